What follows belongs to an exercise in optimizing a design on an open flow for a short achievable clock period and few clock cycles; a production flow would make more cautious choices. Function was checked by simulation only, so behaviour that the tests miss may differ from the original. The runs stand in the order in which they began. Some may have run side by side, so a run need not build on the results above it, and the first need not be the original design. The series may have gaps, and a smaller design here may also do less where the tests do not look. Power is estimated from default activity; no workload was simulated.

$ cat flow/design.v
module mux_2 #(
    parameter WIDTH = 32
) (
    input  select,
    input  [WIDTH-1:0]    D0,
    input  [WIDTH-1:0]    D1,
    output [WIDTH-1:0]    out
);
assign out = ( select == 1'b0   ) ? D0 : D1;
endmodule
module mux_4 (
    input  [1 :0]    select,
    input  [31:0]    D0,
    input  [31:0]    D1,
    input  [31:0]   D2,
    input  [31:0]   D3,
    output [31:0]   out
);
assign out = ( select == 2'd0   ) ? D0 : 
             ( select == 2'd1   ) ? D1 : 
             ( select == 2'd2   ) ? D2 :
                                    D3 ;
endmodule
module add_sub32 (
    input             op,
    input   [31:0]    A,
    input   [31:0]    B,
    output  [31:0]    R,
    output            carryOut
);
    wire [32:0] result;
    assign result = !op ? A + B : A + ((~B) + 1); 
    assign R = result[31:0];
    assign carryOut = op ? result[32] : 1'b0;
endmodule
module comparator (
    input   [31:0]    A,
    input   [31:0]    B,
    output            eq,
    output            lt,
    output            gt
);
    assign eq = ( A == B ); 
    assign lt = ( A <  B ); 
    assign gt = ( A >  B ); 
endmodule
module mod_and (
    input   [31:0]    A,
    input   [31:0]    B,
    output  [31:0]    R
);
    assign R = A & B;
endmodule
module mod_or (
    input   [31:0]    A,
    input   [31:0]    B,
    output  [31:0]    R
);
    assign R = A | B;
endmodule
module mod_xor (
    input   [31:0]    A,
    input   [31:0]    B,
    output  [31:0]    R
);
    assign R = A ^ B;
endmodule
module alu_dp (
    input   [2: 0]    op,
    input   [31:0]    A,
    input   [31:0]    B,
    output  [3: 0]    flags,
    output  [31:0]    R
);
    wire eq, lt, gt;
    wire opAddSub = op[0];
    wire [31:0] resultAddSub;
    wire [31:0] resultOr;
    wire [31:0] resultXor;
    wire [31:0] resultAnd;
    comparator LOGIC (
            .A      ( A     ),
            .B      ( B     ),
            .eq     ( eq    ),
            .lt     ( lt    ),
            .gt     ( gt    )
    );
    assign flags[0] = !(eq);
    assign flags[1] = eq;
    assign flags[2] = lt;
    assign flags[3] = gt;
    add_sub32 ARITHMETIC (
            .op         ( opAddSub      ),
            .A          ( A             ),
            .B          ( B             ),
            .R          ( resultAddSub  ),
            .carryOut   (               )
    );
    mod_or OR (
        .A ( A          ),
        .B ( B          ),
        .R ( resultOr   )
    );
    mod_xor XOR (
        .A ( A          ),
        .B ( B          ),
        .R ( resultXor  )
    );
    mod_and AND (
        .A ( A          ),
        .B ( B          ),
        .R ( resultAnd  )
    );
    assign R =  ( (op ==  3'd0) || (op ==  3'd1) ) ? resultAddSub :  
                (  op ==  3'd2 ) ? resultAnd :                       
                (  op ==  3'd3 ) ? resultOr  :                       
                (  op ==  3'd4 ) ? resultXor :                       
                32'b0;                              
endmodule
module alu_uc (
    input               clk,
    input       [6:0]   funct7e3, 
    input       [1:0]   aluOp,
    input       [3:0]   flags,
    output              branch,
    output reg  [2:0]   op
);
parameter   add     = 3'd0,
            sub     = 3'd1,
            _and    = 3'd2,
            _or     = 3'd3,
            _xor    = 3'd4;
always @(*) begin
    case(aluOp)
        2'b00: begin
            op = add;
        end
        2'b01: begin                 
            op = add;
        end
        2'b10: begin                 
            casex(funct7e3)
                7'b0000000: begin    
                    op = add;
                end
                7'b0100000: begin    
                    op = sub;
                end
                7'bxxxx111: begin    
                    op = _and;
                end
                7'bxxxx110: begin    
                    op = _or;
                end
                7'bxxxx100: begin    
                    op = _xor;
                end
                default: begin
                    op = add;
                end
            endcase
        end
        default: begin
            op = add;
        end
    endcase
end
    assign branch = funct7e3[2:0] == 3'b001 ? flags[0]:   
                    (funct7e3[2:0] == 3'b000 ? flags[1]:   
                    (funct7e3[2:0] == 3'b100 ? flags[2]:   
                    (funct7e3[2:0] == 3'b101 ? flags[3]:   
                    1'b0)));
endmodule
module immediateG(
    input   [31:0]      instruction,
    output  [31:0]      immediate 
);
    assign immediate =  ( instruction[6:0] == 7'b0000011 ) ? {{20{instruction[31]}}, instruction[31:20]                                     } :  
                        ( instruction[6:0] == 7'b1100011 ) ? {{20{instruction[31]}}, instruction[31], instruction[30:25], instruction[11:7] } :  
                        ( instruction[6:0] == 7'b0100011 ) ? {{20{instruction[31]}}, instruction[31:25], instruction[11:7]                  } :  
                        32'b0;  
endmodule
module mod_reg(
        input [31:0] in, 
        input clk, 
        input load, 
        output reg [31:0] out
        );
    always @(posedge clk) begin
        if(load == 1'b1) out <= in; 
    end
endmodule
module reg_file (
    input   [4:0]   ra,     
    input   [4:0]   rb,         
    input           we,      
    input   [31:0]  Din,       
    input   [4: 0]  rw,      
    input           clk,
    input reset,              
    output  [31:0]  DoutA, 
    output  [31:0]  DoutB  
);
    wire [31:0] r_out [31:0];    
    reg [31:0] we_reg;           
    integer j;
    always @ (*) begin
        for(j = 0; j < 32; j = j + 1)
            we_reg[j] = 1'b0;               
        if(we == 1'b1) we_reg[rw] = 1'b1;   
    end
    assign r_out[0] = 32'b0;     
    genvar i;        
    generate    
        for(i = 1; i < 32; i = i+1) begin : regs
            mod_reg xI (.in(Din), .clk(clk), .load(we_reg[i]), .out(r_out[i]));  
        end
    endgenerate
    assign DoutA = (we && (rw == ra) && (ra != 5'd0)) ? Din : r_out[ra];
    assign DoutB = (we && (rw == rb) && (rb != 5'd0)) ? Din : r_out[rb];
endmodule
module controller (
    input       [6 :0]  opcode,
    output reg          mem_re,
    output reg          mem_we,
    output reg          reg_file_write,
    output reg          branch_instruction,
    output reg  [1 :0]  alu_op,
    output reg  [1 :0]  select_mux_1,
    output reg  [1 :0]  select_mux_2,
    output reg  [1 :0]  select_mux_4
);
    always @(*) begin
            case (opcode)
                7'b0110011: begin    
                    mem_re          = 1'b0;
                    mem_we          = 1'b0;
                    reg_file_write  = 1'b1;
                    alu_op          = 2'b10;
                    select_mux_1    = 2'b0;
                    select_mux_2    = 2'b1;
                    select_mux_4    = 2'b0;
                    branch_instruction = 1'b0;
                end    
                7'b0000011: begin    
                    mem_re          = 1'b1;
                    mem_we          = 1'b0;
                    reg_file_write  = 1'b1;
                    alu_op          = 2'b01;
                    select_mux_1    = 2'b1;
                    select_mux_2    = 2'b0;
                    select_mux_4    = 2'b0;
                    branch_instruction = 1'b0;
                end    
                7'b0100011: begin    
                    mem_re          = 1'b0;
                    mem_we          = 1'b1;
                    reg_file_write  = 1'b0;
                    alu_op          = 2'b00;
                    select_mux_1    = 2'b1;
                    select_mux_2    = 2'b0;
                    select_mux_4    = 2'b01;
                    branch_instruction = 1'b0;
                end
                7'b1100011: begin    
                    mem_re          = 1'b0;
                    mem_we          = 1'b0;
                    reg_file_write  = 1'b0;
                    alu_op          = 2'b00;
                    select_mux_1    = 2'b0;
                    select_mux_2    = 2'b0;
                    select_mux_4    = 2'b0;
                    branch_instruction = 1'b1;
                end
                default: begin       
                    mem_re          = 1'b0;
                    mem_we          = 1'b0;
                    reg_file_write  = 1'b0;
                    alu_op          = 2'b0;
                    select_mux_1    = 2'b0;
                    select_mux_2    = 2'b0;
                    select_mux_4    = 2'b0;
                    branch_instruction = 1'b0;
                end
            endcase
    end
endmodule
module hazard(
    input clock,
    input reset,
    input select_mux_3,
    input select_mux_3_wb,
    input [6:0] opcode,
    input [4:0] rs1,
    input [4:0] rs2,
    input [4:0] rd_ex_mem,
    input [4:0] rd_mem_wb,
    input branch_instruction_controller,
    input branch_instruction_id_ex,
    output pc_load,
    output if_id_load,
    output mux5_selector
);
parameter [6:0] RTYPE = 7'b0110011,
                STYPE = 7'b0100011,
                SBTYPE = 7'b1100011,
                ITYPE =  7'b0000011;
wire data_hazard;
assign data_hazard = (((opcode == RTYPE) || (opcode == STYPE) || (opcode == SBTYPE) || (opcode == ITYPE)) && 
                     (((rs1 != 0) && ((rs1 == rd_ex_mem) || (rs1 == rd_mem_wb))))) ||
                     (((opcode == RTYPE) || (opcode == STYPE) || (opcode == SBTYPE)) && 
                     ((rs2 != 0) && ((rs2 == rd_ex_mem) || (rs2 == rd_mem_wb))));
assign pc_load = ~(data_hazard);
assign if_id_load = ~(data_hazard);
assign mux5_selector = data_hazard ;
endmodule
module id_ex_reg (
    input               clk,
    input               reset,
    input               mem_re_in,
    input               mem_we_in,
    input               branch_instruction_in,
    input               reg_file_write_in,
    input       [1:0]   alu_op_in,
    input       [4:0]   addr_rd_in,
    input       [1:0]   select_mux_1_in,
    input       [1:0]   select_mux_2_in,
    input       [1:0]   select_mux_4_in,
    input       [31:0]  reg_a_in,
    input       [31:0]  reg_b_in,
    input       [31:0]  immediate_in,
    input       [31:0]  pc_in,            
    input       [6:0]   funct7e3_in,
    output reg          mem_re_out,
    output reg          branch_instruction_out,
    output reg          mem_we_out,
    output reg          reg_file_write_out,
    output reg  [1:0]   alu_op_out,
    output reg  [1:0]   select_mux_1_out,
    output reg  [1:0]   select_mux_2_out,
    output reg  [1:0]   select_mux_4_out,
    output reg  [31:0]  reg_a_out,
    output reg  [31:0]  reg_b_out,
    output reg  [31:0]  immediate_out,
    output reg  [31:0]  pc_out,    
    output reg  [4:0]   addr_rd_out,       
    output reg  [6:0]   funct7e3_out
);
    always @(posedge clk) begin
        if (reset) begin
            mem_re_out          <= 1'b0;
            mem_we_out          <= 1'b0;
            reg_file_write_out  <= 1'b0;
            alu_op_out          <= 2'b0;
            select_mux_1_out    <= 2'b0;
            select_mux_2_out    <= 2'b0;
            select_mux_4_out    <= 2'b0;
            branch_instruction_out <= 1'b0;
            reg_a_out           <= 32'b0;
            addr_rd_out         <= 5'b0;
            reg_b_out           <= 32'b0;
            immediate_out       <= 32'b0;
            pc_out              <= 32'b0;   
            funct7e3_out        <= 7'b0;
        end else begin
            mem_re_out          <= mem_re_in;
            branch_instruction_out <= branch_instruction_in;
            mem_we_out          <= mem_we_in;
            reg_file_write_out  <= reg_file_write_in;
            alu_op_out          <= alu_op_in;
            select_mux_1_out    <= select_mux_1_in;
            select_mux_2_out    <= select_mux_2_in;
            select_mux_4_out    <= select_mux_4_in;
            addr_rd_out         <= addr_rd_in;            
            reg_a_out           <= reg_a_in;
            reg_b_out           <= reg_b_in;
            immediate_out       <= immediate_in;
            pc_out              <= pc_in;     
            funct7e3_out        <= funct7e3_in;
        end
    end
endmodule
module ex_mem_reg (
    input               clk,
    input               reset,
    input               branch_instruction_in,
    input               mem_re_in,
    input               mem_we_in,
    input               reg_file_write_in,
    input               branch_in,
    input       [1:0]   select_mux_2_in,
    input       [1:0]   select_mux_4_in,
    input       [31:0]  reg_b_in,
    input       [4:0]   addr_rd_in,
    input       [31:0]  alu_in,
    input       [31:0]  add_pc_in,
    output reg          mem_re_out,
    output reg          mem_we_out,
    output reg          reg_file_write_out,
    output reg          branch_out,
    output reg  [1:0]   select_mux_2_out,
    output reg  [1:0]   select_mux_4_out,
    output reg  [31:0]  reg_b_out,
    output reg  [31:0]  alu_out,
    output reg          branch_instruction_out,
    output reg [4:0]    addr_rd_out,
    output reg  [31:0]  add_pc_out
);
    always @(posedge clk) begin
        if (reset) begin
            mem_re_out          <= 1'b0;
            mem_we_out          <= 1'b0;
            branch_instruction_out <= 1'b0;
            reg_file_write_out  <= 1'b0;
            branch_out          <= 1'b0;
            select_mux_2_out    <= 2'b0;
            select_mux_4_out    <= 2'b0;
            addr_rd_out         <= 5'b0;
            reg_b_out           <= 32'b0;
            alu_out             <= 32'b0;
            add_pc_out          <= 32'b0;
        end else begin
            mem_re_out          <= mem_re_in;
            mem_we_out          <= mem_we_in;
            reg_file_write_out  <= reg_file_write_in;
            branch_out          <= branch_in;
            select_mux_2_out    <= select_mux_2_in;
            select_mux_4_out    <= select_mux_4_in;
            branch_instruction_out <= branch_instruction_in;
            addr_rd_out         <= addr_rd_in;
            reg_b_out           <= reg_b_in;
            alu_out             <= alu_in;
            add_pc_out          <= add_pc_in;
        end
    end
endmodule
module mem_wb_reg (
    input               clk,
    input               reset,
    input               select_mux_3_in,
    input        [4:0]  addr_rd_in,
    input               reg_file_write_in,
    input       [31:0]  mem_in,
    input       [31:0]  alu_result_in,
    input       [1:0]   select_mux_2_in,
    output reg          select_mux_3_out,
    output reg          reg_file_write_out,
    output reg  [4:0]   addr_rd_out,
    output reg  [31:0]  mem_out,
    output reg  [31:0]  alu_result_out,
    output reg  [1:0]   select_mux_2_out
);
    always @(posedge clk) begin
        if (reset) begin
            select_mux_3_out          <= 1'b0;
            reg_file_write_out  <= 1'b0;
            select_mux_2_out    <= 2'b0;
            addr_rd_out         <= 5'b0;
            mem_out             <= 32'b0;
            alu_result_out      <= 32'b0;
        end else begin
            select_mux_3_out          <= select_mux_3_in;
            addr_rd_out          <= addr_rd_in;
            reg_file_write_out  <= reg_file_write_in;
            select_mux_2_out    <= select_mux_2_in;
            mem_out             <= mem_in;
            alu_result_out      <= alu_result_in;
        end
    end
endmodule
module if_id_register(
    input clock,
    input reset,
    input load,
    input [31:0] instruction_in,
    input [31:0] pc_in,
    output [31:0] instruction_out,
    output [31:0] pc_out
);
reg [31:0] instruction, pc;
always @(posedge clock) begin
    if(reset) begin
        instruction <= 32'b0;
        pc <= 32'b0;
    end else if (load) begin
        instruction <= instruction_in;
        pc <= pc_in;
    end else begin
        instruction <= instruction;
        pc <= pc;
    end
end
assign instruction_out = instruction;
assign pc_out = pc;
endmodule
module pc(
    input clock,
    input reset,
    input load,
    input [31:0] pc_in,
    output [31:0] pc_out,
    output [31:0] pc_fetch
);
reg [31:0] pc;
    always @(posedge clock) begin
        if(reset) begin
            pc <= 32'hFFFFFFFF;
        end else begin
            pc <= pc_fetch;
        end
    end
assign pc_fetch = load ? pc_in : pc;
assign pc_out = pc;
endmodule
module instruction_fetch(
    input clock,
    input reset,
    input pc_load,
    input if_id_load,
    input mux3_selector,
    input [31:0] pc_branch_in,
    output [31:0] imem_addr,
    input [31:0] imem_rdata,
    output [31:0] pc_out,
    output [31:0] instruction_out
);
parameter WIDTH_PC = 32;
wire [WIDTH_PC - 1:0] s_pc_out, s_pc_in, s_pc_fetch, s_instruction_out;
mux_2 #(
    .WIDTH(32)
) MUX3 (
    .select(mux3_selector),
    .D0(s_pc_out + 32'd1),
    .D1(pc_branch_in),
    .out(s_pc_in)
);
pc PC(
    .clock(clock),
    .reset(reset),
    .load(pc_load),
    .pc_in(s_pc_in),
    .pc_out(s_pc_out),
    .pc_fetch(s_pc_fetch)
);
assign imem_addr = s_pc_fetch;
assign s_instruction_out = imem_rdata;
if_id_register IF_ID (
    .clock(clock),
    .load(if_id_load),
    .reset(reset),
    .instruction_in(s_instruction_out),
    .pc_in(s_pc_fetch),
    .instruction_out(instruction_out),
    .pc_out(pc_out)
);
endmodule
module instruction_decode(
    input clock,
    input reset,
    input write_enable,
    input select_mux_3,
    input select_mux_3_wb,
    input [31:0] instruction,
    input [31:0] pc,
    input [31:0] Din,
    input [4:0]  rw,
    input [4:0]  rd_ex_mem,
    input [4:0]  rd_mem_wb,
    output pc_load,
    output if_id_load,
    output          mem_re_out,
    output          mem_we_out,
    output          reg_file_write_out,
    output          branch_instruction,
    output  [1:0]   alu_op_out,
    output  [1:0]   select_mux_1_out,
    output  [1:0]   select_mux_2_out,
    output  [1:0]   select_mux_4_out,
    output  [31:0]  reg_a_out,
    output  [31:0]  reg_b_out,
    output  [31:0]  immediate_out,
    output  [31:0]  pc_out,
    output  [4:0]   addr_rd_out,           
    output  [6:0]   funct7e3_out,
    output          mux3_selector,
    output  [31:0]   branch_address
);
parameter [6:0] RTYPE = 7'b0110011,
                STYPE = 7'b0100011,
                SBTYPE = 7'b1100011,
                ITYPE =  7'b0000011;
wire [4:0] s_ra, s_rb, s_rd;
wire [31:0] s_out_a, s_out_b, s_immediate, s_branch_address;
wire s_pc_load, s_if_id_load, s_mux5_selector;
wire s_do_branch;
wire mem_re_int, mem_we_int, reg_file_write_int, branch_instruction_int, branch_instruction_id_ex;
wire [1:0] alu_op_int, select_mux_1_int, select_mux_2_int, select_mux_4_int;
hazard HAZARD(
    .clock(clock),
    .reset(reset),
    .rs1(s_ra),
    .select_mux_3(select_mux_3),
    .select_mux_3_wb(select_mux_3_wb),
    .rs2(s_rb),
    .opcode(instruction[6:0]),
    .rd_ex_mem(rd_ex_mem),
    .rd_mem_wb(rd_mem_wb),
    .branch_instruction_controller(branch_instruction_int),
    .branch_instruction_id_ex(branch_instruction_id_ex),
    .pc_load(s_pc_load),
    .if_id_load(s_if_id_load),
    .mux5_selector(s_mux5_selector)
);
controller CONTROLLER(
    .opcode(instruction[6:0]),
    .mem_re(mem_re_int),
    .mem_we(mem_we_int),
    .reg_file_write(reg_file_write_int),
    .branch_instruction(branch_instruction_int),
    .alu_op(alu_op_int),
    .select_mux_1(select_mux_1_int),
    .select_mux_2(select_mux_2_int),
    .select_mux_4(select_mux_4_int)
);
reg_file REGISTER_FILE (
    .reset(reset),
    .ra(s_ra),
    .rb(s_rb),
    .we(write_enable),
    .Din(Din),
    .rw(rw),
    .clk(clock),
    .DoutA(s_out_a),
    .DoutB(s_out_b)
);
immediateG IMMEDIATE(
    .instruction(instruction),
    .immediate(s_immediate)
);
id_ex_reg ID_EX_REGISTER(
    .clk(clock),
    .reset(reset),  
    .mem_re_in(s_mux5_selector ? 1'b0 :  mem_re_int),
    .mem_we_in(s_mux5_selector ? 1'b0  : mem_we_int),
    .reg_file_write_in(s_mux5_selector ? 1'b0  : reg_file_write_int),
    .alu_op_in(s_mux5_selector ? 2'b0  : alu_op_int),
    .select_mux_1_in(s_mux5_selector ? 2'b0  : select_mux_1_int),
    .select_mux_2_in(s_mux5_selector ? 2'b0  : select_mux_2_int),
    .select_mux_4_in(s_mux5_selector ? 2'b0  : select_mux_4_int),
    .reg_a_in(s_out_a),
    .reg_b_in(s_out_b),
    .addr_rd_in((s_mux5_selector || !reg_file_write_int) ? 5'b0 : s_rd),
    .addr_rd_out(addr_rd_out),
    .immediate_in(s_immediate),
    .pc_in(pc),
    .funct7e3_in({1'b0, instruction[30], 2'b00, instruction[14:12]}),
    .mem_re_out(mem_re_out),
    .mem_we_out(mem_we_out),
    .reg_file_write_out(reg_file_write_out),
    .alu_op_out(alu_op_out),
    .select_mux_1_out(select_mux_1_out),
    .select_mux_2_out(select_mux_2_out),
    .select_mux_4_out(select_mux_4_out),
    .reg_a_out(reg_a_out),
    .reg_b_out(reg_b_out),
    .immediate_out(immediate_out),
    .pc_out(pc_out),
    .branch_instruction_in(s_mux5_selector ? 1'b0 : branch_instruction_int),
    .branch_instruction_out(branch_instruction_id_ex),
    .funct7e3_out(funct7e3_out)
);
assign s_ra = instruction[19:15];
assign s_rb = instruction[24:20];
assign s_rd = instruction[11:7];
assign pc_load = s_pc_load;
assign if_id_load = s_if_id_load;
assign branch_instruction = branch_instruction_id_ex;
assign branch_address = pc + s_immediate;
assign mux3_selector = (s_out_a == s_out_b) && (instruction[6:0] == SBTYPE);
endmodule
module ex (
    input               clk,
    input               reset,
    input               mem_re_in,
    input               mem_we_in,
    input               branch_instruction_in,
    input               reg_file_write_in,
    input       [6:0]   funct7e3,
    input       [1:0]   alu_op,
    input       [4:0]   addr_rd_in,
    input       [1:0]   select_mux_1,
    input       [1:0]   select_mux_2_in,
    input       [1:0]   select_mux_4_in,
    input       [31:0]  reg_in_a,
    input       [31:0]  reg_in_b,
    input       [31:0]  immediate_in,
    input       [31:0]  pc_in,
    output              mem_re_out,
    output              mem_we_out,
    output              reg_file_write_out,
    output              branch_out,
    output      [1:0]   select_mux_2_out,
    output      [1:0]   select_mux_4_out,
    output      [4:0]   addr_rd_out,
    output      [31:0]  reg_b_out,
    output      [31:0]  alu_out,
    output              branch_instruction_out,
    output      [31:0]  add_pc_out
    );
    wire [3:0] flags;
    wire [2:0] op;
    wire branch_in;
    wire [31:0] alu_in, add_pc_in;
    wire [31:0] mux_1_out;
    mux_4 MUX_1 (
        .select     (select_mux_1),
        .D0         (reg_in_b),
        .D1         (immediate_in),
        .D2         (32'b0),  
        .D3         (32'b0),
        .out        (mux_1_out)
    );
    alu_uc ALU_UC (
        .clk        (clk),
        .funct7e3   (funct7e3),
        .aluOp      (alu_op),
        .op         (op),
        .branch     (branch_in),
        .flags      (flags)
    );
    alu_dp ALU_DP (
        .op         (op),
        .A          (reg_in_a),
        .B          (mux_1_out),
        .flags      (flags),
        .R          (alu_in)
    );
    add_sub32 ADD_BRANCH (
    .op         ( 1'b0             ),
    .A          ( immediate_in    ),
    .B          ( pc_in           ),
    .R          ( add_pc_in       ),
    .carryOut   (                  )
);
    ex_mem_reg EX_MEM_REG (
        .clk                (clk),
        .reset              (reset),
        .mem_re_in          (mem_re_in),
        .mem_we_in          (mem_we_in),
        .addr_rd_in         (addr_rd_in),
        .addr_rd_out        (addr_rd_out),
        .branch_instruction_in (branch_instruction_in),
        .branch_instruction_out (branch_instruction_out),
        .reg_file_write_in  (reg_file_write_in),
        .branch_in          (branch_in),
        .select_mux_2_in    (select_mux_2_in),
        .select_mux_4_in    (select_mux_4_in),
        .reg_b_in           (reg_in_b),
        .alu_in             (alu_in),
        .add_pc_in          (add_pc_in),
        .mem_re_out         (mem_re_out),
        .mem_we_out         (mem_we_out),
        .reg_file_write_out (reg_file_write_out),
        .branch_out         (branch_out),
        .select_mux_2_out   (select_mux_2_out),
        .select_mux_4_out   (select_mux_4_out),
        .reg_b_out          (reg_b_out),
        .alu_out            (alu_out),
        .add_pc_out         (add_pc_out)
    );
endmodule
module mem (
    input               clk,
    input               reset,
    input               mem_we,
    input               mem_re,
    input   [4:0]       addr_rd_in,
    input               branch_instruction,
    input               branch_in,
    input               reg_file_write_in,
    input       [31:0]  alu_out,
    input       [31:0]  reg_out_b,
    input       [1:0]   select_mux_4_in,
    input       [1:0]   select_mux_2_in,
    output      [31:0]  dmem_addr,
    output      [31:0]  dmem_wdata,
    output              dmem_we,
    input       [31:0]  dmem_rdata,
    output              reg_file_write_out,
    output      [4:0]   addr_rd_out,
    output      [31:0]  mem_out,
    output      [31:0]  alu_result_out,
    output      [1:0]   select_mux_2_out,
    output              select_mux_3_out,
    output             select_mux_3_out_wb
);
    wire [31:0] mem_data_out, mux_4_out;
    assign select_mux_3_out = branch_instruction & branch_in;
    mux_4 MUX_4 (
            .select     ( select_mux_4_in  ),
            .D0         ( alu_out       ),
            .D1         ( reg_out_b     ),
            .D2         ( 32'b0         ),
            .D3         ( 32'b0         ),
            .out        ( mux_4_out     )
    );
    assign dmem_addr    = alu_out;
    assign dmem_wdata   = mux_4_out;
    assign dmem_we      = mem_we;
    assign mem_data_out = dmem_rdata;
    mem_wb_reg MEM_WB (
        .clk                ( clk                ),
        .reset              ( reset              ),
        .reg_file_write_in  ( reg_file_write_in  ),
        .addr_rd_in         (addr_rd_in),
        .select_mux_3_in    (select_mux_3_out),
        .mem_in             ( mem_data_out       ),
        .alu_result_in      ( alu_out            ),
        .select_mux_2_in    ( select_mux_2_in    ),
        .reg_file_write_out ( reg_file_write_out ),
        .mem_out            ( mem_out            ),
        .select_mux_3_out   (select_mux_3_out_wb),
        .addr_rd_out        (addr_rd_out),
        .alu_result_out     ( alu_result_out     ),
        .select_mux_2_out   ( select_mux_2_out   )
    );
endmodule
module wb (
    input wire reg_file_write_in,
    input  wire [4:0] addr_rd,    
    input  wire [1:0] select_mux_2,  
    input  wire [31:0] mem_out,   
    input  wire [31:0] alu_out,   
    output wire [31:0] mux_2_out,  
    output wire [4:0] addr_out,    
    output wire reg_file_write_out
);
    assign addr_out = addr_rd;
    assign reg_file_write_out = reg_file_write_in;
    mux_4 MUX_2 (
        .select (select_mux_2),
        .D0     (mem_out),
        .D1     (alu_out),
        .D2     (32'b0),        
        .D3     (32'b0),        
        .out    (mux_2_out)
    );
endmodule
module riscv_pipeline(
    input               clock,
    input               reset,
    output      [31:0]  imem_addr,
    input       [31:0]  imem_rdata,
    output      [31:0]  dmem_addr,
    output      [31:0]  dmem_wdata,
    output              dmem_we,
    input       [31:0]  dmem_rdata
    );
    wire pc_load, if_id_load;
    wire mem_re_out_id, mem_we_out_id, reg_file_write_out_id, branch_instruction_id, branch_instruction_ex;
    wire [1:0] alu_op_out, select_mux_1_out, select_mux_2_out_id, select_mux_4_out_id;
    wire [31:0] reg_a_out, reg_b_out_id, immediate_out, pc_out_if, pc_out_id, instruction_out, alu_out_ex, add_pc_out_ex;
    wire [6:0] funct7e3_out;
    wire branch_out_ex, mem_re_out_ex, mem_we_out_ex, reg_file_write_out_ex;
    wire [1:0] select_mux_2_out_ex, select_mux_4_out_ex;
    wire [31:0] reg_b_out_ex;
    wire [31:0] alu_result_out_mem, mem_out, add_pc_out_mem;
    wire [1:0] select_mux_2_out_mem;
    wire select_mux_3_out_mem;
    wire select_mux_3_out_wb;
    wire [4:0] addr_rd, addr_rd_out_ID, addr_rd_out_EX, addr_rd_out_MEM, addr_rd_out_WB;
    wire reg_file_write_wb_in, reg_file_write_wb_out;  
    wire [31:0] wb_out;  
    instruction_fetch IF (
        .clock(clock),
        .reset(reset),
        .pc_load(pc_load),
        .if_id_load(if_id_load),
        .mux3_selector(select_mux_3_out_mem),  
        .pc_branch_in(add_pc_out_ex),  
        .imem_addr(imem_addr),
        .imem_rdata(imem_rdata),
        .pc_out(pc_out_if),
        .instruction_out(instruction_out)
    );
    instruction_decode ID (
        .clock(clock),
        .reset(reset),
        .select_mux_3(select_mux_3_out_mem),
        .select_mux_3_wb(select_mux_3_out_wb),
        .write_enable(reg_file_write_wb_out),  
        .instruction(instruction_out),
        .pc(pc_out_if),
        .Din(wb_out),
        .rw(addr_rd_out_WB),
        .rd_ex_mem(addr_rd_out_ID),  
        .rd_mem_wb(addr_rd_out_EX),
        .pc_load(pc_load),
        .if_id_load(if_id_load),
        .mem_re_out(mem_re_out_id),
        .mem_we_out(mem_we_out_id),
        .reg_file_write_out(reg_file_write_out_id),
        .branch_instruction(branch_instruction_id),
        .alu_op_out(alu_op_out),
        .select_mux_1_out(select_mux_1_out),
        .select_mux_2_out(select_mux_2_out_id),
        .select_mux_4_out(select_mux_4_out_id),
        .reg_a_out(reg_a_out),
        .reg_b_out(reg_b_out_id),
        .addr_rd_out(addr_rd_out_ID),
        .immediate_out(immediate_out),
        .pc_out(pc_out_id),
        .funct7e3_out(funct7e3_out),
        .mux3_selector(select_mux_3_out_mem),
        .branch_address(add_pc_out_ex)
    );
    ex EX (
        .clk(clock),
        .reset(reset),
        .addr_rd_in(addr_rd_out_ID),
        .branch_instruction_in(branch_instruction_id),
        .branch_instruction_out(branch_instruction_ex),
        .mem_re_in(mem_re_out_id),
        .mem_we_in(mem_we_out_id),
        .reg_file_write_in(reg_file_write_out_id),
        .funct7e3(funct7e3_out),
        .alu_op(alu_op_out),
        .select_mux_1(select_mux_1_out),
        .select_mux_2_in(select_mux_2_out_id),
        .select_mux_4_in(select_mux_4_out_id),
        .reg_in_a(reg_a_out),
        .reg_in_b(reg_b_out_id),
        .immediate_in(immediate_out),
        .pc_in(pc_out_id),
        .mem_re_out(mem_re_out_ex),
        .mem_we_out(mem_we_out_ex),
        .reg_file_write_out(reg_file_write_out_ex),
        .branch_out(branch_out_ex),
        .select_mux_2_out(select_mux_2_out_ex),
        .select_mux_4_out(select_mux_4_out_ex),
        .reg_b_out(reg_b_out_ex),
        .alu_out(alu_out_ex),
        .addr_rd_out(addr_rd_out_EX),
        .add_pc_out()
    );
    mem MEM (
        .clk(clock),
        .reset(reset),
        .addr_rd_in(addr_rd_out_EX),
        .mem_we(mem_we_out_ex),
        .mem_re(mem_re_out_ex),
        .branch_instruction(branch_instruction_ex),
        .branch_in(branch_out_ex),
        .reg_file_write_in(reg_file_write_out_ex),
        .alu_out(alu_out_ex),
        .reg_out_b(reg_b_out_ex),
        .select_mux_4_in(select_mux_4_out_ex),
        .select_mux_2_in(select_mux_2_out_ex),
        .dmem_addr(dmem_addr),
        .dmem_wdata(dmem_wdata),
        .dmem_we(dmem_we),
        .dmem_rdata(dmem_rdata),
        .reg_file_write_out(reg_file_write_wb_in),
        .mem_out(mem_out),
        .addr_rd_out(addr_rd_out_MEM),
        .alu_result_out(alu_result_out_mem),
        .select_mux_2_out(select_mux_2_out_mem),
        .select_mux_3_out(),
        .select_mux_3_out_wb(select_mux_3_out_wb)
    );
    wb WB (
        .addr_rd(addr_rd_out_MEM),
        .reg_file_write_in(reg_file_write_wb_in),
        .reg_file_write_out(reg_file_write_wb_out),
        .select_mux_2(select_mux_2_out_mem),
        .mem_out(mem_out),
        .alu_out(alu_result_out_mem),
        .mux_2_out(wb_out),
        .addr_out(addr_rd_out_WB)
    );
endmodule
$ cat flow/run.sh
#!/bin/bash
# synth_recipe.tcl (not shown) runs the flow's synth.tcl, then flattens the netlist and writes it again
# the make line also repeats each setting of config.mk as NAME=value (left out here)
make -C /OpenROAD-flow-scripts/flow DESIGN_CONFIG=/design/flow/config.mk WORK_HOME=/design/flow/orfs CLKGATE_MAP_FILE= SYNTH_SCRIPT=/design/flow/synth_recipe.tcl finish
$ cat flow/config.mk
export PLATFORM = sky130hd
export DESIGN_NAME = riscv_pipeline
export DESIGN_NICKNAME = riscv_pipeline
export VERILOG_FILES = /design/flow/design.v
export SDC_FILE = /design/flow/constraint.sdc
export NUM_CORES = 4
export LEC_CHECK = 0
export CAP_MARGIN = 20
export CORE_MARGIN = 2
export CORE_UTILIZATION = 30
export SLEW_MARGIN = 20
$ cat flow/constraint.sdc
create_clock -name core_clock -period 12.0 [get_ports {clock}]
set_input_delay 2.4000 -clock core_clock [delete_from_list [all_inputs] [get_ports {clock}]]
set_output_delay 2.4000 -clock core_clock [all_outputs]
set_load 0.01 [all_outputs]
==> results of run 1 <==
-- stage by stage --
step	utilization [%]	hold slack, ns	cell area, sq um
finish	35.1	0.426	75100
global route	35.1	0.453	75000
CTS	35.0	0.435	75000
detailed placement	32.7	0.434	70000
global placement	32.7	0.421	70000
floorplan	-	0.403	64500
-- area by class of cell --
class | count | area (sq um)
fillers | 20900 | 139000
repair buffers | 366 | 3250
flip-flops and latches | 1353 | 37000
inverters | 140 | 526
diodes | 24 | 60.1
well taps | 2838 | 3550
clock buffers | 183 | 4010
multi-input cells | 3732 | 25700
clock inverters | 87 | 952
-- state kept, by name, summed over array words and instances, names as in the netlist, 2 cells and up, named ones only --
register / cells
EX.EX_MEM_REG.addr_rd_out: 5
EX.EX_MEM_REG.alu_out: 32
EX.EX_MEM_REG.reg_b_out: 32
ID.ID_EX_REGISTER.addr_rd_out: 5
ID.ID_EX_REGISTER.alu_op_out: 2
ID.ID_EX_REGISTER.funct7e3_out: 4
ID.ID_EX_REGISTER.immediate_out: 12
ID.ID_EX_REGISTER.reg_a_out: 32
ID.ID_EX_REGISTER.reg_b_out: 32
ID.REGISTER_FILE.regs.xI.out: 992
IF.IF_ID.instruction: 32
IF.IF_ID.pc: 32
IF.PC.pc: 32
MEM.MEM_WB.addr_rd_out: 5
MEM.MEM_WB.alu_result_out: 32
MEM.MEM_WB.mem_out: 32
-- power breakdown --
group          switching (W)  total [W]  internal (W)
Combinational        0.00104    0.00163      0.000586
Clock                0.00205    0.00478       0.00274
Sequential          0.000128    0.00525       0.00512
Total                0.00321     0.0117       0.00844
-- Yosys cell counts, types with 46 or more instances --
cell type,number,area share (%)
sky130_fd_sc_hd__nand3_1,234,1.8
sky130_fd_sc_hd__a22oi_1,413,4.8
sky130_fd_sc_hd__and3_1,551,5.3
sky130_fd_sc_hd__mux2_2,61,1.1
sky130_fd_sc_hd__a22o_1,71,0.96
sky130_fd_sc_hd__ha_1,127,2.5
sky130_fd_sc_hd__a211oi_1,46,0.54
sky130_fd_sc_hd__dfxtp_1,361,11
sky130_fd_sc_hd__xor2_1,54,0.73
sky130_fd_sc_hd__o21ai_0,84,0.65
sky130_fd_sc_hd__and2_1,76,0.74
sky130_fd_sc_hd__a2111oi_0,167,2.3
sky130_fd_sc_hd__nand2_1,239,1.4
sky130_fd_sc_hd__mux2i_1,61,0.95
sky130_fd_sc_hd__edfxtp_1,992,46
sky130_fd_sc_hd__nand4_1,143,1.4
sky130_fd_sc_hd__nor3_1,59,0.46
sky130_fd_sc_hd__clkbuf_1,318,1.9
sky130_fd_sc_hd__inv_1,140,0.82
sky130_fd_sc_hd__nor2b_1,120,1.2
sky130_fd_sc_hd__a221oi_1,99,1.3
sky130_fd_sc_hd__a21oi_1,174,1.4
sky130_fd_sc_hd__nor2_1,342,2.0
sky130_fd_sc_hd__xnor2_1,104,1.4
sky130_fd_sc_hd__buf_2,47,0.36
-- how the worst min path moves through the flow --
| stage | slack (ns) | to | from |
|---|---|---|---|
| after floorplan | 0.40 | EX.EX_MEM_REG.reg_b_out[11] | ID.ID_EX_REGISTER.reg_b_out[11] |
| after global placement | 0.42 | EX.EX_MEM_REG.select_mux_2_out[0] | ID.ID_EX_REGISTER.select_mux_2_out[0] |
| after detailed placement | 0.43 | EX.EX_MEM_REG.select_mux_2_out[0] | ID.ID_EX_REGISTER.select_mux_2_out[0] |
| after CTS | 0.43 | EX.EX_MEM_REG.select_mux_4_out[0] | ID.ID_EX_REGISTER.select_mux_4_out[0] |
| after global routing | 0.45 | EX.EX_MEM_REG.select_mux_4_out[0] | ID.ID_EX_REGISTER.select_mux_4_out[0] |
| final | 0.43 | EX.EX_MEM_REG.select_mux_4_out[0] | ID.ID_EX_REGISTER.select_mux_4_out[0] |
-- per-layer routing --
metal  vias to the layer above  share of wire (%)
met5                         -               0.15
met4                        35                8.6
met3                      1766                 17
met2                      6030                 40
met1                     28400                 35
li1                      22200                  -
-- worst reg2reg max path: cells and delay by family, from the launching register on --
| family | cells | cell delay [ns] |
|---|---|---|
| compound gates | 4 | 1.40 |
| flops | 1 | 0.91 |
| xor+xnor | 1 | 0.17 |
| simple gates | 7 | 3.77 |
| buf+inv | 3 | 1.46 |
-- layout by cell type, fill, tap and decap left out, drive strengths merged, types with 71 or more instances in the layout --
cell / netlist / layout
xnor2: 104 / 104
nand4: 143 / 143
nand3: 234 / 234
clkbuf: 318 / 183
a2111oi: 167 / 167
buf: 103 / 205
nand2: 239 / 239
a221oi: 99 / 99
nor2: 342 / 342
and2: 77 / 77
and3: 552 / 552
o21ai: 90 / 90
clkdlybuf4s50: 0 / 161
inv: 140 / 150
edfxtp: 992 / 992
a22oi: 413 / 413
nor2b: 120 / 120
dfxtp: 361 / 361
ha: 127 / 127
a22o: 71 / 71
a21oi: 174 / 174
-- cell families (layout without fill, tap and decap cells) --
| family | Yosys count | after routing | share of synthesized area (%) |
|---|---|---|---|
| compound gates | 1324 | 1324 | 15.4 |
| simple gates | 1998 | 1998 | 17.0 |
| fa+ha+maj | 130 | 130 | 2.56 |
| xor+xnor | 158 | 158 | 2.15 |
| flops | 1353 | 1353 | 57.4 |
| mux | 122 | 122 | 2.01 |
| buf+inv | 561 | 776 | 3.49 |
| other cells | 0 | 24 | 0 |
==> reports/qor_table.md, run 1 <==
| Metric | This run |
|---|---|
| Remaining Overflow, GRT | 0 |
| Worst Setup End Kind | primary output |
| Largest net degree at the start of global routing | 140 |
| Clk_skew | 0.0365 ns |
| Post-CTS setup buffer count | 0 |
| HP Class | flop to flop |
| Via count of the first global-routing pass | 53600 |
| Cell area after technology mapping | 0.0645 sq mm |
| Final setup slack of the worst path | 0.604 ns |
| Total power density per cell area | 155 mW/mm^2 |
| Clk buf depth | 3 |
| Die height | 468 um |
| Sum of negative setup slack | 0 ns |
| Minimum setup slack among reg-to-reg paths | 4.16 ns |
| Ratio of cells with drive above 1 in the final layout | 11.6% |
| Number of instances in the synthesized netlist | 5646 |
| Initial antenna violation count | 33 |
| H-tree lvl count | 4 |
| Hold violation total from the final report | 0 |
| Library cell contributing the largest single delay on the critical path | sky130_fd_sc_hd__dfxtp_1 |
| End of the worst register-to-register path | IF.PC.pc[30] |
| Outcome | timing/DRC/antenna clean |
| Max-slew headroom | 12.6% |
| Setup slack at placement | 1.96 ns |
| Detailed-route wire length | 334000 um |
| Clock network latency to the later pin of the worst-skew pair | 0.84 ns |
| Vias after detailed routing | 58400 |
| Detailed Route Iter0 Violations | 12000 |
| Detail Placement HPWL | 202000 um |
| Leakage power | 27.8 nW |
| Most frequently used flop master after synthesis | sky130_fd_sc_hd__edfxtp_1 |
| Capture point of the critical path | imem_addr[0] |
| Resize count post-CTS | 0 |
| Number of cell rows | 170 |
| Syn avg cell area | 11.4 sq um |
| DRC violations left | 0 |
| Vias/cell | 6.70 |
| Longest individual stage delay on the worst path | 0.91 ns |
| Worst Setup Start Kind | flop |
| Achievable frequency | 0.0878 GHz |
| Placeable core area | 0.214 sq mm |
| Global routing met3 resource utilization | 13.8% |
| Average detailed-routed wire length per instance | 38.3 um |
| Critical-path maximum fanout | 92 |
| 1st-pass router iterations | 10 |
| Number of nets in the layout | 5936 |
| Start point of the critical path | IF.IF_ID.instruction[15] |
| Data required, critical path | 9.60 ns |
| Most repeated library cell on the critical path | sky130_fd_sc_hd__buf_4 |
| Crit path time final | 11.40 ns |
| Worst path depth | 16 |
| Die Footprint | 0.219 sq mm |
| Placer Congestion | 1.04 |
| Total placed cells including tap cells | 8429 |
| Synth cell types | 86 |
| Worst EP arrival | 9.00 ns |
| Cell-by-cell trace of the critical path | buf_4 > nand2b_1 > nor2_2 > buf_4 > a221oi_1 > and4_1 > a31oi_1 > xor2_1 > nor4_2 > nand4_1 > nor4_2 > buf_4 > and2_4 > nand2_1 > o211ai_1 > clkdlybuf4s50_1 |
| VDD IR-drop max | 0.000131 V |
| Post-route insts no fill | 8723 |
| Number of instances on the worst hold path | 1 |
| Pwr Total | 0.0117 W |
| Grt met1 use | 35.5% |
| Count of pins over their slew limit | 0 |
| Setup CP Type | flop to primary output |
| Transition at the pin with the smallest max-transition slack | 1.30 ns |
| Dominant delay contributor by cell family on the critical path | simple AND/OR/NAND/NOR gates |
| Global-route total usage across every layer | 29.3% |
| EDFF count, synth | 992 |
| Area overhead of the layout relative to synthesis | 16.5% |
| Initial cell density of the core | 30.1% |
| Final clock period utilization by the worst path | 95.0% |
| Clock slew at reported path FFs | 0.07 ns |
| Startpoint of the worst-slack reg-to-reg timing path | IF.IF_ID.instruction[15] |
| Die Span X | 468 um |
| Number of cells on the worst reg-to-reg path | 15 |
| TritonCTS Sinks | 1353 |
| Antenna Nets Post-Route | 0 |
| Count of state elements after synthesis | 1353 |
| Count of synthesis-stage warnings from yosys | 9 |
| Unrepaired setup endpoints after global routing | false |
| Max-cap viol count | 0 |
| Number of buffers added on ports | 162 |
| Buffers & Inverters on Critical Path | 4 |
| Number of buffers inserted during clock tree synthesis | 147 |
| TritonCTS clock tree | done |
| Routing layer with the top usage in global route | met2 |
| Met2 usage | 41.2% |
| # hold bufs at CTS | 0 |
| Sequential share of the synthesized area | 57.4% |
| CTS root buf | sky130_fd_sc_hd__clkbuf_16 |
| I/O pins | 163 |
| Total setup violations reported at the end of the flow | 0 |
| Share of synthesized registers carrying an async set or reset | 0% |
| Global-route wire length before repair | 446000 um |
Testbench counts, summed over its fixed seeds: cycles 36,745.
==> inputs of run 2 (changes only) <==
==> flow/design.v (replaced) <==
module riscv_pipeline(
    input               clock,
    input               reset,
    output      [31:0]  imem_addr,
    input       [31:0]  imem_rdata,
    output      [31:0]  dmem_addr,
    output      [31:0]  dmem_wdata,
    output              dmem_we,
    input       [31:0]  dmem_rdata
    );
    localparam [6:0] OP_R  = 7'b0110011,
                     OP_LW = 7'b0000011,
                     OP_SW = 7'b0100011,
                     OP_BR = 7'b1100011;
    localparam [2:0] ALU_ADD = 3'd0,
                     ALU_SUB = 3'd1,
                     ALU_AND = 3'd2,
                     ALU_OR  = 3'd3,
                     ALU_XOR = 3'd4;
    reg  [31:0] fpc;                  
    reg         d_valid;
    reg  [31:0] d_ir;
    reg  [31:0] d_pc;
    reg         x_valid;
    reg         x_we;                 
    reg  [4:0]  x_rd;
    reg         x_lw;
    reg         x_br;                 
    reg  [2:0]  x_aluop;
    reg  [31:0] x_a, x_b;
    reg         x_fa, x_fb;           
    reg  [31:0] x_target;
    reg         w_we;
    reg  [4:0]  w_rd;
    reg         w_lw;
    reg  [31:0] w_alu;
    reg  [31:0] w_ld;
    reg  [31:0] m_addr;
    reg  [31:0] m_wdata;
    reg         m_we;
    reg  [31:0] rf [1:31];
    assign imem_addr  = fpc;
    assign dmem_addr  = m_addr;
    assign dmem_wdata = m_wdata;
    assign dmem_we    = m_we;
    wire [31:0] w_res = w_lw ? w_ld : w_alu;
    always @(posedge clock) begin
        if (w_we)
            rf[w_rd] <= w_res;
    end
    wire [31:0] opa = x_fa ? w_res : x_a;
    wire [31:0] opb = x_fb ? w_res : x_b;
    reg  [31:0] alu;
    always @(*) begin
        case (x_aluop)
            ALU_SUB: alu = opa - opb;
            ALU_AND: alu = opa & opb;
            ALU_OR:  alu = opa | opb;
            ALU_XOR: alu = opa ^ opb;
            default: alu = opa + opb;
        endcase
    end
    wire x_redirect = x_valid & x_br & (opa == opb);
    wire [6:0] d_op  = d_ir[6:0];
    wire [4:0] d_rd  = d_ir[11:7];
    wire [4:0] d_rs1 = d_ir[19:15];
    wire [4:0] d_rs2 = d_ir[24:20];
    wire [31:0] d_imm_i = {{20{d_ir[31]}}, d_ir[31:20]};
    wire [31:0] d_imm_s = {{20{d_ir[31]}}, d_ir[31:25], d_ir[11:7]};
    wire d_is_r  = d_op == OP_R;
    wire d_is_lw = d_op == OP_LW;
    wire d_is_sw = d_op == OP_SW;
    wire d_is_br = d_op == OP_BR;
    wire d_same  = d_rs1 == d_rs2;    
    reg  [2:0] d_aluop;
    always @(*) begin
        case (d_ir[14:12])
            3'b111:  d_aluop = ALU_AND;
            3'b110:  d_aluop = ALU_OR;
            3'b100:  d_aluop = ALU_XOR;
            default: d_aluop = d_ir[30] ? ALU_SUB : ALU_ADD;
        endcase
    end
    wire d_we = (d_is_r | d_is_lw) & (d_rd != 5'd0);
    wire [31:0] rf1 = (d_rs1 == 5'd0) ? 32'd0 : rf[d_rs1];
    wire [31:0] rf2 = (d_rs2 == 5'd0) ? 32'd0 : rf[d_rs2];
    wire byp1 = w_we & (w_rd == d_rs1);
    wire byp2 = w_we & (w_rd == d_rs2);
    wire [31:0] v1 = byp1 ? w_res : rf1;
    wire [31:0] v2 = byp2 ? w_res : rf2;
    wire dep1 = x_valid & x_we & (x_rd == d_rs1);
    wire dep2 = x_valid & x_we & (x_rd == d_rs2);
    wire d_stall = d_valid & (
                     ((d_is_lw | d_is_sw) & dep1) |
                     (d_is_sw & dep2 & x_lw & 1'b0));
    wire d_br_late    = d_is_br & ~d_same & (dep1 | dep2);
    wire [31:0] d_target = d_pc + d_imm_s;
    wire d_redirect   = d_valid & ~x_redirect & d_is_br & ~d_same & ~(dep1 | dep2) & (v1 == v2);
    wire d_issue = d_valid & ~d_stall & ~x_redirect;
    wire [31:0] x_res = x_lw ? dmem_rdata : alu;
    wire [31:0] st_data = dep2 ? x_res : v2;
    wire [6:0] f_op  = imem_rdata[6:0];
    wire f_same = (f_op == OP_BR) & (imem_rdata[19:15] == imem_rdata[24:20]);
    wire [31:0] f_imm_s = {{20{imem_rdata[31]}}, imem_rdata[31:25], imem_rdata[11:7]};
    wire [31:0] f_seq = f_same ? fpc + f_imm_s : fpc + 32'd1;
    wire f_keep = ~x_redirect & ~d_redirect & ~d_stall;
    always @(posedge clock) begin
        if (reset) begin
            fpc     <= 32'd0;
            d_valid <= 1'b0;
            x_valid <= 1'b0;
            x_we    <= 1'b0;
            x_br    <= 1'b0;
            x_lw    <= 1'b0;
            w_we    <= 1'b0;
            m_we    <= 1'b0;
        end else begin
            if (x_redirect)
                fpc <= x_target;
            else if (d_redirect)
                fpc <= d_target;
            else if (!d_stall)
                fpc <= f_seq;
            if (x_redirect | d_redirect)
                d_valid <= 1'b0;
            else if (!d_stall)
                d_valid <= 1'b1;
            x_valid <= d_issue;
            x_we    <= d_issue & d_we;
            x_br    <= d_issue & d_br_late;
            x_lw    <= d_issue & d_is_lw;
            m_we    <= d_issue & d_is_sw;
            w_we    <= x_valid & x_we;
        end
    end
    always @(posedge clock) begin
        if (!d_stall) begin
            d_ir <= imem_rdata;
            d_pc <= fpc;
        end
        x_rd     <= d_rd;
        x_aluop  <= d_aluop;
        x_a      <= v1;
        x_b      <= v2;
        x_fa     <= dep1;
        x_fb     <= dep2;
        x_target <= d_target;
        m_addr   <= v1 + (d_is_sw ? d_imm_s : d_imm_i);
        m_wdata  <= st_data;
        w_rd     <= x_rd;
        w_lw     <= x_lw;
        w_alu    <= alu;
        w_ld     <= dmem_rdata;
    end
endmodule
==> run 2 against run 1 <==
Against the previous run: synthesized cell count fell by 12%; sequential power is 7.2% higher; fmax grew 62%; critical path type is now input pin to flop.
==> reports/qor_table.md, run 2 <==
| Metric | This run | Change |
|---|---|---|
| Outcome | timing/DRC/antenna clean | unchanged |
| Top-area cell type share of the netlist area | 46.3% | was 46.2% |
| End of the worst register-to-register path | m_addr[30] | was IF.PC.pc[30] |
| Total power density per cell area | 157 mW/mm^2 | was 155 mW/mm^2 |
| Data required, critical path | 12.68 ns | was 9.60 ns |
| Sequential share of the synthesized area | 54.7% | was 57.4% |
| Crit path time final | 7.02 ns | was 11.40 ns |
| VDD IR-drop max | 0.000113 V | was 0.000131 V |
| Setup slack at placement | 4.22 ns | was 1.96 ns |
| Leakage power | 27.4 nW | was 27.8 nW |
| Clock slew at reported path FFs | 0.06 ns | was 0.07 ns |
| EDFF count, synth | 1056 | was 992 |
| Total placed cells including tap cells | 7981 | was 8429 |
| Minimum setup slack among reg-to-reg paths | 5.03 ns | was 4.16 ns |
| TritonCTS Sinks | 1345 | was 1353 |
| Worst Setup Start Kind | input pin | was flop |
| Most used standard cell by instance count after synthesis | sky130_fd_sc_hd__edfxtp_1 | unchanged |
| Antenna Nets Post-Route | 0 | unchanged |
| Total setup violations reported at the end of the flow | 0 | unchanged |
| Most frequent standard cell in the layout excluding fill and tap cells | sky130_fd_sc_hd__edfxtp_1 | unchanged |
| Most frequent cells in the layout | sky130_fd_sc_hd__edfxtp_1, sky130_fd_sc_hd__mux4_2, sky130_fd_sc_hd__nor2_1 | was sky130_fd_sc_hd__edfxtp_1, sky130_fd_sc_hd__and3_1, sky130_fd_sc_hd__a22oi_1 |
| Hold Path Sink | w_rd[0] | was EX.EX_MEM_REG.select_mux_4_out[0] |
| Critical-path maximum fanout | 21 | was 92 |
| Gate power share | 18.0% | was 14.0% |
| Number of instances on the worst hold path | 0 | was 1 |
| Clk_skew | 0.0550 ns | was 0.0365 ns |
| Clock network latency to the later pin of the worst-skew pair | 0.81 ns | was 0.84 ns |
| Max-cap viol count | 0 | unchanged |
| Buffers & Inverters on Critical Path | 2 | was 4 |
| HP Class | flop to flop | unchanged |
| Average detailed-routed wire length per instance | 29.1 um | was 38.3 um |
| Post-route insts no fill | 8251 | was 8723 |
| Cell-by-cell trace of the critical path | clkdlybuf4s50_1 > xor2_1 > nor3_1 > nand4_1 > nor4b_2 > buf_4 > and2_1 > ha_1 > a21o_1 > a21o_1 > a21oi_1 > nand3_1 > o2111ai_1 > a21boi_0 > o41ai_1 > o21ai_0 > xnor2_1 > nor3_1 > a21oi_1 > o31ai_1 | was buf_4 > nand2b_1 > nor2_2 > buf_4 > a221oi_1 > and4_1 > a31oi_1 > xor2_1 > nor4_2 > nand4_1 > nor4_2 > buf_4 > and2_4 > nand2_1 > o211ai_1 > clkdlybuf4s50_1 |
| Die Footprint | 0.232 sq mm | was 0.219 sq mm |
| Max FFs per register | 992 | unchanged |
| Count of pins over their slew limit | 0 | unchanged |
| Number of buffers added on ports | 162 | unchanged |
| Setup CP Type | input pin to flop | was flop to primary output |
| H-tree lvl count | 4 | unchanged |
| Most frequently used flop master after synthesis | sky130_fd_sc_hd__edfxtp_1 | unchanged |
| Detailed-route wire length | 240000 um | was 334000 um |
| Unrepaired setup endpoints after global routing | false | unchanged |
| Cell type contributing the most total cell area after synthesis | sky130_fd_sc_hd__edfxtp_1 | unchanged |
| Clk pwr share | 36.1% | was 41.0% |
| Number of nets in the layout | 5380 | was 5936 |
| Achievable frequency | 0.142 GHz | was 0.0878 GHz |
| Number of cell rows | 175 | was 170 |
| Net Sw Frac | 28.7% | was 27.6% |
| DRC violations left | 0 | unchanged |
| Top cells by area in the synthesized netlist | sky130_fd_sc_hd__edfxtp_1, sky130_fd_sc_hd__mux4_2, sky130_fd_sc_hd__dfxtp_1 | was sky130_fd_sc_hd__edfxtp_1, sky130_fd_sc_hd__dfxtp_1, sky130_fd_sc_hd__and3_1 |
| Count of state elements after synthesis | 1345 | was 1353 |
| Placeable core area | 0.227 sq mm | was 0.214 sq mm |
| Global-route total usage across every layer | 20.2% | was 29.3% |
| Detailed Route Iter0 Violations | 7202 | was 12000 |
| Portion of total power attributed to sequential cells | 45.9% | was 45.0% |
| Number of inserted filler cells in the final layout | 21900 | was 20900 |
| Initial cell density of the core | 30.1% | about the same |
| Longest individual stage delay on the worst path | 0.81 ns | was 0.91 ns |
| Clk buf depth | 3 | unchanged |
| Utilization after layout | 34.4% | was 35.1% |
| Placer Congestion | 0.946 | was 1.04 |
| Remaining Overflow, GRT | 0 | unchanged |
| Share of synthesized registers carrying an async set or reset | 0% | unchanged |
| Worst EP arrival | 7.71 ns | was 9.00 ns |
| I/O pins | 163 | unchanged |
| Dominant delay contributor by cell family on the critical path | compound AO/OA/AOI/OAI gates | was simple AND/OR/NAND/NOR gates |
| Largest net degree at the start of global routing | 101 | was 140 |
| Library cell contributing the largest single delay on the critical path | sky130_fd_sc_hd__and2_1 | was sky130_fd_sc_hd__dfxtp_1 |
| Vias/cell | 5.82 | was 6.70 |
| Post-synth top cells | sky130_fd_sc_hd__edfxtp_1, sky130_fd_sc_hd__mux4_2, sky130_fd_sc_hd__nor2_1 | was sky130_fd_sc_hd__edfxtp_1, sky130_fd_sc_hd__and3_1, sky130_fd_sc_hd__a22oi_1 |
| Ratio of cells with drive above 1 in the final layout | 17.8% | was 11.6% |
| Number of instances in the synthesized netlist | 4991 | was 5646 |
| Switching Power | 0.00352 W | was 0.00321 W |
| 1st-pass router iterations | 7 | was 10 |
| Cell area after technology mapping | 0.0685 sq mm | was 0.0645 sq mm |
| Detail Placement HPWL | 158000 um | was 202000 um |
| TritonCTS clock tree | done | unchanged |
| Origin of the worst min-delay path | x_rd[0] | was ID.ID_EX_REGISTER.select_mux_4_out[0] |
| Via count of the first global-routing pass | 46600 | was 53600 |
| Number of buffers inserted during clock tree synthesis | 144 | was 147 |
| Area overhead of the layout relative to synthesis | 14.2% | was 16.5% |
| Syn avg cell area | 13.7 sq um | was 11.4 sq um |
| Resize count post-CTS | 0 | unchanged |
| Vias after detailed routing | 48000 | was 58400 |
| Die Span X | 482 um | was 468 um |
| Max-slew headroom | 9.13% | was 12.6% |
| CTS root buf | sky130_fd_sc_hd__clkbuf_16 | unchanged |
| Post-CTS setup buffer count | 0 | unchanged |
| Final clock period utilization by the worst path | 58.5% | was 95.0% |
| Worst Setup End Kind | flop | was primary output |
| Sum of negative setup slack | 0 ns | unchanged |
| Hold violation total from the final report | 0 | unchanged |
| Global-route wire length before repair | 340000 um | was 446000 um |
| Transition at the pin with the smallest max-transition slack | 1.36 ns | was 1.30 ns |
| Internal power summed over all cells | 0.00875 W | was 0.00844 W |
| Final setup slack of the worst path | 4.98 ns | was 0.604 ns |
| Count of synthesis-stage warnings from yosys | 1 | was 9 |
| Number of cells on the worst reg-to-reg path | 19 | was 15 |
| Register containing the most flip-flops in the final layout | rf | was ID.REGISTER_FILE.regs.xI.out |
| Pwr Total | 0.0123 W | was 0.0117 W |
| # hold bufs at CTS | 0 | unchanged |
| Die height | 482 um | was 468 um |
| Initial antenna violation count | 17 | was 33 |
| Synth cell types | 104 | was 86 |
==> run 2: cell types whose count changed after synthesis, sizes merged, moves of 64 or more <==
cell     change
mux2i       +94
nand3      -183
a21o        +78
clkbuf     -148
inv         +71
mux4       +438
a2111oi    -158
nor2b       -76
dfxtp       -72
nand4      -116
a221oi      -78
edfxtp      +64
a22oi      -309
and3       -534
==> run 2: through the flow <==
step,hold slack [ns],area [sq um]
floorplan,0.373,68500
global placement,0.392,73500
detailed placement,0.388,73500
CTS,0.400,78100
global route,0.412,78200
finish,0.401,78200
==> run 2: power groups by stage <==
stage | clock (W) | combinational, W | sequential [W]
after floorplan | 0 | 0.00127 | 0.00569
after global placement | 0 | 0.00209 | 0.00573
after detailed placement | 0 | 0.00212 | 0.00573
after CTS | 0.00448 | 0.00213 | 0.00563
after global routing | 0.00467 | 0.00233 | 0.00564
final | 0.00443 | 0.00220 | 0.00563
==> run 2: routing by layer <==
metal	global-route usage, %	up-vias	wire length (um)
li1	-	20000	-
met1	27.8	24500	96900
met2	30.1	2948	105000
met3	5.40	502	27800
met4	8.19	10	10600
met5	0	-	58
==> run 2: how the worst max path moves through the flow <==
stage / startpoint / to / cells after the start
after global routing: imem_rdata[22] / fpc[30] / 20
final: imem_rdata[22] / fpc[30] / 20
after CTS: imem_rdata[22] / fpc[30] / 20
after floorplan: imem_rdata[3] / fpc[30] / 18
after detailed placement: imem_rdata[22] / fpc[30] / 20
after global placement: imem_rdata[3] / fpc[30] / 20
==> run 2: final cells by class <==
| type | count | area [sq um] | share of cell area, % |
|---|---|---|---|
| Sequential cell | 1345 | 37500 | 48.0 |
| Multi-Input combinational cell | 3119 | 28800 | 36.8 |
| Clock buffer | 196 | 3970 | 5.08 |
| Tap cell | 3009 | 3760 | 4.81 |
| Timing Repair Buffer | 296 | 2730 | 3.49 |
| Inverter | 215 | 808 | 1.03 |
| Clock inverter | 65 | 631 | 0.806 |
| Antenna cell | 6 | 15.0 | 0.0192 |
==> run 2: cells by family after synthesis <==
group                      share of synthesized area (%)
xor gates and xnor gates                            1.73
DFF                                                 54.7
buffers and inverters                               3.68
muxes                                               17.3
adders and majority gates                           3.58
and+or+nand+nor                                     7.13
AOI/OAI and AO/OA                                   11.8
Testbench counts for the RTL of run 2, summed over its fixed seeds: cycles 26,614.
==> inputs of run 3 (changes only) <==
==> flow/design.v (replaced) <==
module add32 (
    input  [31:0] a,
    input  [31:0] b,
    input         cin,
    output [31:0] s
);
    wire [32:0] t = {a, cin} + {b, cin};
    assign s = t[32:1];
endmodule
module add12 (
    input  [11:0] a,
    input  [11:0] b,
    output [12:0] s
);
    assign s = {1'b0, a} + {1'b0, b};
endmodule
module eq32 (
    input  [31:0] a,
    input  [31:0] b,
    output        eq
);
    assign eq = (a == b);
endmodule
module alu_eq (
    input  [2:0]  op,        
    input  [31:0] a,
    input  [31:0] b,
    input  [31:0] c,
    output        eq
);
    wire        sub = (op == 3'd1);
    wire [31:0] bb  = sub ? ~b : b;
    wire [31:0] k   = a ^ bb ^ c;                     
    wire [31:0] co  = (a & bb) | ((a ^ bb) & k);      
    wire        eq_arith = (k == {co[30:0], sub});
    assign eq = (op == 3'd2) ? ((a & b) == c) :
                (op == 3'd3) ? ((a | b) == c) :
                (op == 3'd4) ? ((a ^ b) == c) : eq_arith;
endmodule
module rf_read (
    input  [991:0] r,
    input  [4:0]   sel,
    output [31:0]  q
);
    wire [1023:0] all = {r, 32'd0};
    assign q = all[sel*32 +: 32];
endmodule
module riscv_pipeline(
    input               clock,
    input               reset,
    output      [31:0]  imem_addr,
    input       [31:0]  imem_rdata,
    output      [31:0]  dmem_addr,
    output      [31:0]  dmem_wdata,
    output              dmem_we,
    input       [31:0]  dmem_rdata
    );
    localparam [6:0] OP_R  = 7'b0110011,
                     OP_LW = 7'b0000011,
                     OP_SW = 7'b0100011,
                     OP_BR = 7'b1100011;
    localparam [2:0] ALU_ADD = 3'd0,
                     ALU_SUB = 3'd1,
                     ALU_AND = 3'd2,
                     ALU_OR  = 3'd3,
                     ALU_XOR = 3'd4;
    function automatic [31:0] pick(input s, input [31:0] a, input [31:0] b);
        pick = ({32{s}} & a) | ({32{~s}} & b);
    endfunction
    reg  [31:0] fpc;                  
    reg         d_valid;
    reg  [31:0] d_ir;
    reg  [31:0] d_pc;
    reg  [31:0] d_rf1, d_rf2;         
    reg         x_valid;
    reg         x_we;                 
    reg  [4:0]  x_rd;
    reg         x_lw;
    reg  [2:0]  x_aluop;
    reg  [31:0] x_a, x_b;
    reg         x_fa, x_fb;           
    reg         w_we;
    reg  [4:0]  w_rd;
    reg  [31:0] w_res;
    reg         p_we;                 
    reg  [4:0]  p_rd;
    reg  [31:0] p_res;
    reg  [31:0] m_addr;
    reg  [31:0] m_wdata;
    reg         m_we;
    reg  [31:0] rf [1:31];
    assign imem_addr  = fpc;
    assign dmem_addr  = m_addr;
    assign dmem_wdata = m_wdata;
    assign dmem_we    = m_we;
    always @(posedge clock) begin
        if (w_we)
            rf[w_rd] <= w_res;
    end
    wire [31:0] opa = x_fa ? w_res : x_a;
    wire [31:0] opb = x_fb ? w_res : x_b;
    wire        x_sub = (x_aluop == ALU_SUB);
    wire [31:0] x_sum;
    add32 ALU_ADD_SUB (.a(opa), .b(x_sub ? ~opb : opb), .cin(x_sub), .s(x_sum));
    reg  [31:0] alu;
    always @(*) begin
        case (x_aluop)
            ALU_AND: alu = opa & opb;
            ALU_OR:  alu = opa | opb;
            ALU_XOR: alu = opa ^ opb;
            default: alu = x_sum;
        endcase
    end
    wire [31:0] x_res = x_lw ? dmem_rdata : alu;
    wire [6:0] d_op  = d_ir[6:0];
    wire [4:0] d_rd  = d_ir[11:7];
    wire [4:0] d_rs1 = d_ir[19:15];
    wire [4:0] d_rs2 = d_ir[24:20];
    wire [31:0] d_imm_i = {{20{d_ir[31]}}, d_ir[31:20]};
    wire [31:0] d_imm_s = {{20{d_ir[31]}}, d_ir[31:25], d_ir[11:7]};
    wire d_is_r  = d_op == OP_R;
    wire d_is_lw = d_op == OP_LW;
    wire d_is_sw = d_op == OP_SW;
    wire d_is_br = d_op == OP_BR;
    wire d_same  = d_rs1 == d_rs2;    
    reg  [2:0] d_aluop;
    always @(*) begin
        case (d_ir[14:12])
            3'b111:  d_aluop = ALU_AND;
            3'b110:  d_aluop = ALU_OR;
            3'b100:  d_aluop = ALU_XOR;
            default: d_aluop = d_ir[30] ? ALU_SUB : ALU_ADD;
        endcase
    end
    wire d_we = (d_is_r | d_is_lw) & (d_rd != 5'd0);
    wire [991:0] rf_flat;
    genvar gi;
    generate
        for (gi = 1; gi < 32; gi = gi + 1) begin : flat
            assign rf_flat[32*gi-1 -: 32] = rf[gi];
        end
    endgenerate
    wire [31:0] f_rf1, f_rf2;
    rf_read RD1 (.r(rf_flat), .sel(imem_rdata[19:15]), .q(f_rf1));
    rf_read RD2 (.r(rf_flat), .sel(imem_rdata[24:20]), .q(f_rf2));
    wire byp1  = w_we & (w_rd == d_rs1);
    wire byp2  = w_we & (w_rd == d_rs2);
    wire pbyp1 = p_we & (p_rd == d_rs1);
    wire pbyp2 = p_we & (p_rd == d_rs2);
    wire [31:0] v1 = byp1 ? w_res : pbyp1 ? p_res : d_rf1;
    wire [31:0] v2 = byp2 ? w_res : pbyp2 ? p_res : d_rf2;
    wire dep1 = x_valid & x_we & (x_rd == d_rs1);
    wire dep2 = x_valid & x_we & (x_rd == d_rs2);
    wire [31:0] d_imm_m = d_is_sw ? d_imm_s : d_imm_i;
    wire        x_arith = (x_aluop == ALU_ADD) | (x_aluop == ALU_SUB);
    wire [31:0] x_logic = (x_aluop == ALU_AND) ? (opa & opb) :
                          (x_aluop == ALU_OR)  ? (opa | opb) : (opa ^ opb);
    wire [31:0] csa_u   = x_arith ? opa : x_logic;
    wire [31:0] csa_w   = x_arith ? (x_sub ? ~opb : opb) : 32'd0;
    wire [31:0] csa_s   = csa_u ^ csa_w ^ d_imm_m;
    wire [31:0] csa_c   = (csa_u & csa_w) | (csa_u & d_imm_m) | (csa_w & d_imm_m);
    wire [31:0] addr_alu, addr_ld, addr_rf;
    add32 AGU_X  (.a(csa_s), .b({csa_c[30:0], 1'b0}), .cin(x_sub), .s(addr_alu));
    add32 AGU_LD (.a(dmem_rdata), .b(d_imm_m), .cin(1'b0), .s(addr_ld));
    add32 AGU_RF (.a(v1), .b(d_imm_m), .cin(1'b0), .s(addr_rf));
    wire [31:0] d_addr = pick(dep1, pick(x_lw, addr_ld, addr_alu), addr_rf);
    wire [31:0] d_other = dep1 ? v2 : v1;
    wire eq_rf, eq_ld, eq_alu;
    eq32   CMP_RF  (.a(v1), .b(v2), .eq(eq_rf));
    eq32   CMP_LD  (.a(dmem_rdata), .b(d_other), .eq(eq_ld));
    alu_eq CMP_ALU (.op(x_aluop), .a(opa), .b(opb), .c(d_other), .eq(eq_alu));
    wire d_eq = (dep1 | dep2) ? (x_lw ? eq_ld : eq_alu) : eq_rf;
    wire [31:0] d_target;
    add32 BR_TARGET (.a(d_pc), .b(d_imm_s), .cin(1'b0), .s(d_target));
    wire d_redirect = d_valid & d_is_br & ~d_same & d_eq;
    wire [31:0] st_data = dep2 ? x_res : v2;
    wire [6:0] f_op  = imem_rdata[6:0];
    wire f_same = (f_op == OP_BR) & (imem_rdata[19:15] == imem_rdata[24:20]);
    wire [11:0] f_imm_s = {imem_rdata[31:25], imem_rdata[11:7]};
    wire [12:0] f_lo;
    add12 F_TARGET (.a(fpc[11:0]), .b(f_imm_s), .s(f_lo));
    wire [19:0] f_hi   = fpc[31:12];
    wire [19:0] f_hi_p = fpc[31:12] + 20'd1;
    wire [19:0] f_hi_m = fpc[31:12] - 20'd1;
    wire [31:0] f_hi_t = pick(f_lo[12] == f_imm_s[11], {12'd0, f_hi},
                              pick(f_lo[12], {12'd0, f_hi_p}, {12'd0, f_hi_m}));
    wire [31:0] f_target = {f_hi_t[19:0], f_lo[11:0]};
    wire [31:0] f_inc    = fpc + 32'd1;
    wire [31:0] f_seq    = pick(f_same, f_target, f_inc);
    wire [31:0] f_next   = pick(d_redirect, d_target, f_seq);
    always @(posedge clock) begin
        if (reset) begin
            fpc     <= 32'd0;
            d_valid <= 1'b0;
            x_valid <= 1'b0;
            x_we    <= 1'b0;
            x_lw    <= 1'b0;
            w_we    <= 1'b0;
            p_we    <= 1'b0;
            m_we    <= 1'b0;
        end else begin
            fpc     <= f_next;
            d_valid <= ~d_redirect;
            x_valid <= d_valid;
            x_we    <= d_valid & d_we;
            x_lw    <= d_valid & d_is_lw;
            m_we    <= d_valid & d_is_sw;
            w_we    <= x_valid & x_we;
            p_we    <= w_we;
        end
    end
    always @(posedge clock) begin
        d_ir     <= imem_rdata;
        d_pc     <= fpc;
        d_rf1    <= f_rf1;
        d_rf2    <= f_rf2;
        x_rd     <= d_rd;
        x_aluop  <= d_aluop;
        x_a      <= v1;
        x_b      <= v2;
        x_fa     <= dep1;
        x_fb     <= dep2;
        m_addr   <= d_addr;
        m_wdata  <= st_data;
        w_rd     <= x_rd;
        w_res    <= x_res;
        p_rd     <= w_rd;
        p_res    <= w_res;
    end
endmodule
==> flow/flow/run.sh (new file) <==
#!/bin/bash
# Layout: the standard flow (standard.sh, standard synthesis unchanged),
# with a timing-repair target well below the 12 ns clock, so that the repair
# works on every path and not only on ones that fail 12 ns; repairs may use
# any cell footprint, and the port buffers are strong buffers rather than the
# default delay cell. Everything else is the standard flow.
set -uo pipefail
bash standard.sh \
    SETUP_SLACK_MARGIN=8.7 \
    MATCH_CELL_FOOTPRINT=0 \
    'BUFFER_PORTS_ARGS=-buffer_cell sky130_fd_sc_hd__buf_8' \
    finish > standard_flow.log 2>&1
status=$?
cp -f orfs/logs/*/*/*/*.log . 2>/dev/null || true
exit $status
==> flow/standard.sh (new file) <==
#!/bin/bash
# synth_recipe.tcl (not shown) runs the flow's synth.tcl, then flattens the netlist and writes it again
# the make line also repeats each setting of config.mk as NAME=value (left out here)
make -C /OpenROAD-flow-scripts/flow DESIGN_CONFIG=/design/flow/config.mk WORK_HOME=/design/flow/orfs CLKGATE_MAP_FILE= SYNTH_SCRIPT=/design/flow/synth_recipe.tcl "${@:-finish}"
--- a/flow/config.mk
+++ b/flow/config.mk
@@ -7,5 +7,8 @@
 export LEC_CHECK = 0
 export CAP_MARGIN = 20
 export CORE_MARGIN = 2
-export CORE_UTILIZATION = 30
+export CORE_UTILIZATION = 70
+export PLACE_DENSITY = 0.75
 export SLEW_MARGIN = 20
+export SYNTH_HIERARCHICAL = 1
+export SYNTH_MINIMUM_KEEP_SIZE = 0
removed: flow/run.sh
==> run 3 against run 2 <==
Against the previous run: the flow now stops in global routing; synthesized area increased by 13%; synthesized cell count increased by 23%.
==> reports/qor_table.md, run 3 <==
| Metric | This run | Change |
|---|---|---|
| Cell area after technology mapping | 0.0777 sq mm | was 0.0685 sq mm |
| Placer Congestion | 1.09 | was 0.946 |
| EDFF count, synth | 992 | was 1056 |
| CTS root buf | sky130_fd_sc_hd__clkbuf_16 | unchanged |
| Post-synth top cells | sky130_fd_sc_hd__edfxtp_1, sky130_fd_sc_hd__nand2_1, sky130_fd_sc_hd__mux2i_1 | was sky130_fd_sc_hd__edfxtp_1, sky130_fd_sc_hd__mux4_2, sky130_fd_sc_hd__nor2_1 |
| TritonCTS Sinks | 1371 | was 1345 |
| Top-area cell type share of the netlist area | 38.3% | was 46.3% |
| Stage where the run ended | global routing |  |
| I/O pins | 163 | unchanged |
| Share of synthesized registers carrying an async set or reset | 0% | unchanged |
| Count of state elements after synthesis | 1371 | was 1345 |
| Die height | 337 um | was 482 um |
| First error line in the log | [ERROR GRT-0232] Routing congestion too high. Check the congestion heatmap in the GUI. |  |
| Most frequently used flop master after synthesis | sky130_fd_sc_hd__edfxtp_1 | unchanged |
| Cell type contributing the most total cell area after synthesis | sky130_fd_sc_hd__edfxtp_1 | unchanged |
| Top cells by area in the synthesized netlist | sky130_fd_sc_hd__edfxtp_1, sky130_fd_sc_hd__mux4_2, sky130_fd_sc_hd__dfxtp_1 | unchanged |
| Number of cell rows | 122 | was 175 |
| Number of buffers added on ports | 162 | unchanged |
| Clk buf depth | 3 | unchanged |
| Die Span X | 337 um | was 482 um |
| Most used standard cell by instance count after synthesis | sky130_fd_sc_hd__edfxtp_1 | unchanged |
| Number of instances in the synthesized netlist | 6115 | was 4991 |
| Largest net degree at the start of global routing | 71 |  |
| Number of buffers inserted during clock tree synthesis | 143 | was 144 |
| Detail Placement HPWL | 167000 um | was 158000 um |
| Outcome | aborted with a tool error | was timing/DRC/antenna clean |
| Count of synthesis-stage warnings from yosys | 7 | was 1 |
| Global-route total usage across every layer | 87.4% |  |
| H-tree lvl count | 4 | unchanged |
| Remaining Overflow, GRT | 623 |  |
| Initial cell density of the core | 70.4% | was 30.1% |
| Sequential share of the synthesized area | 48.1% | was 54.7% |
| Syn avg cell area | 12.7 sq um | was 13.7 sq um |
| Synth cell types | 90 | was 104 |
==> run 3: worst max path at each step <==
| stage | end | slack [ns] | depth (start not counted) |
|---|---|---|---|
| CTS | flop | 7.31 | 22 |
| global placement | flop | 5.81 | 17 |
| floorplan | flop | 7.16 | 12 |
| detailed placement | flop | 5.73 | 17 |
==> run 3: what timing repair did <==
action / 4_1_cts
pin swaps: 223
setup endpoints to repair: 288
resized for setup: 1082
cloned: 87
hold buffers: 0
buffers inserted: 317
==> run 3: power groups by stage <==
| stage | combinational, W | sequential (W) | clock [W] |
|---|---|---|---|
| 2_1_floorplan | 0.00217 | 0.00627 | 0 |
| 3_3_place_gp | 0.00328 | 0.00641 | 0 |
| 3_5_place_dp | 0.00332 | 0.00644 | 0 |
| 4_1_cts | 0.00425 | 0.00634 | 0.00462 |
==> run 3: Yosys stat by module, one instance, submodules excluded <==
module / flops+latches / times used / cells
riscv_pipeline: 1371 / 1 / 2987
rf_read: 0 / 2 / 688
alu_eq: 0 / 1 / 379
add32: 0 / 5 / 241
add12: 0 / 1 / 82
eq32: 0 / 2 / 43
==> run 3: logic make-up after synthesis <==
group                    share of synthesized area [%]
AO/OA/AOI/OAI                                     10.9
XOR/XNOR                                          5.53
adder cells (fa/ha/maj)                           6.55
buffers and inverters                             3.62
flip-flops                                        48.1
multiplexers                                      18.4
other                                          0.00483
AND/OR/NAND/NOR                                   6.85
==> run 3: layer usage <==
metal  GRT usage, %  overflow
met5           63.5        20
met1           87.0        46
met2           95.7       232
met3           80.9        77
met4           86.7       248
==> run 3: through the flow <==
stage	util [%]	instances	setup slack, ns	cell area (sq um)	hold slack (ns)
CTS	86.9	8155	7.31	95900	0.393
floorplan	-	6122	7.16	79200	0.326
detailed placement	74.5	7493	5.73	82200	0.390
global placement	74.5	7493	5.81	82200	0.384
Testbench counts for the RTL of run 3, summed over its fixed seeds: cycles 25,940.
==> inputs of run 4 (changes only) <==
==> flow/design.v (replaced) <==
module add32 (
    input  [31:0] a,
    input  [31:0] b,
    input         cin,
    output [31:0] s
);
    wire [32:0] t = {a, cin} + {b, cin};
    assign s = t[32:1];
endmodule
module add12 (
    input  [11:0] a,
    input  [11:0] b,
    output [12:0] s
);
    assign s = {1'b0, a} + {1'b0, b};
endmodule
module eq32 (
    input  [31:0] a,
    input  [31:0] b,
    output        eq
);
    assign eq = (a == b);
endmodule
module alu_pg (
    input  [31:0] a,
    input  [31:0] b,
    output [31:0] p,
    output [31:0] g
);
    assign p = a ^ b;
    assign g = a & b;
endmodule
module alu_eq (
    input  [2:0]  op,        
    input  [31:0] p,
    input  [31:0] g,
    input  [31:0] c,
    output        eq
);
    wire [31:0] k  = p ^ c;
    wire [31:0] co = g | (p & ~c);
    wire        eq_arith = (k == {co[30:0], op == 3'd1});
    assign eq = (op == 3'd2) ? (g == c) :
                (op == 3'd3) ? ((p | g) == c) :
                (op == 3'd4) ? (p == c) : eq_arith;
endmodule
module rf_read (
    input  [991:0] r,
    input  [4:0]   sel,
    output [31:0]  q
);
    wire [1023:0] all = {r, 32'd0};
    assign q = all[sel*32 +: 32];
endmodule
module riscv_pipeline(
    input               clock,
    input               reset,
    output      [31:0]  imem_addr,
    input       [31:0]  imem_rdata,
    output      [31:0]  dmem_addr,
    output      [31:0]  dmem_wdata,
    output              dmem_we,
    input       [31:0]  dmem_rdata
    );
    localparam [6:0] OP_R  = 7'b0110011,
                     OP_LW = 7'b0000011,
                     OP_SW = 7'b0100011,
                     OP_BR = 7'b1100011;
    localparam [2:0] ALU_ADD = 3'd0,
                     ALU_SUB = 3'd1,
                     ALU_AND = 3'd2,
                     ALU_OR  = 3'd3,
                     ALU_XOR = 3'd4;
    function automatic [31:0] pick(input s, input [31:0] a, input [31:0] b);
        pick = ({32{s}} & a) | ({32{~s}} & b);
    endfunction
    reg  [31:0] fpc;                  
    reg         d_valid;
    reg  [31:0] d_ir;
    reg  [31:0] d_rf1, d_rf2;         
    reg         d_is_lw, d_is_sw;
    reg         d_brl;                
    reg         d_we;                 
    reg  [31:0] d_imm_m;              
    reg  [31:0] d_target;             
    reg  [2:0]  d_aluop;
    reg         d_dep1, d_dep2;       
    reg         d_byp1, d_byp2;       
    reg         d_pby1, d_pby2;       
    reg         x_valid;
    reg         x_we;                 
    reg  [4:0]  x_rd;
    reg         x_lw;
    reg  [2:0]  x_aluop;
    reg         x_sub, x_arith;       
    reg  [1:0]  x_lop;                
    reg  [31:0] x_a;
    reg  [31:0] x_b;                  
    reg         w_we;
    reg  [4:0]  w_rd;
    reg  [31:0] w_res;
    reg  [31:0] w_wd;                 
    reg         p_we;                 
    reg  [4:0]  p_rd;
    reg  [31:0] p_res;
    reg  [31:0] m_addr;
    reg  [31:0] m_wdata;
    reg         m_we;
    reg  [31:0] rf [1:31];
    assign imem_addr  = fpc;
    assign dmem_addr  = m_addr;
    assign dmem_wdata = m_wdata;
    assign dmem_we    = m_we;
    always @(posedge clock) begin
        if (w_we)
            rf[w_rd] <= w_wd;
    end
    wire [31:0] x_p, x_g;
    alu_pg ALU_PG (.a(x_a), .b(x_b), .p(x_p), .g(x_g));
    wire [31:0] x_sum;
    add32 ALU_ADD_SUB (.a(x_a), .b(x_b), .cin(x_sub), .s(x_sum));
    wire [31:0] x_logic = (x_lop == 2'd0) ? x_g :
                          (x_lop == 2'd1) ? (x_p | x_g) : x_p;
    wire [31:0] alu   = x_arith ? x_sum : x_logic;
    wire [31:0] x_res = x_lw ? dmem_rdata : alu;
    wire [4:0] d_rd  = d_ir[11:7];
    wire [4:0] d_rs1 = d_ir[19:15];
    wire [4:0] d_rs2 = d_ir[24:20];
    wire [31:0] v1 = d_byp1 ? w_res : d_pby1 ? p_res : d_rf1;
    wire [31:0] v2 = d_byp2 ? w_res : d_pby2 ? p_res : d_rf2;
    wire [31:0] csa_s = x_arith ? (x_p ^ d_imm_m) : (x_logic ^ d_imm_m);
    wire [31:0] csa_c = x_arith ? (x_g | (x_p & d_imm_m)) : (x_logic & d_imm_m);
    wire [31:0] addr_alu, addr_rf;
    add32 AGU_X  (.a(csa_s), .b({csa_c[30:0], 1'b0}), .cin(x_sub), .s(addr_alu));
    add32 AGU_RF (.a(v1), .b(d_imm_m), .cin(1'b0), .s(addr_rf));
    wire [31:0] d_addr = pick(d_dep1, addr_alu, addr_rf);
    wire [31:0] d_other = d_dep1 ? v2 : v1;
    wire eq_rf, eq_ld, eq_alu;
    eq32   CMP_RF  (.a(v1), .b(v2), .eq(eq_rf));
    eq32   CMP_LD  (.a(dmem_rdata), .b(d_other), .eq(eq_ld));
    alu_eq CMP_ALU (.op(x_aluop), .p(x_p), .g(x_g), .c(d_other), .eq(eq_alu));
    wire d_eq = (d_dep1 | d_dep2) ? (x_lw ? eq_ld : eq_alu) : eq_rf;
    wire d_stall = d_valid & x_lw & (d_is_lw | d_is_sw) & d_dep1;
    wire d_go = d_valid & ~d_stall;
    wire d_redirect = d_go & d_brl & d_eq;
    wire [31:0] st_data = d_dep2 ? x_res : v2;
    wire [6:0] f_op  = imem_rdata[6:0];
    wire [4:0] f_rd  = imem_rdata[11:7];
    wire f_is_r  = f_op == OP_R;
    wire f_is_lw = f_op == OP_LW;
    wire f_is_sw = f_op == OP_SW;
    wire f_is_br = f_op == OP_BR;
    wire f_same  = f_is_br & (imem_rdata[19:15] == imem_rdata[24:20]);
    wire f_brl   = f_is_br & (imem_rdata[19:15] != imem_rdata[24:20]);
    wire f_we    = (f_is_r | f_is_lw) & (f_rd != 5'd0);
    wire [11:0] f_imm_s = {imem_rdata[31:25], imem_rdata[11:7]};
    wire [31:0] f_imm_m = f_is_sw ? {{20{imem_rdata[31]}}, f_imm_s}
                                  : {{20{imem_rdata[31]}}, imem_rdata[31:20]};
    reg  [2:0] f_aluop;
    always @(*) begin
        case (imem_rdata[14:12])
            3'b111:  f_aluop = ALU_AND;
            3'b110:  f_aluop = ALU_OR;
            3'b100:  f_aluop = ALU_XOR;
            default: f_aluop = imem_rdata[30] ? ALU_SUB : ALU_ADD;
        endcase
    end
    wire [12:0] f_lo;
    add12 F_TARGET (.a(fpc[11:0]), .b(f_imm_s), .s(f_lo));
    wire [19:0] f_hi   = fpc[31:12];
    wire [19:0] f_hi_p = fpc[31:12] + 20'd1;
    wire [19:0] f_hi_m = fpc[31:12] - 20'd1;
    wire [31:0] f_hi_t = pick(f_lo[12] == f_imm_s[11], {12'd0, f_hi},
                              pick(f_lo[12], {12'd0, f_hi_p}, {12'd0, f_hi_m}));
    wire [31:0] f_target = {f_hi_t[19:0], f_lo[11:0]};
    wire [31:0] f_inc    = fpc + 32'd1;
    wire [31:0] f_seq    = pick(f_same, f_target, f_inc);
    wire [31:0] f_next   = d_stall ? fpc : pick(d_redirect, d_target, f_seq);
    wire [4:0] n_rs1 = d_stall ? d_rs1 : imem_rdata[19:15];
    wire [4:0] n_rs2 = d_stall ? d_rs2 : imem_rdata[24:20];
    wire [31:0] f_rf1, f_rf2;
    wire [991:0] rf_flat;
    genvar gi;
    generate
        for (gi = 1; gi < 32; gi = gi + 1) begin : flat
            assign rf_flat[32*gi-1 -: 32] = rf[gi];
        end
    endgenerate
    rf_read RD1 (.r(rf_flat), .sel(imem_rdata[19:15]), .q(f_rf1));
    rf_read RD2 (.r(rf_flat), .sel(imem_rdata[24:20]), .q(f_rf2));
    wire       n_xwe = d_go & d_we;
    wire       n_wwe = x_valid & x_we;
    always @(posedge clock) begin
        if (reset) begin
            fpc     <= 32'd0;
            d_valid <= 1'b0;
            d_dep1  <= 1'b0;
            d_dep2  <= 1'b0;
            d_byp1  <= 1'b0;
            d_byp2  <= 1'b0;
            d_pby1  <= 1'b0;
            d_pby2  <= 1'b0;
            x_valid <= 1'b0;
            x_we    <= 1'b0;
            x_lw    <= 1'b0;
            w_we    <= 1'b0;
            p_we    <= 1'b0;
            m_we    <= 1'b0;
        end else begin
            fpc     <= f_next;
            if (!d_stall)
                d_valid <= ~d_redirect;
            d_dep1  <= n_xwe & (d_rd == n_rs1);
            d_dep2  <= n_xwe & (d_rd == n_rs2);
            d_byp1  <= n_wwe & (x_rd == n_rs1);
            d_byp2  <= n_wwe & (x_rd == n_rs2);
            d_pby1  <= w_we & (w_rd == n_rs1);
            d_pby2  <= w_we & (w_rd == n_rs2);
            x_valid <= d_go;
            x_we    <= n_xwe;
            x_lw    <= d_go & d_is_lw;
            m_we    <= d_go & d_is_sw;
            w_we    <= n_wwe;
            p_we    <= w_we;
        end
    end
    always @(posedge clock) begin
        if (!d_stall) begin
            d_ir     <= imem_rdata;
            d_is_lw  <= f_is_lw;
            d_is_sw  <= f_is_sw;
            d_brl    <= f_brl;
            d_we     <= f_we;
            d_imm_m  <= f_imm_m;
            d_target <= f_target;
            d_aluop  <= f_aluop;
        end
        d_rf1    <= d_stall ? v1 : f_rf1;
        d_rf2    <= d_stall ? v2 : f_rf2;
        x_rd     <= d_rd;
        x_aluop  <= d_aluop;
        x_sub    <= d_aluop == ALU_SUB;
        x_arith  <= (d_aluop == ALU_ADD) | (d_aluop == ALU_SUB);
        x_lop    <= (d_aluop == ALU_AND) ? 2'd0 : (d_aluop == ALU_OR) ? 2'd1 : 2'd2;
        x_a      <= d_dep1 ? x_res : v1;
        x_b      <= (d_dep2 ? x_res : v2) ^ {32{d_aluop == ALU_SUB}};
        m_addr   <= d_addr;
        m_wdata  <= st_data;
        w_rd     <= x_rd;
        w_res    <= x_res;
        if (n_wwe)
            w_wd <= x_res;
        p_rd     <= w_rd;
        p_res    <= w_res;
    end
endmodule
--- a/flow/flow/run.sh
+++ b/flow/flow/run.sh
@@ -6,7 +6,7 @@
 # default delay cell. Everything else is the standard flow.
 set -uo pipefail
 bash standard.sh \
-    SETUP_SLACK_MARGIN=8.7 \
+    SETUP_SLACK_MARGIN=8.3 \
     MATCH_CELL_FOOTPRINT=0 \
     'BUFFER_PORTS_ARGS=-buffer_cell sky130_fd_sc_hd__buf_8' \
     finish > standard_flow.log 2>&1
--- a/flow/config.mk
+++ b/flow/config.mk
@@ -7,8 +7,7 @@
 export LEC_CHECK = 0
 export CAP_MARGIN = 20
 export CORE_MARGIN = 2
-export CORE_UTILIZATION = 70
-export PLACE_DENSITY = 0.75
+export CORE_UTILIZATION = 45
 export SLEW_MARGIN = 20
 export SYNTH_HIERARCHICAL = 1
 export SYNTH_MINIMUM_KEEP_SIZE = 0
==> run 4 against run 3 <==
Against the previous run: the layout now fails its checks (capacitance limit, slew limit); synthesized area decreased by 4.8%; synthesized cell count decreased by 8.2%.
==> reports/qor_table.md, run 4 <==
| Metric | This run | Change |
|---|---|---|
| Clock network latency to the later pin of the worst-skew pair | 0.83 ns |  |
| Placer Congestion | 0.972 | was 1.09 |
| Cell-by-cell trace of the critical path | buf_8 > xor2_1 > or2_2 > o31ai_1 > o32ai_4 > buf_4 > a211o_1 |  |
| Number of inserted filler cells in the final layout | 13200 |  |
| Via count of the first global-routing pass | 52300 |  |
| Critical-path maximum fanout | 67 |  |
| TritonCTS clock tree | done |  |
| Most frequent cells in the layout | sky130_fd_sc_hd__edfxtp_1, sky130_fd_sc_hd__mux4_2, sky130_fd_sc_hd__nand2_1 |  |
| Unrepaired setup endpoints after global routing | true |  |
| Top cells by area in the synthesized netlist | sky130_fd_sc_hd__edfxtp_1, sky130_fd_sc_hd__mux4_2, sky130_fd_sc_hd__dfxtp_1 | unchanged |
| Worst Setup Start Kind | input pin |  |
| Gate power share | 24.5% |  |
| Global-route wire length before repair | 382000 um |  |
| Switching Power | 0.00423 W |  |
| Die height | 409 um | was 337 um |
| Number of cell rows | 148 | was 122 |
| Synth cell types | 97 | was 90 |
| Number of cells on the worst reg-to-reg path | 21 |  |
| Transition at the pin with the smallest max-transition slack | 1.50 ns |  |
| HP Class | flop to flop |  |
| Summed area of non-filler cells in the final layout | 0.0909 sq mm |  |
| I/O pins | 163 | unchanged |
| Count of state elements after synthesis | 1407 | was 1371 |
| Layout violations | capacitance limit, slew limit |  |
| Internal power summed over all cells | 0.00963 W |  |
| Clk pwr share | 35.0% |  |
| Remaining Overflow, GRT | 0 |  |
| Share of synthesized registers carrying an async set or reset | 0% | unchanged |
| Post-synth top cells | sky130_fd_sc_hd__edfxtp_1, sky130_fd_sc_hd__mux4_2, sky130_fd_sc_hd__nand2_1 | was sky130_fd_sc_hd__edfxtp_1, sky130_fd_sc_hd__nand2_1, sky130_fd_sc_hd__mux2i_1 |
| Portion of total power attributed to sequential cells | 40.5% |  |
| Crit path time final | 4.88 ns |  |
| EDFF count, synth | 1090 | was 992 |
| Number of nets in the layout | 6245 |  |
| Worst path depth | 7 |  |
| Placed Area | 0.0789 sq mm | was 0.0822 sq mm |
| Initial cell density of the core | 45.4% | was 70.4% |
| Total power density per cell area | 152 mW/mm^2 |  |
| Detail Placement HPWL | 166000 um | was 167000 um |
| Number of buffers added on ports | 162 | unchanged |
| Dominant delay contributor by cell family on the critical path | compound AO/OA/AOI/OAI gates |  |
| Buffers & Inverters on Critical Path | 2 |  |
| Most used standard cell by instance count after synthesis | sky130_fd_sc_hd__edfxtp_1 | unchanged |
| Final clock period utilization by the worst path | 40.6% |  |
| Data required, critical path | 12.67 ns |  |
| Max-slew headroom | -0.588% |  |
| VDD IR-drop max | 0.000159 V |  |
| Top-area cell type share of the netlist area | 44.2% | was 38.3% |
| CTS root buf | sky130_fd_sc_hd__clkbuf_16 | unchanged |
| Count of pins over their slew limit | 1 |  |
| Net Sw Frac | 30.5% |  |
| Syn avg cell area | 13.2 sq um | was 12.7 sq um |
| TritonCTS Sinks | 1407 | was 1371 |
| Setup CP Type | input pin to flop |  |
| Number of instances in the synthesized netlist | 5615 | was 6115 |
| Library cell contributing the largest single delay on the critical path | sky130_fd_sc_hd__o31ai_1 |  |
| Global-route total usage across every layer | 31.6% |  |
| Worst EP arrival | 5.55 ns |  |
| Antenna Nets Post-Route | 0 |  |
| Ratio of cells with drive above 1 in the final layout | 31.3% |  |
| Die Footprint | 0.168 sq mm |  |
| Cell area after technology mapping | 0.0740 sq mm | was 0.0777 sq mm |
| Vias/cell | 6.58 |  |
| Max FFs per register | 992 |  |
| 1st-pass router iterations | 6 |  |
| Sequential share of the synthesized area | 52.8% | was 48.1% |
| Total setup violations reported at the end of the flow | 0 |  |
| Most frequently used flop master after synthesis | sky130_fd_sc_hd__edfxtp_1 | unchanged |
| Sum of negative setup slack | 0 ns |  |
| Count of synthesis-stage warnings from yosys | 7 | unchanged |
| Cell type contributing the most total cell area after synthesis | sky130_fd_sc_hd__edfxtp_1 | unchanged |
| Area overhead of the layout relative to synthesis | 22.9% |  |
| Outcome | finished with violations | was aborted with a tool error |
| H-tree lvl count | 4 | unchanged |
| Die Span X | 409 um | was 337 um |
| Average detailed-routed wire length per instance | 33.2 um |  |
| Clock slew at reported path FFs | 0.06 ns |  |
| Most frequent standard cell in the layout excluding fill and tap cells | sky130_fd_sc_hd__edfxtp_1 |  |
| Number of buffers inserted during clock tree synthesis | 156 | was 143 |
| Achievable frequency | 0.205 GHz |  |
| Detailed Route Iter0 Violations | 7133 |  |
| Max-cap viol count | 1 |  |
| Pwr Total | 0.0139 W |  |
| Register containing the most flip-flops in the final layout | rf |  |
| Vias after detailed routing | 54700 |  |
| Longest individual stage delay on the worst path | 1.21 ns |  |
| Detailed-route wire length | 276000 um |  |
| Leakage power | 32.7 nW |  |
| Hold violation total from the final report | 0 |  |
| Largest net degree at the start of global routing | 87 |  |
| Clk_skew | 0.0492 ns |  |
| Clk buf depth | 3 | unchanged |
| Number of instances on the worst hold path | 0 |  |
| Worst Setup End Kind | flop |  |
| Placeable core area | 0.163 sq mm |  |
| Initial antenna violation count | 10 |  |
| DRC violations left | 0 |  |
[run 4: layout make-up]
type | count | area, sq um | area share, %
clock buffers | 216 | 4340 | 4.78
multi-input cells | 3729 | 35500 | 39.1
flip-flops and latches | 1407 | 39300 | 43.2
repair buffers | 613 | 7810 | 8.58
inverters | 97 | 410 | 0.451
well taps | 2175 | 2720 | 2.99
diodes | 4 | 10.0 | 0.0110
clock inverters | 74 | 818 | 0.900
[run 4: what timing repair did]
item | CTS | global route
cloned | 23 | 22
setup buffers | 145 | 134
pin swaps | 64 | 101
setup endpoints to repair | 263 | 236
hold buffers | 0 | 0
gates resized for setup | 551 | 301
[run 4: metrics by stage]
stage / hold slack (ns) / utilization [%] / cells / worst slack [ns]
global route: 0.356 / 55.8 / 8311 / 7.07
detailed placement: 0.358 / 48.4 / 7677 / 5.73
CTS: 0.349 / 53.8 / 8135 / 7.29
global placement: 0.355 / 48.4 / 7677 / 5.76
finish: 0.352 / 55.8 / 8315 / 7.12
floorplan: 0.348 / - / 5618 / 6.80
[run 4: worst paths after layout]
| path | start | endpoint | slack (ns) |
|---|---|---|---|
| max reg2reg | d_pby1 | fpc[31] | 7.54 |
| max | imem_rdata[19] | fpc[30] | 7.12 |
| min reg2reg | w_res[8] | p_res[8] | 0.35 |
| min | w_res[8] | p_res[8] | 0.35 |
[run 4: power groups by stage]
stage	sequential (W)	combinational (W)	clock [W]
2_1_floorplan	0.00565	0.00188	0
3_3_place_gp	0.00569	0.00298	0
4_1_cts	0.00561	0.00315	0.00491
3_5_place_dp	0.00570	0.00296	0
6_report	0.00561	0.00339	0.00485
5_1_grt	0.00563	0.00358	0.00510
[run 4: per-module statistics from Yosys, one instance, submodules excluded]
module,area (sq um),cells,copies in the design,flops+latches
add32,1740,243,3,0
riscv_pipeline,48900,3036,1,1407
rf_read,8130,688,2,0
alu_pg,400,32,1,0
add12,628,82,1,0
eq32,347,43,2,0
alu_eq,1920,274,1,0
[run 4: cell families after synthesis]
logic type	Yosys count	synth area share, %
fa+ha+maj	175	3.00
buf+inv	485	2.94
other cells	1	0.00507
compound gates	1258	11.9
xor+xnor	352	4.17
flops	1407	52.8
mux	793	17.5
simple gates	1144	7.67
[run 4: per-layer routing]
layer | part of all wire [%] | track usage (%) | routed length (um) | vias up
li1 | - | - | - | 22900
met3 | 9.8 | 6.50 | 27100 | 552
met4 | 4.9 | 13.1 | 13400 | 4
met1 | 40 | 43.2 | 109000 | 28200
met2 | 46 | 49.0 | 127000 | 3074
met5 | 0.012 | 0 | 34 | -
Testbench counts for the RTL of run 4, summed over its fixed seeds: cycles 25,994.
==> inputs of run 5 (changes only) <==
--- a/flow/design.v
+++ b/flow/design.v
@@ -1,18 +1,96 @@
+module pg32 (
+    input  [31:0] a,
+    input  [31:0] b,
+    output [31:0] p,
+    output [31:0] g
+);
+    assign p = a ^ b;
+    assign g = a & b;
+endmodule
+module ks32 (
+    input  [31:0] p,
+    input  [31:0] g,
+    input         cin,
+    output [31:0] s
+);
+    wire [31:0] G0, P0, G1, P1, G2, P2, G3, P3, G4, P4, G5;
+    assign G0 = {g[31:1], g[0] | (p[0] & cin)};
+    assign P0 = p;
+    genvar i;
+    generate
+        for (i = 0; i < 32; i = i + 1) begin : lvl
+            if (i >= 1)  begin : a1 assign G1[i] = G0[i] | (P0[i] & G0[i-1]);  assign P1[i] = P0[i] & P0[i-1];  end
+            else         begin : b1 assign G1[i] = G0[i];                       assign P1[i] = P0[i];             end
+            if (i >= 2)  begin : a2 assign G2[i] = G1[i] | (P1[i] & G1[i-2]);  assign P2[i] = P1[i] & P1[i-2];  end
+            else         begin : b2 assign G2[i] = G1[i];                       assign P2[i] = P1[i];             end
+            if (i >= 4)  begin : a3 assign G3[i] = G2[i] | (P2[i] & G2[i-4]);  assign P3[i] = P2[i] & P2[i-4];  end
+            else         begin : b3 assign G3[i] = G2[i];                       assign P3[i] = P2[i];             end
+            if (i >= 8)  begin : a4 assign G4[i] = G3[i] | (P3[i] & G3[i-8]);  assign P4[i] = P3[i] & P3[i-8];  end
+            else         begin : b4 assign G4[i] = G3[i];                       assign P4[i] = P3[i];             end
+            if (i >= 16) begin : a5 assign G5[i] = G4[i] | (P4[i] & G4[i-16]); end
+            else         begin : b5 assign G5[i] = G4[i];                       end
+        end
+    endgenerate
+    assign s = p ^ {G5[30:0], cin};
+endmodule
 module add32 (
     input  [31:0] a,
     input  [31:0] b,
     input         cin,
     output [31:0] s
 );
-    wire [32:0] t = {a, cin} + {b, cin};
-    assign s = t[32:1];
+    wire [31:0] p, g;
+    pg32 PG (.a(a), .b(b), .p(p), .g(g));
+    ks32 KS (.p(p), .g(g), .cin(cin), .s(s));
+endmodule
+module pg12 (
+    input  [11:0] a,
+    input  [11:0] b,
+    output [11:0] p,
+    output [11:0] g
+);
+    assign p = a ^ b;
+    assign g = a & b;
+endmodule
+module ks12 (
+    input  [11:0] p,
+    input  [11:0] g,
+    output [12:0] s
+);
+    wire [11:0] G1, P1, G2, P2, G3, P3, G4;
+    genvar i;
+    generate
+        for (i = 0; i < 12; i = i + 1) begin : lvl
+            if (i >= 1) begin : a1 assign G1[i] = g[i] | (p[i] & g[i-1]);    assign P1[i] = p[i] & p[i-1];   end
+            else        begin : b1 assign G1[i] = g[i];                      assign P1[i] = p[i];            end
+            if (i >= 2) begin : a2 assign G2[i] = G1[i] | (P1[i] & G1[i-2]); assign P2[i] = P1[i] & P1[i-2]; end
+            else        begin : b2 assign G2[i] = G1[i];                     assign P2[i] = P1[i];           end
+            if (i >= 4) begin : a3 assign G3[i] = G2[i] | (P2[i] & G2[i-4]); assign P3[i] = P2[i] & P2[i-4]; end
+            else        begin : b3 assign G3[i] = G2[i];                     assign P3[i] = P2[i];           end
+            if (i >= 8) begin : a4 assign G4[i] = G3[i] | (P3[i] & G3[i-8]); end
+            else        begin : b4 assign G4[i] = G3[i];                     end
+        end
+    endgenerate
+    assign s = {G4[11], p ^ {G4[10:0], 1'b0}};
 endmodule
 module add12 (
     input  [11:0] a,
     input  [11:0] b,
     output [12:0] s
 );
-    assign s = {1'b0, a} + {1'b0, b};
+    wire [11:0] p, g;
+    pg12 PG (.a(a), .b(b), .p(p), .g(g));
+    ks12 KS (.p(p), .g(g), .s(s));
+endmodule
+module sel20 (
+    input  [19:0] hi,
+    input  [19:0] hi_p,
+    input  [19:0] hi_m,
+    input         keep,
+    input         up,
+    output [19:0] q
+);
+    assign q = keep ? hi : (up ? hi_p : hi_m);
 endmodule
 module eq32 (
     input  [31:0] a,
@@ -170,12 +248,14 @@
     wire [19:0] f_hi   = fpc[31:12];
     wire [19:0] f_hi_p = fpc[31:12] + 20'd1;
     wire [19:0] f_hi_m = fpc[31:12] - 20'd1;
-    wire [31:0] f_hi_t = pick(f_lo[12] == f_imm_s[11], {12'd0, f_hi},
-                              pick(f_lo[12], {12'd0, f_hi_p}, {12'd0, f_hi_m}));
-    wire [31:0] f_target = {f_hi_t[19:0], f_lo[11:0]};
+    wire [19:0] f_hi_t;
+    sel20 F_TARGET_HI (.hi(f_hi), .hi_p(f_hi_p), .hi_m(f_hi_m),
+                       .keep(f_lo[12] == f_imm_s[11]), .up(f_lo[12]), .q(f_hi_t));
+    wire [31:0] f_target = {f_hi_t, f_lo[11:0]};
     wire [31:0] f_inc    = fpc + 32'd1;
-    wire [31:0] f_seq    = pick(f_same, f_target, f_inc);
-    wire [31:0] f_next   = d_stall ? fpc : pick(d_redirect, d_target, f_seq);
+    wire [31:0] f_other  = d_stall ? fpc : pick(d_redirect, d_target, f_inc);
+    wire        f_take   = f_same & ~d_stall & ~d_redirect;
+    wire [31:0] f_next   = pick(f_take, f_target, f_other);
     wire [4:0] n_rs1 = d_stall ? d_rs1 : imem_rdata[19:15];
     wire [4:0] n_rs2 = d_stall ? d_rs2 : imem_rdata[24:20];
     wire [31:0] f_rf1, f_rf2;
--- a/flow/flow/run.sh
+++ b/flow/flow/run.sh
@@ -6,7 +6,7 @@
 # default delay cell. Everything else is the standard flow.
 set -uo pipefail
 bash standard.sh \
-    SETUP_SLACK_MARGIN=8.3 \
+    SETUP_SLACK_MARGIN=8.0 \
     MATCH_CELL_FOOTPRINT=0 \
     'BUFFER_PORTS_ARGS=-buffer_cell sky130_fd_sc_hd__buf_8' \
     finish > standard_flow.log 2>&1
--- a/flow/config.mk
+++ b/flow/config.mk
@@ -5,9 +5,9 @@
 export SDC_FILE = /design/flow/constraint.sdc
 export NUM_CORES = 4
 export LEC_CHECK = 0
-export CAP_MARGIN = 20
+export CAP_MARGIN = 40
 export CORE_MARGIN = 2
-export CORE_UTILIZATION = 45
-export SLEW_MARGIN = 20
+export CORE_UTILIZATION = 40
+export SLEW_MARGIN = 40
 export SYNTH_HIERARCHICAL = 1
 export SYNTH_MINIMUM_KEEP_SIZE = 0
==> run 5 against run 4 <==
Against the previous run: now clean on timing, DRC and antenna; flip-flop and latch count unchanged; clock skew decreased by 0.0071 ns; count of clock-buffer cells in the layout decreased by 13; combinational power barely moved; critical path depth grew 13; synthesized cell count shrank 1.8%; non-clock buffer count is 167 lower; largest cell class unchanged; clock power fell by 2%.
==> reports/qor_table.md, run 5 <==
| Metric | This run | Change |
|---|---|---|
| Final clock period utilization by the worst path | 35.6% | was 40.6% |
| Most frequent standard cell in the layout excluding fill and tap cells | sky130_fd_sc_hd__edfxtp_1 | unchanged |
| Remaining Overflow, GRT | 0 | unchanged |
| Net Sw Frac | 30.4% | was 30.5% |
| Detailed-route wire length | 260000 um | was 276000 um |
| Portion of total power attributed to sequential cells | 40.9% | was 40.5% |
| Number of instances on the worst hold path | 0 | unchanged |
| Area overhead of the layout relative to synthesis | 19.3% | was 22.9% |
| Achievable frequency | 0.234 GHz | was 0.205 GHz |
| Number of cells on the worst reg-to-reg path | 20 | was 21 |
| Switching Power | 0.00419 W | was 0.00423 W |
| Global-route wire length before repair | 363000 um | was 382000 um |
| Sequential cell area | 0.0391 sq mm | was 0.0393 sq mm |
| Hold violation total from the final report | 0 | unchanged |
| Placer Congestion | 0.970 | was 0.972 |
| Clock network latency to the later pin of the worst-skew pair | 0.83 ns | about the same |
| Number of buffers inserted during clock tree synthesis | 151 | was 156 |
| Detailed Route Iter0 Violations | 5223 | was 7133 |
| Leakage power | 32.0 nW | was 32.7 nW |
| Number of buffers added on ports | 162 | unchanged |
| Xor and xnor area share after synthesis | 4.30% | was 4.17% |
| VDD IR-drop max | 0.000140 V | was 0.000159 V |
| Share of synthesized registers carrying an async set or reset | 0% | unchanged |
| Post-synth top cells | sky130_fd_sc_hd__edfxtp_1, sky130_fd_sc_hd__mux4_2, sky130_fd_sc_hd__mux2i_1 | was sky130_fd_sc_hd__edfxtp_1, sky130_fd_sc_hd__mux4_2, sky130_fd_sc_hd__nand2_1 |
| Most frequent cells in the layout | sky130_fd_sc_hd__edfxtp_1, sky130_fd_sc_hd__mux4_2, sky130_fd_sc_hd__mux2i_1 | was sky130_fd_sc_hd__edfxtp_1, sky130_fd_sc_hd__mux4_2, sky130_fd_sc_hd__nand2_1 |
| Number of cell rows | 157 | was 148 |
| Initial cell density of the core | 40.3% | was 45.4% |
| Multi-input logic area | 0.0346 sq mm | was 0.0355 sq mm |
| TritonCTS clock tree | done | unchanged |
| Multiplexer area fraction after synthesis | 18.7% | was 17.5% |
| Top cells by area in the synthesized netlist | sky130_fd_sc_hd__edfxtp_1, sky130_fd_sc_hd__mux4_2, sky130_fd_sc_hd__dfxtp_1 | unchanged |
| Most frequently used flop master after synthesis | sky130_fd_sc_hd__edfxtp_1 | unchanged |
| Die height | 434 um | was 409 um |
| Sum of negative setup slack | 0 ns | unchanged |
| EDFF count, synth | 1090 | unchanged |
| Total setup violations reported at the end of the flow | 0 | unchanged |
| Count of pins over their slew limit | 0 | was 1 |
| H-tree lvl count | 4 | unchanged |
| Number of nets in the layout | 6000 | was 6245 |
| Max-slew headroom | 36.6% | was -0.588% |
| Placeable core area | 0.183 sq mm | was 0.163 sq mm |
| Clk_skew | 0.0421 ns | was 0.0492 ns |
| Worst Setup End Kind | flop | unchanged |
| Clock slew at reported path FFs | 0.06 ns | about the same |
| Library cell contributing the largest single delay on the critical path | sky130_fd_sc_hd__or4_1 | was sky130_fd_sc_hd__o31ai_1 |
| Average detailed-routed wire length per instance | 31.1 um | was 33.2 um |
| Minimum setup slack among reg-to-reg paths | 7.73 ns | was 7.54 ns |
| Worst Setup Start Kind | flop | was input pin |
| Gate power share | 24.5% | about the same |
| Most repeated library cell on the critical path | sky130_fd_sc_hd__nor2_1 |  |
| Buffers & Inverters on Critical Path | 4 | was 2 |
| Main combinational cell family by area after synthesis | multiplexers | unchanged |
| Crit path time final | 4.27 ns | was 4.88 ns |
| Vias/cell | 6.14 | was 6.58 |
| Internal power summed over all cells | 0.00959 W | was 0.00963 W |
| Clk buf depth | 3 | unchanged |
| Dominant delay contributor by cell family on the critical path | compound AO/OA/AOI/OAI gates | unchanged |
| Count of state elements after synthesis | 1407 | unchanged |
| Cell type contributing the most total cell area after synthesis | sky130_fd_sc_hd__edfxtp_1 | unchanged |
| Vias after detailed routing | 51200 | was 54700 |
| Largest net degree at the start of global routing | 81 | was 87 |
| Setup CP Type | flop to flop | was input pin to flop |
| Clk pwr share | 34.6% | was 35.0% |
| TritonCTS Sinks | 1407 | unchanged |
| Antenna Nets Post-Route | 0 | unchanged |
| Initial antenna violation count | 5 | was 10 |
| Cell area after technology mapping | 0.0739 sq mm | was 0.0740 sq mm |
| Critical-path maximum fanout | 8 | was 67 |
| 1st-pass router iterations | 6 | unchanged |
| Sequential share of the synthesized area | 52.9% | was 52.8% |
| Cell-by-cell trace of the critical path | buf_12 > buf_4 > mux2i_1 > nor2_1 > a21oi_2 > nor2_1 > a21o_4 > a22oi_2 > o221ai_2 > or4_1 > o31a_1 > o211ai_4 > nand2b_4 > a311oi_4 > buf_12 > buf_8 > a22oi_1 > nor2_1 > a31oi_4 > o21ai_1 | was buf_8 > xor2_1 > or2_2 > o31ai_1 > o32ai_4 > buf_4 > a211o_1 |
| Unrepaired setup endpoints after global routing | true | unchanged |
| HP Class | flop to flop | unchanged |
| Die Footprint | 0.188 sq mm | was 0.168 sq mm |
| Number of instances in the synthesized netlist | 5512 | was 5615 |
| Tightest hold margin | 0.364 ns | was 0.352 ns |
| Hold Path Sink | p_res[22] | was p_res[8] |
| Post-synthesis compound-gate area fraction | 11.7% | was 11.9% |
| Total power density per cell area | 156 mW/mm^2 | was 152 mW/mm^2 |
| Number of inserted filler cells in the final layout | 15800 | was 13200 |
| Max-cap viol count | 0 | was 1 |
| Count of synthesis-stage warnings from yosys | 7 | unchanged |
| Data required, critical path | 12.75 ns | was 12.67 ns |
| Die Span X | 434 um | was 409 um |
| Transition at the pin with the smallest max-transition slack | 0.951 ns | was 1.50 ns |
| Startpoint of the worst-slack reg-to-reg timing path | d_pby1 | unchanged |
| DRC violations left | 0 | unchanged |
| Outcome | timing/DRC/antenna clean | was finished with violations |
| Worst EP arrival | 5.02 ns | was 5.55 ns |
| Detail Placement HPWL | 160000 um | was 166000 um |
| Top-area cell type share of the netlist area | 44.3% | was 44.2% |
| CTS root buf | sky130_fd_sc_hd__clkbuf_16 | unchanged |
| Ratio of cells with drive above 1 in the final layout | 27.5% | was 31.3% |
| Synthesized-area fraction occupied by adder cells | 3.07% | was 3.00% |
| Longest individual stage delay on the worst path | 0.53 ns | was 1.21 ns |
| Origin of the worst min-delay path | w_res[22] | was w_res[8] |
| Via count of the first global-routing pass | 50400 | was 52300 |
| Area share of and/or/nand/nor cells after synthesis | 6.48% | was 7.67% |
| Most used standard cell by instance count after synthesis | sky130_fd_sc_hd__edfxtp_1 | unchanged |
| I/O pins | 163 | unchanged |
| Synth cell types | 103 | was 97 |
| Max FFs per register | 992 | unchanged |
| Register containing the most flip-flops in the final layout | rf | unchanged |
| Syn avg cell area | 13.4 sq um | was 13.2 sq um |
| Global-route total usage across every layer | 26.8% | was 31.6% |
[run 5: cell count changes after synthesis, moves of 32 or more]
| cell | change |
|---|---|
| sky130_fd_sc_hd__a21o_1 | +32 |
| sky130_fd_sc_hd__a21oi_1 | -33 |
| sky130_fd_sc_hd__a221oi_1 | -38 |
| sky130_fd_sc_hd__a22o_1 | +51 |
| sky130_fd_sc_hd__buf_2 | +38 |
| sky130_fd_sc_hd__clkbuf_1 | -80 |
| sky130_fd_sc_hd__mux2i_1 | +85 |
| sky130_fd_sc_hd__nor2b_1 | -37 |
| sky130_fd_sc_hd__o21ai_1 | +42 |
| sky130_fd_sc_hd__o31ai_1 | -35 |
| sky130_fd_sc_hd__or3_1 | -32 |
[run 5: timing repair]
item | CTS | global route
setup buffers | 59 | 68
gates resized for setup | 365 | 146
pin swaps | 60 | 74
cloned | 24 | 10
endpoints found under the setup margin | 178 | 117
hold buffers | 0 | 0
[run 5: cell families (layout without fill, tap and decap cells)]
group	Yosys count	after routing
adders and majority gates	181	181
other	1	5
AOI/OAI and AO/OA	1243	1244
xor gates and xnor gates	363	363
buffers and inverters	451	818
and+or+nand+nor	987	987
DFF	1407	1407
muxes	879	879
[run 5: per-module statistics from Yosys (local to each module, per instance), excerpt]
module	area, sq um	cells inside	flops+latches
ks32	1300	207	0
alu_pg	400	32	0
alu_eq	1920	274	0
rf_read	8130	688	0
riscv_pipeline	48500	2885	1407
ks12	415	64	0
sel20	419	66	0
pg32	400	32	0
eq32	347	43	0
pg12	150	12	0
[run 5: cell type report]
cell class	count	area share, %
diodes	3	0.00852
clock buffers	203	4.90
clock inverters	78	0.862
inverters	91	0.406
multi-input cells	3656	39.2
flip-flops and latches	1407	44.4
well taps	2464	3.50
repair buffers	446	6.68
[run 5: how the worst max path moves through the flow]
stage          depth (start not counted)      startpoint  slack (ns)   endpoint
2_1_floorplan                         14  imem_rdata[27]        7.47       flop
3_3_place_gp                           9  imem_rdata[15]        5.75  d_rf1[24]
3_5_place_dp                          10  imem_rdata[15]        5.78  d_rf1[24]
4_1_cts                               16          d_pby2        7.85       flop
5_1_grt                               21          d_pby1        7.60       flop
6_report                              20          d_pby1        7.73       flop
[run 5: through the flow]
stage / setup WS (ns) / power (W) / utilization (%) / instances / instance area, sq um
floorplan: 7.47 / 0.00760 / - / 5513 / 74100
global placement: 5.75 / 0.00873 / 43.0 / 7864 / 78700
detailed placement: 5.78 / 0.00872 / 43.3 / 7902 / 79300
CTS: 7.85 / 0.0137 / 47.3 / 8266 / 86700
global route: 7.60 / 0.0142 / 48.1 / 8346 / 88100
finish: 7.73 / 0.0138 / 48.1 / 8348 / 88100
[run 5: power groups by stage]
| stage | Clock (W) | Combinational (W) | Sequential (W) |
|---|---|---|---|
| 6_report | 0.00477 | 0.00337 | 0.00564 |
| 5_1_grt | 0.00501 | 0.00357 | 0.00566 |
| 4_1_cts | 0.00483 | 0.00319 | 0.00564 |
| 3_5_place_dp | 0 | 0.00300 | 0.00573 |
| 3_3_place_gp | 0 | 0.00301 | 0.00572 |
| 2_1_floorplan | 0 | 0.00193 | 0.00567 |
[run 5: per-layer routing]
metal | global-route usage, % | part of all wire (%) | wire length [um]
met1 | 35.5 | 40 | 105000
met2 | 44.2 | 48 | 124000
met5 | 0 | 0.0069 | 18
met3 | 4.24 | 7.4 | 19100
met4 | 10.6 | 4.3 | 11300
Testbench counts for the RTL of run 5, summed over its fixed seeds: cycles 25,994.
==> inputs of run 6 (changes only) <==
--- a/flow/design.v
+++ b/flow/design.v
@@ -83,14 +83,20 @@
     ks12 KS (.p(p), .g(g), .s(s));
 endmodule
 module sel20 (
-    input  [19:0] hi,
-    input  [19:0] hi_p,
-    input  [19:0] hi_m,
-    input         keep,
-    input         up,
+    input  [19:0] a,
+    input  [19:0] b,
+    input         s,
     output [19:0] q
 );
-    assign q = keep ? hi : (up ? hi_p : hi_m);
+    assign q = s ? a : b;
+endmodule
+module sel32 (
+    input  [31:0] a,
+    input  [31:0] b,
+    input         s,
+    output [31:0] q
+);
+    assign q = s ? a : b;
 endmodule
 module eq32 (
     input  [31:0] a,
@@ -248,14 +254,16 @@
     wire [19:0] f_hi   = fpc[31:12];
     wire [19:0] f_hi_p = fpc[31:12] + 20'd1;
     wire [19:0] f_hi_m = fpc[31:12] - 20'd1;
+    wire [19:0] f_hi_c  = f_imm_s[11] ? f_hi   : f_hi_p;
+    wire [19:0] f_hi_nc = f_imm_s[11] ? f_hi_m : f_hi;
     wire [19:0] f_hi_t;
-    sel20 F_TARGET_HI (.hi(f_hi), .hi_p(f_hi_p), .hi_m(f_hi_m),
-                       .keep(f_lo[12] == f_imm_s[11]), .up(f_lo[12]), .q(f_hi_t));
+    sel20 F_TARGET_HI (.a(f_hi_c), .b(f_hi_nc), .s(f_lo[12]), .q(f_hi_t));
     wire [31:0] f_target = {f_hi_t, f_lo[11:0]};
     wire [31:0] f_inc    = fpc + 32'd1;
     wire [31:0] f_other  = d_stall ? fpc : pick(d_redirect, d_target, f_inc);
     wire        f_take   = f_same & ~d_stall & ~d_redirect;
-    wire [31:0] f_next   = pick(f_take, f_target, f_other);
+    wire [31:0] f_next;
+    sel32 F_NEXT (.a(f_target), .b(f_other), .s(f_take), .q(f_next));
     wire [4:0] n_rs1 = d_stall ? d_rs1 : imem_rdata[19:15];
     wire [4:0] n_rs2 = d_stall ? d_rs2 : imem_rdata[24:20];
     wire [31:0] f_rf1, f_rf2;
--- a/flow/flow/run.sh
+++ b/flow/flow/run.sh
@@ -6,7 +6,7 @@
 # default delay cell. Everything else is the standard flow.
 set -uo pipefail
 bash standard.sh \
-    SETUP_SLACK_MARGIN=8.0 \
+    SETUP_SLACK_MARGIN=8.3 \
     MATCH_CELL_FOOTPRINT=0 \
     'BUFFER_PORTS_ARGS=-buffer_cell sky130_fd_sc_hd__buf_8' \
     finish > standard_flow.log 2>&1
--- a/flow/config.mk
+++ b/flow/config.mk
@@ -7,7 +7,7 @@
 export LEC_CHECK = 0
 export CAP_MARGIN = 40
 export CORE_MARGIN = 2
-export CORE_UTILIZATION = 40
+export CORE_UTILIZATION = 45
 export SLEW_MARGIN = 40
 export SYNTH_HIERARCHICAL = 1
 export SYNTH_MINIMUM_KEEP_SIZE = 0
==> run 6 against run 5 <==
Against the previous run: critical path depth decreased by 7; still clean; sequential share of layout area fell by 1.1 points; fmax down 7.1%; sequential power decreased by 0.7%; global-route usage up 3.6 points; core utilization rose by 6.9 points; clock power barely moved.
==> reports/qor_table.md, run 6 <==
| Metric | This run | Change |
|---|---|---|
| Origin of the worst min-delay path | w_res[31] | was w_res[22] |
| Library cell contributing the largest single delay on the critical path | sky130_fd_sc_hd__nor4_4 | was sky130_fd_sc_hd__or4_1 |
| Placeable core area | 0.165 sq mm | was 0.183 sq mm |
| Achievable frequency | 0.218 GHz | was 0.234 GHz |
| Detailed Route Iter0 Violations | 5559 | was 5223 |
| Grt met1 use | 40.6% | was 35.5% |
| HP Class | flop to flop | unchanged |
| Clock network latency to the later pin of the worst-skew pair | 0.82 ns | was 0.83 ns |
| Clk buf depth | 3 | unchanged |
| Count of synthesis-stage warnings from yosys | 7 | unchanged |
| Clk_skew | 0.0274 ns | was 0.0421 ns |
| Met2 usage | 49.2% | was 44.2% |
| Vias/cell | 6.41 | was 6.14 |
| Remaining Overflow, GRT | 0 | unchanged |
| Worst Setup End Kind | flop | unchanged |
| Global-route wire length before repair | 372000 um | was 363000 um |
| Routing layer with the top usage in global route | met2 | unchanged |
| Most frequently used flop master after synthesis | sky130_fd_sc_hd__edfxtp_1 | unchanged |
| Final clock period utilization by the worst path | 38.3% | was 35.6% |
| TritonCTS clock tree | done | unchanged |
| Largest net degree at the start of global routing | 86 | was 81 |
| Clock slew at reported path FFs | 0.06 ns | about the same |
| Global-route total usage across every layer | 30.4% | was 26.8% |
| Longest individual stage delay on the worst path | 0.55 ns | was 0.53 ns |
| Die height | 412 um | was 434 um |
| Initial antenna violation count | 4 | was 5 |
| Outcome | timing/DRC/antenna clean | unchanged |
| Most frequent standard cell in the layout excluding fill and tap cells | sky130_fd_sc_hd__edfxtp_1 | unchanged |
| Number of inserted filler cells in the final layout | 13400 | was 15800 |
| Number of cell rows | 149 | was 157 |
| Number of nets in the layout | 6191 | was 6000 |
| Number of instances on the worst hold path | 0 | unchanged |
| Average detailed-routed wire length per instance | 32.2 um | was 31.1 um |
| Transition at the pin with the smallest max-transition slack | 0.977 ns | was 0.951 ns |
| Multi-input logic area | 0.0360 sq mm | was 0.0346 sq mm |
| Max-cap viol count | 0 | unchanged |
| Register containing the most flip-flops in the final layout | rf | unchanged |
| H-tree lvl count | 4 | unchanged |
| Die Span X | 412 um | was 434 um |
| Antenna Nets Post-Route | 0 | unchanged |
| Worst EP arrival | 5.29 ns | was 5.02 ns |
| Most used standard cell by instance count after synthesis | sky130_fd_sc_hd__edfxtp_1 | unchanged |
| Sequential cell area | 0.0393 sq mm | was 0.0391 sq mm |
| Syn avg cell area | 13.3 sq um | was 13.4 sq um |
| Cell-by-cell trace of the critical path | buf_8 > xor2_1 > nor4_1 > nand4_1 > nor2_4 > nand2_1 > a311oi_4 > buf_4 > buf_12 > nor4_4 > clkbuf_16 > mux2_2 > nor2b_1 | was buf_12 > buf_4 > mux2i_1 > nor2_1 > a21oi_2 > nor2_1 > a21o_4 > a22oi_2 > o221ai_2 > or4_1 > o31a_1 > o211ai_4 > nand2b_4 > a311oi_4 > buf_12 > buf_8 > a22oi_1 > nor2_1 > a31oi_4 > o21ai_1 |
| Area overhead of the layout relative to synthesis | 21.2% | was 19.3% |
| Data required, critical path | 12.69 ns | was 12.75 ns |
| EDFF count, synth | 1090 | unchanged |
| Global routing met3 resource utilization | 5.17% | was 4.24% |
| Number of cells on the worst reg-to-reg path | 19 | was 20 |
| Startpoint of the worst-slack reg-to-reg timing path | d_pby1 | unchanged |
| Number of buffers added on ports | 162 | unchanged |
| TritonCTS Sinks | 1407 | unchanged |
| I/O pins | 163 | unchanged |
| Via count of the first global-routing pass | 51800 | was 50400 |
| Leakage power | 32.8 nW | was 32.0 nW |
| Crit path time final | 4.59 ns | was 4.27 ns |
| Worst Setup Start Kind | input pin | was flop |
| Synth cell types | 108 | was 103 |
| Critical-path maximum fanout | 8 | unchanged |
| Vias after detailed routing | 52900 | was 51200 |
| Tightest hold margin | 0.358 ns | was 0.364 ns |
| Count of state elements after synthesis | 1407 | unchanged |
| Hold violation total from the final report | 0 | unchanged |
| Share of synthesized registers carrying an async set or reset | 0% | unchanged |
| Number of buffers inserted during clock tree synthesis | 155 | was 151 |
| Die Footprint | 0.170 sq mm | was 0.188 sq mm |
| 1st-pass router iterations | 5 | was 6 |
| Cell area after technology mapping | 0.0748 sq mm | was 0.0739 sq mm |
| Placer Congestion | 0.995 | was 0.970 |
| Total power density per cell area | 153 mW/mm^2 | was 156 mW/mm^2 |
| Post-synth top cells | sky130_fd_sc_hd__edfxtp_1, sky130_fd_sc_hd__mux4_2, sky130_fd_sc_hd__dfxtp_1 | was sky130_fd_sc_hd__edfxtp_1, sky130_fd_sc_hd__mux4_2, sky130_fd_sc_hd__mux2i_1 |
| Detail Placement HPWL | 159000 um | was 160000 um |
| Count of pins over their slew limit | 0 | unchanged |
| Top-area cell type share of the netlist area | 43.7% | was 44.3% |
| Top cells by area in the synthesized netlist | sky130_fd_sc_hd__edfxtp_1, sky130_fd_sc_hd__mux4_2, sky130_fd_sc_hd__dfxtp_1 | unchanged |
| Detailed-route wire length | 266000 um | was 260000 um |
| Sequential share of the synthesized area | 52.2% | was 52.9% |
| Max FFs per register | 992 | unchanged |
| Number of instances in the synthesized netlist | 5639 | was 5512 |
| Initial cell density of the core | 45.3% | was 40.3% |
| Sum of negative setup slack | 0 ns | unchanged |
| DRC violations left | 0 | unchanged |
| Setup CP Type | input pin to flop | was flop to flop |
| CTS root buf | sky130_fd_sc_hd__clkbuf_16 | unchanged |
| Unrepaired setup endpoints after global routing | true | unchanged |
| VDD IR-drop max | 0.000130 V | was 0.000140 V |
| Max-slew headroom | 34.8% | was 36.6% |
| Ratio of cells with drive above 1 in the final layout | 31.7% | was 27.5% |
| Start point of the critical path | dmem_rdata[23] | was d_pby1 |
| Most frequent cells in the layout | sky130_fd_sc_hd__edfxtp_1, sky130_fd_sc_hd__mux4_2, sky130_fd_sc_hd__nand2_1 | was sky130_fd_sc_hd__edfxtp_1, sky130_fd_sc_hd__mux4_2, sky130_fd_sc_hd__mux2i_1 |
| Cell type contributing the most total cell area after synthesis | sky130_fd_sc_hd__edfxtp_1 | unchanged |
| Total setup violations reported at the end of the flow | 0 | unchanged |
==> run 6: changes by cell type in the layout (fill, tap and decap cells not counted), sizes merged, moves of 29 or more <==
cell,before,now
a21oi,196,294
a22o,247,207
buf,418,477
clkbuf,231,260
inv,95,140
mux2,132,185
mux2i,363,267
nand2,335,304
nor2,260,293
nor2b,24,76
o21ai,271,219
o31ai,72,103
xnor2,172,140
==> run 6: worst max-delay path: cells and delay by family <==
kind / cells / cell delay (ns)
simple gates: 6 / 1.36
buf+inv: 4 / 0.73
mux: 1 / 0.34
xor+xnor: 1 / 0.30
compound gates: 1 / 0.14
==> run 6: through the flow <==
| stage | utilization, % | total power, W | setup WS (ns) | instances | area (sq um) |
|---|---|---|---|---|---|
| finish | 55.0 | 0.0139 | 7.41 | 8265 | 90700 |
| CTS | 53.9 | 0.0137 | 7.55 | 8187 | 88900 |
| global route | 55.0 | 0.0144 | 7.30 | 8263 | 90700 |
| floorplan | - | 0.00755 | 7.45 | 5640 | 75300 |
| detailed placement | 48.3 | 0.00859 | 5.83 | 7740 | 79700 |
| global placement | 48.0 | 0.00860 | 5.82 | 7702 | 79200 |
==> run 6: logic make-up (layout without fill, tap and decap cells) <==
logic type | Yosys count | in the layout | synth area share, %
and+or+nand+nor | 1058 | 1058 | 7.02
DFF | 1407 | 1407 | 52.2
muxes | 836 | 836 | 18.2
adders and majority gates | 181 | 181 | 3.03
other | 1 | 4 | 0.00501
buffers and inverters | 511 | 942 | 3.27
AOI/OAI and AO/OA | 1306 | 1309 | 12.3
xor gates and xnor gates | 339 | 339 | 3.97
==> run 6: per-module statistics from Yosys (local to each module, per instance), excerpt <==
| module | cells inside | flip-flops and latches | copies in the design | cell area [sq um] |
|---|---|---|---|---|
| alu_pg | 32 | 0 | 1 | 400 |
| rf_read | 688 | 0 | 2 | 8130 |
| ks32 | 207 | 0 | 3 | 1300 |
| eq32 | 43 | 0 | 2 | 347 |
| sel32 | 36 | 0 | 1 | 544 |
| pg12 | 12 | 0 | 1 | 150 |
==> run 6: power breakdown <==
part / internal (W) / switching, W
registers: 0.00543 / 0.000165
clock network: 0.00277 / 0.00203
logic: 0.00149 / 0.00203
==> run 6: area by class of cell <==
class | instances | area share, %
clock inverters | 73 | 0.864
diodes | 2 | 0.00552
well taps | 2189 | 3.02
flip-flops and latches | 1407 | 43.3
clock buffers | 214 | 4.72
repair buffers | 523 | 7.77
inverters | 132 | 0.580
multi-input cells | 3725 | 39.7
==> run 6: timing repair <==
action                     in CTS  in global routing
setup endpoints to repair     266                167
gates cloned                   46                 15
gates resized for setup       587                217
hold buffers                    0                  0
setup buffers                 114                 59
pin swaps                      78                 86
==> run 6: worst paths after layout <==
path / slack [ns] / to
max: 7.41 / fpc[29]
min: 0.36 / p_res[31]
max reg2reg: 7.43 / fpc[29]
min reg2reg: 0.36 / p_res[31]
==> run 6: routing by layer <==
| metal | wire length (um) | part of all wire, % | vias to the layer above |
|---|---|---|---|
| met5 | 6 | 0.0023 | - |
| met4 | 12900 | 4.9 | 2 |
| met3 | 21500 | 8.1 | 574 |
| met2 | 125000 | 47 | 2584 |
| met1 | 106000 | 40 | 27100 |
| li1 | - | - | 22700 |
Testbench counts for the RTL of run 6, summed over its fixed seeds: cycles 25,994.
==> inputs of run 7 (changes only) <==
--- a/flow/design.v
+++ b/flow/design.v
@@ -177,7 +177,7 @@
     reg         x_lw;
     reg  [2:0]  x_aluop;
     reg         x_sub, x_arith;       
-    reg  [1:0]  x_lop;                
+    reg  [2:0]  x_lop;                
     reg  [31:0] x_a;
     reg  [31:0] x_b;                  
     reg         w_we;
@@ -203,8 +203,8 @@
     alu_pg ALU_PG (.a(x_a), .b(x_b), .p(x_p), .g(x_g));
     wire [31:0] x_sum;
     add32 ALU_ADD_SUB (.a(x_a), .b(x_b), .cin(x_sub), .s(x_sum));
-    wire [31:0] x_logic = (x_lop == 2'd0) ? x_g :
-                          (x_lop == 2'd1) ? (x_p | x_g) : x_p;
+    wire [31:0] x_logic = ({32{x_lop[0]}} & x_g) | ({32{x_lop[1]}} & (x_p | x_g)) |
+                          ({32{x_lop[2]}} & x_p);
     wire [31:0] alu   = x_arith ? x_sum : x_logic;
     wire [31:0] x_res = x_lw ? dmem_rdata : alu;
     wire [4:0] d_rd  = d_ir[11:7];
@@ -219,12 +219,12 @@
     add32 AGU_RF (.a(v1), .b(d_imm_m), .cin(1'b0), .s(addr_rf));
     wire [31:0] d_addr = pick(d_dep1, addr_alu, addr_rf);
     wire [31:0] d_other = d_dep1 ? v2 : v1;
-    wire eq_rf, eq_ld, eq_alu;
+    wire eq_rf, eq_alu;
     eq32   CMP_RF  (.a(v1), .b(v2), .eq(eq_rf));
-    eq32   CMP_LD  (.a(dmem_rdata), .b(d_other), .eq(eq_ld));
     alu_eq CMP_ALU (.op(x_aluop), .p(x_p), .g(x_g), .c(d_other), .eq(eq_alu));
-    wire d_eq = (d_dep1 | d_dep2) ? (x_lw ? eq_ld : eq_alu) : eq_rf;
-    wire d_stall = d_valid & x_lw & (d_is_lw | d_is_sw) & d_dep1;
+    wire d_eq = (d_dep1 | d_dep2) ? eq_alu : eq_rf;
+    wire d_stall = d_valid & x_lw & (((d_is_lw | d_is_sw) & d_dep1) |
+                                     (d_brl & (d_dep1 | d_dep2)));
     wire d_go = d_valid & ~d_stall;
     wire d_redirect = d_go & d_brl & d_eq;
     wire [31:0] st_data = d_dep2 ? x_res : v2;
@@ -260,10 +260,11 @@
     sel20 F_TARGET_HI (.a(f_hi_c), .b(f_hi_nc), .s(f_lo[12]), .q(f_hi_t));
     wire [31:0] f_target = {f_hi_t, f_lo[11:0]};
     wire [31:0] f_inc    = fpc + 32'd1;
-    wire [31:0] f_other  = d_stall ? fpc : pick(d_redirect, d_target, f_inc);
-    wire        f_take   = f_same & ~d_stall & ~d_redirect;
-    wire [31:0] f_next;
-    sel32 F_NEXT (.a(f_target), .b(f_other), .s(f_take), .q(f_next));
+    wire [31:0] f_other  = d_stall ? fpc : f_inc;
+    wire        f_take   = f_same & ~d_stall;
+    wire [31:0] f_seq, f_next;
+    sel32 F_SEQ  (.a(f_target), .b(f_other), .s(f_take), .q(f_seq));
+    sel32 F_NEXT (.a(d_target), .b(f_seq), .s(d_redirect), .q(f_next));
     wire [4:0] n_rs1 = d_stall ? d_rs1 : imem_rdata[19:15];
     wire [4:0] n_rs2 = d_stall ? d_rs2 : imem_rdata[24:20];
     wire [31:0] f_rf1, f_rf2;
@@ -329,7 +330,7 @@
         x_aluop  <= d_aluop;
         x_sub    <= d_aluop == ALU_SUB;
         x_arith  <= (d_aluop == ALU_ADD) | (d_aluop == ALU_SUB);
-        x_lop    <= (d_aluop == ALU_AND) ? 2'd0 : (d_aluop == ALU_OR) ? 2'd1 : 2'd2;
+        x_lop    <= {d_aluop == ALU_XOR, d_aluop == ALU_OR, d_aluop == ALU_AND};
         x_a      <= d_dep1 ? x_res : v1;
         x_b      <= (d_dep2 ? x_res : v2) ^ {32{d_aluop == ALU_SUB}};
         m_addr   <= d_addr;
==> run 7 against run 6 <==
Against the previous run: clock skew grew 0.0030 ns; die area shrank 0.84%; wire length shrank 5.7%.
==> reports/qor_table.md, run 7 <==
| Metric | This run | Change |
|---|---|---|
| Sequential cell area | 0.0393 sq mm | about the same |
| Number of instances in the synthesized netlist | 5587 | was 5639 |
| Average detailed-routed wire length per instance | 30.6 um | was 32.2 um |
| Worst Setup Start Kind | flop | was input pin |
| Hold violation total from the final report | 0 | unchanged |
| Final clock period utilization by the worst path | 34.8% | was 38.3% |
| Leakage power | 32.2 nW | was 32.8 nW |
| Total setup violations reported at the end of the flow | 0 | unchanged |
| Max FFs per register | 992 | unchanged |
| Most repeated library cell on the critical path | sky130_fd_sc_hd__nand4_1 |  |
| Initial antenna violation count | 1 | was 4 |
| Post-synth top cells | sky130_fd_sc_hd__edfxtp_1, sky130_fd_sc_hd__mux4_2, sky130_fd_sc_hd__dfxtp_1 | unchanged |
| Most used standard cell by instance count after synthesis | sky130_fd_sc_hd__edfxtp_1 | unchanged |
| EDFF count, synth | 1090 | unchanged |
| Top cells by area in the synthesized netlist | sky130_fd_sc_hd__edfxtp_1, sky130_fd_sc_hd__mux4_2, sky130_fd_sc_hd__dfxtp_1 | unchanged |
| Worst EP arrival | 4.86 ns | was 5.29 ns |
| Clock slew at reported path FFs | 0.06 ns | about the same |
| Remaining Overflow, GRT | 0 | unchanged |
| Sequential share of the synthesized area | 52.7% | was 52.2% |
| H-tree lvl count | 4 | unchanged |
| Most frequently used flop master after synthesis | sky130_fd_sc_hd__edfxtp_1 | unchanged |
| Most frequent cells in the layout | sky130_fd_sc_hd__edfxtp_1, sky130_fd_sc_hd__mux4_2, sky130_fd_sc_hd__mux2i_1 | was sky130_fd_sc_hd__edfxtp_1, sky130_fd_sc_hd__mux4_2, sky130_fd_sc_hd__nand2_1 |
| Cell type contributing the most total cell area after synthesis | sky130_fd_sc_hd__edfxtp_1 | unchanged |
| Total placed cells including tap cells | 7710 | was 7740 |
| Most frequent standard cell in the layout excluding fill and tap cells | sky130_fd_sc_hd__edfxtp_1 | unchanged |
| 1st-pass router iterations | 6 | was 5 |
| Global-route wire length before repair | 354000 um | was 372000 um |
| Buffers & Inverters on Critical Path | 4 | unchanged |
| Die height | 410 um | was 412 um |
| Via count of the first global-routing pass | 51000 | was 51800 |
| Setup CP Type | flop to flop | was input pin to flop |
| Number of inserted filler cells in the final layout | 13400 | about the same |
| Longest individual stage delay on the worst path | 0.46 ns | was 0.55 ns |
| Count of synthesis-stage warnings from yosys | 7 | unchanged |
| Area overhead of the layout relative to synthesis | 20.6% | was 21.2% |
| Detail Placement HPWL | 150000 um | was 159000 um |
| Initial cell density of the core | 45.1% | was 45.3% |
| Cell-by-cell trace of the critical path | buf_6 > mux2i_1 > o21a_1 > inv_1 > a21o_1 > xnor2_2 > nand4_1 > nor4_2 > nand4_1 > o31a_1 > o211ai_2 > nor3b_4 > a21oi_4 > nor2_4 > buf_12 > clkbuf_16 > mux2_4 > nor2b_1 | was buf_8 > xor2_1 > nor4_1 > nand4_1 > nor2_4 > nand2_1 > a311oi_4 > buf_4 > buf_12 > nor4_4 > clkbuf_16 > mux2_2 > nor2b_1 |
| VDD IR-drop max | 0.000141 V | was 0.000130 V |
| Outcome | timing/DRC/antenna clean | unchanged |
| Clk_skew | 0.0303 ns | was 0.0274 ns |
| Unrepaired setup endpoints after global routing | true | unchanged |
| Critical-path maximum fanout | 8 | unchanged |
| Placer Congestion | 0.965 | was 0.995 |
| Clk buf depth | 3 | unchanged |
| Die Footprint | 0.168 sq mm | was 0.170 sq mm |
| Largest net degree at the start of global routing | 74 | was 86 |
| Worst Setup End Kind | flop | unchanged |
| Die Span X | 410 um | was 412 um |
| Number of buffers added on ports | 162 | unchanged |
| Register containing the most flip-flops in the final layout | rf | unchanged |
| Origin of the worst min-delay path | w_res[16] | was w_res[31] |
| Placeable core area | 0.164 sq mm | was 0.165 sq mm |
| Vias/cell | 6.30 | was 6.41 |
| HP Class | flop to flop | unchanged |
| Data required, critical path | 12.69 ns | about the same |
| Top-area cell type share of the netlist area | 44.1% | was 43.7% |
| Sum of negative setup slack | 0 ns | unchanged |
| Count of state elements after synthesis | 1408 | was 1407 |
| Number of nets in the layout | 6106 | was 6191 |
| Count of pins over their slew limit | 0 | unchanged |
| Vias after detailed routing | 51500 | was 52900 |
| Startpoint of the worst-slack reg-to-reg timing path | d_pby2 | was d_pby1 |
| Clock network latency to the later pin of the worst-skew pair | 0.82 ns | about the same |
| Detailed Route Iter0 Violations | 5653 | was 5559 |
| Number of cell rows | 149 | unchanged |
| TritonCTS clock tree | done | unchanged |
| CTS root buf | sky130_fd_sc_hd__clkbuf_16 | unchanged |
| Dominant delay contributor by cell family on the critical path | simple AND/OR/NAND/NOR gates | unchanged |
| Share of synthesized registers carrying an async set or reset | 0% | unchanged |
| Max-cap viol count | 0 | unchanged |
| Start point of the critical path | d_pby2 | was dmem_rdata[23] |
| Library cell contributing the largest single delay on the critical path | sky130_fd_sc_hd__dfxtp_4 | was sky130_fd_sc_hd__nor4_4 |
| Ratio of cells with drive above 1 in the final layout | 30.9% | was 31.7% |
| Multi-input logic area | 0.0351 sq mm | was 0.0360 sq mm |
| Transition at the pin with the smallest max-transition slack | 0.856 ns | was 0.977 ns |
| TritonCTS Sinks | 1408 | was 1407 |
| Placed Area | 0.0793 sq mm | was 0.0797 sq mm |
| Antenna Nets Post-Route | 0 | unchanged |
| Number of buffers inserted during clock tree synthesis | 152 | was 155 |
| Syn avg cell area | 13.3 sq um | about the same |
| Detailed-route wire length | 250000 um | was 266000 um |
| Max-slew headroom | 43.0% | was 34.8% |
| Cell area after technology mapping | 0.0742 sq mm | was 0.0748 sq mm |
| DRC violations left | 0 | unchanged |
| Achievable frequency | 0.240 GHz | was 0.218 GHz |
| Post-route insts no fill | 8179 | was 8265 |
| Total power density per cell area | 152 mW/mm^2 | was 153 mW/mm^2 |
| I/O pins | 163 | unchanged |
| Summed area of non-filler cells in the final layout | 0.0894 sq mm | was 0.0907 sq mm |
| Synth cell types | 92 | was 108 |
| Crit path time final | 4.17 ns | was 4.59 ns |
| Global-route total usage across every layer | 28.9% | was 30.4% |
run 7: per-layer routing:
metal / up-vias / track usage (%) / wire length [um]
met3: 508 / 4.51 / 18200
met5: - / 0 / 13
met1: 26300 / 37.9 / 98900
met4: 2 / 11.4 / 10700
met2: 2312 / 48.3 / 123000
li1: 22400 / - / -
run 7: per-module statistics from Yosys, one instance, submodules excluded, a selection:
module | flops+latches | copies in the design | cells | cell area [sq um]
ks32 | 0 | 3 | 207 | 1300
ks12 | 0 | 1 | 64 | 415
sel32 | 0 | 2 | 36 | 544
pg12 | 0 | 1 | 12 | 150
alu_eq | 0 | 1 | 274 | 1920
riscv_pipeline | 1408 | 1 | 2975 | 48200
alu_pg | 0 | 1 | 32 | 400
pg32 | 0 | 3 | 32 | 400
eq32 | 0 | 1 | 43 | 347
sel20 | 0 | 1 | 22 | 323
rf_read | 0 | 2 | 688 | 8130
run 7: what timing repair did:
item / 4_1_cts / 5_1_grt
setup endpoints to repair: 259 / 188
buffers inserted: 97 / 35
resized for setup: 606 / 161
pin swaps: 59 / 54
cloned: 37 / 15
hold buffers: 0 / 0
run 7: power breakdown:
group | switching (W) | total, W | leakage [nW] | internal, W
clock | 0.00204 | 0.00480 | 2.51 | 0.00276
combinational | 0.00183 | 0.00318 | 17.1 | 0.00136
sequential | 0.000156 | 0.00558 | 12.6 | 0.00542
total | 0.00403 | 0.0136 | 32.2 | 0.00954
run 7: cells by family (layout without fill, tap and decap cells):
logic type	after synthesis	after routing	synth area share (%)
muxes	859	859	18.8
DFF	1408	1408	52.7
buffers and inverters	525	926	3.31
xor gates and xnor gates	324	324	3.83
AOI/OAI and AO/OA	1288	1288	11.6
other	1	3	0.00506
and+or+nand+nor	1001	1001	6.68
adders and majority gates	181	181	3.05
run 7: path summary, 6_finish.rpt:
kind              cells after the start  slack, ns         to
hold / removal                        0       0.37  p_res[16]
hold reg to reg                       0       0.37  p_res[16]
setup / recovery                     18       7.83    fpc[21]
setup reg to reg                     18       7.83    fpc[21]
run 7: area by class of cell:
class | count | area share (%)
Sequential cell | 1408 | 44.0
Multi-Input combinational cell | 3655 | 39.2
Timing Repair Buffer | 490 | 7.38
Clock buffer | 187 | 4.67
Tap cell | 2189 | 3.06
Clock inverter | 97 | 1.06
Inverter | 152 | 0.659
Antenna cell | 1 | 0.00280
run 7: per-stage QoR:
| step | util (%) | hold slack, ns | total power (W) | setup slack [ns] |
|---|---|---|---|---|
| 2_1_floorplan | - | 0.351 | 0.00740 | 7.42 |
| 3_3_place_gp | 47.9 | 0.355 | 0.00835 | 6.17 |
| 3_5_place_dp | 48.2 | 0.358 | 0.00835 | 6.17 |
| 4_1_cts | 53.6 | 0.358 | 0.0134 | 7.91 |
| 5_1_grt | 54.4 | 0.378 | 0.0140 | 7.75 |
| 6_report | 54.4 | 0.370 | 0.0136 | 7.83 |
Testbench counts for the RTL of run 7, summed over its fixed seeds: cycles 26,076.
==> inputs of run 8 (changes only) <==
--- a/flow/design.v
+++ b/flow/design.v
@@ -264,7 +264,7 @@
     wire        f_take   = f_same & ~d_stall;
     wire [31:0] f_seq, f_next;
     sel32 F_SEQ  (.a(f_target), .b(f_other), .s(f_take), .q(f_seq));
-    sel32 F_NEXT (.a(d_target), .b(f_seq), .s(d_redirect), .q(f_next));
+    sel32 F_NEXT (.a(d_target & ~{32{reset}}), .b(f_seq), .s(d_redirect | reset), .q(f_next));
     wire [4:0] n_rs1 = d_stall ? d_rs1 : imem_rdata[19:15];
     wire [4:0] n_rs2 = d_stall ? d_rs2 : imem_rdata[24:20];
     wire [31:0] f_rf1, f_rf2;
@@ -280,8 +280,8 @@
     wire       n_xwe = d_go & d_we;
     wire       n_wwe = x_valid & x_we;
     always @(posedge clock) begin
+        fpc <= f_next;
         if (reset) begin
-            fpc     <= 32'd0;
             d_valid <= 1'b0;
             d_dep1  <= 1'b0;
             d_dep2  <= 1'b0;
@@ -296,7 +296,6 @@
             p_we    <= 1'b0;
             m_we    <= 1'b0;
         end else begin
-            fpc     <= f_next;
             if (!d_stall)
                 d_valid <= ~d_redirect;
             d_dep1  <= n_xwe & (d_rd == n_rs1);
==> run 8 against run 7 <==
Against the previous run: sequential share of layout area shrank 0.37 points; global-route usage grew 0.92 points; total power grew 7.1%; cell count grew 0.39%; synthesized area grew 0.11%; highest routed layer unchanged; critical endpoint is now m_addr[28]; worst setup slack gained 0.18 ns; clock power grew 1%; register-to-register slack gained 0.18 ns; cell area grew 0.82%; flip-flop and latch count is the same; wire length grew 2.7%; count of clock-buffer cells in the layout grew 16.
==> reports/qor_table.md, run 8 <==
| Metric | This run | Change |
|---|---|---|
| Vias/cell | 6.36 | was 6.30 |
| Final setup slack of the worst path | 8.01 ns | was 7.83 ns |
| Count of synthesis-stage warnings from yosys | 7 | unchanged |
| TritonCTS clock tree | done | unchanged |
| Post-synth top cells | sky130_fd_sc_hd__edfxtp_1, sky130_fd_sc_hd__mux4_2, sky130_fd_sc_hd__dfxtp_1 | unchanged |
| Xor and xnor area share after synthesis | 3.83% | about the same |
| EDFF count, synth | 1090 | unchanged |
| Leakage power | 32.5 nW | was 32.2 nW |
| Top-area cell type share of the netlist area | 44.1% | about the same |
| Main combinational cell family by area after synthesis | multiplexers | unchanged |
| Clock slew at reported path FFs | 0.07 ns | was 0.06 ns |
| Clock network latency to the later pin of the worst-skew pair | 0.83 ns | was 0.82 ns |
| Number of buffers added on ports | 162 | unchanged |
| DRC violations left | 0 | unchanged |
| Longest individual stage delay on the worst path | 0.55 ns | was 0.46 ns |
| Most frequent standard cell in the layout excluding fill and tap cells | sky130_fd_sc_hd__edfxtp_1 | unchanged |
| TritonCTS Sinks | 1408 | unchanged |
| Initial antenna violation count | 3 | was 1 |
| Achievable frequency | 0.251 GHz | was 0.240 GHz |
| Register containing the most flip-flops in the final layout | rf | unchanged |
| Area share of and/or/nand/nor cells after synthesis | 6.63% | was 6.68% |
| Transition at the pin with the smallest max-transition slack | 0.870 ns | was 0.856 ns |
| Largest net degree at the start of global routing | 73 | was 74 |
| Clk buf depth | 3 | unchanged |
| Initial cell density of the core | 45.2% | was 45.1% |
| Synthesized-area fraction occupied by adder cells | 3.05% | about the same |
| VDD IR-drop max | 0.000138 V | was 0.000141 V |
| Vias after detailed routing | 52200 | was 51500 |
| Most frequent cells in the layout | sky130_fd_sc_hd__edfxtp_1, sky130_fd_sc_hd__mux4_2, sky130_fd_sc_hd__mux2i_1, sky130_fd_sc_hd__nand2_1, sky130_fd_sc_hd__buf_4 | was sky130_fd_sc_hd__edfxtp_1, sky130_fd_sc_hd__mux4_2, sky130_fd_sc_hd__mux2i_1 |
| Tightest hold margin | 0.363 ns | was 0.370 ns |
| Number of cell rows | 149 | unchanged |
| Die Footprint | 0.168 sq mm | about the same |
| Library cell contributing the largest single delay on the critical path | sky130_fd_sc_hd__or4_1 | was sky130_fd_sc_hd__dfxtp_4 |
| Number of buffers inserted during clock tree synthesis | 154 | was 152 |
| Detailed Route Iter0 Violations | 5978 | was 5653 |
| Clk_skew | 0.0355 ns | was 0.0303 ns |
| Final clock period utilization by the worst path | 33.2% | was 34.8% |
| Count of pins over their slew limit | 0 | unchanged |
| I/O pins | 163 | unchanged |
| Worst Setup Start Kind | flop | unchanged |
| H-tree lvl count | 4 | unchanged |
| Number of instances in the synthesized netlist | 5572 | was 5587 |
| Number of nets in the layout | 6139 | was 6106 |
| Diode insertion count for antenna repair | 0 | was 1 |
| Worst EP arrival | 4.69 ns | was 4.86 ns |
| Setup slack at placement | 5.89 ns | was 6.17 ns |
| Max FFs per register | 992 | unchanged |
| Cell type contributing the most total cell area after synthesis | sky130_fd_sc_hd__edfxtp_1 | unchanged |
| Average detailed-routed wire length per instance | 31.3 um | was 30.6 um |
| Placer Congestion | 1.01 | was 0.965 |
| Share of synthesized registers carrying an async set or reset | 0% | unchanged |
| Hold violation total from the final report | 0 | unchanged |
| Count of state elements after synthesis | 1408 | unchanged |
| Antenna Nets Post-Route | 0 | unchanged |
| Global-route total usage across every layer | 29.8% | was 28.9% |
| Max-slew headroom | 42.0% | was 43.0% |
| Cell area after technology mapping | 0.0743 sq mm | was 0.0742 sq mm |
| Placeable core area | 0.164 sq mm | unchanged |
| Most frequently used flop master after synthesis | sky130_fd_sc_hd__edfxtp_1 | unchanged |
| Detail Placement HPWL | 153000 um | was 150000 um |
| Top cells by area in the synthesized netlist | sky130_fd_sc_hd__edfxtp_1, sky130_fd_sc_hd__mux4_2, sky130_fd_sc_hd__dfxtp_1 | unchanged |
| Most used standard cell by instance count after synthesis | sky130_fd_sc_hd__edfxtp_1 | unchanged |
| CTS root buf | sky130_fd_sc_hd__clkbuf_16 | unchanged |
| Global-route wire length before repair | 364000 um | was 354000 um |
| Outcome | timing/DRC/antenna clean | unchanged |
| Multiplexer area fraction after synthesis | 18.9% | was 18.8% |
| Crit path time final | 3.99 ns | was 4.17 ns |
| 1st-pass router iterations | 6 | unchanged |
| Cell-by-cell trace of the critical path | clkbuf_16 > mux2i_1 > nor2_1 > a21oi_2 > inv_2 > ha_1 > or2_2 > ha_1 > o211ai_2 > a211oi_4 > o21ai_4 > a311oi_4 > or4_1 > a21oi_2 > xnor2_1 > mux2_4 | was buf_6 > mux2i_1 > o21a_1 > inv_1 > a21o_1 > xnor2_2 > nand4_1 > nor4_2 > nand4_1 > o31a_1 > o211ai_2 > nor3b_4 > a21oi_4 > nor2_4 > buf_12 > clkbuf_16 > mux2_4 > nor2b_1 |
| Total power density per cell area | 161 mW/mm^2 | was 152 mW/mm^2 |
| Die height | 410 um | about the same |
| Ratio of cells with drive above 1 in the final layout | 31.9% | was 30.9% |
| Total setup violations reported at the end of the flow | 0 | unchanged |
| HP Class | flop to flop | unchanged |
| Unrepaired setup endpoints after global routing | true | unchanged |
| Utilization after layout | 54.8% | was 54.4% |
| Detailed-route wire length | 257000 um | was 250000 um |
| Post-synthesis compound-gate area fraction | 11.6% | about the same |
| Number of inserted filler cells in the final layout | 13300 | was 13400 |
| Worst Setup End Kind | flop | unchanged |
| Critical-path maximum fanout | 8 | unchanged |
| Setup CP Type | flop to flop | unchanged |
| Max-cap viol count | 0 | unchanged |
| Area overhead of the layout relative to synthesis | 21.4% | was 20.6% |
| Placed Area | 0.0792 sq mm | was 0.0793 sq mm |
| Via count of the first global-routing pass | 51300 | was 51000 |
| Die Span X | 410 um | about the same |
| Data required, critical path | 12.70 ns | was 12.69 ns |
| Sequential share of the synthesized area | 52.6% | was 52.7% |
| Synth cell types | 97 | was 92 |
| Syn avg cell area | 13.3 sq um | about the same |
| Remaining Overflow, GRT | 0 | unchanged |
| Sum of negative setup slack | 0 ns | unchanged |
| Summed area of non-filler cells in the final layout | 0.0902 sq mm | was 0.0894 sq mm |
-- run 8: cell types whose count changed in the layout (fill, tap and decap cells not counted), sizes merged, moves of 8 or more --
| cell | before | now |
|---|---|---|
| buf | 447 | 484 |
| clkbuf | 230 | 248 |
| xnor2 | 137 | 151 |
| xor2 | 187 | 174 |
| a21oi | 278 | 268 |
| nand3 | 78 | 86 |
| nor2 | 247 | 239 |
-- run 8: timing repair --
| action | in CTS | in global routing |
|---|---|---|
| pin swaps | 78 | 57 |
| gates resized for setup | 679 | 163 |
| hold buffers | 0 | 0 |
| cloned | 49 | 8 |
| setup buffers | 108 | 71 |
| setup endpoints to repair | 271 | 159 |
-- run 8: power breakdown --
part	internal, W	leakage [nW]	switching (W)
registers	0.00553	12.6	0.000200
clock network	0.00282	2.51	0.00205
logic	0.00177	17.4	0.00215
-- run 8: kinds of logic after synthesis --
group,count (synthesis)
AND/OR/NAND/NOR,994
multiplexers,862
adder cells (fa/ha/maj),181
other,1
flip-flops,1408
buffers and inverters,519
XOR/XNOR,325
AO/OA/AOI/OAI,1282
-- run 8: cell type report --
| class | instances | area, sq um | share of cell area (%) |
|---|---|---|---|
| Sequential cell | 1408 | 39300 | 43.6 |
| Timing Repair inverter | 3 | 90.1 | 0.0999 |
| Timing Repair Buffer | 529 | 6980 | 7.75 |
| Tap cell | 2189 | 2740 | 3.04 |
| Clock buffer | 203 | 4270 | 4.73 |
| Multi-Input combinational cell | 3646 | 35300 | 39.1 |
| Clock inverter | 83 | 902 | 1.00 |
| Inverter | 150 | 601 | 0.666 |
-- run 8: stage by stage --
step                      total power (W)  std cells
final                              0.0145       8211
after global routing               0.0150       8211
after CTS                          0.0144       8129
after detailed placement          0.00910       7686
after global placement            0.00909       7647
after floorplan                   0.00797       5573
-- run 8: worst paths after layout --
path / from / to / slack, ns / cells after the start
max: d_pby1 / m_addr[28] / 8.01 / 16
min: w_res[3] / p_res[3] / 0.36 / 0
max reg2reg: d_pby1 / m_addr[28] / 8.01 / 16
min reg2reg: w_res[3] / p_res[3] / 0.36 / 0
-- run 8: critical path: cells and delay by family (launching register included) --
kind                     cells  cell delay (ns)
AO/OA/AOI/OAI                6             1.17
AND/OR/NAND/NOR              3             0.90
multiplexers                 2             0.46
flip-flops                   1             0.45
adder cells (fa/ha/maj)      2             0.44
buffers and inverters        2             0.35
XOR/XNOR                     1             0.08
-- run 8: metal layers --
metal,up-vias,routed length [um],global-route usage [%],part of all wire (%)
li1,22400,-,-,-
met1,26700,103000,39.5,40
met2,2648,124000,49.5,48
met3,460,20400,5.00,7.9
met4,2,10100,10.8,3.9
met5,-,13,0,0.0051
-- run 8: per-module statistics from Yosys, one instance, submodules excluded, a selection --
module	cell area (sq um)	cells inside	flip-flops and latches	copies in the design
alu_eq	1920	274	0	1
ks32	1300	207	0	3
pg32	400	32	0	3
eq32	347	43	0	1
alu_pg	400	32	0	1
sel20	323	22	0	1
pg12	150	12	0	1
ks12	415	64	0	1
rf_read	8130	688	0	2
sel32	544	36	0	2
riscv_pipeline	48300	2960	1408	1
Testbench counts for the RTL of run 8, summed over its fixed seeds: cycles 26,076.
==> inputs of run 9 (changes only) <==
--- a/flow/flow/run.sh
+++ b/flow/flow/run.sh
@@ -6,7 +6,7 @@
 # default delay cell. Everything else is the standard flow.
 set -uo pipefail
 bash standard.sh \
-    SETUP_SLACK_MARGIN=8.3 \
+    SETUP_SLACK_MARGIN=8.5 \
     MATCH_CELL_FOOTPRINT=0 \
     'BUFFER_PORTS_ARGS=-buffer_cell sky130_fd_sc_hd__buf_8' \
     finish > standard_flow.log 2>&1
--- a/flow/config.mk
+++ b/flow/config.mk
@@ -7,7 +7,7 @@
 export LEC_CHECK = 0
 export CAP_MARGIN = 40
 export CORE_MARGIN = 2
-export CORE_UTILIZATION = 45
+export CORE_UTILIZATION = 50
 export SLEW_MARGIN = 40
 export SYNTH_HIERARCHICAL = 1
 export SYNTH_MINIMUM_KEEP_SIZE = 0
==> run 9 against run 8 <==
Against the previous run: register-to-register slack barely moved; core utilization increased by 7.6 points; combinational power is 4% higher; wire length increased by 1.6%; global-route usage is 3.7 points higher; clock power fell by 2%; largest cell class unchanged; flip-flop and latch count did not move; cell area increased by 2.2%; die area shrank 9.9%.
==> reports/qor_table.md, run 9 <==
| Metric | This run | Change |
|---|---|---|
| Top-area cell type share of the netlist area | 44.1% | unchanged |
| Buffers & Inverters on Critical Path | 4 | was 2 |
| Number of cell rows | 141 | was 149 |
| Share of synthesized registers carrying an async set or reset | 0% | unchanged |
| Max-slew headroom | 26.3% | was 42.0% |
| Antenna Nets Post-Route | 0 | unchanged |
| Number of buffers inserted during clock tree synthesis | 154 | unchanged |
| Number of instances in the synthesized netlist | 5572 | unchanged |
| Leakage power | 33.5 nW | was 32.5 nW |
| Number of cells on the worst reg-to-reg path | 17 | was 16 |
| Number of buffers added on ports | 162 | unchanged |
| Cell-by-cell trace of the critical path | buf_12 > mux2i_1 > o21ai_2 > nand2_1 > o21ai_2 > inv_2 > xnor2_4 > o311ai_4 > or4_1 > o31a_1 > o211ai_2 > nand2b_1 > o21ai_4 > a31oi_4 > buf_12 > clkinv_8 > mux2_4 | was clkbuf_16 > mux2i_1 > nor2_1 > a21oi_2 > inv_2 > ha_1 > or2_2 > ha_1 > o211ai_2 > a211oi_4 > o21ai_4 > a311oi_4 > or4_1 > a21oi_2 > xnor2_1 > mux2_4 |
| Multiplexer area fraction after synthesis | 18.9% | unchanged |
| Vias/cell | 6.58 | was 6.36 |
| Clock network latency to the later pin of the worst-skew pair | 0.83 ns | about the same |
| Summed area of non-filler cells in the final layout | 0.0922 sq mm | was 0.0902 sq mm |
| Remaining Overflow, GRT | 0 | unchanged |
| # hold bufs at CTS | 0 | unchanged |
| Initial cell density of the core | 50.3% | was 45.2% |
| Main combinational cell family by area after synthesis | multiplexers | unchanged |
| Placer Congestion | 1.00 | was 1.01 |
| Total power density per cell area | 158 mW/mm^2 | was 161 mW/mm^2 |
| Number of nets in the layout | 6251 | was 6139 |
| Post-synthesis compound-gate area fraction | 11.6% | unchanged |
| Detailed-route wire length | 261000 um | was 257000 um |
| Total setup violations reported at the end of the flow | 0 | unchanged |
| Critical-path maximum fanout | 8 | unchanged |
| Cell area after technology mapping | 0.0743 sq mm | unchanged |
| Average detailed-routed wire length per instance | 32.4 um | was 31.3 um |
| Most frequent standard cell in the layout excluding fill and tap cells | sky130_fd_sc_hd__edfxtp_1 | unchanged |
| Setup CP Type | flop to flop | unchanged |
| Placed Area | 0.0791 sq mm | was 0.0792 sq mm |
| Vias after detailed routing | 53100 | was 52200 |
| Count of state elements after synthesis | 1408 | unchanged |
| Placeable core area | 0.148 sq mm | was 0.164 sq mm |
| Synthesized-area fraction occupied by adder cells | 3.05% | unchanged |
| Die Footprint | 0.152 sq mm | was 0.168 sq mm |
| End of the worst register-to-register path | fpc[4] | was m_addr[28] |
| Data required, critical path | 12.69 ns | was 12.70 ns |
| TritonCTS Sinks | 1408 | unchanged |
| Max FFs per register | 992 | unchanged |
| Register containing the most flip-flops in the final layout | rf | unchanged |
| Area share of and/or/nand/nor cells after synthesis | 6.63% | unchanged |
| Utilization after layout | 62.4% | was 54.8% |
| Number of instances on the worst hold path | 0 | unchanged |
| HP Class | flop to flop | unchanged |
| Top cells by area in the synthesized netlist | sky130_fd_sc_hd__edfxtp_1, sky130_fd_sc_hd__mux4_2, sky130_fd_sc_hd__dfxtp_1 | unchanged |
| Xor and xnor area share after synthesis | 3.83% | unchanged |
| Syn avg cell area | 13.3 sq um | unchanged |
| H-tree lvl count | 4 | unchanged |
| Most used standard cell by instance count after synthesis | sky130_fd_sc_hd__edfxtp_1 | unchanged |
| Count of pins over their slew limit | 0 | unchanged |
| Clk_skew | 0.0524 ns | was 0.0355 ns |
| Most frequently used flop master after synthesis | sky130_fd_sc_hd__edfxtp_1 | unchanged |
| Via count of the first global-routing pass | 51600 | was 51300 |
| Final setup slack of the worst path | 8.00 ns | was 8.01 ns |
| Sequential share of the synthesized area | 52.6% | unchanged |
| Count of synthesis-stage warnings from yosys | 7 | unchanged |
| Detail Placement HPWL | 149000 um | was 153000 um |
| Detailed Route Iter0 Violations | 5908 | was 5978 |
| Max-cap viol count | 0 | unchanged |
| Synth cell types | 97 | unchanged |
| Hold violation total from the final report | 0 | unchanged |
| Post-route insts no fill | 8064 | was 8211 |
| VDD IR-drop max | 0.000117 V | was 0.000138 V |
| Origin of the worst min-delay path | w_res[20] | was w_res[3] |
| Startpoint of the worst-slack reg-to-reg timing path | d_pby2 | was d_pby1 |
| Achievable frequency | 0.250 GHz | was 0.251 GHz |
| Cell type contributing the most total cell area after synthesis | sky130_fd_sc_hd__edfxtp_1 | unchanged |
| Ratio of cells with drive above 1 in the final layout | 33.9% | was 31.9% |
| Dominant delay contributor by cell family on the critical path | compound AO/OA/AOI/OAI gates | unchanged |
| Minimum setup slack among reg-to-reg paths | 8.00 ns | was 8.01 ns |
| Initial antenna violation count | 2 | was 3 |
| Area overhead of the layout relative to synthesis | 24.1% | was 21.4% |
| Worst Setup Start Kind | flop | unchanged |
| Library cell contributing the largest single delay on the critical path | sky130_fd_sc_hd__or4_1 | unchanged |
| Clock slew at reported path FFs | 0.06 ns | was 0.07 ns |
| TritonCTS clock tree | done | unchanged |
| Sum of negative setup slack | 0 ns | unchanged |
| Die Span X | 389 um | was 410 um |
| Crit path time final | 4.00 ns | was 3.99 ns |
| Setup slack at placement | 6.08 ns | was 5.89 ns |
| EDFF count, synth | 1090 | unchanged |
| Transition at the pin with the smallest max-transition slack | 1.10 ns | was 0.870 ns |
| Total placed cells including tap cells | 7432 | was 7686 |
| Hold Path Sink | p_res[20] | was p_res[3] |
| DRC violations left | 0 | unchanged |
| Unrepaired setup endpoints after global routing | true | unchanged |
| 1st-pass router iterations | 6 | unchanged |
| Global-route wire length before repair | 366000 um | was 364000 um |
| Longest individual stage delay on the worst path | 0.51 ns | was 0.55 ns |
| Global-route total usage across every layer | 33.5% | was 29.8% |
| Worst Setup End Kind | flop | unchanged |
| Die height | 389 um | was 410 um |
| Final clock period utilization by the worst path | 33.4% | was 33.2% |
| Worst EP arrival | 4.69 ns | about the same |
| Most frequent cells in the layout | sky130_fd_sc_hd__edfxtp_1, sky130_fd_sc_hd__mux4_2, sky130_fd_sc_hd__mux2i_1 | was sky130_fd_sc_hd__edfxtp_1, sky130_fd_sc_hd__mux4_2, sky130_fd_sc_hd__mux2i_1, sky130_fd_sc_hd__nand2_1, sky130_fd_sc_hd__buf_4 |
| Outcome | timing/DRC/antenna clean | unchanged |
| Largest net degree at the start of global routing | 73 | unchanged |
| Clk buf depth | 3 | unchanged |
| I/O pins | 163 | unchanged |
| CTS root buf | sky130_fd_sc_hd__clkbuf_16 | unchanged |
| Post-synth top cells | sky130_fd_sc_hd__edfxtp_1, sky130_fd_sc_hd__mux4_2, sky130_fd_sc_hd__dfxtp_1 | unchanged |
run 9: cell type report:
type | instances | area, sq um
clock buffers | 205 | 4180
clock inverters | 80 | 831
repair inverters | 3 | 66.3
diodes | 1 | 2.50
multi-input cells | 3646 | 36200
flip-flops and latches | 1408 | 39300
well taps | 1930 | 2410
fillers | 11100 | 55500
inverters | 150 | 597
repair buffers | 641 | 8570
run 9: power breakdown:
group / total [W] / switching [W] / internal (W)
Combinational: 0.00409 / 0.00221 / 0.00188
Sequential: 0.00572 / 0.000195 / 0.00553
Clock: 0.00477 / 0.00202 / 0.00274
Total: 0.0146 / 0.00443 / 0.0101
run 9: worst register-to-register path, stage by stage, from the launching register on:
cell and delay, ns:
sky130_fd_sc_hd__dfxtp_4 0.45, sky130_fd_sc_hd__buf_12 0.18, sky130_fd_sc_hd__mux2i_1 0.11, sky130_fd_sc_hd__o21ai_2 0.23, sky130_fd_sc_hd__nand2_1 0.10, sky130_fd_sc_hd__o21ai_2 0.13, sky130_fd_sc_hd__inv_2 0.10, sky130_fd_sc_hd__xnor2_4 0.20
sky130_fd_sc_hd__o311ai_4 0.18, sky130_fd_sc_hd__or4_1 0.52, sky130_fd_sc_hd__o31a_1 0.36, sky130_fd_sc_hd__o211ai_2 0.23, sky130_fd_sc_hd__nand2b_1 0.13, sky130_fd_sc_hd__o21ai_4 0.22, sky130_fd_sc_hd__a31oi_4 0.14, sky130_fd_sc_hd__buf_12 0.20
sky130_fd_sc_hd__clkinv_8 0.11, sky130_fd_sc_hd__mux2_4 0.30
run 9: Yosys stat by module, one instance, submodules excluded, a selection:
module	cells inside	times used
eq32	43	1
alu_pg	32	1
rf_read	688	2
pg12	12	1
riscv_pipeline	2960	1
ks32	207	3
sel20	22	1
run 9: cells by family (layout without fill, tap and decap cells):
logic type | count (synthesis) | after routing
flip-flops | 1408 | 1408
other | 1 | 3
multiplexers | 862 | 862
buffers and inverters | 519 | 1079
XOR/XNOR | 325 | 325
AND/OR/NAND/NOR | 994 | 994
AO/OA/AOI/OAI | 1282 | 1282
adder cells (fa/ha/maj) | 181 | 181
run 9: through the flow:
step	hold slack (ns)	power [W]
after global placement	0.356	0.00909
after CTS	0.348	0.0144
after detailed placement	0.358	0.00910
final	0.352	0.0146
after floorplan	0.351	0.00798
after global routing	0.347	0.0151
run 9: routing by layer:
layer	GRT usage (%)	routed length, um	share of wire [%]	vias to the layer above
met5	0	13	0.0050	-
li1	-	-	-	22600
met1	44.6	103000	39	27000
met3	5.44	22200	8.5	554
met2	55.3	125000	48	2822
met4	13.0	11000	4.2	2
run 9: worst max-delay path by stage:
stage	slack, ns	endpoint	cells after the start	from
6_report	8.00	fpc[4]	17	d_pby2
4_1_cts	8.03	fpc[11]	8	imem_rdata[19]
3_5_place_dp	6.08	d_rf2[12]	9	imem_rdata[20]
3_3_place_gp	5.77	d_rf1[26]	9	imem_rdata[15]
5_1_grt	7.91	fpc[4]	19	d_pby1
2_1_floorplan	7.44	fpc[31]	9	imem_rdata[31]
run 9: repair_timing:
item,in CTS,in global routing
buffers inserted,156,101
endpoints found under the setup margin,346,279
pin swaps,122,131
gates resized for setup,791,246
cloned,75,14
endpoints found under the hold margin,0,0

port drivers added, routing unchanged:
How much do the figures lean on ideal ports? The routed layouts below were timed once more, with nothing changed but the port constraints. Step 1 (the two cells are an assumption about what drives the block):
set clk [get_ports {clock}]
set_driving_cell -lib_cell sky130_fd_sc_hd__clkbuf_16 $clk
set_driving_cell -lib_cell sky130_fd_sc_hd__buf_2 [delete_from_list [all_inputs] $clk]
Step 2 also shifts input and output timing later by t, the mid clock arrival at the registers, as if the neighbouring blocks saw the same clock. a / b / c = no drivers / after step 1 / after step 2; a / b = the first two.
run | t (ns) | slack for setup (ns) | worst setup path at the end | latest minus earliest clock arrival (ns) | worst data-port slew with drivers (ns)
run 1 | 0.909 | 0.604 / 0.511 / 1.419 | register to output | 0.050 / 0.049 | 0.08
run 2 | 0.869 | 4.976 / 5.028 / 4.164 | input to register | 0.059 / 0.059 | 0.07
run 4 | 0.891 | 7.124 / 7.165 / 6.274 | input to register | 0.049 / 0.049 | 0.32
run 5 | 0.891 | 7.731 / 7.731 / 6.897 | input to register | 0.042 / 0.043 | 0.25
run 6 | 0.893 | 7.407 / 7.426 / 6.560 | input to register | 0.029 / 0.029 | 0.47
run 7 | 0.899 | 7.828 / 7.828 / 7.040 | input to register | 0.033 / 0.032 | 0.37
run 8 | 0.895 | 8.012 / 7.995 / 7.099 | input to register | 0.036 / 0.035 | 0.38
run 9 | 0.881 | 7.997 / 7.997 / 7.168 | input to register | 0.052 / 0.053 | 0.48
For run 8, which loses most, drivers alone change the setup slack by -0.017 ns; drivers and shift together by -0.913 ns.
